From an optimization exercise on the open Yosys and OpenROAD flow, aimed at a short achievable clock period, few clock cycles and low power; shortcuts taken in it are not production practice.
Where RTL was checked, it was by simulation tests only, not by an equivalence proof against the original.
Order is by start time. A run may have started before the one above it ended, and the first run may already hold edits.
Not every run is shown, and edits may drop behaviour that the tests do not exercise.
Only the layout flow was run in runs 4 to 6; the RTL was not checked for function there.
No activity file was given, so power comes from the tool's default toggle rates.

==> flow/design.v <==
module rv32i_mc (
    input         clk,
    input         reset,        
    input  [31:0] mem_rdata,    
    output [31:0] mem_addr,     
    output [31:0] mem_wdata,    
    output        mem_we        
);
    reg        v;               
    reg [9:0]  ipc;             
    reg [31:0] a;               
    reg [31:0] b;               
    reg [11:0] imm;             
    reg [4:0]  rd;
    reg [2:0]  f3;
    reg        alt;             
    reg        wr;              
    reg        i_ld, i_st, i_br, i_jal, i_agu, i_link;
    reg [31:0] rf [1:31];
    wire [31:0] asum = a + {{20{imm[11]}}, imm};     
    wire [9:0]  seq  = ipc + 10'd1;
    wire [9:0]  tgt  = ipc + imm[11:2];                
    wire eq  = a == b;
    wire ltu = a < b;
    wire lt  = $signed(a) < $signed(b);
    wire cond = f3[2] ? ((f3[1] ? ltu : lt) ^ f3[0]) : (~f3[1] & (eq ^ f3[0]));
    wire dsel  = v & (i_ld | i_st);                    
    wire asel  = v & i_agu;
    wire taken = v & (i_jal | (i_br & cond));
    wire [9:0] nxt = taken ? tgt : seq;
    wire [9:0] fpc = asel ? asum[11:2] : nxt;
    assign mem_addr  = asel ? asum : {20'b0, nxt, 2'b00};
    assign mem_wdata = b;
    assign mem_we    = v & i_st;
    wire [31:0] sum = a + (alt ? ~b : b) + {31'b0, alt};
    wire        left = ~f3[2];
    wire [31:0] arev;
    genvar gi;
    generate
        for (gi = 0; gi < 32; gi = gi + 1) begin : g_rev
            assign arev[gi] = a[31 - gi];
        end
    endgenerate
    wire [31:0] shin = left ? arev : a;
    wire [32:0] shx  = {alt & a[31], shin};
    wire [32:0] shs  = $signed(shx) >>> b[4:0];
    wire [31:0] shr  = shs[31:0];
    wire [31:0] shl;
    generate
        for (gi = 0; gi < 32; gi = gi + 1) begin : g_rev2
            assign shl[gi] = shr[31 - gi];
        end
    endgenerate
    reg [31:0] alu;
    always @(*) begin
        case (f3)
            3'd0: alu = sum;
            3'd1: alu = shl;
            3'd2: alu = {31'b0, lt};
            3'd3: alu = {31'b0, ltu};
            3'd4: alu = a ^ b;
            3'd5: alu = shr;
            3'd6: alu = a | b;
            default: alu = a & b;
        endcase
    end
    wire [31:0] res   = i_link ? {20'b0, seq, 2'b00} : alu;
    wire [31:0] wdata = i_ld ? mem_rdata : res;
    wire        we    = v & wr;
    always @(posedge clk) begin
        if (we) rf[rd] <= wdata;
    end
    wire [31:0] ins = mem_rdata;
    wire [4:0]  rs1 = ins[19:15];
    wire [4:0]  rs2 = ins[24:20];
    wire d_br   = ins[6] & ~ins[2];
    wire d_jal  = ins[6] & ins[3];
    wire d_jalr = ins[6] & ins[2] & ~ins[3];
    wire d_ld   = ~ins[6] & ~ins[4] & ~ins[5];
    wire d_st   = ~ins[6] & ~ins[4] & ins[5];
    wire d_u    = ~ins[6] & ins[4] & ins[2];
    wire d_lui  = d_u & ins[5];
    wire d_aui  = d_u & ~ins[5];
    wire d_op   = ~ins[6] & ins[4] & ~ins[2] & ins[5];
    wire d_rs2  = d_op | d_br | d_st;
    wire [31:0] r1 = (rs1 == 5'd0) ? 32'd0 : rf[rs1];
    wire [31:0] r2 = (rs2 == 5'd0) ? 32'd0 : rf[rs2];
    wire [31:0] v1 = (we & (rd == rs1)) ? res : r1;
    wire [31:0] v2 = (we & (rd == rs2)) ? res : r2;
    wire [31:0] imm_iu = d_u ? {ins[31:12], 12'b0} : {{20{ins[31]}}, ins[31:20]};
    wire [11:0] imm_a  = d_st  ? {ins[31:25], ins[11:7]} :
                         d_br  ? {ins[7], ins[30:25], ins[11:8], 1'b0} :
                         d_jal ? {ins[20], ins[30:21], 1'b0} :
                                 ins[31:20];
    always @(posedge clk) begin
        a      <= d_lui ? 32'd0 : d_aui ? {20'b0, fpc, 2'b00} : v1;
        b      <= d_rs2 ? v2 : imm_iu;
        imm    <= imm_a;
        rd     <= ins[11:7];
        f3     <= d_u ? 3'd0 : ins[14:12];
        alt    <= ~d_u & ins[30] & (ins[5] | (ins[14:12] == 3'd5));
        wr     <= (ins[11:7] != 5'd0) & ~d_br & ~d_st;
        i_ld   <= d_ld;
        i_st   <= d_st;
        i_br   <= d_br;
        i_jal  <= d_jal;
        i_agu  <= d_ld | d_st | d_jalr;
        i_link <= d_jal | d_jalr;
    end
    always @(posedge clk) begin
        if (reset) begin
            v   <= 1'b0;
            ipc <= 10'h3ff;
        end else begin
            v <= ~dsel;
            if (~dsel) ipc <= fpc;
        end
    end
endmodule
==> flow/run.sh <==
#!/bin/bash
# synth_recipe.tcl (not shown) runs the flow's synth.tcl, then flattens the netlist and writes it again
# the make line also repeats each setting of config.mk as NAME=value (left out here)
make -C /OpenROAD-flow-scripts/flow DESIGN_CONFIG=/design/flow/config.mk WORK_HOME=/design/flow/orfs CLKGATE_MAP_FILE= SYNTH_SCRIPT=/design/flow/synth_recipe.tcl finish
==> flow/config.mk <==
export PLATFORM = sky130hd
export DESIGN_NAME = rv32i_mc
export DESIGN_NICKNAME = rv32i_mc
export VERILOG_FILES = /design/flow/design.v
export SDC_FILE = /design/flow/constraint.sdc
export NUM_CORES = 4
export LEC_CHECK = 0
export CAP_MARGIN = 20
export CORE_MARGIN = 2
export CORE_UTILIZATION = 40
export SLEW_MARGIN = 20
==> flow/constraint.sdc <==
create_clock -name core_clock -period 11.0 [get_ports {clk}]
set_input_delay 2.2000 -clock core_clock [delete_from_list [all_inputs] [get_ports {clk}]]
set_output_delay 2.2000 -clock core_clock [all_outputs]
set_load 0.01 [all_outputs]
==> results.txt, run 1 <==
- The run finished with no timing, DRC or antenna violations.
- The number of antenna diodes in the final layout is 0.
- The relative slew slack is 22.5%.
- Row generation in the floorplan step produced 142 rows.
- The synthesized-area fraction occupied by ao, oa, aoi and oai cells is 8.00%.
- In this run the worst hold path is classified as flop to flop.
- The synthesized netlist devotes under 10% of its cell area to simple gates.
- The routed wire length is about 210000 um.
- The post-route netlist has 24.2% of its cells at a drive strength greater than 1.
- Clock skew on the completed layout was measured at roughly 45 ps.
- The flip-flop and latch count after synthesis is 1095.
- The core region is 0.150 mm^2.
- The number of warnings reported in the yosys synthesis log is 1.
- In the layout the commonest cells are edfxtp_1, mux4_2, nor2_1, nand2_1, a21oi_1.
- The die is 393 um wide.
- The number of pins with negative max-slew slack in the final report is 0.
- Setup repair after global routing left no endpoint under its margin.
- The number of antenna violations at the first check in global routing is 11.
- In the synthesized netlist, mux cells make up a little over a quarter of the area.
- Derived from the worst setup path, the maximum achievable clock frequency is 124 MHz.
- The DRC violation count after routing is 0.
- From synthesis to final layout, the design area changed by 12.2%.
- The power per cell area is 171 mW/mm^2.
- Input and output buffers added on the ports amount to 98.
- The largest fanout on the critical path is 57.
- The first detailed-routing pass took 6 iterations.
- The endpoint of the worst register-to-register path is rf[27][26]$_DFFE_PP_.
- TritonCTS created approximately 120 clock buffers.
- The boundary pin count is a little under 100.
- The clock reaches the later pin of the worst-skew pair after between 700 and 800 ps.
- The static leakage power is between 20 and 25 nW.
- The most common library cell in the layout ignoring fill and taps is edfxtp_1.
- The quantity of gates resized following cts is 0.
- The slew at the pin closest to its max-slew limit is around 1100 ps.
- For this design, the CTS-stage hold fixing added 0 buffers.
- The data arrival time of the worst path is about 5900 ps.
- The number of nets in the synthesized netlist is 4248.
- The area share of fa/ha/maj cells after synthesis is 3.56%.
- The reg-to-reg setup timing slack is 5680 ps.
- VDD sags by at most 127 uV.
- The root cell of the clock tree is clkbuf_16.
- The async set-reset flop share out of synthesis is 0%.
- The clock period minus worst slack is 8090 ps.
- The mean cell area of the mapped netlist is 14.9 um^2.
- The cell area after synthesis is 0.0604 mm^2.
- Setup total negative slack on the finished layout was measured at 0 ps.
- The die covers 0.154 mm^2.
- The final number of hold-violating endpoints is 0.
- The sequential cell area fraction in the yosys report is 52.7%.
- The count of buffers added by post-CTS timing repair for setup is 0.
- The first global-routing pass estimated 290000 um of wire.
- For this run the aggregate overflow at the end of global routing stands at 0.
- The largest family of logic cells by synthesized area is multiplexers.
- Once detailed placement completed, the half-perimeter wirelength came to 127000 um.
- Synthesis handed over a netlist of 4044 instances.
- The count of nets left with antenna violations once routing finished came out at 0.
- After detailed routing, the number of vias per cell comes to 6.50.
- The clock transition at the registers of the reported paths is around 60 ps.
- The number of endpoints failing setup at the final stage is 0.
- CTS saw between 1k and 1.5k sinks.
- TritonCTS built the clock tree.
- STA classifies the critical path startpoint as a flop.
- The count of cells along the worst hold path is 2.
- The area share of the largest cell type after synthesis is ~50%.
- The number of nets in the final layout is between 4k and 5k.
- The biggest area contributor in the post-synthesis netlist is edfxtp_1.
- The congestion estimate from routability-driven global placement came to approximately 0.95.
- Across the run, the number of max-cap violations was 0.
- The number of design-rule violations left by the first detailed-router iteration is 5463.
- The via total after detailed routing is 40.3k.
- The aggregate global-route resource usage is roughly a quarter.
- The setup path with the least slack is of type flop to primary output.
- Synthesis instantiated 86 different standard cells from the library.
- In the final routed layout, each cell accounts on average for 33.2 um.
- The H-tree was split into 3 levels.
- The end point of the worst hold path is ipc[9]$_SDFFE_PP1N_.
- The number of global-route vias before repair is about 40k.
- The combined flip-flop and latch cell area is ~0.032 mm^2.
- Summing internal, switching and leakage power gives 0.0116 W.
- Entering global routing, the biggest net connects 133 pins.
- The multi-input combinational cell area is 0.0273 mm^2.
- The worst reg-to-reg path cell count is 13.
- The filler cells instantiated in the layout total 13.1k.
- In the synthesized netlist the dominant register cell turns out to be edfxtp_1.
- The nature of the critical path endpoint is a primary output.
- The post-synthesis share of cell area spent on xor and xnor gates is 1.67%.
- The synthesized design contains 992 enable-type register cells.
- The startpoint identified for the worst register-to-register timing path is alt$_DFF_P_.
- The starting density of the core is between 40 and 50%.
- The die is ~390 um tall.
- The final critical path takes up 73.5% of the cycle.
- The critical hold path startpoint is ipc[9]$_SDFFE_PP1N_.
- The maximum clock insertion buffer count is 3.
- Sorting the synthesized cells by area gives the leading types as edfxtp_1, mux4_2, ha_1, dfxtp_1, mux2i_1.
- The required time reported for the critical path endpoint is 8800 ps.
[layer usage]
metal  part of all wire, %  vias up  routed length, um  global-route usage [%]
met4                   3.8       14               7800                    9.70
met3                   9.7      395              20100                    5.34
li1                      -    16500                  -                       -
met5                 0.046        -                 94                       0
met1                    39    21100              80900                    35.8
met2                    47     2273              97200                    42.3
[worst max-delay path, cell delays in order (launching register included)]
cell and delay, ps:
dfxtp_2 320, buf_4 560, clkinv_1 690, ha_1 550
o21bai_1 90, a21oi_1 190, o21bai_1 90, a221oi_1 280
nor2_1 130, o21ai_0 490, a31oi_4 240, o31a_2 420
o21ai_0 530, inv_1 80, clkdlybuf4s50_1 500
[state kept, by name, indices dropped and copies added (netlist names), 3 cells and up]
register and count:
a 32, b 32, f3 3, imm 12, ipc 10, rd 5
rf 992
[cells by family (layout without fill, tap and decap cells)]
group	Yosys count	count (layout)
AND/OR/NAND/NOR	689	689
adder cells (fa/ha/maj)	170	170
buffers and inverters	401	543
flip-flops	1095	1095
AO/OA/AOI/OAI	746	746
multiplexers	828	828
XOR/XNOR	115	115
[area by class of cell]
type | instances | area share, %
sequential | 1095 | 47.0
multi-input combinational | 2548 | 40.2
clock buffer | 146 | 4.52
tap | 2016 | 3.72
timing repair buffer | 220 | 2.91
clock inverter | 68 | 0.980
inverter | 109 | 0.607
[worst max-delay path by stage]
stage	from	end	slack, ps	cells past startpoint
after floorplan	b[3]$_DFF_P_	mem_addr[9]	5150	12
after global placement	b[1]$_DFF_P_	mem_addr[4]	3840	14
after detailed placement	b[1]$_DFF_P_	mem_addr[4]	3750	14
after CTS	b[1]$_DFF_P_	mem_addr[4]	2960	14
after global routing	b[1]$_DFF_P_	mem_addr[4]	2700	14
final	b[1]$_DFF_P_	mem_addr[4]	2910	14
[power by group]
part	leakage, nW	switching, W	internal [W]
clock network	1.82	0.00167	0.00223
logic	11.3	0.00171	0.00103
registers	9.89	0.000143	0.00482
total	23.0	0.00352	0.00808
[cells in the mapped netlist, types with 14 or more instances]
| cell type | n |
|---|---|
| buf_1 | 35 |
| a21o_1 | 45 |
| or3_1 | 14 |
| and2_1 | 17 |
| o31ai_1 | 15 |
| a21oi_1 | 205 |
| nor2b_1 | 19 |
| o221ai_1 | 38 |
| ha_1 | 167 |
| a221oi_1 | 27 |
| mux2i_1 | 197 |
| mux4_1 | 15 |
| xnor2_1 | 50 |
| o21ai_0 | 157 |
| xor2_1 | 65 |
| a31oi_1 | 39 |
| buf_4 | 22 |
| nand3_1 | 46 |
| edfxtp_1 | 992 |
| clkbuf_1 | 172 |
| inv_1 | 104 |
| nand2b_1 | 14 |
| o22ai_1 | 43 |
| a211oi_1 | 34 |
| nand2_1 | 206 |
| and3_1 | 21 |
| nor2_1 | 267 |
| buf_2 | 59 |
| o211ai_1 | 17 |
| mux4_2 | 575 |
| dfxtp_1 | 103 |
| mux2_2 | 41 |
| nor3_1 | 33 |
[per-stage QoR]
stage                     std cells  cell area, um^2  setup slack [ps]  hold slack [ps]  utilization, %
after CTS                      6199            67700              2960              647            45.2
after global routing           6202            67800              2700              685            45.2
final                          6202            67800              2910              645            45.2
after global placement         5984            64000              3840              610            42.7
after detailed placement       5985            64000              3750              633            42.7
after floorplan                4044            60400              5150              540               -
Testbench counts, summed over its fixed seeds: cycles 45,721.
==> run 2, diff against run 1 <==
--- a/flow/config.mk
+++ b/flow/config.mk
@@ -5,7 +5,9 @@
 export SDC_FILE = /design/flow/constraint.sdc
 export NUM_CORES = 4
 export LEC_CHECK = 0
+export ABC_CLOCK_PERIOD_IN_PS = 3000
 export CAP_MARGIN = 20
 export CORE_MARGIN = 2
 export CORE_UTILIZATION = 40
+export SETUP_SLACK_MARGIN = 5
 export SLEW_MARGIN = 20
==> run 2 against run 1 <==
Still clean. Critical path depth increased by 2. Sequential power about the same. Combinational power increased by 11%. Wire length increased by 2.1%. Sequential share of layout area decreased by 1.0 points. Core utilization increased by 1.2 points. Area after synthesis unchanged. Register-to-register slack got worse by 50 ps. Count of clock-buffer cells in the layout unchanged. Hold slack improved by 9.5 ps. Critical endpoint is now mem_addr[9].
==> results.txt, run 2 <==
- The library cell used most frequently in the layout, excluding fill and tap cells, is edfxtp_1.
- The static leakage power is 23.8 nW (+3.4%).
- The row count is 142 (unchanged).
- The number of flip-flops in the largest register is 992 (unchanged).
- The count of hold buffers inserted by post-cts repair was 0 (unchanged).
- The cell count after placement came to 5985 (unchanged).
- The routed wire length per instance was 33.4 um (+0.47%).
- The quantity of I/O buffers inserted on ports is 98 (unchanged).
- The number of pins with negative max-slew slack in the final report was 0 (unchanged).
- The tree is rooted in a clkbuf_16.
- The number of design-rule violations left by the first detailed-router iteration was 5754 (+5.3%).
- The via density per instance is 6.49 (-0.24%).
- The run finished with no timing, DRC or antenna violations.
- For this run, the leading register cell type out of synthesis is edfxtp_1.
- The cell area after synthesis is 0.0604 mm^2 (unchanged).
- Compared with the post-synthesis result, the final layout area differs by 15.3%.
- After synthesis, the cell types taking the most area are edfxtp_1, mux4_2, ha_1, dfxtp_1, mux2i_1.
- The area of the die came to 0.154 mm^2 (unchanged).
- The nature of the critical path endpoint is a primary output.
- In this run the worst hold path is classified as flop to flop.
- The cell that appears most often on the critical path is buf_6.
- The worst setup slack after placement is 3750 ps (unchanged).
- The layout cell share with drive strength beyond 1 came to 29.5% (+5.3 points).
- The total number of cells along the worst setup path is 16 (+2).
- The peak supply drop was 126 uV (-1.1%).
- The critical path's slowest cell is or4_4.
- The final number of hold-violating endpoints is 0 (unchanged).
- The chip width came to 393 um (unchanged).
- The number of standard cells after synthesis was 4044 (unchanged).
- The worst setup slack after layout came to 4890 ps (+1970 ps).
- The boundary pin count is 99 (unchanged).
- The period utilization came to 55.6% (-18 points).
- The DRC violation count after routing is 0 (unchanged).
- The layout filler cell count is 13.0k (-1.0%).
- The clock transition at the registers of the reported paths was 60 ps (about the same).
- The clock period minus worst slack is 6110 ps (-1970 ps).
- TritonCTS built the clock tree.
- The remaining global-route overflow came to 0 (unchanged).
- The highest attainable clock frequency is 164 MHz (+32%).
- In the final layout, the registers with the most flip-flops are rf: 992 flops, a: 32 flops, b: 32 flops.
- The number of enable flip-flop cells after synthesis is 992 (unchanged).
- The register with the most flip-flops is rf.
- The power per cell area came to 171 mW/mm^2 (-0.27%).
- The final cell utilization of the core came to 46.4% (+1.2 points).
- The count of cells along the worst hold path is 2 (unchanged).
- The global-route wire length before repair is 296000 um (+2.1%).
- The sequential cell area fraction in the yosys report is 52.7% (unchanged).
- Setup repair after global routing could not meet its margin everywhere.
- The worst register-to-register path ends at rf[3][24]$_DFFE_PP_.
- The number of nets in the synthesized netlist was 4248 (unchanged).
- The clock skew is 40.9 ps (-3.81 ps).
- The aggregate global-route resource usage is 27.0% (+0.52 points).
- The flip-flop and latch count after synthesis is 1095 (unchanged).
- The final weighted congestion in routability-driven placement is 0.952 (unchanged).
- The worst hold path terminates at ipc[9]$_SDFFE_PP1N_.
- The startpoint identified for the worst register-to-register timing path is f3[2]$_SDFF_PP0_.
- The relative slew slack is 24.0% (+1.5 points).
- The launching element type of the critical path is a flop.
- The via total after detailed routing was 40.9k (+1.4%).
- The async set-reset flop share out of synthesis came to 0% (unchanged).
- The height of the die is 393 um (unchanged).
- The maximum number of pins on one net before global-route repair was 133 (unchanged).
- The maximum level of the CTS H-tree is 3 (unchanged).
- The cell type contributing the most total cell area after synthesis is edfxtp_1.
- The area of the core is 0.150 mm^2 (unchanged).
- The reg-to-reg setup timing slack is 5630 ps (-50 ps).
- The worst reg-to-reg path cell count was 10 (-3).
- The insertion delay of the later-clocked pin in the worst-skew pair is 760 ps (about the same).
- The number of buffer and inverter stages on the critical path is 6 (+2).
- The length of the first detailed-routing pass in iterations is 8 (+2).
- The max-cap violation count is 0 (unchanged).
- The highest cell delay on the worst timing path was 580 ps (-110 ps).
- The mean cell area of the mapped netlist is 14.9 um^2 (unchanged).
- The required time reported for the critical path endpoint is 8800 ps (about the same).
- The total clock buffers created by CTS is 116 (unchanged).
- The category of the most critical setup path is flop to primary output.
- Counting instances in the post-synthesis netlist gives the leading cell types as edfxtp_1, mux4_2, nor2_1.
- The number of routed nets with antenna violations came to 0 (unchanged).
- The number of nets in the final layout is 4391 (+2.3%).
- The number of warnings reported in the yosys synthesis log is 1 (unchanged).
- The number of antenna violations at the first check in global routing is 12 (+1).
- The final cell count without fillers is 6302 (+1.6%).
- The starting density of the core was 40.3% (unchanged).
- The maximum clock insertion buffer count was 3 (unchanged).
- The area share of the largest cell type after synthesis is 49.3% (unchanged).
- In the post-synthesis netlist, the cell with the most instances is edfxtp_1.
- The library cells used most frequently in the layout, excluding fill and tap cells, are edfxtp_1, mux4_2, nor2_1, nand2_1.
- Among cell families on the critical path, the largest total delay comes from compound AO/OA/AOI/OAI gates.
- The number of endpoints failing setup at the final stage is 0 (unchanged).
- The routed wire length is 210000 um (+2.1%).
- The placed wire-length estimate after detailed placement is 127000 um (unchanged).
- Traced cell by cell, the critical path runs through buf_6 -> inv_4 -> ha_4 -> inv_2 -> a21oi_2 -> o21bai_2 -> a2111oi_4 -> a21oi_4 -> or4_4 -> a31oi_4 -> buf_6 -> buf_6 -> o211ai_1 -> a21o_1 -> nand2_1 -> buf_2.
- The slew at the pin closest to its max-slew limit is 1110 ps (-21.6 ps).
- The final sum of negative setup slack is 0 ps (unchanged).
- The worst hold path begins at ipc[9]$_SDFFE_PP1N_.
- The data arrival time of the worst path was 3910 ps (-1980 ps).
- The sum of internal, switching and leakage power is 0.0119 W (+2.5%).
- The number of library cell types mapped by synthesis is 86 (unchanged).
- The number of clock sinks seen by CTS is 1095 (unchanged).
- The largest fanout on the critical path is 3 (-95%).
- The number of global-route vias before repair is 40.0k (+2.6%).
run 2: cell counts after synthesis:
No cell type changed its count.
run 2: area by class of cell:
| type | instances | area [um^2] | area share (%) |
|---|---|---|---|
| Clock inverter | 68 | 664 | 0.954 |
| Antenna cell | 3 | 7.51 | 0.0108 |
| Sequential cell | 1095 | 32000 | 46.0 |
| Timing Repair inverter | 3 | 16.3 | 0.0234 |
| Clock buffer | 146 | 3070 | 4.40 |
| Multi-Input combinational cell | 2548 | 28000 | 40.2 |
| Tap cell | 2016 | 2520 | 3.62 |
| Inverter | 109 | 445 | 0.640 |
| Timing Repair Buffer | 314 | 2870 | 4.12 |
run 2: logic make-up (layout without fill, tap and decap cells):
logic type	after synthesis	in the layout	synth area share (%)
simple gates	689	689	5.08
mux	828	828	26.1
other cells	0	3	0
buf+inv	401	640	2.83
xor+xnor	115	115	1.67
fa+ha+maj	170	170	3.56
compound gates	746	746	8.00
flops	1095	1095	52.7
run 2: what timing repair did:
action                                  in CTS  in global routing
endpoints found under the setup margin      30                 26
gates resized for setup                    270                 57
cloned                                       8                  0
setup buffers                               76                 13
pin swaps                                   40                 36
run 2: worst min-delay path, stage by stage, from the launching register on:
cell	delay, ps
dfxtp_1	400
nor3_1	90
a31oi_1	130
run 2: stage by stage:
| step | area [um^2] | hold WS (ps) |
|---|---|---|
| after global placement | 64000 | 610 |
| final | 69600 | 654 |
| after detailed placement | 64000 | 633 |
| after global routing | 69600 | 669 |
| after CTS | 69300 | 646 |
| after floorplan | 60400 | 540 |
run 2: worst max path at each step:
stage | start | to | slack, ps
after floorplan | b[3]$_DFF_P_ | mem_addr[9] | 5150
after global placement | b[1]$_DFF_P_ | mem_addr[4] | 3840
after detailed placement | b[1]$_DFF_P_ | mem_addr[4] | 3750
after CTS | b[1]$_DFF_P_ | mem_addr[4] | 4830
after global routing | a[21]$_SDFF_PP0_ | mem_addr[9] | 4760
final | a[21]$_SDFF_PP0_ | mem_addr[9] | 4890
run 2: metal layers:
metal  up-vias  GRT usage (%)  routed length, um  part of all wire [%]
li1      16700              -                  -                     -
met1     21300           36.2              81700                    39
met3       477           5.50              20700                   9.8
met2      2388           42.9              98600                    47
met4        14           11.2               9240                   4.4
met5         -              0                122                 0.058
run 2: report_power, final:
group          internal (W)  switching [W]
Clock               0.00223        0.00167
Sequential          0.00483       0.000104
Combinational       0.00119        0.00186
==> run 3, diff against run 2 <==
--- a/flow/config.mk
+++ b/flow/config.mk
@@ -5,9 +5,8 @@
 export SDC_FILE = /design/flow/constraint.sdc
 export NUM_CORES = 4
 export LEC_CHECK = 0
-export ABC_CLOCK_PERIOD_IN_PS = 3000
 export CAP_MARGIN = 20
 export CORE_MARGIN = 2
 export CORE_UTILIZATION = 40
-export SETUP_SLACK_MARGIN = 5
+export CTS_BUF_LIST = sky130_fd_sc_hd__clkbuf_4
 export SLEW_MARGIN = 20
==> run 3 against run 2 <==
Largest power group unchanged. Combinational power decreased by about 10%. Largest cell class unchanged. Count of clock-buffer cells in the layout increased by 270. Critical endpoint is now mem_addr[4]. Still clean on timing, DRC and antenna. Clock skew increased by 56 ps. Critical path type unchanged. Final cell count increased by 2.9%. Total power decreased by 5.5%. Core utilization decreased by 1.3 points. Maximum frequency decreased by 29%. Global-route usage decreased by 0.26 points.
==> results.txt, run 3 <==
- The clock group share of total power was 31.5% (-1.3 points).
- The number of design-rule violations left by the first detailed-router iteration came to 5390 (-6.3%).
- The reg-to-reg setup timing slack came to 5710 ps (+80 ps).
- The layout filler cell count is 13.3k (+2.5%).
- The flow ran to the end and the layout has no timing, DRC or antenna violations.
- The highest attainable clock frequency is 117 MHz (-29%).
- The nature of the critical path endpoint is a primary output.
- The number of antenna violations at the first check in global routing is 10 (-2).
- The via total after detailed routing is 41.4k (+1.3%).
- The worst setup slack after layout is 2440 ps (-2450 ps).
- The critical register-to-register path startpoint is alt$_DFF_P_.
- The cell type contributing the most total cell area after synthesis is edfxtp_1.
- The required time reported for the critical path endpoint was 8800 ps (about the same).
- The largest registers in the layout are rf: 992 flops, a: 32 flops, b: 32 flops.
- In the synthesized netlist the dominant register cell turns out to be edfxtp_1.
- The area of the die is 0.154 mm^2 (unchanged).
- From synthesis to final layout, the design area changed by 12.0%.
- The clock transition at the registers of the reported paths is 60 ps (about the same).
- The number of pins with negative max-slew slack in the final report is 0 (unchanged).
- The end point of the worst hold path is ipc[9]$_SDFFE_PP1N_.
- The internal power summed over all cells is 0.00770 W (-6.6%).
- The length of the first detailed-routing pass in iterations is 6 (-2).
- The area share of the largest cell type after synthesis was 49.3% (unchanged).
- The combined flip-flop and latch cell area came to 0.0319 mm^2 (-0.48%).
- In the synthesized netlist, the cells that appear most often are edfxtp_1, mux4_2, nor2_1.
- Setup repair after global routing left no endpoint under its margin.
- The peak supply drop came to 121 uV (-3.5%).
- The mean cell area of the mapped netlist is 14.9 um^2 (unchanged).
- The remaining global-route overflow is 0 (unchanged).
- The maximum level of the CTS H-tree is 5 (+2).
- Leaving out fill and tap cells, the most frequent cell in the layout is edfxtp_1.
- The number of endpoints failing setup at the final stage is 0 (unchanged).
- The met1 layer usage reported by global route is 35.8% (-0.42 points).
- The chip width is 393 um (unchanged).
- The area of the core was 0.150 mm^2 (unchanged).
- The worst setup slack after placement was 3750 ps (unchanged).
- The number of routed nets with antenna violations came to 0 (unchanged).
- The slew at the pin closest to its max-slew limit is 1170 ps (+58.4 ps).
- The number of global-route vias before repair is 40.3k (+0.86%).
- The quantity of gates resized following cts was 0 (-100%).
- The starting density of the core is 40.3% (unchanged).
- The launching element type of the critical path is a flop.
- The count of buffers added by post-CTS timing repair for setup is 0 (-100%).
- The height of the die is 393 um (unchanged).
- The sequential cell area fraction in the yosys report is 52.7% (unchanged).
- The tightest min-delay check is of the flop to flop type.
- The async set-reset flop share out of synthesis was 0% (unchanged).
- The number of flip-flops in the largest register came to 992 (unchanged).
- The row count is 142 (unchanged).
- The number of nets in the final layout was 4484 (+2.1%).
- The via density per instance is 6.39 (-1.6%).
- The static leakage power was 23.3 nW (-1.9%).
- The cell area after synthesis is 0.0604 mm^2 (unchanged).
- The flip-flop and latch count after synthesis came to 1095 (unchanged).
- The critical hold path startpoint is ipc[9]$_SDFFE_PP1N_.
- The worst reg-to-reg path cell count came to 13 (+3).
- The final weighted congestion in routability-driven placement is 0.952 (unchanged).
- The maximum number of pins on one net before global-route repair came to 133 (unchanged).
- After synthesis, the cell types taking the most area are edfxtp_1, mux4_2, ha_1, dfxtp_1, mux2i_1.
- The routed wire length per instance came to 31.9 um (-4.4%).
- The number of standard cells after synthesis is 4044 (unchanged).
- The final sum of negative setup slack came to 0 ps (unchanged).
- The total clock buffers created by CTS is 306 (+160%).
- The number of warnings reported in the yosys synthesis log was 1 (unchanged).
- The count of cells along the worst hold path was 2 (unchanged).
- Ranked by flip-flop count, first place goes to rf.
- In the layout the commonest cells are edfxtp_1, mux4_2, clkbuf_4, nor2_1, nand2_1.
- The quantity of I/O buffers inserted on ports came to 98 (unchanged).
- The max-cap violation count is 0 (unchanged).
- The layout cell share with drive strength beyond 1 is 28.7% (-0.75 points).
- The routed wire length was 207000 um (-1.6%).
- The insertion delay of the later-clocked pin in the worst-skew pair is 1250 ps (+490 ps).
- The sequential cell fraction of total power is 44.2% (+2.7 points).
- The count of hold buffers inserted by post-cts repair was 0 (unchanged).
- The switching power of the nets came to 0.00353 W (-3.0%).
- The number of nets in the synthesized netlist is 4248 (unchanged).
- The global-route wire length before repair is 292000 um (-1.3%).
- The portion of total power attributed to combinational logic is 24.4% (-1.3 points).
- The multi-input combinational cell area is 0.0273 mm^2 (-2.7%).
- The placed wire-length estimate after detailed placement is 127000 um (unchanged).
- The number of clock sinks seen by CTS is 1095 (unchanged).
- The tree is rooted in a clkbuf_4.
- The final number of hold-violating endpoints is 0 (unchanged).
- The clock period minus worst slack is 8560 ps (+2450 ps).
- The fraction of power spent switching nets is 31.4% (+0.80 points).
- The category of the most critical setup path is flop to primary output.
- The clock skew is 96.4 ps (+55.5 ps).
- The met2 capacity usage during global routing is 42.5% (-0.37 points).
- The boundary pin count came to 99 (unchanged).
- The relative slew slack is 21.4% (-2.6 points).
- The TritonCTS clock tree is done.
- The power per cell area is 166 mW/mm^2 (-2.6%).
- The global routing's busiest layer is met2.
- The number of library cell types mapped by synthesis is 86 (unchanged).
- edfxtp_1 is the most common cell in the netlist.
- The maximum clock insertion buffer count is 4 (+1).
- The number of enable flip-flop cells after synthesis was 992 (unchanged).
- The largest fanout on the critical path is 57 (+54).
- The aggregate global-route resource usage is 26.7% (-0.26 points).
- The period utilization was 77.8% (+22 points).
- The DRC violation count after routing is 0 (unchanged).
- The data arrival time of the worst path came to 6360 ps (+2450 ps).
- The met3 capacity usage during global routing is 6.22% (+0.72 points).
- The endpoint of the worst register-to-register path is rf[6][26]$_DFFE_PP_.
-- run 3: cell counts after synthesis --
No cell type changed its count.
-- run 3: metrics by stage --
step / hold WS [ps] / cell area (um^2) / cells / total power [W] / utilization, %
after detailed placement: 633 / 64000 / 5985 / 0.00772 / 42.7
final: 643 / 67600 / 6487 / 0.0112 / 45.1
after floorplan: 540 / 60400 / 4044 / 0.00672 / -
after CTS: 648 / 67600 / 6478 / 0.0113 / 45.1
after global placement: 610 / 64000 / 5984 / 0.00771 / 42.7
after global routing: 695 / 67600 / 6486 / 0.0117 / 45.1
-- run 3: final cells by class --
type                            count  share of cell area, %
Clock inverter                     77                  0.638
Multi-Input combinational cell   2548                   40.3
Timing Repair Buffer              220                   2.91
Inverter                          109                  0.609
Tap cell                         2016                   3.73
Sequential cell                  1095                   47.1
Antenna cell                        6                 0.0222
Clock buffer                      416                   4.62
-- run 3: how the worst max path moves through the flow --
stage	startpoint	end	slack (ps)	cells past startpoint
final	b[1]$_DFF_P_	mem_addr[4]	2440	14
after global routing	b[1]$_DFF_P_	mem_addr[4]	2120	14
after CTS	b[1]$_DFF_P_	mem_addr[4]	2400	14
after detailed placement	b[1]$_DFF_P_	mem_addr[4]	3750	14
after global placement	b[1]$_DFF_P_	mem_addr[4]	3840	14
after floorplan	b[3]$_DFF_P_	mem_addr[9]	5150	12
-- run 3: cell families (layout without fill, tap and decap cells) --
| group | Yosys count | count (layout) | synth area share (%) |
|---|---|---|---|
| and+or+nand+nor | 689 | 689 | 5.08 |
| xor gates and xnor gates | 115 | 115 | 1.67 |
| other | 0 | 6 | 0 |
| adders and majority gates | 170 | 170 | 3.56 |
| muxes | 828 | 828 | 26.1 |
| AOI/OAI and AO/OA | 746 | 746 | 8.00 |
| DFF | 1095 | 1095 | 52.7 |
| buffers and inverters | 401 | 822 | 2.83 |
-- run 3: worst max-delay path: stages, from the launching register on --
cell and delay, ps:
dfxtp_2 320, buf_4 560, clkinv_1 690, ha_1 550
o21bai_1 90, a21oi_1 180, o21bai_1 90, a221oi_1 290
nor2_1 130, o21ai_0 520, a31oi_4 250, o31a_2 430
o21ai_0 490, inv_1 80, clkdlybuf4s50_1 490
-- run 3: layer usage --
layer / wire [um] / vias to the layer above
li1: - / 17100
met1: 81000 / 21500
met2: 98200 / 2431
met3: 20800 / 396
met4: 7060 / 8
met5: 55 / -
-- run 3: power by group through the flow --
stage	logic, W	clock network (W)	registers [W]
after global routing	0.00291	0.00384	0.00497
after global placement	0.00267	0	0.00504
final	0.00274	0.00354	0.00496
after CTS	0.00269	0.00361	0.00496
after floorplan	0.00171	0	0.00501
after detailed placement	0.00267	0	0.00505
==> run 4, diff against run 3 <==
--- a/flow/design.v
+++ b/flow/design.v
@@ -6,7 +6,6 @@
     output [31:0] mem_wdata,    
     output        mem_we        
 );
-    reg        v;               
     reg [9:0]  ipc;             
     reg [31:0] a;               
     reg [31:0] b;               
@@ -24,14 +23,13 @@
     wire ltu = a < b;
     wire lt  = $signed(a) < $signed(b);
     wire cond = f3[2] ? ((f3[1] ? ltu : lt) ^ f3[0]) : (~f3[1] & (eq ^ f3[0]));
-    wire dsel  = v & (i_ld | i_st);                    
-    wire asel  = v & i_agu;
-    wire taken = v & (i_jal | (i_br & cond));
+    wire dsel  = i_ld | i_st;                          
+    wire taken = i_jal | (i_br & cond);
     wire [9:0] nxt = taken ? tgt : seq;
-    wire [9:0] fpc = asel ? asum[11:2] : nxt;
-    assign mem_addr  = asel ? asum : {20'b0, nxt, 2'b00};
+    wire [9:0] fpc = i_agu ? asum[11:2] : nxt;
+    assign mem_addr  = i_agu ? asum : {20'b0, nxt, 2'b00};
     assign mem_wdata = b;
-    assign mem_we    = v & i_st;
+    assign mem_we    = i_st;
     wire [31:0] sum = a + (alt ? ~b : b) + {31'b0, alt};
     wire        left = ~f3[2];
     wire [31:0] arev;
@@ -66,7 +64,7 @@
     end
     wire [31:0] res   = i_link ? {20'b0, seq, 2'b00} : alu;
     wire [31:0] wdata = i_ld ? mem_rdata : res;
-    wire        we    = v & wr;
+    wire        we    = wr;
     always @(posedge clk) begin
         if (we) rf[rd] <= wdata;
     end
@@ -99,21 +97,21 @@
         rd     <= ins[11:7];
         f3     <= d_u ? 3'd0 : ins[14:12];
         alt    <= ~d_u & ins[30] & (ins[5] | (ins[14:12] == 3'd5));
-        wr     <= (ins[11:7] != 5'd0) & ~d_br & ~d_st;
-        i_ld   <= d_ld;
-        i_st   <= d_st;
-        i_br   <= d_br;
-        i_jal  <= d_jal;
-        i_agu  <= d_ld | d_st | d_jalr;
         i_link <= d_jal | d_jalr;
     end
+    wire go = ~reset & ~dsel;                          
     always @(posedge clk) begin
-        if (reset) begin
-            v   <= 1'b0;
+        wr     <= go & (ins[11:7] != 5'd0) & ~d_br & ~d_st;
+        i_ld   <= go & d_ld;
+        i_st   <= go & d_st;
+        i_br   <= go & d_br;
+        i_jal  <= go & d_jal;
+        i_agu  <= go & (d_ld | d_st | d_jalr);
+    end
+    always @(posedge clk) begin
+        if (reset)
             ipc <= 10'h3ff;
-        end else begin
-            v <= ~dsel;
-            if (~dsel) ipc <= fpc;
-        end
+        else if (~dsel)
+            ipc <= fpc;
     end
 endmodule
--- a/flow/config.mk
+++ b/flow/config.mk
@@ -8,5 +8,5 @@
 export CAP_MARGIN = 20
 export CORE_MARGIN = 2
 export CORE_UTILIZATION = 40
-export CTS_BUF_LIST = sky130_fd_sc_hd__clkbuf_4
+export SETUP_SLACK_MARGIN = 5
 export SLEW_MARGIN = 20
==> run 4 against run 3 <==
Hold slack lost 57 ps. Cell area grew 1.7%. Maximum frequency increased by 37%. First-iteration DRC count rose by 1.1%. Die area shrank 0.49%. Count of clock-buffer cells in the layout is 286 lower. Non-clock buffer count up 52. Via count down 3.4%. Wire length up 1.8%. Critical endpoint is now mem_addr[9]. Largest cell class unchanged. Largest power group unchanged.
==> results.txt, run 4 <==
- The run finished with no timing, DRC or antenna violations.
- The nature of the critical path endpoint is a primary output.
- The largest registers in the layout are rf: 992 flops, a: 32 flops, b: 32 flops.
- The quantity of I/O buffers inserted on ports is 98 (unchanged).
- The boundary pin count is 99 (unchanged).
- The total clock buffers created by CTS is 115 (-62%).
- The multi-input combinational cell area was 0.0275 mm^2 (+0.98%).
- The number of global-route vias before repair came to 39.2k (-2.9%).
- The largest family of logic cells by synthesized area is multiplexers.
- Among cell families on the critical path, the largest total delay comes from simple AND/OR/NAND/NOR gates.
- The library cell used most frequently in the layout, excluding fill and tap cells, is edfxtp_1.
- The layout filler cell count is 12.9k (-2.8%).
- The maximum number of pins on one net before global-route repair is 135 (+1.5%).
- The final weighted congestion in routability-driven placement is 0.999 (+4.9%).
- The TritonCTS clock tree is done.
- The static leakage power is 23.2 nW (-0.33%).
- The placed wire-length estimate after detailed placement came to 132000 um (+4.0%).
- The starting density of the core is 40.2% (-0.055 points).
- The routed wire length was 211000 um (+1.8%).
- The root cell of the clock tree is clkbuf_16.
- The highest attainable clock frequency is 160 MHz (+37%).
- The area of the die came to 0.153 mm^2 (-0.49%).
- Walking the worst path, the cells encountered are inv_1 -> ha_4 -> or4_4 -> or4_4 -> nor3_2 -> xnor2_1 -> nor2_2 -> a21oi_4 -> buf_6 -> o21ai_4 -> buf_12 -> mux2i_2 -> mux2i_4 -> buf_2.
- The worst reg-to-reg path cell count is 14 (+1).
- The flip-flop and latch count after synthesis is 1094 (-0.091%).
- The required time reported for the critical path endpoint is 8800 ps (about the same).
- The maximum clock insertion buffer count is 3 (-1).
- The global-route wire length before repair came to 297000 um (+1.5%).
- The async set-reset flop share out of synthesis was 0% (unchanged).
- The sum of internal, switching and leakage power is 0.0120 W (+6.5%).
- The reg-to-reg setup timing slack is 5400 ps (-310 ps).
- In the layout the commonest cells are edfxtp_1, mux4_2, nor2_1, a21oi_1, nand2_1.
- The number of enable flip-flop cells after synthesis is 992 (unchanged).
- The via total after detailed routing was 40.0k (-3.4%).
- The data arrival time of the worst path is 4040 ps (-2320 ps).
- The routed wire length per instance is 34.0 um (+6.6%).
- The DRC violation count after routing was 0 (unchanged).
- The critical path's slowest cell is or4_4.
- The post-synthesis simple-gate area fraction was 4.77% (-0.31 points).
- The number of endpoints failing setup at the final stage is 0 (unchanged).
- The class of the tightest hold or removal check is flop to flop.
- The number of design-rule violations left by the first detailed-router iteration is 5450 (+1.1%).
- Ranked by flip-flop count, first place goes to rf.
- The number of pins with negative max-slew slack in the final report is 0 (unchanged).
- The post-synthesis share of cell area spent on xor and xnor gates came to 1.69% (+0.023 points).
- The launching element type of the critical path is a flop.
- The length of the first detailed-routing pass in iterations came to 8 (+2).
- The max-cap violation count is 0 (unchanged).
- The critical register-to-register path startpoint is alt$_DFF_P_.
- The highest cell delay on the worst timing path came to 580 ps (-110 ps).
- The layout cell share with drive strength beyond 1 was 29.4% (+0.69 points).
- The maximum level of the CTS H-tree is 3 (-2).
- The number of flip-flops in the largest register was 992 (unchanged).
- The primary flip-flop cell chosen by synthesis mapping is edfxtp_1.
- The clock period minus worst slack is 6240 ps (-2320 ps).
- The relative slew slack is 21.7% (+0.37 points).
- The number of buffer and inverter stages on the critical path is 4 (unchanged).
- The final number of hold-violating endpoints is 0 (unchanged).
- The sequential cell area fraction in the yosys report is 53.0% (+0.23 points).
- The chip width was 392 um (-0.24%).
- The category of the most critical setup path is flop to primary output.
- The clock transition at the registers of the reported paths is 60 ps (about the same).
- The cell area after synthesis came to 0.0601 mm^2 (-0.49%).
- The area of the core is 0.149 mm^2 (-0.36%).
- The number of routed nets with antenna violations is 0 (unchanged).
- The multiplexer area fraction after synthesis was 26.5% (+0.41 points).
- By area the synthesized netlist is led by edfxtp_1, mux4_2, ha_1, dfxtp_1, mux2i_1.
- The height of the die is 392 um (-0.24%).
- The area share of the largest cell type after synthesis came to 49.6% (+0.24 points).
- The number of antenna violations at the first check in global routing was 2 (-8).
- The most used standard cell by instance count after synthesis is edfxtp_1.
- The insertion delay of the later-clocked pin in the worst-skew pair came to 780 ps (-470 ps).
- The via density per instance was 6.46 (+1.2%).
- The minimum hold slack is 586 ps (-56.5 ps).
- Setup repair after global routing could not meet its margin everywhere.
- The clock skew is 60.2 ps (-36.2 ps).
- The number of warnings reported in the yosys synthesis log is 1 (unchanged).
- The end point of the worst hold path is ipc[8]$_SDFFE_PP1N_.
- The aggregate global-route resource usage is 27.3% (+0.62 points).
- The row count was 142 (unchanged).
- Counting instances in the post-synthesis netlist gives the leading cell types as edfxtp_1, mux4_2, nor2_1.
- Of all cell types, the one taking the most synthesized area is edfxtp_1.
- The power per cell area is 174 mW/mm^2 (+4.7%).
- The number of nets in the synthesized netlist is 4181 (-1.6%).
- The number of clock sinks seen by CTS is 1094 (-0.091%).
- The number of library cell types mapped by synthesis was 86 (unchanged).
- The final sum of negative setup slack is 0 ps (unchanged).
- The number of standard cells after synthesis is 3977 (-1.7%).
- The mean cell area of the mapped netlist is 15.1 um^2 (+1.2%).
- The cell type with the highest occurrence count on the critical path is or4_4.
- The combined flip-flop and latch cell area is 0.0320 mm^2 (+0.41%).
- The slew at the pin closest to its max-slew limit is 1170 ps (+6.75 ps).
- The count of cells along the worst hold path was 2 (unchanged).
- The endpoint identified for the worst register-to-register timing path is rf[16][20]$_DFFE_PP_.
- The remaining global-route overflow is 0 (unchanged).
- The number of nets in the final layout is 4285 (-4.4%).
- The largest fanout on the critical path is 7 (-88%).
- The area added between synthesis and finish is 14.5%.
- The peak supply drop is 136 uV (+12%).
- The synthesized-area fraction occupied by ao, oa, aoi and oai cells is 7.63% (-0.37 points).
- The period utilization is 56.8% (-21 points).
- The area share of fa/ha/maj cells after synthesis is 3.58% (+0.018 points).
- The critical hold path startpoint is ipc[8]$_SDFFE_PP1N_.
run 4: what timing repair did:
action | 4_1_cts | 5_1_grt
hold buffers | 0 | 0
setup endpoints to repair | 29 | 19
cloned | 1 | 0
buffers inserted | 52 | 8
resized for setup | 208 | 43
pin swaps | 29 | 24
run 4: cell type report:
| cell class | instances | share of cell area (%) |
|---|---|---|
| repair buffers | 272 | 3.46 |
| clock inverters | 80 | 1.33 |
| multi-input cells | 2474 | 40.1 |
| inverters | 124 | 0.695 |
| clock buffers | 130 | 4.27 |
| diodes | 2 | 0.00728 |
| flip-flops and latches | 1094 | 46.5 |
| well taps | 2016 | 3.67 |
run 4: power breakdown:
group	total [W]	switching (W)	leakage [nW]	internal (W)
registers	0.00496	0.000108	9.89	0.00486
clock network	0.00397	0.00172	1.85	0.00226
logic	0.00303	0.00189	11.5	0.00114
total	0.0120	0.00372	23.2	0.00825
run 4: kinds of logic (layout without fill, tap and decap cells):
kind of cell,count (synthesis),in the layout
DFF,1094,1094
muxes,826,826
AOI/OAI and AO/OA,719,720
and+or+nand+nor,642,642
buffers and inverters,410,606
adders and majority gates,170,170
xor gates and xnor gates,116,116
other,0,2
run 4: worst max path at each step:
stage	end	from	depth (start not counted)	slack, ps
after floorplan	mem_addr[8]	b[1]$_DFF_P_	16	5440
after global placement	mem_addr[9]	a[23]$_SDFF_PP0_	12	4320
after detailed placement	mem_addr[9]	a[23]$_SDFF_PP0_	12	4260
after CTS	mem_addr[2]	b[17]$_DFF_P_	15	4690
after global routing	mem_addr[6]	b[17]$_DFF_P_	15	4650
final	mem_addr[9]	b[30]$_DFF_P_	14	4760
run 4: per-layer routing:
| layer | GRT usage [%] | wire length, um | share of wire (%) |
|---|---|---|---|
| met1 | 36.7 | 81200 | 39 |
| met3 | 5.27 | 20100 | 9.6 |
| met4 | 11.4 | 9680 | 4.6 |
| met2 | 43.7 | 99700 | 47 |
| met5 | 0 | 11 | 0.0052 |
run 4: tightest hold or removal path, cell delays in order, from the launching register on:
cell	delay, ps
dfxtp_1	350
a21oi_1	120
o21ai_1	70
run 4: per-stage QoR:
stage,instances,instance area [um^2],setup slack (ps),util (%)
after floorplan,3977,60100,5440,-
after global placement,5915,63600,4320,42.6
after detailed placement,5915,63600,4260,42.6
after CTS,6178,68500,4690,45.8
after global routing,6190,68800,4650,46.0
final,6192,68800,4760,46.0
==> run 5, diff against run 4 <==
==> flow/design.v (replaced) <==
module rv32i_mc (
    input         clk,
    input         reset,        
    input  [31:0] mem_rdata,    
    output [31:0] mem_addr,     
    output [31:0] mem_wdata,    
    output        mem_we        
);
    reg [9:0]  ipc;             
    reg [31:0] a;               
    reg [31:0] b;               
    reg [11:0] imm;             
    reg [4:0]  rd;
    reg        wr;              
    reg        i_ld, i_st, i_jal, i_agu;
    reg        k_eq, k_lt, k_ltu, k_inv;    
    reg        sub, sra, left;  
    reg        s_add, s_sh, s_slt, s_sltu, s_xor, s_or, s_and, s_link;
    reg [31:0] rf [1:31];
    wire [12:0] alo  = {1'b0, a[11:0]} + {1'b0, imm};
    wire [19:0] ahi  = a[31:12];
    wire [19:0] ainc = ahi + 20'd1;
    wire [19:0] adec = ahi - 20'd1;
    wire [31:0] asum = {(alo[12] ^ imm[11]) ? (imm[11] ? adec : ainc) : ahi, alo[11:0]};
    wire [9:0]  seq  = ipc + 10'd1;
    wire [9:0]  tgt  = ipc + imm[11:2];                
    wire [31:0] cg = ~a & b;
    wire [31:0] ce = ~(a ^ b);
    wire [30:0] g0 = cg[30:0];
    wire [30:0] e0 = ce[30:0];
    function automatic [1:0] cmb(input [1:0] hi, input [1:0] lo);
        cmb = {hi[1] | (hi[0] & lo[1]), hi[0] & lo[0]};    
    endfunction
    wire [1:0] l1 [0:15];
    wire [1:0] l2 [0:7];
    wire [1:0] l3 [0:3];
    wire [1:0] l4 [0:1];
    genvar gi;
    generate
        for (gi = 0; gi < 15; gi = gi + 1) begin : g_c1
            assign l1[gi] = cmb({g0[2*gi+1], e0[2*gi+1]}, {g0[2*gi], e0[2*gi]});
        end
        assign l1[15] = {g0[30], e0[30]};
        for (gi = 0; gi < 8; gi = gi + 1) begin : g_c2
            assign l2[gi] = cmb(l1[2*gi+1], l1[2*gi]);
        end
        for (gi = 0; gi < 4; gi = gi + 1) begin : g_c3
            assign l3[gi] = cmb(l2[2*gi+1], l2[2*gi]);
        end
        for (gi = 0; gi < 2; gi = gi + 1) begin : g_c4
            assign l4[gi] = cmb(l3[2*gi+1], l3[2*gi]);
        end
    endgenerate
    wire [1:0] low31 = cmb(l4[1], l4[0]);
    wire ltu = cg[31] | (ce[31] & low31[1]);
    wire lt  = (a[31] & ~b[31]) | (ce[31] & low31[1]);
    wire eq  = ce[31] & low31[0];
    wire cond  = (k_eq & (eq ^ k_inv)) | (k_lt & (lt ^ k_inv)) | (k_ltu & (ltu ^ k_inv));
    wire dsel  = i_ld | i_st;                          
    wire taken = i_jal | cond;
    wire [9:0] nxt = taken ? tgt : seq;
    wire [9:0] fpc = i_agu ? asum[11:2] : nxt;
    assign mem_addr  = i_agu ? asum : {20'b0, nxt, 2'b00};
    assign mem_wdata = b;
    assign mem_we    = i_st;
    wire [31:0] sum = a + (sub ? ~b : b) + {31'b0, sub};
    wire [31:0] arev;
    generate
        for (gi = 0; gi < 32; gi = gi + 1) begin : g_rev
            assign arev[gi] = a[31 - gi];
        end
    endgenerate
    wire [31:0] shin = left ? arev : a;
    wire [32:0] shx  = {sra & a[31], shin};
    wire [32:0] shs  = $signed(shx) >>> b[4:0];
    wire [31:0] shr  = shs[31:0];
    wire [31:0] shl;
    generate
        for (gi = 0; gi < 32; gi = gi + 1) begin : g_rev2
            assign shl[gi] = shr[31 - gi];
        end
    endgenerate
    wire [31:0] sh = left ? shl : shr;
    wire [31:0] res = ({32{s_add}}  & sum)
                    | ({32{s_sh}}   & sh)
                    | {31'b0, s_slt & lt}
                    | {31'b0, s_sltu & ltu}
                    | ({32{s_xor}}  & (a ^ b))
                    | ({32{s_or}}   & (a | b))
                    | ({32{s_and}}  & (a & b))
                    | ({32{s_link}} & {20'b0, seq, 2'b00});
    wire [31:0] wdata = i_ld ? mem_rdata : res;
    wire        we    = wr;
    always @(posedge clk) begin
        if (we) rf[rd] <= wdata;
    end
    wire [31:0] ins = mem_rdata;
    wire [4:0]  rs1 = ins[19:15];
    wire [4:0]  rs2 = ins[24:20];
    wire [2:0]  fn3 = ins[14:12];
    wire d_br   = ins[6] & ~ins[2];
    wire d_jal  = ins[6] & ins[3];
    wire d_jalr = ins[6] & ins[2] & ~ins[3];
    wire d_ld   = ~ins[6] & ~ins[4] & ~ins[5];
    wire d_st   = ~ins[6] & ~ins[4] & ins[5];
    wire d_u    = ~ins[6] & ins[4] & ins[2];
    wire d_lui  = d_u & ins[5];
    wire d_aui  = d_u & ~ins[5];
    wire d_alu  = ~ins[6] & ins[4] & ~ins[2];         
    wire d_op   = d_alu & ins[5];
    wire d_rs2  = d_op | d_br | d_st;
    wire [31:0] r1 = (rs1 == 5'd0) ? 32'd0 : rf[rs1];
    wire [31:0] r2 = (rs2 == 5'd0) ? 32'd0 : rf[rs2];
    wire [31:0] v1 = (we & (rd == rs1)) ? res : r1;
    wire [31:0] v2 = (we & (rd == rs2)) ? res : r2;
    wire [31:0] imm_iu = d_u ? {ins[31:12], 12'b0} : {{20{ins[31]}}, ins[31:20]};
    wire [11:0] imm_a  = d_st  ? {ins[31:25], ins[11:7]} :
                         d_br  ? {ins[7], ins[30:25], ins[11:8], 1'b0} :
                         d_jal ? {ins[20], ins[30:21], 1'b0} :
                                 ins[31:20];
    always @(posedge clk) begin
        a      <= d_lui ? 32'd0 : d_aui ? {20'b0, fpc, 2'b00} : v1;
        b      <= d_rs2 ? v2 : imm_iu;
        imm    <= imm_a;
        rd     <= ins[11:7];
        sub    <= d_op & ins[30];
        sra    <= ins[30];
        left   <= ~fn3[2];
        s_add  <= d_u | (d_alu & (fn3 == 3'd0));
        s_sh   <= d_alu & (fn3[1:0] == 2'b01);
        s_slt  <= d_alu & (fn3 == 3'd2);
        s_sltu <= d_alu & (fn3 == 3'd3);
        s_xor  <= d_alu & (fn3 == 3'd4);
        s_or   <= d_alu & (fn3 == 3'd6);
        s_and  <= d_alu & (fn3 == 3'd7);
        s_link <= d_jal | d_jalr;
        k_inv  <= fn3[0];
    end
    wire go = ~reset & ~dsel;                          
    always @(posedge clk) begin
        wr     <= go & (ins[11:7] != 5'd0) & ~d_br & ~d_st;
        i_ld   <= go & d_ld;
        i_st   <= go & d_st;
        i_jal  <= go & d_jal;
        i_agu  <= go & (d_ld | d_st | d_jalr);
        k_eq   <= go & d_br & (fn3[2:1] == 2'b00);
        k_lt   <= go & d_br & (fn3[2:1] == 2'b10);
        k_ltu  <= go & d_br & (fn3[2:1] == 2'b11);
    end
    always @(posedge clk) begin
        if (reset)
            ipc <= 10'h3ff;
        else if (~dsel)
            ipc <= fpc;
    end
endmodule
==> flow/flow/run.sh (new file) <==
#!/bin/bash
set -euo pipefail
bash standard.sh SETUP_SLACK_MARGIN=6 finish > standard_flow.log 2>&1
==> flow/standard.sh (new file) <==
#!/bin/bash
# synth_recipe.tcl (not shown) runs the flow's synth.tcl, then flattens the netlist and writes it again
# the make line also repeats each setting of config.mk as NAME=value (left out here)
make -C /OpenROAD-flow-scripts/flow DESIGN_CONFIG=/design/flow/config.mk WORK_HOME=/design/flow/orfs CLKGATE_MAP_FILE= SYNTH_SCRIPT=/design/flow/synth_recipe.tcl "${@:-finish}"
--- a/flow/config.mk
+++ b/flow/config.mk
@@ -8,5 +8,4 @@
 export CAP_MARGIN = 20
 export CORE_MARGIN = 2
 export CORE_UTILIZATION = 40
-export SETUP_SLACK_MARGIN = 5
 export SLEW_MARGIN = 20
removed: flow/run.sh
==> run 5 against run 4 <==
Still clean. First-iteration DRC count down 1.0%. Non-clock buffer count increased by 34. Combinational power up 5%. Die area is 0.37% lower. Count of clock-buffer cells in the layout up 4. Cell area up 0.71%. Critical path type unchanged.
==> results.txt, run 5 <==
- The sum of internal, switching and leakage power is 0.0121 W (+1.4%).
- The critical register-to-register path startpoint is sub$_DFF_P_.
- The maximum level of the CTS H-tree is 3 (unchanged).
- The final sum of negative setup slack is 0 ps (unchanged).
- The height of the die is 391 um (-0.18%).
- The maximum clock insertion buffer count is 3 (unchanged).
- The number of clock sinks seen by CTS is 1102 (+0.73%).
- The quantity of I/O buffers inserted on ports is 98 (unchanged).
- The max-cap violation count is 0 (unchanged).
- The chip width came to 391 um (-0.18%).
- The routed wire length is 211000 um (about the same).
- The clock period minus worst slack came to 6160 ps (-84.0 ps).
- The static leakage power is 24.0 nW (+3.2%).
- The relative slew slack is 23.5% (+1.7 points).
- The final weighted congestion in routability-driven placement is 0.941 (-5.8%).
- The routed wire length on met2 is 98300 um (-1.4%).
- The number of warnings reported in the yosys synthesis log is 1 (unchanged).
- The peak supply drop was 124 uV (-9.2%).
- The highest cell delay on the worst timing path is 520 ps (-60 ps).
- The number of endpoints failing setup at the final stage came to 0 (unchanged).
- The fraction of power spent switching nets is 30.9% (-0.11 points).
- The register with the most flip-flops is rf.
- The flip-flop and latch count after synthesis is 1102 (+0.73%).
- The number of enable flip-flop cells after synthesis was 992 (unchanged).
- The count of hold buffers inserted by post-cts repair is 0 (unchanged).
- The maximum number of pins on one net before global-route repair is 119 (-12%).
- The remaining global-route overflow came to 0 (unchanged).
- The sequential cell area fraction in the yosys report is 53.4% (+0.46 points).
- The category of the most critical setup path is flop to primary output.
- The portion of total power attributed to combinational logic is 26.1% (+0.8 points).
- The required time reported for the critical path endpoint is 8800 ps (about the same).
- Leaving out fill and tap cells, the most frequent cell in the layout is edfxtp_1.
- The data arrival time of the worst path is 3960 ps (-80 ps).
- The class of the tightest hold or removal check is flop to flop.
- Clock tree synthesis selected as its root buffer the cell clkbuf_16.
- The total routed wire length on the met1 layer is 82100 um (+1.1%).
- STA classifies the critical path endpoint as a primary output.
- The length of the first detailed-routing pass in iterations came to 5 (-3).
- The flow ran to the end and the layout has no timing, DRC or antenna violations.
- The number of library cell types mapped by synthesis is 85 (-1.2%).
- By instance count, the leading cell after synthesis is edfxtp_1.
- The area added between synthesis and finish is 15.7%.
- The placed wire-length estimate after detailed placement came to 126000 um (-4.6%).
- The total clock buffers created by CTS was 115 (unchanged).
- The via total after detailed routing is 41.2k (+2.9%).
- By area the synthesized netlist is led by edfxtp_1, mux4_2, mux2i_1, dfxtp_1, ha_1.
- The number of global-route vias before repair is 39.9k (+1.8%).
- The mean cell area of the mapped netlist is 14.7 um^2 (-2.7%).
- In the final layout, the registers with the most flip-flops are rf: 992 flops, a: 32 flops, b: 32 flops.
- The aggregate global-route resource usage came to 27.2% (-0.14 points).
- The final number of hold-violating endpoints was 0 (unchanged).
- The routed wire length per instance is 33.8 um (-0.83%).
- The number of pins with negative max-slew slack in the final report came to 0 (unchanged).
- The internal power summed over all cells is 0.00838 W (+1.5%).
- The layout filler cell count is 12.7k (-1.4%).
- The async set-reset flop share out of synthesis is 0% (unchanged).
- The number of routed nets with antenna violations is 0 (unchanged).
- STA classifies the critical path startpoint as a flop.
- The number of antenna violations at the first check in global routing is 7 (+5).
- The number of nets in the final layout is 4419 (+3.1%).
- The area of the core was 0.148 mm^2 (-0.82%).
- The period utilization is 56.0% (-0.76 points).
- The boundary pin count is 99 (unchanged).
- The via density per instance came to 6.59 (+1.9%).
- The power per cell area is 175 mW/mm^2 (+0.65%).
- The largest fanout on the critical path is 5 (-2).
- The cell type with the highest occurrence count on the critical path is nor2_4.
- The number of design-rule violations left by the first detailed-router iteration was 5394 (-1.0%).
- The number of flip-flops in the largest register was 992 (unchanged).
- The number of standard cells after synthesis is 4071 (+2.4%).
- The most critical setup path has its startpoint at a[4]$_SDFF_PP0_.
- The number of nets in the synthesized netlist is 4276 (+2.3%).
- The row count came to 141 (-0.70%).
- The cell type contributing the most total cell area after synthesis is edfxtp_1.
- The clock transition at the registers of the reported paths came to 60 ps (about the same).
- TritonCTS built the clock tree.
- The worst hold path begins at ipc[3]$_SDFFE_PP1N_.
- Traced cell by cell, the critical path runs through inv_1 -> ha_1 -> or4_4 -> nor2_4 -> nor4bb_4 -> a21oi_1 -> a41o_1 -> and4bb_4 -> nor2_4 -> buf_6 -> mux2i_2 -> mux2i_1 -> buf_2.
- By count the netlist is led by edfxtp_1, mux4_2, mux2i_1.
- The highest attainable clock frequency is 162 MHz (+1.4%).
- The critical path's slowest cell is or4_4.
- The switching power of the nets is 0.00375 W (+1.0%).
- The insertion delay of the later-clocked pin in the worst-skew pair was 760 ps (-20 ps).
- The reg-to-reg setup timing slack came to 6080 ps (+680 ps).
- In this run the top signal layer used is met5.
- The clock skew was 37.0 ps (-23.2 ps).
- The area share of the largest cell type after synthesis is 49.8% (+0.18 points).
- The slew at the pin closest to its max-slew limit is 1150 ps (-28.0 ps).
- Setup repair after global routing could not meet its margin everywhere.
- The layout cell share with drive strength beyond 1 is 27.8% (-1.6 points).
- In the layout the commonest cells are edfxtp_1, mux4_2, mux2i_1, nor2_1, a21oi_1.
- The sequential cell fraction of total power came to 41.1% (-0.4 points).
- The DRC violation count after routing came to 0 (unchanged).
- The global-route wire length before repair was 297000 um (+0.13%).
- The starting density of the core is 40.4% (+0.18 points).
- The cell area after synthesis is 0.0599 mm^2 (-0.37%).
- The area of the die came to 0.153 mm^2 (-0.37%).
- The clock group share of total power is 32.8% (-0.4 points).
- The primary flip-flop cell chosen by synthesis mapping is edfxtp_1.
- The sum of met3 wire segment lengths after detailed routing came to 20500 um (+1.7%).
## run 5: cells by family (layout without fill, tap and decap cells)
group,after synthesis,count (layout),synth area share (%)
AOI/OAI and AO/OA,793,794,8.89
xor gates and xnor gates,104,104,1.52
adders and majority gates,171,171,3.62
buffers and inverters,402,643,2.72
DFF,1102,1102,53.4
muxes,850,850,24.9
other,0,4,0
and+or+nand+nor,649,650,4.88
## run 5: final timing paths
| kind | endpoint | cells after the start |
|---|---|---|
| min reg2reg | ipc[3]$_SDFFE_PP1N_ | 1 |
| max reg2reg | rf[3][31]$_DFFE_PP_ | 13 |
| min | ipc[3]$_SDFFE_PP1N_ | 1 |
| max | mem_addr[6] | 13 |
## run 5: what timing repair did
item,in CTS,in global routing
endpoints found under the setup margin,208,210
pin swaps,33,32
resized for setup,341,72
buffers inserted,73,16
hold endpoints to repair,0,0
cloned,10,2
## run 5: worst max-delay path, delay by kind of cell, from the launching register on
kind | cells | cell delay (ps)
simple gates | 5 | 1490
flops | 1 | 370
buf+inv | 3 | 360
compound gates | 2 | 340
mux | 2 | 330
fa+ha+maj | 1 | 320
## run 5: layout make-up
type                            count  area [um^2]  area share (%)
Sequential cell                  1102        32200            46.5
Multi-Input combinational cell   2569        27500            39.6
Clock buffer                      134         2950            4.26
Timing Repair Buffer              306         2870            4.14
Tap cell                         1930         2410            3.49
Clock inverter                     83          871            1.26
Inverter                          118          504           0.728
Timing Repair inverter              2         17.5          0.0253
Antenna cell                        4         10.0          0.0144
## run 5: per-layer routing
metal / track usage, % / vias up
met5: 0 / -
met4: 11.6 / 6
met3: 4.67 / 473
met2: 43.4 / 2368
met1: 36.8 / 21400
li1: - / 16900
## run 5: power by group through the flow
stage / combinational (W) / clock, W / sequential [W]
floorplan: 0.00171 / 0 / 0.00505
global placement: 0.00266 / 0 / 0.00510
detailed placement: 0.00266 / 0 / 0.00511
CTS: 0.00304 / 0.00402 / 0.00498
global route: 0.00335 / 0.00418 / 0.00499
finish: 0.00317 / 0.00397 / 0.00499
## run 5: through the flow
step	util, %	hold WS, ps	area (um^2)	setup slack, ps	instances
2_1_floorplan	-	501	60000	5810	4071
3_3_place_gp	42.8	566	63400	4340	5926
3_5_place_dp	42.8	558	63400	4320	5926
4_1_cts	46.4	567	68800	4820	6226
5_1_grt	46.7	596	69300	4770	6244
6_report	46.7	579	69300	4840	6248
==> run 6, diff against run 5 <==
--- a/flow/design.v
+++ b/flow/design.v
@@ -6,13 +6,15 @@
     output [31:0] mem_wdata,    
     output        mem_we        
 );
+    reg [9:0]  pcf;             
     reg [9:0]  ipc;             
+    reg        pred;            
     reg [31:0] a;               
     reg [31:0] b;               
     reg [11:0] imm;             
     reg [4:0]  rd;
     reg        wr;              
-    reg        i_ld, i_st, i_jal, i_agu;
+    reg        i_ld, i_st, i_agu;
     reg        k_eq, k_lt, k_ltu, k_inv;    
     reg        sub, sra, left;  
     reg        s_add, s_sh, s_slt, s_sltu, s_xor, s_or, s_and, s_link;
@@ -56,11 +58,10 @@
     wire lt  = (a[31] & ~b[31]) | (ce[31] & low31[1]);
     wire eq  = ce[31] & low31[0];
     wire cond  = (k_eq & (eq ^ k_inv)) | (k_lt & (lt ^ k_inv)) | (k_ltu & (ltu ^ k_inv));
+    wire mis   = cond ^ pred;                          
     wire dsel  = i_ld | i_st;                          
-    wire taken = i_jal | cond;
-    wire [9:0] nxt = taken ? tgt : seq;
-    wire [9:0] fpc = i_agu ? asum[11:2] : nxt;
-    assign mem_addr  = i_agu ? asum : {20'b0, nxt, 2'b00};
+    wire [9:0] fpc = i_agu ? asum[11:2] : pcf;         
+    assign mem_addr  = i_agu ? asum : {20'b0, pcf, 2'b00};
     assign mem_wdata = b;
     assign mem_we    = i_st;
     wire [31:0] sum = a + (sub ? ~b : b) + {31'b0, sub};
@@ -136,21 +137,27 @@
         s_link <= d_jal | d_jalr;
         k_inv  <= fn3[0];
     end
-    wire go = ~reset & ~dsel;                          
+    wire [9:0] pimm = d_jal ? {ins[20], ins[30:22]} : {ins[7], ins[30:25], ins[11:9]};
+    wire       ptk  = d_jal | (d_br & ins[31]);
+    wire [9:0] pnx  = fpc + (ptk ? pimm : 10'd1);
+    wire go = ~reset & ~dsel & ~mis;                   
     always @(posedge clk) begin
         wr     <= go & (ins[11:7] != 5'd0) & ~d_br & ~d_st;
         i_ld   <= go & d_ld;
         i_st   <= go & d_st;
-        i_jal  <= go & d_jal;
+        pred   <= go & d_br & ins[31];
         i_agu  <= go & (d_ld | d_st | d_jalr);
         k_eq   <= go & d_br & (fn3[2:1] == 2'b00);
         k_lt   <= go & d_br & (fn3[2:1] == 2'b10);
         k_ltu  <= go & d_br & (fn3[2:1] == 2'b11);
     end
     always @(posedge clk) begin
+        if (~dsel) ipc <= fpc;
         if (reset)
-            ipc <= 10'h3ff;
+            pcf <= 10'd0;
+        else if (mis)
+            pcf <= pred ? seq : tgt;
         else if (~dsel)
-            ipc <= fpc;
+            pcf <= pnx;
     end
 endmodule
==> flow/run.sh (new file) <==
#!/bin/bash
# synth_recipe.tcl (not shown) runs the flow's synth.tcl, then flattens the netlist and writes it again
# the make line also repeats each setting of config.mk as NAME=value (left out here)
make -C /OpenROAD-flow-scripts/flow DESIGN_CONFIG=/design/flow/config.mk WORK_HOME=/design/flow/orfs CLKGATE_MAP_FILE= SYNTH_SCRIPT=/design/flow/synth_recipe.tcl finish
--- a/flow/config.mk
+++ b/flow/config.mk
@@ -7,5 +7,9 @@
 export LEC_CHECK = 0
 export CAP_MARGIN = 20
 export CORE_MARGIN = 2
-export CORE_UTILIZATION = 40
+export CORE_UTILIZATION = 65
+export CTS_BUF_LIST = sky130_fd_sc_hd__clkbuf_8
+export CTS_CLUSTER_DIAMETER = 60
+export CTS_CLUSTER_SIZE = 14
+export SETUP_SLACK_MARGIN = 5
 export SLEW_MARGIN = 20
removed: flow/flow/run.sh
removed: flow/standard.sh
==> run 6 against run 5 <==
Hold slack gained 41 ps. Sequential power is essentially flat. Worst setup slack better by 200 ps. Global-route usage increased by 15 points. Synthesized cell count shrank 2.4%. Clock power down 41%. Cell area down 6.5%. Die area shrank 38%. Critical path type unchanged. Critical path depth increased by 2. Total power fell by 19%. Register-to-register slack worse by 760 ps. Area after synthesis grew 0.14%.
==> results.txt, run 6 <==
- Counting stages on the worst path, the most repeated cell is a21oi_2.
- The count of cells along the worst hold path is 2 (+1).
- The root cell of the clock tree is clkbuf_8.
- The clock period minus worst slack is 5960 ps (-204 ps).
- The final sum of negative setup slack is 0 ps (unchanged).
- The via density per instance is 7.69 (+17%).
- Of all cell types, the one taking the most synthesized area is edfxtp_1.
- The primary flip-flop cell chosen by synthesis mapping is edfxtp_1.
- The routed wire length on met2 is 89800 um (-8.7%).
- The total clock buffers created by CTS is 95 (-17%).
- The number of enable flip-flop cells after synthesis is 1002 (+1.0%).
- The final cell utilization of the core came to 70.8% (+24 points).
- The number of warnings reported in the yosys synthesis log is 1 (unchanged).
- The period utilization is 54.1% (-1.9 points).
- The sum of met3 wire segment lengths after detailed routing is 28600 um (+40%).
- The number of global-route vias before repair is 39.9k (+0.17%).
- The nature of the critical path endpoint is a primary output.
- The number of buffer and inverter stages on the critical path is 5 (+2).
- The power per cell area is 152 mW/mm^2 (-13%).
- The quantity of I/O buffers inserted on ports is 98 (unchanged).
- The chip width was 308 um (-21%).
- The required time reported for the critical path endpoint is 8800 ps (about the same).
- TritonCTS built the clock tree.
- The clock transition at the registers of the reported paths was 80 ps (+20 ps).
- The area of the core is 0.0915 mm^2 (-38%).
- The placed wire-length estimate after detailed placement came to 123000 um (-2.6%).
- The routed wire length per instance came to 37.1 um (+10%).
- The DRC violation count after routing is 0 (unchanged).
- The clock skew came to 81.8 ps (+44.8 ps).
- The number of nets in the final layout came to 4248 (-3.9%).
- The row count is 111 (-21%).
- The layout cell share with drive strength beyond 1 came to 24.9% (-2.9 points).
- The sequential cell area fraction in the yosys report came to 53.9% (+0.43 points).
- The number of pins with negative max-slew slack in the final report was 0 (unchanged).
- The maximum number of pins on one net before global-route repair is 159 (+34%).
- The number of endpoints failing setup at the final stage is 0 (unchanged).
- The peak supply drop is 142 uV (+14%).
- The number of design-rule violations left by the first detailed-router iteration was 6609 (+23%).
- The reg-to-reg setup timing slack is 5320 ps (-760 ps).
- The number of library cell types mapped by synthesis was 78 (-8.2%).
- The area added between synthesis and finish is 8.03%.
- The flip-flop and latch count after synthesis came to 1112 (+0.91%).
- The final weighted congestion in routability-driven placement is 0.969 (+2.9%).
- The number of standard cells after synthesis is 3975 (-2.4%).
- The cell area after synthesis was 0.0600 mm^2 (+0.14%).
- The insertion delay of the later-clocked pin in the worst-skew pair is 810 ps (+50 ps).
- The number of antenna violations at the first check in global routing came to 5 (-2).
- The number of routed nets with antenna violations was 0 (unchanged).
- The starting density of the core was 65.5% (+25 points).
- The remaining global-route overflow is 0 (unchanged).
- The via total after detailed routing came to 40.6k (-1.3%).
- The maximum clock insertion buffer count is 3 (unchanged).
- The register with the most flip-flops in the final layout is rf.
- The most common cell in the synthesized netlist is edfxtp_1.
- The launching element type of the critical path is a flop.
- The class of the tightest hold or removal check is flop to flop.
- The slew at the pin closest to its max-slew limit is 1100 ps (-45.5 ps).
- The relative slew slack was 26.6% (+3.2 points).
- The area of the die is 0.0947 mm^2 (-38%).
- The count of hold buffers inserted by post-cts repair is 0 (unchanged).
- The critical path's slowest cell is dfxtp_4.
- By area the synthesized netlist is led by edfxtp_1, mux4_2, dfxtp_1, ha_1, mux2i_1.
- The routed wire length came to 196000 um (-7.0%).
- After synthesis, the most frequently instantiated cells are edfxtp_1, mux4_2, nor2_1.
- The total routed wire length on the met1 layer came to 65600 um (-20%).
- The data arrival time of the worst path is 3760 ps (-200 ps).
- The area share of the largest cell type after synthesis is 50.2% (+0.43 points).
- The startpoint identified for the worst hold timing path is pcf[0]$_SDFFE_PP0P_.
- Traced cell by cell, the critical path runs through inv_1 -> fa_2 -> nor2b_2 -> o21ai_2 -> a21oi_2 -> o211ai_1 -> a21oi_2 -> o31ai_2 -> buf_4 -> xnor2_4 -> buf_6 -> buf_16 -> mux2_4 -> nor2_2 -> buf_2.
- The number of clock sinks seen by CTS is 1112 (+0.91%).
- The library cell used most frequently in the layout, excluding fill and tap cells, is edfxtp_1.
- The max-cap violation count is 0 (unchanged).
- The worst reg-to-reg path cell count came to 12 (-1).
- The boundary pin count is 99 (unchanged).
- The flow ran to the end and the layout has no timing, DRC or antenna violations.
- The final number of hold-violating endpoints came to 0 (unchanged).
- Leaving out fill and tap cells, the most frequent cells in the layout are edfxtp_1, mux4_2, a21oi_1, nor2_1, nand2_1.
- The largest registers in the layout are rf: 992 flops, a: 32 flops, b: 32 flops.
- The critical path in this run is classified as flop to primary output.
- The top routing layer in use is met5.
- The global-route wire length before repair came to 280000 um (-6.0%).
- The maximum level of the CTS H-tree was 3 (unchanged).
- The end point of the worst hold path is pcf[0]$_SDFFE_PP0P_.
- The number of nets in the synthesized netlist is 4190 (-2.0%).
- Setup repair after global routing could not meet its margin everywhere.
- The mean cell area of the mapped netlist is 15.1 um^2 (+2.6%).
- The highest cell delay on the worst timing path is 360 ps (-160 ps).
- The height of the die came to 308 um (-21%).
- The aggregate global-route resource usage is 41.9% (+15 points).
- The static leakage power came to 22.5 nW (-6.3%).
- The async set-reset flop share out of synthesis is 0% (unchanged).
- The length of the first detailed-routing pass in iterations was 6 (+1).
- The largest fanout on the critical path is 5 (unchanged).
- The highest attainable clock frequency came to 168 MHz (+3.4%).
- In this run the critical register-to-register path is captured at rf[8][25]$_DFFE_PP_.
- The family with the most delay on the worst path is compound AO/OA/AOI/OAI gates.
- The number of flip-flops in the largest register is 992 (unchanged).
- The worst register-to-register path begins at sub$_DFF_P_.
-- run 6: cells by family (layout without fill, tap and decap cells) --
kind of cell    Yosys count  in the layout  synth area share [%]
flops                  1112           1112                  53.9
mux                     826            826                  25.6
compound gates          705            705                  7.57
simple gates            630            630                  4.65
buf+inv                 400            519                  2.66
fa+ha+maj               181            181                  3.84
xor+xnor                121            121                  1.78
other cells               0              2                     0
-- run 6: tightest hold or removal path: cells and delay by family (launching register included) --
family	cells	cell delay, ps
flops	1	330
compound gates	1	60
simple gates	1	190
-- run 6: worst max path at each step --
stage / slack (ps) / startpoint / endpoint / cells after the start
after CTS: 4960 / a[0]$_SDFF_PP0_ / mem_addr[20] / 16
final: 5040 / a[1]$_SDFF_PP0_ / mem_addr[20] / 15
after global placement: 4710 / mem_rdata[15] / a[2]$_SDFF_PP0_ / 6
after detailed placement: 4870 / mem_rdata[2] / pcf[9]$_SDFFE_PP0P_ / 14
after global routing: 4890 / a[0]$_SDFF_PP0_ / mem_addr[18] / 17
after floorplan: 5440 / mem_rdata[23] / pcf[9]$_SDFFE_PP0P_ / 17
-- run 6: metrics by stage --
stage / setup slack, ps / power, W / std cells / hold WS, ps / area [um^2]
after floorplan: 5440 / 0.00657 / 3975 / 556 / 60000
after global placement: 4710 / 0.00737 / 5093 / 590 / 62500
after detailed placement: 4870 / 0.00743 / 5095 / 599 / 62500
after CTS: 4960 / 0.00973 / 5268 / 612 / 64600
after global routing: 4890 / 0.0101 / 5282 / 643 / 64800
final: 5040 / 0.00983 / 5282 / 620 / 64800
-- run 6: where the power goes --
| part | switching (W) | internal, W | total, W |
|---|---|---|---|
| registers | 0.000149 | 0.00486 | 0.00501 |
| clock network | 0.00139 | 0.000945 | 0.00233 |
| logic | 0.00152 | 0.000976 | 0.00249 |
| total | 0.00306 | 0.00678 | 0.00983 |
-- run 6: cell type report --
class	instances	area, um^2
antenna	2	5.00
clock inverter	58	380
clock buffer	100	1380
multi-input combinational	2463	26600
fill	5794	26800
sequential	1112	32300
timing repair buffer	234	2090
tap	1186	1480
inverter	127	482
-- run 6: what timing repair did --
action | 4_1_cts | 5_1_grt
endpoints found under the hold margin | 0 | 0
gates resized for setup | 74 | 57
setup endpoints to repair | 23 | 53
cloned | 2 | 3
pin swaps | 10 | 22
setup buffers | 13 | 9
-- run 6: metal layers --
| layer | vias to the layer above | global-route usage, % |
|---|---|---|
| met4 | 2 | 22.0 |
| met3 | 666 | 12.5 |
| met1 | 20400 | 55.1 |
| met5 | - | 0 |
| li1 | 16100 | - |
| met2 | 3426 | 63.7 |
==> run 7, diff against run 6 <==
==> flow/design.v (replaced) <==
module rv32i_mc (
    input         clk,
    input         reset,        
    input  [31:0] mem_rdata,    
    output [31:0] mem_addr,     
    output [31:0] mem_wdata,    
    output        mem_we        
);
    reg [9:0]  pcf;             
    reg [9:0]  ipc;             
    reg [31:0] a;               
    reg [31:0] b;               
    reg [11:0] imm;             
    reg [4:0]  rd;
    reg        r_wr, r_ld, r_st, r_jalr, r_pred, r_eq, r_lt, r_ltu;
    reg        sq;              
    reg        k_inv;           
    reg        sub, sra, left;  
    reg        s_add, s_sh, s_slt, s_sltu, s_xor, s_or, s_and, s_link;
    reg        d_ld, d_st;      
    reg        d_lw;            
    reg [31:0] maddr;           
    reg [31:0] wd;              
    reg [4:0]  lrd;             
    reg        fw1, fw2;        
    reg [31:0] rf [1:31];
    wire dcyc = d_ld | d_st;
    wire wr     = r_wr   & ~sq;     
    wire i_ld   = r_ld   & ~sq;
    wire i_st   = r_st   & ~sq;
    wire i_jalr = r_jalr & ~sq;
    wire pred   = r_pred & ~sq;     
    wire k_eq   = r_eq   & ~sq;     
    wire k_lt   = r_lt   & ~sq;
    wire k_ltu  = r_ltu  & ~sq;
    assign mem_addr  = maddr;
    assign mem_wdata = wd;
    assign mem_we    = d_st;
    wire [31:0] asum = a + {{20{imm[11]}}, imm};
    wire [9:0]  seq  = ipc + 10'd1;
    wire [9:0]  tgt  = ipc + imm[11:2];                
    wire [31:0] cg = ~a & b;
    wire [31:0] ce = ~(a ^ b);
    function automatic [1:0] cmb(input [1:0] hi, input [1:0] lo);
        cmb = {hi[1] | (hi[0] & lo[1]), hi[0] & lo[0]};    
    endfunction
    wire [1:0] l1 [0:15];
    wire [1:0] l2 [0:7];
    wire [1:0] l3 [0:3];
    wire [1:0] l4 [0:1];
    genvar gi;
    generate
        for (gi = 0; gi < 15; gi = gi + 1) begin : g_c1
            assign l1[gi] = cmb({cg[2*gi+1], ce[2*gi+1]}, {cg[2*gi], ce[2*gi]});
        end
        assign l1[15] = {cg[30], ce[30]};
        for (gi = 0; gi < 8; gi = gi + 1) begin : g_c2
            assign l2[gi] = cmb(l1[2*gi+1], l1[2*gi]);
        end
        for (gi = 0; gi < 4; gi = gi + 1) begin : g_c3
            assign l3[gi] = cmb(l2[2*gi+1], l2[2*gi]);
        end
        for (gi = 0; gi < 2; gi = gi + 1) begin : g_c4
            assign l4[gi] = cmb(l3[2*gi+1], l3[2*gi]);
        end
    endgenerate
    wire [1:0] low31 = cmb(l4[1], l4[0]);
    wire ltu = cg[31] | (ce[31] & low31[1]);
    wire lt  = (a[31] & ~b[31]) | (ce[31] & low31[1]);
    wire eq  = ce[31] & low31[0];
    wire cond  = (k_eq & (eq ^ k_inv)) | (k_lt & (lt ^ k_inv)) | (k_ltu & (ltu ^ k_inv));
    wire mis   = ~dcyc & (cond ^ pred);                
    wire jump  = ~dcyc & i_jalr;
    wire redir = mis | jump;                           
    wire [31:0] sum = a + (sub ? ~b : b) + {31'b0, sub};
    wire [31:0] arev;
    generate
        for (gi = 0; gi < 32; gi = gi + 1) begin : g_rev
            assign arev[gi] = a[31 - gi];
        end
    endgenerate
    wire [31:0] shin = left ? arev : a;
    wire [32:0] shx  = {sra & a[31], shin};
    wire [32:0] shs  = $signed(shx) >>> b[4:0];
    wire [31:0] shr  = shs[31:0];
    wire [31:0] shl;
    generate
        for (gi = 0; gi < 32; gi = gi + 1) begin : g_rev2
            assign shl[gi] = shr[31 - gi];
        end
    endgenerate
    wire [31:0] sh = left ? shl : shr;
    wire [31:0] res = ({32{s_add}}  & sum)
                    | ({32{s_sh}}   & sh)
                    | {31'b0, s_slt & lt}
                    | {31'b0, s_sltu & ltu}
                    | ({32{s_xor}}  & (a ^ b))
                    | ({32{s_or}}   & (a | b))
                    | ({32{s_and}}  & (a & b))
                    | ({32{s_link}} & {20'b0, seq, 2'b00});
    wire        we    = dcyc ? d_lw : wr;
    wire [4:0]  wa    = dcyc ? lrd : rd;
    wire [31:0] wdata = dcyc ? mem_rdata : res;
    always @(posedge clk) begin
        if (we) rf[wa] <= wdata;
    end
    wire [31:0] ins = mem_rdata;
    wire [4:0]  rs1 = ins[19:15];
    wire [4:0]  rs2 = ins[24:20];
    wire [2:0]  fn3 = ins[14:12];
    wire d_br   = ins[6] & ~ins[2];
    wire d_jal  = ins[6] & ins[3];
    wire d_jalr = ins[6] & ins[2] & ~ins[3];
    wire d_lo   = ~ins[6] & ~ins[4] & ~ins[5];
    wire d_so   = ~ins[6] & ~ins[4] & ins[5];
    wire d_u    = ~ins[6] & ins[4] & ins[2];
    wire d_lui  = d_u & ins[5];
    wire d_aui  = d_u & ~ins[5];
    wire d_alu  = ~ins[6] & ins[4] & ~ins[2];         
    wire d_op   = d_alu & ins[5];
    wire d_rs2  = d_op | d_br | d_so;
    wire [31:0] r1 = (rs1 == 5'd0) ? 32'd0 : rf[rs1];
    wire [31:0] r2 = (rs2 == 5'd0) ? 32'd0 : rf[rs2];
    wire f1x = ~dcyc & wr & (rd == rs1);
    wire f2x = ~dcyc & wr & (rd == rs2);
    wire f1  = f1x | (dcyc & fw1);
    wire f2  = f2x | (dcyc & fw2);
    wire [31:0] v1 = f1 ? (dcyc ? mem_rdata : res) : r1;
    wire [31:0] v2 = f2 ? (dcyc ? mem_rdata : res) : r2;
    wire [31:0] imm_iu = d_u ? {ins[31:12], 12'b0} : {{20{ins[31]}}, ins[31:20]};
    wire [11:0] imm_a  = d_so  ? {ins[31:25], ins[11:7]} :
                         d_br  ? {ins[7], ins[30:25], ins[11:8], 1'b0} :
                                 ins[31:20];
    wire [9:0] pnj  = pcf + {ins[20], ins[30:22]};
    wire [9:0] pnb  = pcf + {ins[7], ins[30:25], ins[11:9]};
    wire [9:0] pn1  = pcf + 10'd1;
    wire [9:0] pnx  = d_jal ? pnj : (d_br & ins[31]) ? pnb : pn1;
    always @(posedge clk) begin
        if (dcyc) begin
            if (fw1) a <= v1;
            if (fw2) b <= v2;
        end else begin
            a      <= d_lui ? 32'd0 : d_aui ? {20'b0, pcf, 2'b00} : v1;
            b      <= d_rs2 ? v2 : imm_iu;
            imm    <= imm_a;
            rd     <= ins[11:7];
            sub    <= d_op & ins[30];
            sra    <= ins[30];
            left   <= ~fn3[2];
            s_add  <= d_u | (d_alu & (fn3 == 3'd0));
            s_sh   <= d_alu & (fn3[1:0] == 2'b01);
            s_slt  <= d_alu & (fn3 == 3'd2);
            s_sltu <= d_alu & (fn3 == 3'd3);
            s_xor  <= d_alu & (fn3 == 3'd4);
            s_or   <= d_alu & (fn3 == 3'd6);
            s_and  <= d_alu & (fn3 == 3'd7);
            s_link <= d_jal | d_jalr;
            k_inv  <= fn3[0];
            ipc    <= pcf;
            fw1    <= i_ld & (rd != 5'd0) & (rd == rs1) & ~d_u;
            fw2    <= i_ld & (rd != 5'd0) & (rd == rs2) & d_rs2;
        end
    end
    always @(posedge clk) begin
        if (reset) begin
            r_wr <= 1'b0; r_ld <= 1'b0; r_st <= 1'b0; r_jalr <= 1'b0;
            r_pred <= 1'b0; r_eq <= 1'b0; r_lt <= 1'b0; r_ltu <= 1'b0;
            sq <= 1'b0;
        end else if (~dcyc) begin
            r_wr   <= (ins[11:7] != 5'd0) & ~d_br & ~d_so & ~d_lo;
            r_ld   <= d_lo;
            r_st   <= d_so;
            r_jalr <= d_jalr;
            r_pred <= d_br & ins[31];
            r_eq   <= d_br & (fn3[2:1] == 2'b00);
            r_lt   <= d_br & (fn3[2:1] == 2'b10);
            r_ltu  <= d_br & (fn3[2:1] == 2'b11);
            sq     <= redir;
        end
    end
    always @(posedge clk) begin
        if (reset) begin
            d_ld <= 1'b0;
            d_st <= 1'b0;
            d_lw <= 1'b0;
        end else begin
            d_ld <= ~dcyc & i_ld;
            d_st <= ~dcyc & i_st;
            d_lw <= ~dcyc & i_ld & (rd != 5'd0);
        end
        wd  <= b;
        lrd <= rd;
    end
    wire [9:0] pcn = mis ? (pred ? seq : tgt) : jump ? asum[11:2] : pnx;
    always @(posedge clk) begin
        if (reset) begin
            pcf   <= 10'd0;
            maddr <= 32'd0;
        end else if (dcyc) begin
            maddr <= {20'b0, pcf, 2'b00};
        end else begin
            pcf   <= pcn;
            maddr <= (i_ld | i_st) ? asum : {20'b0, pcn, 2'b00};
        end
    end
endmodule
==> flow/flow/run.sh (new file) <==
#!/bin/bash
set -euo pipefail
bash standard.sh SETUP_SLACK_MARGIN=7 finish > standard_flow.log 2>&1
==> flow/standard.sh (new file) <==
#!/bin/bash
# synth_recipe.tcl (not shown) runs the flow's synth.tcl, then flattens the netlist and writes it again
# the make line also repeats each setting of config.mk as NAME=value (left out here)
make -C /OpenROAD-flow-scripts/flow DESIGN_CONFIG=/design/flow/config.mk WORK_HOME=/design/flow/orfs CLKGATE_MAP_FILE= SYNTH_SCRIPT=/design/flow/synth_recipe.tcl "${@:-finish}"
--- a/flow/config.mk
+++ b/flow/config.mk
@@ -11,5 +11,4 @@
 export CTS_BUF_LIST = sky130_fd_sc_hd__clkbuf_8
 export CTS_CLUSTER_DIAMETER = 60
 export CTS_CLUSTER_SIZE = 14
-export SETUP_SLACK_MARGIN = 5
 export SLEW_MARGIN = 20
removed: flow/run.sh
==> run 7 against run 6 <==
Total power up 17%. Hold slack worse by 150 ps. Core utilization up 3.8 points. Sequential power up 11%. Global-route usage up 3.7 points. First-iteration DRC count up 22%. Area after synthesis up 5.9%. Synthesized cell count up 4.7%. Flip-flop and latch count up 75.
==> results.txt, run 7 <==
- The maximum clock insertion buffer count is 3 (unchanged).
- The final number of hold-violating endpoints came to 0 (unchanged).
- The worst reg-to-reg path cell count is 10 (-2).
- By count the netlist is led by edfxtp_1, mux4_2, nor2_1.
- The remaining global-route overflow is 0 (unchanged).
- The slew at the pin closest to its max-slew limit is 1250 ps (+149 ps).
- The start point of the critical path is mem_rdata[19].
- The worst setup path is launched from a primary input.
- The maximum level of the CTS H-tree is 3 (unchanged).
- The row count is 114 (+2.7%).
- The power per cell area was 159 mW/mm^2 (+4.8%).
- The DRC violation count after routing was 0 (unchanged).
- The category of the most critical setup path is primary input to flop.
- The class of the tightest hold or removal check is flop to flop.
- The async set-reset flop share out of synthesis is 0% (unchanged).
- The nature of the critical path endpoint is a flop.
- The number of standard cells after synthesis was 4160 (+4.7%).
- The max-cap violation count is 0 (unchanged).
- The number of antenna violations at the first check in global routing came to 10 (+5).
- The placed wire-length estimate after detailed placement was 133000 um (+8.8%).
- The total routed wire length on the met1 layer is 70100 um (+6.7%).
- The sum of met3 wire segment lengths after detailed routing was 36300 um (+27%).
- The clock period minus worst slack is 4260 ps (-1690 ps).
- The critical register-to-register path startpoint is a[10]$_DFFE_PP_.
- The number of enable flip-flop cells after synthesis is 1096 (+9.4%).
- The quantity of I/O buffers inserted on ports was 98 (unchanged).
- The number of routed nets with antenna violations is 0 (unchanged).
- The routed wire length was 237000 um (+21%).
- The area share of the largest cell type after synthesis is 51.8% (+1.6 points).
- The aggregate global-route resource usage is 45.5% (+3.7 points).
- TritonCTS built the clock tree.
- The area added between synthesis and finish is 13.6%.
- The largest fanout on the critical path was 37 (+32).
- The starting density of the core is 65.7% (+0.17 points).
- The boundary pin count is 99 (unchanged).
- The via density per instance came to 8.01 (+4.2%).
- The number of warnings reported in the yosys synthesis log was 1 (unchanged).
- The primary flip-flop cell chosen by synthesis mapping is edfxtp_1.
- The routed wire length per instance is 41.5 um (+12%).
- The count of hold buffers inserted by post-cts repair is 0 (unchanged).
- The final cell utilization of the core came to 74.6% (+3.8 points).
- The flip-flop and latch count after synthesis is 1187 (+6.7%).
- The area of the die is 0.100 mm^2 (+5.9%).
- The detailed router used layers up to and including met5.
- The tree is rooted in a clkbuf_8.
- The insertion delay of the later-clocked pin in the worst-skew pair is 860 ps (+50 ps).
- The relative slew slack is 16.7% (-9.9 points).
- The routed wire length on met2 is 107000 um (+19%).
- The chip width is 317 um (+2.9%).
- The period utilization is 38.8% (-15 points).
- The library cell used most frequently in the layout, excluding fill and tap cells, is edfxtp_1.
- The maximum number of pins on one net before global-route repair is 69 (-57%).
- Setup repair after global routing could not meet its margin everywhere.
- The cell type contributing the most total cell area after synthesis is edfxtp_1.
- The number of design-rule violations left by the first detailed-router iteration is 8094 (+22%).
- The sequential cell area fraction in the yosys report was 54.7% (+0.83 points).
- By area the synthesized netlist is led by edfxtp_1, mux4_2, ha_1, mux2i_1, dfxtp_1.
- The height of the die is 317 um (+2.9%).
- The number of nets in the synthesized netlist is 4375 (+4.4%).
- In the layout the commonest cells are edfxtp_1, mux4_2, nor2_1, a21oi_1, buf_4.
- The register with the most flip-flops is rf.
- The highest attainable clock frequency came to 235 MHz (+40%).
- The number of endpoints failing setup at the final stage is 0 (unchanged).
- The mean cell area of the mapped netlist was 15.3 um^2 (+1.2%).
- The data arrival time of the worst path came to 4850 ps (+1090 ps).
- The global-route wire length before repair was 316000 um (+13%).
- The area of the core is 0.0967 mm^2 (+5.7%).
- The most common cell in the synthesized netlist is edfxtp_1.
- The required time reported for the critical path endpoint was 11580 ps (+2780 ps).
- The total clock buffers created by CTS came to 102 (+7.4%).
- The length of the first detailed-routing pass in iterations was 7 (+1).
- The number of pins with negative max-slew slack in the final report is 0 (unchanged).
- The endpoint of the worst register-to-register path is a[4]$_DFFE_PP_.
- The number of global-route vias before repair is 44.2k (+11%).
- The minimum hold slack is 465 ps (-154 ps).
- The clock transition at the registers of the reported paths is 100 ps (+20 ps).
- The final sum of negative setup slack was 0 ps (unchanged).
- The via total after detailed routing is 45.7k (+13%).
- The static leakage power is 24.9 nW (+11%).
- The layout cell share with drive strength beyond 1 is 30.0% (+5.1 points).
- The cell area after synthesis is 0.0635 mm^2 (+5.9%).
- The reg-to-reg setup timing slack is 6830 ps (+1510 ps).
- The final weighted congestion in routability-driven placement is 0.973 (+0.44%).
- The number of clock sinks seen by CTS was 1187 (+6.7%).
- The number of flip-flops in the largest register is 992 (unchanged).
- The number of nets in the final layout is 4598 (+8.2%).
- The capture point of the critical path is a[1]$_DFFE_PP_.
- The peak supply drop is 145 uV (+2.2%).
- The number of library cell types mapped by synthesis is 107 (+37%).
- The run finished with no timing, DRC or antenna violations.
- The clock skew is 53.7 ps (-28.0 ps).
-- run 7: cell types whose count changed in the layout (fill, tap and decap cells not counted), sizes merged, moves of 19 or more --
cell / change
a21oi: +35
o221ai: -25
nand2b: +19
nor2: +61
edfxtp: +94
o22ai: -21
mux4: +25
buf: +132
inv: -29
mux2i: -19
dfxtp: -19
nand2: -23
-- run 7: cells by family after synthesis --
family	Yosys count	share of synthesized area [%]
AO/OA/AOI/OAI	750	7.62
XOR/XNOR	118	1.64
adder cells (fa/ha/maj)	181	3.61
buffers and inverters	401	2.66
flip-flops	1187	54.7
multiplexers	833	24.9
AND/OR/NAND/NOR	690	4.91
-- run 7: worst min path at each step --
stage | to | cells past startpoint | startpoint | slack [ps]
detailed placement | r_ltu$_SDFFE_PP0P_ | 2 | r_ltu$_SDFFE_PP0P_ | 450
CTS | r_ltu$_SDFFE_PP0P_ | 2 | r_ltu$_SDFFE_PP0P_ | 460
global placement | r_ltu$_SDFFE_PP0P_ | 2 | r_ltu$_SDFFE_PP0P_ | 460
floorplan | lrd[2]$_DFF_P_ | 0 | rd[2]$_DFFE_PP_ | 350
global route | r_st$_SDFFE_PP0P_ | 2 | r_st$_SDFFE_PP0P_ | 510
finish | r_ltu$_SDFFE_PP0P_ | 2 | r_ltu$_SDFFE_PP0P_ | 470
-- run 7: stage by stage --
stage	cells	area, um^2	power [W]	worst slack (ps)
detailed placement	5360	66200	0.00837	4800
global placement	5360	66200	0.00830	4890
finish	5710	72100	0.0115	6740
CTS	5647	70700	0.0111	6930
floorplan	4160	64800	0.00741	6170
global route	5706	72100	0.0117	6780
-- run 7: timing repair --
| action | 4_1_cts | 5_1_grt |
|---|---|---|
| setup endpoints to repair | 1321 | 605 |
| gates cloned | 32 | 13 |
| resized for setup | 262 | 150 |
| setup buffers | 106 | 44 |
| pin swaps | 60 | 61 |
-- run 7: final cells by class --
cell class | instances | area (um^2)
diodes | 6 | 15.0
clock buffers | 103 | 1420
clock inverters | 46 | 320
fillers | 5544 | 24600
inverters | 121 | 475
multi-input cells | 2587 | 28900
flip-flops and latches | 1187 | 34700
well taps | 1276 | 1600
repair buffers | 383 | 4660
repair inverters | 1 | 7.51
-- run 7: where the power goes --
part	switching (W)	internal, W
Combinational	0.00211	0.00137
Sequential	0.000169	0.00537
Clock	0.00155	0.000905
-- run 7: worst max-delay path, cell delays in order --
cell and delay [ps]:
buf_2 140, buf_4 900, nand2b_1 680, a211oi_1 120, a21oi_2 450, nand2_1 140
o211a_1 190
-- run 7: metal layers --
| layer | global-route usage, % | vias to the layer above |
|---|---|---|
| met5 | 0.426 | - |
| met4 | 34.0 | 10 |
| met3 | 14.2 | 1348 |
| met2 | 69.1 | 4813 |
| met1 | 55.3 | 22300 |
| li1 | - | 17300 |
Testbench counts for the RTL of run 7, summed over its fixed seeds: cycles 48,162.
==> run 8, diff against run 7 <==
--- a/flow/config.mk
+++ b/flow/config.mk
@@ -9,6 +9,6 @@
 export CORE_MARGIN = 2
 export CORE_UTILIZATION = 65
 export CTS_BUF_LIST = sky130_fd_sc_hd__clkbuf_8
-export CTS_CLUSTER_DIAMETER = 60
-export CTS_CLUSTER_SIZE = 14
+export CTS_CLUSTER_DIAMETER = 70
+export CTS_CLUSTER_SIZE = 16
 export SLEW_MARGIN = 20
==> run 8 against run 7 <==
Maximum frequency shrank 1.8%. Worst setup slack worse by 79 ps. Sequential power hardly changed. Wire length down 0.97%. First-iteration DRC count rose by 2.1%. Final cell count down 0.28%. Sequential share of layout area rose by 0.14 points. Non-clock buffer count grew 2. Hold slack about the same. Clock power fell by 3%. Largest cell class unchanged. Largest power group unchanged. Highest routed layer unchanged.
==> results.txt, run 8 <==
- The run finished with no timing, DRC or antenna violations.
- The global-route wire length before repair came to 316000 um (about the same).
- The final weighted congestion in routability-driven placement is 0.973 (unchanged).
- The final number of hold-violating endpoints is 0 (unchanged).
- The launching element type of the critical path is a primary input.
- The number of routed nets with antenna violations was 0 (unchanged).
- In this run the worst hold path is classified as flop to flop.
- The cell area after synthesis came to 0.0635 mm^2 (unchanged).
- The sequential cell area fraction in the yosys report was 54.7% (unchanged).
- The period utilization is 39.5% (+0.72 points).
- The number of library cell types mapped by synthesis came to 107 (unchanged).
- The routed wire length per instance was 41.2 um (-0.69%).
- Summed over all instances, the cell type with the most area after synthesis is edfxtp_1.
- The area of the die is 0.100 mm^2 (unchanged).
- The number of antenna violations at the first check in global routing is 7 (-3).
- The area share of the largest cell type after synthesis was 51.8% (unchanged).
- The remaining global-route overflow was 0 (unchanged).
- The most used flip-flop cell after synthesis is edfxtp_1.
- The final cell count without fillers is 5694 (-0.28%).
- The worst reg-to-reg path cell count was 9 (-1).
- The data arrival time of the worst path is 4930 ps (+80 ps).
- The count of cells along the worst hold path is 2 (unchanged).
- The insertion delay of the later-clocked pin in the worst-skew pair is 830 ps (-30 ps).
- The DRC violation count after routing is 0 (unchanged).
- More flip-flops sit in one register than any other, and that register is rf.
- The boundary pin count was 99 (unchanged).
- The routed wire length is 235000 um (-0.97%).
- The total clock buffers created by CTS was 90 (-12%).
- The category of the most critical setup path is primary input to flop.
- The number of endpoints failing setup at the final stage was 0 (unchanged).
- The power per cell area came to 158 mW/mm^2 (-0.43%).
- The row count is 114 (unchanged).
- The clock transition at the registers of the reported paths is 120 ps (+20 ps).
- The number of nets in the final layout is 4590 (-0.17%).
- Traced cell by cell, the critical path runs through buf_2 -> buf_4 -> nand2b_1 -> a211oi_1 -> a21oi_2 -> nand2_1 -> o211a_1.
- The layout cell share with drive strength beyond 1 is 29.6% (-0.42 points).
- The length of the first detailed-routing pass in iterations is 7 (unchanged).
- The number of global-route vias before repair is 44.0k (-0.40%).
- Leaving out fill and tap cells, the most frequent cell in the layout is edfxtp_1.
- The required time reported for the critical path endpoint was 11590 ps (about the same).
- The peak supply drop came to 179 uV (+24%).
- The count of hold buffers inserted by post-cts repair was 0 (unchanged).
- The slew at the pin closest to its max-slew limit is 1260 ps (+14.6 ps).
- The number of buffer and inverter stages on the critical path was 2 (unchanged).
- The critical path's slowest cell is buf_4.
- The number of pins with negative max-slew slack in the final report came to 0 (unchanged).
- The minimum hold slack came to 465 ps (+0.0900 ps).
- The clock skew is 47.2 ps (-6.51 ps).
- The area added between synthesis and finish is 13.2%.
- The cell count after placement is 5360 (unchanged).
- The final sum of negative setup slack is 0 ps (unchanged).
- The via total after detailed routing came to 46.0k (+0.59%).
- The number of warnings reported in the yosys synthesis log is 1 (unchanged).
- In the post-synthesis netlist, the biggest area contributors are edfxtp_1, mux4_2, ha_1, mux2i_1, dfxtp_1.
- The static leakage power was 24.9 nW (-0.29%).
- The number of standard cells after synthesis was 4160 (unchanged).
- The cell sitting at the root of the clock tree is a clkbuf_8.
- The highest cell delay on the worst timing path is 940 ps (+40 ps).
- By instance count, the leading cell after synthesis is edfxtp_1.
- The highest attainable clock frequency is 230 MHz (-1.8%).
- The relative slew slack is 15.7% (-0.98 points).
- The clock period minus worst slack is 4340 ps (+79.1 ps).
- The aggregate global-route resource usage is 45.4% (-0.11 points).
- The number of clock sinks seen by CTS came to 1187 (unchanged).
- The placed wire-length estimate after detailed placement came to 133000 um (unchanged).
- The TritonCTS clock tree is done.
- Counting instances in the post-synthesis netlist gives the leading cell types as edfxtp_1, mux4_2, nor2_1.
- The async set-reset flop share out of synthesis is 0% (unchanged).
- The top cell types in the final layout, fill and taps aside, are edfxtp_1, mux4_2, nor2_1, a21oi_1, buf_4.
- The quantity of I/O buffers inserted on ports was 98 (unchanged).
- The height of the die came to 317 um (unchanged).
- The maximum number of pins on one net before global-route repair is 69 (unchanged).
- The max-cap violation count is 0 (unchanged).
- The total number of cells along the worst setup path is 7 (unchanged).
- The final cell utilization of the core was 74.4% (-0.21 points).
- The number of nets in the synthesized netlist is 4375 (unchanged).
- The chip width came to 317 um (unchanged).
- The flip-flop and latch count after synthesis is 1187 (unchanged).
- The largest fanout on the critical path came to 37 (unchanged).
- The nature of the critical path endpoint is a flop.
- The number of enable flip-flop cells after synthesis is 1096 (unchanged).
- The number of flip-flops in the largest register is 992 (unchanged).
- The mean cell area of the mapped netlist was 15.3 um^2 (unchanged).
- The maximum level of the CTS H-tree is 3 (unchanged).
- The maximum clock insertion buffer count came to 3 (unchanged).
- The number of design-rule violations left by the first detailed-router iteration is 8267 (+2.1%).
- The via density per instance is 8.08 (+0.88%).
- Setup repair after global routing could not meet its margin everywhere.
- The family with the most delay on the worst path is buffers and inverters.
- The area of the core is 0.0967 mm^2 (unchanged).
- The starting density of the core is 65.7% (unchanged).
## run 8: cell counts after synthesis
No cell type changed its count.
## run 8: stage by stage
step           power [W]  setup WS, ps  area [um^2]
2_1_floorplan    0.00741          6170        64800
3_3_place_gp     0.00830          4890        66200
3_5_place_dp     0.00837          4800        66200
4_1_cts           0.0110          6920        70600
5_1_grt           0.0117          6810        71900
6_report          0.0114          6660        71900
## run 8: logic make-up (layout without fill, tap and decap cells)
family                   after synthesis  in the layout  share of synthesized area [%]
flip-flops                          1187           1187                           54.7
multiplexers                         833            833                           24.9
AO/OA/AOI/OAI                        750            754                           7.62
AND/OR/NAND/NOR                      690            702                           4.91
buffers and inverters                401            638                           2.66
adder cells (fa/ha/maj)              181            181                           3.61
XOR/XNOR                             118            118                           1.64
other                                  0              5                              0
## run 8: report_power, final
part | internal (W) | leakage (nW) | total [W] | switching (W)
sequential | 0.00537 | 10.9 | 0.00553 | 0.000163
combinational | 0.00138 | 13.1 | 0.00348 | 0.00211
clock | 0.000859 | 0.854 | 0.00238 | 0.00152
total | 0.00760 | 24.9 | 0.0114 | 0.00379
## run 8: layout make-up
type / count / area [um^2]
flip-flops and latches: 1187 / 34700
multi-input cells: 2588 / 28800
clock inverters: 35 / 289
inverters: 121 / 470
clock buffers: 95 / 1310
repair buffers: 385 / 4720
fillers: 5536 / 24800
repair inverters: 2 / 15.0
diodes: 5 / 12.5
well taps: 1276 / 1600
## run 8: metal layers
layer | global-route usage [%] | share of wire [%] | vias up
li1 | - | - | 17200
met1 | 55.5 | 30 | 22600
met2 | 69.2 | 45 | 4880
met3 | 14.0 | 15 | 1322
met4 | 33.0 | 9.6 | 6
met5 | 0 | 0.018 | -
## run 8: worst paths after layout
check | from | to | slack (ps)
max reg2reg | a[14]$_DFFE_PP_ | a[4]$_DFFE_PP_ | 6810
min reg2reg | r_ltu$_SDFFE_PP0P_ | r_ltu$_SDFFE_PP0P_ | 470
min | r_ltu$_SDFFE_PP0P_ | r_ltu$_SDFFE_PP0P_ | 470
max | mem_rdata[19] | a[1]$_DFFE_PP_ | 6660
## run 8: what timing repair did
item                                    in CTS  in global routing
pin swaps                                   54                 46
gates cloned                                33                 15
buffers inserted                           112                 39
gates resized for setup                    268                114
endpoints found under the setup margin    1330                548
## run 8: worst register-to-register path, stage by stage (launching register included)
cell and delay (ps):
edfxtp_1 570, buf_4 270, mux4_2 490, mux2_2 300, mux2_2 310, mux4_2 500
o211ai_1 760, a21oi_4 240, buf_12 220, a221o_1 290
==> run 9, diff against run 8 <==
==> flow/flow/run.sh (replaced) <==
#!/bin/bash
set -euo pipefail
bash standard.sh SETUP_SLACK_MARGIN=7.5 finish > standard_flow.log 2>&1
--- a/flow/config.mk
+++ b/flow/config.mk
@@ -9,6 +9,6 @@
 export CORE_MARGIN = 2
 export CORE_UTILIZATION = 65
 export CTS_BUF_LIST = sky130_fd_sc_hd__clkbuf_8
-export CTS_CLUSTER_DIAMETER = 70
-export CTS_CLUSTER_SIZE = 16
+export CTS_CLUSTER_DIAMETER = 60
+export CTS_CLUSTER_SIZE = 14
 export SLEW_MARGIN = 20
==> run 9 against run 8 <==
Cell area is 12% higher. Sequential power hardly changed. Largest power group unchanged. Final cell count is 7.3% higher. Largest cell class unchanged. Area after synthesis stayed put. Combinational power is 49% higher. Wire length is 22% higher.
==> results.txt, run 9 <==
- The area added between synthesis and finish is 26.8%.
- The number of nets in the final layout is 4996 (+8.8%).
- The power per cell area came to 165 mW/mm^2 (+4.4%).
- The final sum of negative setup slack is 0 ps (unchanged).
- The number of routed nets with antenna violations is 0 (unchanged).
- The cell type contributing the most total cell area after synthesis is edfxtp_1.
- The reg-to-reg setup timing slack came to 6930 ps (+120 ps).
- The number of endpoints failing setup at the final stage came to 0 (unchanged).
- The final cell count without fillers was 6109 (+7.3%).
- The row count is 114 (unchanged).
- STA classifies the critical path startpoint as a primary input.
- The number of enable flip-flop cells after synthesis is 1096 (unchanged).
- The clock skew is 82.3 ps (+35.0 ps).
- The top routing layer in use is met5.
- The critical hold path startpoint is r_ltu$_SDFFE_PP0P_.
- The final weighted congestion in routability-driven placement is 1.01 (+4.0%).
- The cell area after synthesis is 0.0635 mm^2 (unchanged).
- The number of antenna violations at the first check in global routing is 18 (+11).
- The slew at the pin closest to its max-slew limit is 1340 ps (+72.7 ps).
- The sum of met3 wire segment lengths after detailed routing is 53100 um (+49%).
- The number of library cell types mapped by synthesis is 107 (unchanged).
- The most common library cell in the layout ignoring fill and taps is edfxtp_1.
- Setup repair after global routing could not meet its margin everywhere.
- The number of global-route vias before repair is 49.3k (+12%).
- The routed wire length came to 287000 um (+22%).
- The insertion delay of the later-clocked pin in the worst-skew pair is 880 ps (+50 ps).
- The via density per instance is 8.65 (+7.0%).
- The routed wire length per instance is 47.0 um (+14%).
- The placed wire-length estimate after detailed placement was 127000 um (-4.9%).
- The highest attainable clock frequency is 244 MHz (+5.9%).
- The data arrival time of the worst path is 4780 ps (-150 ps).
- The worst reg-to-reg path cell count came to 15 (+6).
- The number of design-rule violations left by the first detailed-router iteration is 10.8k (+30%).
- The register with the most flip-flops is rf.
- The root cell of the clock tree is clkbuf_8.
- The nature of the critical path endpoint is a flop.
- The area of the core is 0.0967 mm^2 (unchanged).
- The worst setup slack after layout is 6900 ps (+244 ps).
- The count of cells along the worst hold path is 2 (unchanged).
- The number of warnings reported in the yosys synthesis log is 1 (unchanged).
- The largest fanout on the critical path came to 2 (-95%).
- The area share of the largest cell type after synthesis was 51.8% (unchanged).
- The clock transition at the registers of the reported paths is 100 ps (-20 ps).
- The worst register-to-register path ends at b[31]$_DFFE_PP_.
- The critical path goes through buf_12 -> nor2b_4 -> nor3b_4 -> o21ai_2 -> ha_2 -> fa_2 -> a21oi_2 -> nor2_1 -> nor2_1 -> o21bai_1 -> a21oi_2 -> o21ai_1 -> xor2_1 -> mux2_4 -> a221oi_2 -> o22ai_1.
- The height of the die was 317 um (unchanged).
- The area of the die is 0.100 mm^2 (unchanged).
- The sequential cell area fraction in the yosys report is 54.7% (unchanged).
- Ranked by total cell area, the synthesized netlist is headed by edfxtp_1, mux4_2, ha_1, mux2i_1, dfxtp_1.
- The category of the most critical setup path is primary input to flop.
- The class of the tightest hold or removal check is flop to flop.
- The length of the first detailed-routing pass in iterations is 10 (+3).
- The static leakage power came to 28.5 nW (+15%).
- The flip-flop and latch count after synthesis is 1187 (unchanged).
- The clock period minus worst slack is 4100 ps (-244 ps).
- The peak supply drop is 166 uV (-7.1%).
- The number of flip-flops in the largest register is 992 (unchanged).
- The number of buffer and inverter stages on the critical path is 1 (-1).
- The mean cell area of the mapped netlist is 15.3 um^2 (unchanged).
- The DRC violation count after routing is 0 (unchanged).
- The required time reported for the critical path endpoint is 11680 ps (+90 ps).
- The chip width is 317 um (unchanged).
- The number of pins with negative max-slew slack in the final report is 0 (unchanged).
- The boundary pin count came to 99 (unchanged).
- The max-cap violation count is 0 (unchanged).
- The async set-reset flop share out of synthesis is 0% (unchanged).
- The number of standard cells after synthesis is 4160 (unchanged).
- The layout filler cell count is 4135 (-25%).
- The routed wire length on met2 is 118000 um (+11%).
- The aggregate global-route resource usage was 53.3% (+7.8 points).
- For hold timing, the worst endpoint is r_ltu$_SDFFE_PP0P_.
- The library cells used most frequently in the layout, excluding fill and tap cells, are edfxtp_1, mux4_2, buf_4, nor2_1, a21oi_1.
- The maximum clock insertion buffer count came to 3 (unchanged).
- By count the netlist is led by edfxtp_1, mux4_2, nor2_1.
- The number of clock sinks seen by CTS is 1187 (unchanged).
- The most common cell in the synthesized netlist is edfxtp_1.
- The run finished with no timing, DRC or antenna violations.
- The total clock buffers created by CTS came to 103 (+14%).
- The remaining global-route overflow is 0 (unchanged).
- Broken down by cell family, the worst path's largest delay share belongs to compound AO/OA/AOI/OAI gates.
- The critical register-to-register path startpoint is sub$_DFFE_PP_.
- The relative slew slack is 10.6% (-5.2 points).
- The starting density of the core is 65.7% (unchanged).
- The cell count after placement is 5352 (-0.15%).
- The layout cell share with drive strength beyond 1 was 42.6% (+13 points).
- The number of nets in the synthesized netlist is 4375 (unchanged).
- The global-route wire length before repair is 367000 um (+16%).
- The count of hold buffers inserted by post-cts repair was 0 (unchanged).
- The quantity of I/O buffers inserted on ports is 98 (unchanged).
- The period utilization is 37.3% (-2.2 points).
- The via total after detailed routing is 52.8k (+15%).
- The total routed wire length on the met1 layer was 77500 um (+9.8%).
- The final number of hold-violating endpoints came to 0 (unchanged).
- The worst setup slack after placement came to 4810 ps (+4.44 ps).
- The highest cell delay on the worst timing path was 360 ps (-580 ps).
- The most used flip-flop cell after synthesis is edfxtp_1.
- The maximum level of the CTS H-tree is 3 (unchanged).
- The maximum number of pins on one net before global-route repair is 71 (+2.9%).
- The largest individual stage delay along the critical path comes from the cell fa_2.
- TritonCTS built the clock tree.
[run 9: cell counts after synthesis]
No cell type changed its count.
[run 9: cell families (layout without fill, tap and decap cells)]
kind of cell | Yosys count | count (layout) | synth area share [%]
DFF | 1187 | 1187 | 54.7
muxes | 833 | 833 | 24.9
AOI/OAI and AO/OA | 750 | 761 | 7.62
and+or+nand+nor | 690 | 706 | 4.91
buffers and inverters | 401 | 1033 | 2.66
adders and majority gates | 181 | 181 | 3.61
xor gates and xnor gates | 118 | 118 | 1.64
other | 0 | 14 | 0
[run 9: what timing repair did]
| item | CTS | global route |
|---|---|---|
| pin swaps | 152 | 150 |
| buffers inserted | 339 | 111 |
| endpoints found under the setup margin | 1584 | 1740 |
| gates cloned | 121 | 29 |
| gates resized for setup | 1083 | 345 |
[run 9: layer usage]
| layer | up-vias | track usage [%] |
|---|---|---|
| met1 | 25000 | 60.4 |
| met3 | 2629 | 25.8 |
| met5 | - | 0.189 |
| li1 | 18200 | - |
| met4 | 30 | 43.2 |
| met2 | 7035 | 76.8 |
[run 9: worst max-delay path by stage]
stage	slack [ps]	cells after the start	startpoint	endpoint
2_1_floorplan	6170	17	mem_rdata[22]	maddr[10]$_SDFF_PP0_
3_3_place_gp	4830	9	mem_rdata[21]	b[0]$_DFFE_PP_
3_5_place_dp	4810	9	mem_rdata[21]	b[28]$_DFFE_PP_
4_1_cts	7010	16	mem_rdata[31]	maddr[10]$_SDFF_PP0_
5_1_grt	6820	16	mem_rdata[31]	maddr[10]$_SDFF_PP0_
6_report	6900	16	mem_rdata[31]	maddr[10]$_SDFF_PP0_
[run 9: stage by stage]
step,area (um^2),power [W],hold slack (ps),utilization [%]
floorplan,65200,0.00745,346,-
global placement,66300,0.00830,456,68.5
detailed placement,66300,0.00839,449,68.6
CTS,77400,0.0122,463,80.0
global route,80500,0.0134,477,83.3
finish,80600,0.0133,467,83.3
[run 9: layout make-up]
type / count / area, um^2 / area share, %
Sequential cell: 1187 / 34800 / 43.1
Multi-Input combinational cell: 2599 / 31100 / 38.6
Timing Repair Buffer: 765 / 10700 / 13.3
Tap cell: 1276 / 1600 / 1.98
Clock buffer: 103 / 1420 / 1.76
Inverter: 121 / 528 / 0.655
Clock inverter: 40 / 367 / 0.455
Antenna cell: 14 / 35.0 / 0.0435
Timing Repair inverter: 4 / 31.3 / 0.0388
[run 9: worst reg2reg max path, cell delays in order, from the launching register on]
cell,delay [ps]
edfxtp_1,490
buf_6,190
buf_16,150
xor2_1,170
ha_2,440
and3_4,240
and3_4,210
a32o_2,260
buf_6,140
o2111ai_4,120
a2111oi_4,480
o2111a_1,280
nor3_4,60
buf_12,140
or3_4,370
a31oi_4,180
[run 9: where the power goes]
| group | leakage (nW) | total [W] | internal, W | switching (W) |
|---|---|---|---|---|
| sequential | 10.9 | 0.00552 | 0.00537 | 0.000154 |
| combinational | 16.6 | 0.00518 | 0.00232 | 0.00287 |
| clock | 0.948 | 0.00263 | 0.000971 | 0.00166 |
==> run 10, diff against run 9 <==
==> flow/flow/run.sh (replaced) <==
#!/bin/bash
set -euo pipefail
bash standard.sh SETUP_SLACK_MARGIN=7 finish > standard_flow.log 2>&1
--- a/flow/config.mk
+++ b/flow/config.mk
@@ -7,7 +7,7 @@
 export LEC_CHECK = 0
 export CAP_MARGIN = 20
 export CORE_MARGIN = 2
-export CORE_UTILIZATION = 65
+export CORE_UTILIZATION = 75
 export CTS_BUF_LIST = sky130_fd_sc_hd__clkbuf_8
 export CTS_CLUSTER_DIAMETER = 60
 export CTS_CLUSTER_SIZE = 14
==> run 10 against run 9 <==
Area after synthesis stayed put. The run now fails in global routing. Synthesized cell count stayed put.
==> results.txt, run 10 <==
- The run stopped with a tool error.
- The step where the flow halted is global routing.
- The first error in the log reads "[ERROR GRT-0116] Global routing finished with congestion. Check the congestion regions in the DRC Viewer".
- The maximum level of the CTS H-tree was 3 (unchanged).
- The total clock buffers created by CTS was 102 (-0.97%).
- The number of nets in the synthesized netlist was 4375 (unchanged).
- The number of warnings reported in the yosys synthesis log is 1 (unchanged).
- The most used standard cell by instance count after synthesis is edfxtp_1.
- The starting density of the core was 75.9% (+10 points).
- Ranked by instance count, the synthesized netlist is headed by edfxtp_1, mux4_2, nor2_1.
- The quantity of I/O buffers inserted on ports is 98 (unchanged).
- Across every metal layer, demand over resource in global routing totals between 80 and 90%.
- The placed wire-length estimate after detailed placement is 154000 um (+22%).
- The final weighted congestion in routability-driven placement is 1.03 (+1.3%).
- The cell count after placement was 5207 (-2.7%).
- For this run, the leading register cell type out of synthesis is edfxtp_1.
- The number of clock sinks seen by CTS is 1187 (unchanged).
- The mean cell area of the mapped netlist is 15.3 um^2 (unchanged).
- The first global-routing pass estimated roughly 480000 um of wire.
- In the post-synthesis netlist, the biggest area contributors are edfxtp_1, mux4_2, ha_1, mux2i_1, dfxtp_1.
- The number of library cell types mapped by synthesis is 107 (unchanged).
- The number of enable flip-flop cells after synthesis is 1096 (unchanged).
- The area share of the largest cell type after synthesis is 51.8% (unchanged).
- The sequential cell area fraction in the yosys report is 54.7% (unchanged).
- The chip width is 295 um (-6.8%).
- The cell type contributing the most total cell area after synthesis is edfxtp_1.
- The cell area after synthesis is 0.0635 mm^2 (unchanged).
- The maximum number of pins on one net before global-route repair is 61.
- The number of global-route vias before repair is 59.7k.
- The height of the die came to 295 um (-6.8%).
- The maximum clock insertion buffer count came to 3 (unchanged).
- The flip-flop and latch count after synthesis is 1187 (unchanged).
- The async set-reset flop share out of synthesis is 0% (unchanged).
- Global routing finished with a remaining overflow of 168.
- The row count came to 106 (-7.0%).
- The number of standard cells after synthesis is 4160 (unchanged).
- Clock tree synthesis selected as its root buffer the cell clkbuf_8.
- The boundary pin count is 99 (unchanged).
- The placement-stage cell area is 0.0659 mm^2 (-0.56%).
[run 10: cell counts after synthesis]
Identical to the previous run, type by type.
[run 10: kinds of logic after synthesis]
kind of cell	Yosys count	share of synthesized area [%]
flip-flops	1187	54.7
XOR/XNOR	118	1.64
multiplexers	833	24.9
AO/OA/AOI/OAI	750	7.62
AND/OR/NAND/NOR	690	4.91
buffers and inverters	401	2.66
adder cells (fa/ha/maj)	181	3.61
[run 10: worst max-delay path by stage]
stage                        from                    to  slack [ps]  cells past startpoint
detailed placement  mem_rdata[20]       b[17]$_DFFE_PP_        4690                      8
floorplan           mem_rdata[22]  maddr[10]$_SDFF_PP0_        6170                     17
global placement    mem_rdata[20]       b[21]$_DFFE_PP_        4900                     10
CTS                 mem_rdata[31]  maddr[10]$_SDFF_PP0_        6700                     16
[run 10: metrics by stage]
step,hold WS (ps),setup slack [ps],utilization [%]
2_1_floorplan,346,6170,-
3_3_place_gp,453,4900,78.8
3_5_place_dp,459,4690,78.8
4_1_cts,471,6700,85.5
[run 10: metal layers]
layer	overflow	track usage, %
met1	14	82.1
met2	61	92.2
met3	11	73.3
met4	79	75.7
met5	3	61.9
[run 10: power by group through the flow]
| stage | Combinational (W) | Sequential [W] | Clock, W |
|---|---|---|---|
| 2_1_floorplan | 0.00183 | 0.00558 | 0 |
| 3_3_place_gp | 0.00258 | 0.00568 | 0 |
| 3_5_place_dp | 0.00276 | 0.00569 | 0 |
| 4_1_cts | 0.00338 | 0.00554 | 0.00260 |
[run 10: what timing repair did]
action	4_1_cts
pin swaps	59
setup buffers	123
setup endpoints to repair	1079
resized for setup	356
gates cloned	53
hold buffers	0
==> run 11, diff against run 10 <==
--- a/flow/design.v
+++ b/flow/design.v
@@ -7,7 +7,6 @@
     output        mem_we        
 );
     reg [9:0]  pcf;             
-    reg [9:0]  ipc;             
     reg [31:0] a;               
     reg [31:0] b;               
     reg [11:0] imm;             
@@ -37,8 +36,6 @@
     assign mem_wdata = wd;
     assign mem_we    = d_st;
     wire [31:0] asum = a + {{20{imm[11]}}, imm};
-    wire [9:0]  seq  = ipc + 10'd1;
-    wire [9:0]  tgt  = ipc + imm[11:2];                
     wire [31:0] cg = ~a & b;
     wire [31:0] ce = ~(a ^ b);
     function automatic [1:0] cmb(input [1:0] hi, input [1:0] lo);
@@ -97,7 +94,7 @@
                     | ({32{s_xor}}  & (a ^ b))
                     | ({32{s_or}}   & (a | b))
                     | ({32{s_and}}  & (a & b))
-                    | ({32{s_link}} & {20'b0, seq, 2'b00});
+                    | ({32{s_link}} & b);               
     wire        we    = dcyc ? d_lw : wr;
     wire [4:0]  wa    = dcyc ? lrd : rd;
     wire [31:0] wdata = dcyc ? mem_rdata : res;
@@ -128,20 +125,20 @@
     wire [31:0] v1 = f1 ? (dcyc ? mem_rdata : res) : r1;
     wire [31:0] v2 = f2 ? (dcyc ? mem_rdata : res) : r2;
     wire [31:0] imm_iu = d_u ? {ins[31:12], 12'b0} : {{20{ins[31]}}, ins[31:20]};
-    wire [11:0] imm_a  = d_so  ? {ins[31:25], ins[11:7]} :
-                         d_br  ? {ins[7], ins[30:25], ins[11:8], 1'b0} :
-                                 ins[31:20];
     wire [9:0] pnj  = pcf + {ins[20], ins[30:22]};
     wire [9:0] pnb  = pcf + {ins[7], ins[30:25], ins[11:9]};
     wire [9:0] pn1  = pcf + 10'd1;
     wire [9:0] pnx  = d_jal ? pnj : (d_br & ins[31]) ? pnb : pn1;
+    wire [11:0] imm_a  = d_so  ? {ins[31:25], ins[11:7]} :
+                         d_br  ? {(ins[31] ? pn1 : pnb), 2'b00} :
+                                 ins[31:20];
     always @(posedge clk) begin
         if (dcyc) begin
             if (fw1) a <= v1;
             if (fw2) b <= v2;
         end else begin
             a      <= d_lui ? 32'd0 : d_aui ? {20'b0, pcf, 2'b00} : v1;
-            b      <= d_rs2 ? v2 : imm_iu;
+            b      <= d_rs2 ? v2 : (d_jal | d_jalr) ? {20'b0, pn1, 2'b00} : imm_iu;
             imm    <= imm_a;
             rd     <= ins[11:7];
             sub    <= d_op & ins[30];
@@ -156,7 +153,6 @@
             s_and  <= d_alu & (fn3 == 3'd7);
             s_link <= d_jal | d_jalr;
             k_inv  <= fn3[0];
-            ipc    <= pcf;
             fw1    <= i_ld & (rd != 5'd0) & (rd == rs1) & ~d_u;
             fw2    <= i_ld & (rd != 5'd0) & (rd == rs2) & d_rs2;
         end
@@ -191,7 +187,7 @@
         wd  <= b;
         lrd <= rd;
     end
-    wire [9:0] pcn = mis ? (pred ? seq : tgt) : jump ? asum[11:2] : pnx;
+    wire [9:0] pcn = mis ? imm[11:2] : jump ? asum[11:2] : pnx;
     always @(posedge clk) begin
         if (reset) begin
             pcf   <= 10'd0;
--- a/flow/config.mk
+++ b/flow/config.mk
@@ -7,7 +7,7 @@
 export LEC_CHECK = 0
 export CAP_MARGIN = 20
 export CORE_MARGIN = 2
-export CORE_UTILIZATION = 75
+export CORE_UTILIZATION = 65
 export CTS_BUF_LIST = sky130_fd_sc_hd__clkbuf_8
 export CTS_CLUSTER_DIAMETER = 60
 export CTS_CLUSTER_SIZE = 14
==> run 11 against run 10 <==
Now clean on timing, DRC and antenna. Area after synthesis decreased by 0.20%. Synthesized cell count increased by 4.3%.
==> results.txt, run 11 <==
- The flow ran to the end and the layout has no timing, DRC or antenna violations.
- The critical path starts at sub$_DFFE_PP_.
- The total clock buffers created by CTS is 106 (+3.9%).
- Setup violations remaining at the end of the flow were counted as 0.
- The maximum clock insertion buffer count is 3 (unchanged).
- Setup repair after global routing could not meet its margin everywhere.
- Among all cell types in the netlist, the one instantiated most often is edfxtp_1.
- In this run the remaining antenna-violating nets after routing total 0.
- In the synthesized netlist the dominant register cell turns out to be edfxtp_1.
- The row count is 114 (+7.5%).
- The number of pins with negative max-slew slack in the final report is 0.
- The via total after detailed routing is 44.9k.
- The area share of the largest cell type after synthesis is 51.5% (-0.33 points).
- The largest fanout on the critical path is 15.
- VDD sags by at most 145 uV.
- The power per cell area is 162 mW/mm^2.
- The worst register-to-register path begins at sub$_DFFE_PP_.
- The height of the die was 316 um (+7.2%).
- The slowest stage of the critical path is the o21ai_1 cell.
- The area added between synthesis and finish is 13.0%.
- The number of nets in the final layout is around 4.7k.
- Cells with a size suffix above 1 make up 27.0% of the layout.
- Entering global routing, the biggest net connects 67 pins.
- The nature of the critical path endpoint is a flop.
- For this run, the top clock speed supported by timing is 233 MHz.
- The worst reg-to-reg path cell count is 16.
- The root cell of the clock tree is clkbuf_8.
- The minimum hold slack is around 480 ps.
- The via density per instance is 7.68.
- By area the synthesized netlist is led by edfxtp_1, mux4_2, mux2i_1, ha_1, dfxtp_1.
- The class of the tightest hold or removal check is flop to flop.
- The first global-routing pass estimated 303000 um of wire.
- The mean cell area of the mapped netlist is 14.6 um^2 (-4.3%).
- Before antenna repair, the detailed router went through 9 iterations.
- TritonCTS built the clock tree.
- The signal on the critical path passes through buf_6 -> clkbuf_16 -> buf_6 -> xor2_2 -> ha_4 -> a21oi_2 -> o21ai_1 -> nand3_1 -> nand2_2 -> o211ai_1 -> a21boi_0 -> mux2i_2 -> a21oi_4 -> buf_4 -> nor2_4 -> buf_12.
- The count of hold buffers inserted by post-cts repair was 0 (unchanged).
- After synthesis, the most frequently instantiated cells are edfxtp_1, mux4_2, nor2_1.
- After detailed routing, the average wire length per cell comes to 37.8 um.
- The multi-input combinational cell area is between 0.02 and 0.03 mm^2.
- The static leakage power is 24.8 nW.
- The cell area after synthesis is 0.0634 mm^2 (-0.20%).
- The number of enable flip-flop cells after synthesis is 1087 (-0.82%).
- The top cell types in the final layout, fill and taps aside, are edfxtp_1, mux4_2, a21oi_1, nor2_1.
- The clock transition at the registers of the reported paths is 100 ps.
- The clock skew is 61.7 ps.
- The number of clock sinks seen by CTS is 1178 (-0.76%).
- On the worst path, the slowest cell contributes a delay of 720 ps.
- The register with the most flip-flops in the layout has 992 of them.
- The data arrival time of the worst path is 5000 ps.
- In this design, the critical path's most frequently occurring cell is buf_6.
- The maximum level of the CTS H-tree is 3 (unchanged).
- The remaining global-route overflow is 0.
- The area of the core is 0.0967 mm^2.
- STA classifies the critical path startpoint as a flop.
- The slew at the pin closest to its max-slew limit is 1340 ps.
- The number of warnings reported in the yosys synthesis log is 1 (unchanged).
- The sequential cell area fraction in the yosys report came to 54.4% (-0.32 points).
- The final weighted congestion in routability-driven placement is 1.01 (-1.6%).
- Across every metal layer, demand over resource in global routing totals 43.4%.
- In this run the most critical hold path is launched from r_st$_SDFFE_PP0P_.
- The quantity of I/O buffers inserted on ports was 98 (unchanged).
- The number of standard cells after synthesis came to 4337 (+4.3%).
- The starting density of the core is 65.6% (-10 points).
- The reg-to-reg setup timing slack is ~6700 ps.
- The layout has 6027 filler cells.
- The worst pin sits at a relative slew slack of 10.1%.
- Summing all flip-flop and latch instances after layout gives about 0.034 mm^2.
- The final sum of negative setup slack is 0 ps.
- The routed design could run at a clock period as short as 4300 ps.
- The async set-reset flop share out of synthesis is 0% (unchanged).
- The worst setup path is of the flop to flop kind.
- The placed wire-length estimate after detailed placement came to 122000 um (-21%).
- The boundary pin count is 99 (unchanged).
- Of all cell types, the one taking the most synthesized area is edfxtp_1.
- The capture point of the critical path is rf[12][30]$_DFFE_PP_.
- For the worst setup path, the data required time is 11700 ps.
- The chip width came to 316 um (+7.2%).
- For the worst-skew pair, the clock arrives at the later sink with an insertion delay of 840 ps.
- Summed over all layers, the routed wires come to between 200000 and 250000 um.
- The final number of hold-violating endpoints is 0.
- The number of antenna violations at the first check in global routing is 15.
- The final critical path takes up 39.1% of the cycle.
- For this run, design rule violations remaining after detail routing come to 0.
- The area of the die is between 0.1 and 0.15 mm^2.
- The number of nets in the synthesized netlist came to 4546 (+3.9%).
- The register with the most flip-flops in the final layout is rf.
- The number of global-route vias before repair is about 42k.
- The tool flagged a number of max-cap violations equal to 0.
- The worst hold path passes through 2 cells.
- The number of library cell types mapped by synthesis is 81 (-24%).
- The most common library cell in the layout ignoring fill and taps is edfxtp_1.
- The first routing iteration left 7521 violations.
- The endpoint of the worst register-to-register path is rf[12][30]$_DFFE_PP_.
- The flip-flop and latch count after synthesis is 1178 (-0.76%).
## run 11: cell types whose count changed after synthesis, moves of 14 or more
cell and change:
nand2_1 +59, mux2_2 -28, a21oi_1 +14, o21ai_0 +21, buf_1 +16, clkbuf_1 +26
a221oi_1 +15, mux2i_1 +63, nor2_1 +18, mux4_2 -39, o221ai_1 +25, o22ai_1 +18
## run 11: timing repair
item / CTS / global route
setup endpoints to repair: 976 / 1089
cloned: 34 / 17
pin swaps: 21 / 44
setup buffers: 67 / 53
gates resized for setup: 221 / 131
endpoints found under the hold margin: 0 / 0
## run 11: how the worst min path moves through the flow
stage                                    to
final                     r_st$_SDFFE_PP0P_
after global routing      r_st$_SDFFE_PP0P_
after CTS                 r_st$_SDFFE_PP0P_
after detailed placement  r_st$_SDFFE_PP0P_
after global placement    r_st$_SDFFE_PP0P_
after floorplan              lrd[2]$_DFF_P_
## run 11: power breakdown
| group | internal (W) | leakage [nW] | switching [W] |
|---|---|---|---|
| Sequential | 0.00534 | 10.8 | 0.000168 |
| Clock | 0.00106 | 1.00 | 0.00154 |
| Combinational | 0.00134 | 13.1 | 0.00214 |
## run 11: kinds of logic (layout without fill, tap and decap cells)
kind of cell / count (synthesis) / after routing / synth area share (%)
flip-flops: 1178 / 1178 / 54.4
AO/OA/AOI/OAI: 844 / 846 / 8.73
multiplexers: 821 / 821 / 23.7
AND/OR/NAND/NOR: 784 / 790 / 5.52
buffers and inverters: 423 / 639 / 2.63
adder cells (fa/ha/maj): 175 / 175 / 3.50
XOR/XNOR: 112 / 112 / 1.55
other: 0 / 5 / 0
## run 11: per-layer routing
layer / global-route usage, % / wire length, um / vias to the layer above
met4: 26.5 / 17500 / 10
met3: 14.3 / 33600 / 905
met2: 65.3 / 98200 / 3860
li1: - / - / 17800
met5: 0 / 69 / -
met1: 55.4 / 71500 / 22300
## run 11: metrics by stage
step                      power, W  cell area [um^2]  utilization (%)  std cells  worst slack (ps)
after detailed placement   0.00841             66100             68.3       5515              4570
after floorplan            0.00745             64500                -       4337              6710
after CTS                   0.0112             70300             72.7       5766              6970
final                       0.0116             71700             74.1       5842              6700
after global placement     0.00839             66100             68.3       5515              4570
after global routing        0.0119             71700             74.1       5839              6680
## run 11: area by class of cell
class | instances | area share [%]
flip-flops and latches | 1178 | 48.1
multi-input cells | 2744 | 40.1
clock buffers | 106 | 2.04
well taps | 1276 | 2.23
diodes | 5 | 0.0175
repair buffers | 358 | 6.04
repair inverters | 11 | 0.115
clock inverters | 44 | 0.663
inverters | 120 | 0.707
## run 11: worst max-delay path: cells and delay by family, from the launching register on
| kind | cells | cell delay [ps] |
|---|---|---|
| multiplexers | 1 | 350 |
| AO/OA/AOI/OAI | 5 | 1360 |
| adder cells (fa/ha/maj) | 1 | 310 |
| XOR/XNOR | 1 | 180 |
| buffers and inverters | 5 | 820 |
| flip-flops | 1 | 470 |
| AND/OR/NAND/NOR | 3 | 710 |
Testbench counts for the RTL of run 11, summed over its fixed seeds: cycles 48,162.
==> run 12, diff against run 11 <==
==> flow/design.v: back to that of run 7 <==
==> flow/flow/run.sh (replaced) <==
#!/bin/bash
set -euo pipefail
bash standard.sh SETUP_SLACK_MARGIN=6.5 finish > standard_flow.log 2>&1
==> run 12 against run 11 <==
Still clean on timing, DRC and antenna. Wire length is 5.4% lower. Clock skew is 2.5 ps higher. Final cell count fell by 4.7%. Global-route usage shrank 1.7 points. Hold slack gained 1.9 ps. Synthesized cell count shrank 4.1%. Highest routed layer unchanged.
==> results.txt, run 12 <==
- The run finished with no timing, DRC or antenna violations.
- The number of design-rule violations left by the first detailed-router iteration is 6952 (-7.6%).
- The height of the die is 317 um (about the same).
- The clock period minus worst slack came to 4520 ps (+224 ps).
- Setup repair after global routing could not meet its margin everywhere.
- The DRC violation count after routing is 0 (unchanged).
- The static leakage power was 23.6 nW (-4.9%).
- The area share of the largest cell type after synthesis is 51.8% (+0.33 points).
- The cell type contributing the most total cell area after synthesis is edfxtp_1.
- The minimum hold slack is 482 ps (+1.89 ps).
- The length of the first detailed-routing pass in iterations was 6 (-3).
- The worst hold path terminates at r_ltu$_SDFFE_PP0P_.
- The launching element type of the critical path is a flop.
- The clock skew is 64.1 ps (+2.45 ps).
- The max-cap violation count is 0 (unchanged).
- The library cell used most frequently in the layout, excluding fill and tap cells, is edfxtp_1.
- The nature of the critical path endpoint is a flop.
- The primary flip-flop cell chosen by synthesis mapping is edfxtp_1.
- The area of the die is 0.100 mm^2 (+0.19%).
- The maximum level of the CTS H-tree is 3 (unchanged).
- The peak supply drop is 180 uV (+24%).
- The number of nets in the synthesized netlist is 4375 (-3.8%).
- In this run the critical register-to-register path is launched from a[29]$_DFFE_PP_.
- The number of standard cells after synthesis is 4160 (-4.1%).
- The number of pins with negative max-slew slack in the final report is 0 (unchanged).
- The area share of fa/ha/maj cells after synthesis is 3.61% (+0.11 points).
- The total clock buffers created by CTS was 104 (-1.9%).
- The via total after detailed routing came to 42.8k (-4.6%).
- By count the netlist is led by edfxtp_1, mux4_2, nor2_1.
- The category of the most critical setup path is flop to flop.
- The final weighted congestion in routability-driven placement is 1.02 (+1.5%).
- The starting density of the core is 65.7% (+0.13 points).
- The worst setup slack after placement came to 4800 ps (+234 ps).
- The placed wire-length estimate after detailed placement came to 127000 um (+3.6%).
- The number of endpoints failing setup at the final stage is 0 (unchanged).
- The start point of the critical path is a[29]$_DFFE_PP_.
- The chip width is 317 um (about the same).
- From synthesis to final layout, the design area changed by 8.79%.
- The global-route wire length before repair is 293000 um (-3.1%).
- The maximum number of pins on one net before global-route repair is 101 (+51%).
- The final cell utilization of the core is 71.5% (-2.7 points).
- The number of routed nets with antenna violations came to 0 (unchanged).
- The remaining global-route overflow is 0 (unchanged).
- The aggregate global-route resource usage came to 41.7% (-1.7 points).
- The slew at the pin closest to its max-slew limit was 1120 ps (-223 ps).
- The post-synthesis share of cell area spent on xor and xnor gates is 1.64% (+0.092 points).
- The post-synthesis simple-gate area fraction was 4.91% (-0.61 points).
- The routed wire length per instance came to 37.6 um (-0.68%).
- The register with the most flip-flops is rf.
- The count of hold buffers inserted by post-cts repair is 0 (unchanged).
- The flip-flop and latch count after synthesis is 1187 (+0.76%).
- The critical hold path startpoint is r_ltu$_SDFFE_PP0P_.
- The layout cell share with drive strength beyond 1 is 25.3% (-1.8 points).
- The critical path's slowest cell is edfxtp_1.
- The required time reported for the critical path endpoint came to 11440 ps (-260 ps).
- The count of cells along the worst hold path is 2 (unchanged).
- By area, the combinational part of the netlist is dominated by multiplexers.
- The period utilization is 41.1% (+2.0 points).
- The boundary pin count is 99 (unchanged).
- The maximum clock insertion buffer count came to 3 (unchanged).
- The cell type with the highest occurrence count on the critical path is o21ai_1.
- The relative slew slack is 25.1% (+15 points).
- The number of global-route vias before repair is 41.9k (-1.2%).
- The row count is 114 (unchanged).
- The cell area after synthesis is 0.0635 mm^2 (+0.20%).
- Clock tree synthesis selected as its root buffer the cell clkbuf_8.
- The TritonCTS clock tree is done.
- The insertion delay of the later-clocked pin in the worst-skew pair is 850 ps (about the same).
- The class of the tightest hold or removal check is flop to flop.
- The multiplexer area fraction after synthesis is 24.9% (+1.2 points).
- The number of flip-flops in the largest register is 992 (unchanged).
- The data arrival time of the worst path was 4960 ps (-40 ps).
- The highest cell delay on the worst timing path is 770 ps (+50 ps).
- The number of nets in the final layout is 4450 (-5.9%).
- The sum of internal, switching and leakage power is 0.0110 W (-5.0%).
- The largest fanout on the critical path is 31 (+16).
- The final sum of negative setup slack was 0 ps (unchanged).
- The reg-to-reg setup timing slack is 6480 ps (-220 ps).
- In this run the critical register-to-register path is captured at rf[1][8]$_DFFE_PP_.
- The power per cell area is 159 mW/mm^2 (-1.5%).
- The number of warnings reported in the yosys synthesis log came to 1 (unchanged).
- Traced cell by cell, the critical path runs through mux4_1 -> mux2_2 -> mux2i_1 -> mux4_2 -> nor2_1 -> o21ai_1 -> nand2_1 -> o21ai_1 -> inv_2.
- The synthesized-area fraction occupied by ao, oa, aoi and oai cells is 7.62% (-1.1 points).
- The async set-reset flop share out of synthesis came to 0% (unchanged).
- The area of the core is 0.0967 mm^2 (unchanged).
- The final number of hold-violating endpoints is 0 (unchanged).
- The number of enable flip-flop cells after synthesis was 1096 (+0.83%).
- The mean cell area of the mapped netlist is 15.3 um^2 (+4.5%).
- In the layout the commonest cells are edfxtp_1, mux4_2, a21oi_1, nor2_1, nand2_1.
- The highest attainable clock frequency is 221 MHz (-5.0%).
- The number of library cell types mapped by synthesis is 107 (+32%).
- The worst reg-to-reg path cell count is 9 (-7).
- By area the synthesized netlist is led by edfxtp_1, mux4_2, ha_1, mux2i_1, dfxtp_1.
- The worst setup slack after layout came to 6480 ps (-224 ps).
- The clock transition at the registers of the reported paths was 90 ps (about the same).
- The via density per instance was 7.70 (+0.18%).
- By instance count, the leading cell after synthesis is edfxtp_1.
- The sequential cell area fraction in the yosys report is 54.7% (+0.32 points).
- The routed wire length is 209000 um (-5.4%).
- The quantity of I/O buffers inserted on ports is 98 (unchanged).
- The number of clock sinks seen by CTS was 1187 (+0.76%).
- The number of antenna violations at the first check in global routing is 7 (-8).
## run 12: how the worst max path moves through the flow
stage | endpoint | cells past startpoint
after CTS | b[11]$_DFFE_PP_ | 10
final | rf[1][8]$_DFFE_PP_ | 9
after floorplan | maddr[10]$_SDFF_PP0_ | 17
after global placement | b[18]$_DFFE_PP_ | 12
after detailed placement | b[8]$_DFFE_PP_ | 12
after global routing | pcf[9]$_SDFFE_PP0P_ | 12
## run 12: final cells by class
cell class                 count  area [um^2]
timing repair buffer         242         2520
tap                         1276         1600
sequential                  1187        34700
antenna                       10         25.0
fill                        6071        27600
multi-input combinational   2577        27900
timing repair inverter         2         10.0
clock buffer                 106         1460
inverter                     121          477
clock inverter                44          377
## run 12: routing by layer
metal	global-route usage, %	share of wire (%)	vias up
li1	-	-	17000
met1	54.1	33	21600
met2	63.3	46	3554
met3	11.5	14	773
met4	26.1	7.4	6
met5	0	0.018	-
## run 12: what timing repair did
action	in CTS	in global routing
hold endpoints to repair	0	0
setup buffers	8	29
gates cloned	8	4
gates resized for setup	96	85
setup endpoints to repair	686	462
pin swaps	5	4
## run 12: kinds of logic (layout without fill, tap and decap cells)
family | after synthesis | after routing
buf+inv | 401 | 515
fa+ha+maj | 181 | 181
xor+xnor | 118 | 118
compound gates | 750 | 753
other cells | 0 | 10
mux | 833 | 833
simple gates | 690 | 692
flops | 1187 | 1187
## run 12: power breakdown
part / total (W) / switching, W / internal (W)
clock: 0.00249 / 0.00153 / 0.000960
sequential: 0.00558 / 0.000211 / 0.00537
combinational: 0.00293 / 0.00184 / 0.00110
## run 12: per-stage QoR
stage	area [um^2]	instances
after CTS	68400	5522
final	69100	5565
after floorplan	63700	4160
after global placement	66000	5356
after global routing	69100	5562
after detailed placement	66000	5356
## run 12: worst max-delay path, delay by kind of cell, from the launching register on
| kind | cells | cell delay [ps] |
|---|---|---|
| simple gates | 2 | 240 |
| compound gates | 2 | 920 |
| flops | 1 | 770 |
| mux | 4 | 1740 |
| buf+inv | 1 | 450 |
Testbench counts for the RTL of run 12, summed over its fixed seeds: cycles 48,162.
==> run 13, diff against run 12 <==
==> flow/flow/run.sh (replaced) <==
#!/bin/bash
set -euo pipefail
bash standard.sh SETUP_SLACK_MARGIN=7 finish > standard_flow.log 2>&1
--- a/flow/config.mk
+++ b/flow/config.mk
@@ -7,7 +7,7 @@
 export LEC_CHECK = 0
 export CAP_MARGIN = 20
 export CORE_MARGIN = 2
-export CORE_UTILIZATION = 65
+export CORE_UTILIZATION = 60
 export CTS_BUF_LIST = sky130_fd_sc_hd__clkbuf_8
 export CTS_CLUSTER_DIAMETER = 60
 export CTS_CLUSTER_SIZE = 14
==> run 13 against run 12 <==
Still clean. Synthesized cell count unchanged. Count of clock-buffer cells in the layout unchanged. Area after synthesis did not move. Non-clock buffer count grew 157. Critical path depth up 5. Critical path type unchanged. Largest cell class unchanged.
==> results.txt, run 13 <==
- The number of library cell types mapped by synthesis is 107 (unchanged).
- The starting density of the core came to 60.4% (-5.3 points).
- The number of flip-flops in the largest register is 992 (unchanged).
- The via total after detailed routing is 44.0k (+2.6%).
- The via density per instance was 7.52 (-2.3%).
- The flip-flop and latch count after synthesis is 1187 (unchanged).
- The number of nets in the final layout is 4617 (+3.8%).
- The biggest area contributor in the post-synthesis netlist is edfxtp_1.
- The largest fanout on the critical path is 12 (-61%).
- The count of hold buffers inserted by post-cts repair is 0 (unchanged).
- The clock skew came to 76.0 ps (+11.9 ps).
- The sequential cell area fraction in the yosys report is 54.7% (unchanged).
- The maximum level of the CTS H-tree was 3 (unchanged).
- The clock period minus worst slack is 4110 ps (-414 ps).
- The number of endpoints failing setup at the final stage is 0 (unchanged).
- The number of standard cells after synthesis came to 4160 (unchanged).
- The period utilization is 37.3% (-3.8 points).
- The DRC violation count after routing came to 0 (unchanged).
- The worst setup path is of the flop to flop kind.
- The chip width is 329 um (+4.0%).
- The cell area after synthesis was 0.0635 mm^2 (unchanged).
- The worst setup path is captured at a flop.
- The layout filler cell count is 7090 (+17%).
- The peak supply drop is 148 uV (-18%).
- The slew at the pin closest to its max-slew limit is 1110 ps (-8.56 ps).
- The root cell of the clock tree is clkbuf_8.
- The data arrival time of the worst path is 4690 ps (-270 ps).
- The global-route wire length before repair is 306000 um (+4.4%).
- The number of antenna violations at the first check in global routing was 4 (-3).
- The number of clock sinks seen by CTS is 1187 (unchanged).
- The TritonCTS clock tree is done.
- The number of global-route vias before repair is 42.5k (+1.4%).
- The placed wire-length estimate after detailed placement is 128000 um (+0.86%).
- The worst setup slack after placement is 5070 ps (+266 ps).
- The max-cap violation count is 0 (unchanged).
- The row count is 119 (+4.4%).
- The number of enable flip-flop cells after synthesis is 1096 (unchanged).
- The number of design-rule violations left by the first detailed-router iteration was 6927 (-0.36%).
- The highest attainable clock frequency is 244 MHz (+10%).
- Setup repair after global routing could not meet its margin everywhere.
- Traced cell by cell, the critical path runs through buf_12 -> xor2_2 -> ha_2 -> or4_1 -> o2111ai_2 -> o21ai_2 -> a32o_2 -> nor3_4 -> buf_6 -> o41ai_4 -> a221o_2 -> buf_6 -> a21boi_4 -> buf_4.
- The maximum number of pins on one net before global-route repair came to 75 (-26%).
- The maximum clock insertion buffer count is 3 (unchanged).
- The register with the most flip-flops in the final layout is rf.
- The number of pins with negative max-slew slack in the final report was 0 (unchanged).
- The required time reported for the critical path endpoint is 11580 ps (+140 ps).
- The clock transition at the registers of the reported paths is 100 ps (about the same).
- The commonest cells after synthesis are edfxtp_1, mux4_2, nor2_1.
- The final cell utilization of the core came to 68.6% (-2.8 points).
- The remaining global-route overflow is 0 (unchanged).
- Among all flip-flop cells after synthesis, the most frequent one is edfxtp_1.
- The final sum of negative setup slack is 0 ps (unchanged).
- The worst reg-to-reg path cell count is 14 (+5).
- The worst setup slack after layout is 6890 ps (+414 ps).
- The number of buffer and inverter stages on the critical path is 4 (+3).
- The highest cell delay on the worst timing path was 520 ps (-250 ps).
- The final number of hold-violating endpoints was 0 (unchanged).
- The height of the die is 329 um (+4.0%).
- edfxtp_1 is the most common cell in the netlist.
- The total number of cells along the worst setup path is 14 (+5).
- The area of the die was 0.108 mm^2 (+8.2%).
- The boundary pin count is 99 (unchanged).
- The launching element type of the critical path is a flop.
- The path class of the tightest hold or removal check is flop to flop.
- The quantity of I/O buffers inserted on ports is 98 (unchanged).
- The routed wire length per instance was 37.9 um (+1.0%).
- The area of the core is 0.105 mm^2 (+8.7%).
- The mean cell area of the mapped netlist was 15.3 um^2 (unchanged).
- The aggregate global-route resource usage is 40.5% (-1.2 points).
- The layout cell share with drive strength beyond 1 is 30.3% (+5.1 points).
- The most common library cell in the layout ignoring fill and taps is edfxtp_1.
- The number of routed nets with antenna violations is 0 (unchanged).
- The insertion delay of the later-clocked pin in the worst-skew pair is 880 ps (+30 ps).
- By instance count, the cell type seen most on the critical path is buf_6.
- The async set-reset flop share out of synthesis was 0% (unchanged).
- The library cells used most frequently in the layout, excluding fill and tap cells, are edfxtp_1, mux4_2, nor2_1, a21oi_1, buf_4.
- The total clock buffers created by CTS is 105 (+0.96%).
- The count of cells along the worst hold path is 2 (unchanged).
- On the critical path the largest part of the delay comes from compound AO/OA/AOI/OAI gates.
- The area share of the largest cell type after synthesis is 51.8% (unchanged).
- The static leakage power came to 25.0 nW (+5.9%).
- The number of warnings reported in the yosys synthesis log is 1 (unchanged).
- The length of the first detailed-routing pass in iterations is 6 (unchanged).
- The final weighted congestion in routability-driven placement is 0.991 (-3.2%).
- The relative slew slack is 25.9% (+0.75 points).
- The power per cell area is 160 mW/mm^2 (+0.49%).
- The number of nets in the synthesized netlist came to 4375 (unchanged).
- The area added between synthesis and finish is 13.6%.
- The routed wire length is 222000 um (+6.2%).
- The run finished with no timing, DRC or antenna violations.
- After synthesis, the cell types taking the most area are edfxtp_1, mux4_2, ha_1, mux2i_1, dfxtp_1.
- The critical path's slowest cell is a221o_2.
==> run 13: cell count changes in the layout (fill, tap and decap cells not counted), moves of 9 or more <==
| cell | previous run | this run |
|---|---|---|
| nor2_4 | 37 | 47 |
| bufbuf_16 | 2 | 15 |
| buf_6 | 8 | 27 |
| a21oi_1 | 255 | 234 |
| o21ai_1 | 21 | 43 |
| o21ai_0 | 111 | 81 |
| clkdlybuf4s50_1 | 81 | 72 |
| buf_12 | 14 | 37 |
| a21oi_2 | 11 | 33 |
| buf_4 | 111 | 203 |
==> run 13: report_power, final <==
group	switching, W	total, W	internal [W]
sequential	0.000155	0.00552	0.00537
combinational	0.00211	0.00347	0.00136
clock	0.00156	0.00255	0.000993
total	0.00383	0.0115	0.00772
==> run 13: final timing paths <==
check,from,to,slack [ps]
max,sub$_DFFE_PP_,rf[2][25]$_DFFE_PP_,6890
max reg2reg,sub$_DFFE_PP_,rf[2][25]$_DFFE_PP_,6890
min reg2reg,r_ltu$_SDFFE_PP0P_,r_ltu$_SDFFE_PP0P_,490
min,r_ltu$_SDFFE_PP0P_,r_ltu$_SDFFE_PP0P_,490
==> run 13: timing repair <==
item | 4_1_cts | 5_1_grt
resized for setup | 230 | 145
pin swaps | 41 | 51
setup buffers | 112 | 58
gates cloned | 32 | 10
endpoints found under the setup margin | 1231 | 618
==> run 13: cell type report <==
type,instances,area (um^2),share of cell area (%)
flip-flops and latches,1187,34700,48.1
multi-input cells,2584,28700,39.8
repair buffers,399,4570,6.33
well taps,1391,1740,2.41
clock buffers,106,1460,2.02
inverters,121,479,0.664
clock inverters,51,444,0.616
repair inverters,4,25.0,0.0347
diodes,6,15.0,0.0208
==> run 13: kinds of logic after synthesis <==
family / share of synthesized area [%]
AOI/OAI and AO/OA: 7.62
muxes: 24.9
and+or+nand+nor: 4.91
DFF: 54.7
buffers and inverters: 2.66
xor gates and xnor gates: 1.64
adders and majority gates: 3.61
==> run 13: tightest hold or removal path, cell delays in order (launching register included) <==
cell and delay, ps:
dfxtp_1 340, nand2_1 60, a21oi_1 50
==> run 13: metal layers <==
layer / track usage (%) / vias to the layer above / part of all wire [%]
li1: - / 17300 / -
met1: 52.4 / 22200 / 34
met2: 61.8 / 3598 / 46
met3: 10.4 / 800 / 13
met4: 25.8 / 0 / 7.6
met5: 0 / - / 0
==> run 13: through the flow <==
stage                     power [W]  std cells  hold slack (ps)  cell area [um^2]
final                        0.0115       5849              486             72100
after global routing         0.0119       5845              513             72100
after CTS                    0.0113       5775              475             70900
after detailed placement    0.00840       5474              460             66400
after global placement      0.00834       5471              454             66300
after floorplan             0.00741       4160              346             64800

==> port drivers added, routing unchanged <==
In the flow no input, the clock included, has a driving cell. The finished layouts below were timed again as built, in two steps. Step 1, drivers: a clkbuf_16 drives clk and a buf_2 each remaining input, both assumed. Step 2 times the ports against the registers' clock, not the clock port: input delays grow and output delays shrink by t, the midpoint of the rising clock arrivals with the driver on. a / b / c = no drivers / after step 1 / after step 2; a / b = the first two.
run | t (ns) | slack for setup (ns) | clock arrival spread, ns | worst slew at a driven data input, ns
run 1 | 0.813 | 2.915 / 2.837 / 3.650 | 0.045 / 0.046 | 0.14
run 2 | 0.814 | 4.888 / 4.811 / 4.683 | 0.042 / 0.043 | 0.14
run 3 | 1.266 | 2.439 / 2.371 / 3.638 | 0.096 / 0.097 | 0.13
run 4 | 0.836 | 4.757 / 4.672 / 4.601 | 0.060 / 0.061 | 0.18
run 5 | 0.827 | 4.841 / 4.757 / 5.261 | 0.037 / 0.037 | 0.10
run 6 | 0.838 | 5.045 / 4.978 / 4.792 | 0.082 / 0.082 | 0.21
run 7 | 0.908 | 6.736 / 6.615 / 5.707 | 0.059 / 0.059 | 0.43
run 8 | 0.883 | 6.657 / 6.612 / 5.728 | 0.050 / 0.051 | 0.40
run 9 | 0.925 | 6.901 / 6.518 / 5.593 | 0.086 / 0.086 | 0.57
run 11 | 0.871 | 6.704 / 6.704 / 5.905 | 0.066 / 0.066 | 0.35
run 12 | 0.875 | 6.480 / 6.427 / 5.552 | 0.076 / 0.076 | 0.31
run 13 | 0.905 | 6.894 / 6.716 / 5.810 | 0.079 / 0.079 | 0.29
After both steps every run listed still meets setup and hold. For run 9, which loses most, drivers alone change the setup slack by -0.383 ns; drivers and shift together by -1.308 ns.
